Background: an optimization exercise with open tools, aiming at small area. Do not read the settings as production practice.
Where RTL was checked, it was by simulation tests only, not by an equivalence proof against the original.
Runs are listed by start time; runs that overlapped did not see each other's results, and the first one shown may already differ from the original design.
The series may have gaps, and a smaller design here may also do less where the tests do not look.
The RTL of run 2 was laid out without a check of its function.

`design.v`:
```
`timescale 1ns / 1ps
module counter_100M(clk, rst, scale, cnt);
	input clk;
	input rst;
	input [26:0] scale;
	output reg [31:0] cnt;
	always @(posedge clk) begin
		if (rst) cnt <= 0;
		else if( cnt == scale - 1 )	cnt <= 0;
		else cnt <= cnt + 1;
	end
endmodule
module gen_rand_seq(clk, rst, clkCnt, scale, seq);
	input clk;
	input rst;
	input [31:0] clkCnt;
	input [26:0] scale;
	output reg [0:15] seq;
	reg [31:0] cnt;
	reg [31:0] pi;
	reg [5:0] mod;
	reg [31:0] var_r;
	reg [3:0] rand1;
	reg [3:0] rand2;
	reg [3:0] rand3;
	reg [3:0] rand4;
	reg [3:0] rand5;
	reg [3:0] rand6;
	reg [31:0] temp;
	reg [31:0] cnt_n;
	reg [31:0] pi_n;
	reg [5:0] mod_n;
	reg [31:0] var_r_n;
	reg [0:15] seq_n;
	always @ (*) begin
		seq_n = seq;
		pi_n = pi;
		mod_n = mod;
		var_r_n = var_r;
		temp = 0;
		rand1 = 0; rand2 = 0; rand3 = 0; rand4 = 0; rand5 = 0; rand6 = 0;
		if (cnt > 100000000) cnt_n = 0;
		else cnt_n = cnt + var_r;
		if (clkCnt == (scale/2)) begin
			seq_n = 16'b1000000110000001;
			temp = cnt_n;
			rand1 = temp % 8;
			temp = temp + (pi_n % mod_n);
			pi_n = pi_n/10;
			mod_n = mod_n + 1;
			rand2 = temp % 8;
			temp = temp + (pi_n % mod_n);
			pi_n = pi_n/10;
			mod_n = mod_n + 1;
			rand3 = temp % 8;
			temp = temp + (pi_n % mod_n);
			pi_n = pi_n/10;
			mod_n = mod_n + 1;
			rand4 = (temp % 8) + 8;
			temp = temp + (pi_n % mod_n);
			pi_n = pi_n/10;
			mod_n = mod_n + 1;
			rand5 = (temp % 8) + 8;
			temp = temp + (pi_n % mod_n);
			pi_n = pi_n/10;
			mod_n = mod_n + 1;
			rand6 = (temp % 8) + 8;
			temp = temp + (pi_n % mod_n);
			pi_n = pi_n/10;
			mod_n = mod_n + 1;
			seq_n[rand1] = 1;
			seq_n[rand2] = 1;
			seq_n[rand3] = 1;
			seq_n[rand4] = 1;
			seq_n[rand5] = 1;
			seq_n[rand6] = 1;
			pi_n = 314159265;
			mod_n = 3;
			if (var_r > 100000000) var_r_n = 0;
            else var_r_n = var_r + 1;
		end
	end
	always @ (posedge clk) begin
		if (rst) begin
			seq <= 16'b1000000110000001;
			pi <= 314159265;
			mod <= 3;
			cnt <= 0;
			var_r <= 1;
		end
		else begin
			seq <= seq_n;
			pi <= pi_n;
			mod <= mod_n;
			cnt <= cnt_n;
			var_r <= var_r_n;
		end
	end
endmodule
`timescale 1ns / 1ps
module moveCarImmunity (clk, rst, reset, nextRow, headRow, position, attemptMove, moveResult);
	input clk, rst, reset;
	input [5:0] nextRow, headRow;
	input [2:0] position;
	input [1:0] attemptMove;
	output reg [2:0] moveResult;  
	reg [1:0] moveInput;
	reg [2:0] state;
	reg immunity;
	reg [31:0] immuneCount;
	parameter immuneCycles = 4;	
    always @ (posedge clk) begin
		if (rst) begin
			moveResult <= 0;
			moveInput <= 0;
			state <= 0;
			immunity <= 0;
			immuneCount <= 0;
		end
		else
		case (state) 
			0: begin
				if (reset) state <= 1;
				else if (attemptMove && !moveInput) moveInput <= attemptMove;
            end
			1: begin
				state <= 2;
				if (immunity) begin
					if ((immuneCount + 1) == immuneCycles) begin	
						immunity <= 0;
						immuneCount <= 0;
					end
					else immuneCount <= immuneCount + 1;
					case (moveInput)
						2'b00: begin  
							moveResult <= {1'b0, moveInput};
						end
						2'b10: begin  
							if (position != 5) moveResult <= {1'b0, moveInput}; 
							else moveResult <= 3'b000; 
						end
						2'b01: begin  
							if (position != 0) moveResult <= {1'b0, moveInput}; 
							else moveResult <= 3'b000; 
						end		
					endcase
				end  
				else begin  
					case (moveInput)
						2'b00: begin  
							if (nextRow[position]) begin
								moveResult <= {1'b1, moveInput}; 
								immunity <= 1;
							end
							else moveResult <= {1'b0, moveInput};
						end
						2'b10: begin  
							if ((position != 5) && (nextRow[position + 1] || headRow[position + 1])) begin
								moveResult <= {1'b1, moveInput};
								immunity <= 1;
							end
							else if (position != 5) moveResult <= {1'b0, moveInput};
							else if(position == 5 && nextRow[position]) begin
								moveResult <= {1'b1, moveInput};
								immunity <= 1;
							end
							else moveResult <= 3'b000; 
						end
						2'b01: begin  
							if ((position != 0) && (nextRow[position - 1] || headRow[position - 1])) begin
								moveResult <= {1'b1, moveInput};
								immunity <= 1;
							end
							else if (position != 0) moveResult <= {1'b0, moveInput}; 
							else if(position == 0  && nextRow[position]) begin 
								moveResult <= {1'b1, moveInput};
								immunity <= 1;
							end
							else moveResult <= 3'b000; 
						end		
					endcase
				end
			end  
			2: begin
                if (!reset) begin
                    state <= 0;
				    moveInput <= 0;
                end
			end
		endcase
	end
endmodule
`timescale 1ns / 1ps
module format(
    output reg [1:0] OUT,
    input clk,
    input rst,
    input [9:0] xpos
    );
    always @ (posedge clk) begin
        if (rst) OUT <= 0;
        else if (xpos < 9'd400) begin
            OUT <= 2;
        end
        else if (xpos > 10'd600) begin
            OUT <= 1;
        end
        else OUT <= 0;
    end
endmodule
`timescale 1ns / 1ps
module LED_matrix(clk, rst, cnt_100M, wr_seq, wr_seq_nbits, cs, write, data, debug);
	parameter REFRESH = 25000000;
    input clk;
    input rst;
    input [31:0] cnt_100M;
	input [393:0] wr_seq;
	input [31:0] wr_seq_nbits;
	output reg cs;
	output reg write;
	output reg data;
	output reg debug;
	reg [4:0] curr_seq_idx;
	reg setup_complete;
	reg [393:0] seq_to_board;
	reg [31:0] nbits_to_board;
	parameter HT1632_SYS_DIS = 8'H00;
	parameter HT1632_SYS_EN = 8'H01;
	parameter HT1632_LED_OFF = 8'H02;
	parameter HT1632_LED_ON = 8'H03;
	parameter HT1632_BLINK_OFF = 8'H08;
	parameter HT1632_BLINK_ON = 8'H09;
	parameter HT1632_SLAVE_MODE = 8'H10;
	parameter HT1632_MASTER_MODE = 8'H14;
	parameter HT1632_INT_RC = 8'H18;
	parameter HT1632_EXT_CLK = 8'H1C;
	parameter HT1632_PWM_CONTROL = 8'HA0;
	parameter HT1632_COMMON_16NMOS = 8'H24;
	reg [19:0] sequence_val;
	reg [19:0] sequence_nbits;
	always @(*) begin
		sequence_val = 0;
		sequence_nbits = 0;
		case (curr_seq_idx)
			0: begin sequence_val = (( 4 << 8 ) | HT1632_SYS_EN) << 1; sequence_nbits = 12; end
			1: begin sequence_val = (( 4 << 8 ) | HT1632_LED_ON) << 1; sequence_nbits = 12; end
			2: begin sequence_val = (( 4 << 8 ) | HT1632_BLINK_OFF) << 1; sequence_nbits = 12; end
			3: begin sequence_val = (( 4 << 8 ) | HT1632_MASTER_MODE) << 1; sequence_nbits = 12; end
			4: begin sequence_val = (( 4 << 8 ) | HT1632_INT_RC) << 1; sequence_nbits = 12; end
			5: begin sequence_val = (( 4 << 8 ) | HT1632_COMMON_16NMOS) << 1; sequence_nbits = 12; end
			6: begin sequence_val = (( 4 << 8 ) | (HT1632_PWM_CONTROL | 15)) << 1; sequence_nbits = 12; end
			7: begin sequence_val = (( 5 << 15 ) | 8'b11110000); sequence_nbits = 18; end
			default: begin sequence_val = 0; sequence_nbits = 0; end
		endcase
	end
	integer state;
	always @(posedge clk) begin
		if (rst) begin
			debug <= 1;
			cs <= 1;
			write <= 1;
			data <= 0;
			curr_seq_idx <= 0;
			state <= 0;  
			setup_complete <= 0;
		end
		else
		case(state)
			0:  
				begin
				   if(!setup_complete)  begin
                       seq_to_board <= sequence_val;
                       nbits_to_board <= sequence_nbits;
					   state <= 1;  
                   end
                   else begin
					   if(!(cnt_100M % REFRESH)) begin
						   seq_to_board <= wr_seq;
						   nbits_to_board <= wr_seq_nbits;
						   state <= 1;  
					   end
                   end
                end
			1:  
				begin
					cs <= 0;
					state <= 2;  
				end
			2:  
				begin
					nbits_to_board <= nbits_to_board - 1;
					if( (seq_to_board >> (nbits_to_board - 1)) & 1 )
						data <= 1;
					else
						data <= 0;
					write <= 0;
					state <= 3;  
				end
			3:  
				begin
					write <= 1;
					if(nbits_to_board == 0)	state <= 4;  
					else	state <= 2;  
				end
			4:  
				begin
					cs <= 1;
					state <= 5;  
					curr_seq_idx <= curr_seq_idx + 1;
				end
		    5:  
		        begin
                    if( curr_seq_idx >= 7 ) setup_complete <= 1;
                    state <= 0;	 
	            end
	   endcase
	end
endmodule
`timescale 1ns / 1ps
module seven_seg(clk, rst, en, digit, pos, anode, segment);
    input clk;
    input rst;
    input en;
    input [3:0] digit;
	input [3:0] pos;
	output reg [7:0] anode;
	output reg [6:0] segment;
	always @(posedge clk) begin
		if (rst) begin
			anode <= 8'b11111111;
			segment <= 7'b1111111;
		end
		else if (en) begin
		case (digit)
			0: segment <= 7'b1000000;
			1: segment <= 7'b1111001;
			2: segment <= 7'b0100100;
			3: segment <= 7'b0110000;
			4: segment <= 7'b0011001;
			5: segment <= 7'b0010010;
			6: segment <= 7'b0000010;
			7: segment <= 7'b1111000;
			8: segment <= 7'b0000000;
			9: segment <= 7'b0010000;
		endcase
		case (pos)
		     1: anode <= 8'b11111110;
		     2: anode <= 8'b11111101;
		     3: anode <= 8'b11111011;
		     4: anode <= 8'b11110111;
		     5: anode <= 8'b11101111;
		     6: anode <= 8'b11011111;
		     7: anode <= 8'b10111111;
		     8: anode <= 8'b01111111;
		endcase
		end
	end
endmodule
`timescale 1ns / 1ps
module segmain(anode, segment, clk_100MHz, rst, wins1, wins2);
	parameter SEG_DIV = 100000;
	output [7:0] anode;
	output [6:0] segment;
	input clk_100MHz;
	input rst;
	input [5:0] wins1;
	input [5:0] wins2;
    reg clk_for_7seg;
	reg [3:0] pos;
	reg [3:0] digit;
	reg [31:0] cnt;
	reg [31:0] num;
	integer state;
	wire tick = (cnt == SEG_DIV) && !clk_for_7seg;
	seven_seg seven_seg(
		.clk(clk_100MHz),
		.rst(rst),
		.en(tick),
		.digit(digit),
		.pos(pos),
		.anode(anode),
		.segment(segment)
	);
	always @(posedge clk_100MHz) begin
	   if (rst) begin
			cnt <= 0;
			clk_for_7seg <= 0;
	   end
	   else if( cnt == SEG_DIV)	begin
			cnt <= 0;
			clk_for_7seg <= !clk_for_7seg;
		end
		else begin
		  cnt <= cnt + 1;
	    end
	end
	reg [3:0] pos_n;
	reg [3:0] digit_n;
	reg [31:0] num_n;
	integer state_n;
	always @(*) begin
	       pos_n = pos;
	       digit_n = digit;
	       num_n = num;
	       state_n = state;
	       case(state)
	       0: begin
	           pos_n = 1;
	           num_n = wins2;
	           digit_n = num_n%10;
	           num_n = num_n/10;
	           state_n = state + 1;
	        end
	        1: begin
	           pos_n = 2;
	           digit_n = num_n%10;
	           num_n = num_n/10;
	           state_n = state + 1;
	        end
	        2: begin
	           pos_n = 5;
	           if(num_n == 0) begin
	               num_n = wins1;
	           end
	           digit_n = num_n%10;
	           num_n = num_n/10;
	           state_n = state + 1;
	        end
	        3: begin
	           pos_n = 6;
	           digit_n = num_n%10;
	           num_n = num_n/10;
	           state_n = 0;
	        end
	      endcase
	end
	always @(posedge clk_100MHz) begin
		if (rst) begin
			digit <= 0;
			pos <= 1;
			num <= 0;
			state <= 0;
		end
		else if (tick) begin
			digit <= digit_n;
			pos <= pos_n;
			num <= num_n;
			state <= state_n;
		end
	end
endmodule
`timescale 1ns / 1ps
module car_dash(clk, RST, Buttons, SW, JSTK_X, cs, write, data, debug, anode, segment);
    input clk;
    input RST;                   
    input [1:0] Buttons;         
    input [15:0] SW;             
    input [9:0] JSTK_X;          
    output cs, write, data, debug;
    output [7:0] anode;
    output [6:0] segment;
	parameter SCALE = 2000;
	parameter SEG_DIV = 49;
	reg [3:0] state;
	reg [5:0] wins1;
	reg [5:0] wins2;
    wire [31:0] cnt_100M;
    wire [0:15] rand_seq;
    reg [1:0] get_rand;
	reg moveReset;
	wire [5:0] headRow1;
	wire [5:0] nextRow1;
	wire [5:0] headRow2;
	wire [5:0] nextRow2;
    reg [3:0] headpos1;
	reg [3:0] headpos2;
	wire [2:0] headIn1, headIn2;
	wire [2:0] nextMove1;
	wire [2:0] nextMove2;
    parameter headStart1 = 12;
    parameter headStart2 = 4;
    parameter nextPlace = 15;
    parameter headPlace = 16;
    parameter tailPlace = 17;
    wire [1:0] Joystick;				 
	reg [393:0] seq;
	reg [31:0] seq_nbits;
	parameter ROWS = 16;
	parameter COLS = 24;
	parameter MATRIX_TOTAL = ROWS * COLS;  
	(* mem2reg *) reg [31:0] game_matrix [0:ROWS*COLS-1];
	integer i, j;
    assign headIn1 = ((headpos1-3)%6);
    assign headIn2 = ((headpos2 - 1)% 6);
    wire po5, po4, po3, po2, po1, po0, pt5, pt4, pt3, pt2, pt1, pt0;
    wire pon5, pon4, pon3, pon2, pon1, pon0, ptn5, ptn4, ptn3, ptn2, ptn1, ptn0;
    assign pt5 = ((game_matrix[6*COLS+headPlace] == 100) ? 0 : game_matrix[6*COLS+headPlace]);
    assign pt4 = ((game_matrix[5*COLS+headPlace] == 100) ? 0 : game_matrix[5*COLS+headPlace]);
    assign pt3 = ((game_matrix[4*COLS+headPlace] == 100) ? 0 : game_matrix[4*COLS+headPlace]);
    assign pt2 = ((game_matrix[3*COLS+headPlace] == 100) ? 0 : game_matrix[3*COLS+headPlace]);
    assign pt1 = ((game_matrix[2*COLS+headPlace] == 100) ? 0 : game_matrix[2*COLS+headPlace]);
    assign pt0 = ((game_matrix[1*COLS+headPlace] == 100) ? 0 : game_matrix[1*COLS+headPlace]);
    assign headRow2 = {pt5, pt4, pt3, pt2, pt1, pt0};
    assign ptn5 = game_matrix[6*COLS+nextPlace];
    assign ptn4 = game_matrix[5*COLS+nextPlace];
    assign ptn3 = game_matrix[4*COLS+nextPlace];
    assign ptn2 = game_matrix[3*COLS+nextPlace];
    assign ptn1 = game_matrix[2*COLS+nextPlace];
    assign ptn0 = game_matrix[1*COLS+nextPlace];
    assign nextRow2 = {ptn5, ptn4, ptn3, ptn2, ptn1, ptn0};
    assign po5 = ((game_matrix[14*COLS+headPlace] == 100) ? 0 : game_matrix[14*COLS+headPlace]);
    assign po4 = ((game_matrix[13*COLS+headPlace] == 100) ? 0 : game_matrix[13*COLS+headPlace]);
    assign po3 = ((game_matrix[12*COLS+headPlace] == 100) ? 0 : game_matrix[12*COLS+headPlace]);
    assign po2 = ((game_matrix[11*COLS+headPlace] == 100) ? 0 : game_matrix[11*COLS+headPlace]);
    assign po1 = ((game_matrix[10*COLS+headPlace] == 100) ? 0 : game_matrix[10*COLS+headPlace]);
    assign po0 = ((game_matrix[9*COLS+headPlace] == 100) ? 0 : game_matrix[9*COLS+headPlace]);
    assign headRow1 = {po5, po4, po3, po2, po1, po0};
    assign pon5 = game_matrix[14*COLS+nextPlace];
    assign pon4 = game_matrix[13*COLS+nextPlace];
    assign pon3 = game_matrix[12*COLS+nextPlace];
    assign pon2 = game_matrix[11*COLS+nextPlace];
    assign pon1 = game_matrix[10*COLS+nextPlace];
    assign pon0 = game_matrix[9*COLS+nextPlace];
    assign nextRow1 = {pon5, pon4, pon3, pon2, pon1, pon0};
	counter_100M counter(
		clk,
		RST,
		SCALE,
		cnt_100M
    );
    gen_rand_seq rand_gen(
        clk,
        RST,
        cnt_100M,
        SCALE,
        rand_seq
    );
    moveCarImmunity player1(
        clk,
        RST,
        moveReset,
        nextRow1,
        headRow1,
        headIn1,
        Buttons,
        nextMove1
    );
    moveCarImmunity player2(
        clk,
        RST,
        moveReset,
        nextRow2,
        headRow2,
        headIn2,
        Joystick,
        nextMove2
    );
    format my_format(
       .xpos(JSTK_X),
       .clk(clk),
       .rst(RST),
       .OUT(Joystick)
       );
	LED_matrix #(.REFRESH(SCALE/4)) mat(
		.clk(clk),
		.rst(RST),
		.cnt_100M(cnt_100M),
		.wr_seq(seq),
		.wr_seq_nbits(seq_nbits),
		.cs(cs),
		.write(write),
		.data(data),
		.debug(debug)
    );
    segmain #(.SEG_DIV(SEG_DIV)) main_for_7_seg(
        .anode(anode),
        .segment(segment),
        .clk_100MHz(clk),
        .rst(RST),
        .wins1(wins1),
        .wins2(wins2)
    );
    reg [393:0] seq_comb;
    integer a, b, L, fr, fc;
    always @(*) begin
        seq_comb = 5 << (7 + MATRIX_TOTAL);
        for( a=0; a<ROWS; a = a + 1 ) begin
            for( b=0; b<COLS; b = b + 1 ) begin
                L = a*3 + b/8;
                fr = (L%16)/2 + 8*(L%2);
                fc = 8*(L/16) + b%8;
                if(game_matrix[fr*COLS+fc] == 0)	seq_comb[MATRIX_TOTAL-1 - (a*COLS+b)] = 1'b0;
                else    seq_comb[MATRIX_TOTAL-1 - (a*COLS+b)] = 1'b1;
            end
        end
    end
	always @ (posedge clk) begin
		if (RST) begin
			seq_nbits <= 394;
			get_rand <= 0;
			for( i=0; i<ROWS; i = i + 1 ) begin
				for( j=0; j<COLS; j = j + 1 ) begin
					if (i == 0 || i == 7 || i == 8 || i == 15)
						game_matrix[i*COLS+j] <= 2;
					else if ((i == headStart1 || i == headStart2) && (j == headPlace || j == tailPlace))
						game_matrix[i*COLS+j] <= 100;
					else
						game_matrix[i*COLS+j] <= 0;
				end
			end
			seq <= {10'b1010000000, 24'hffff00, 24'h000000, 24'h000000, 24'h000000,
			        24'h0000ff, 24'hffffff, 24'h000000, 24'h000000, 24'h000000, 24'h000000,
			        24'hffffff, 24'hff0000, 24'h000000, 24'h000000, 24'h000000, 24'h00ffff};
			headpos1 <= headStart1;
			headpos2 <= headStart2;
			state <= 0;
			moveReset <= 0;
			wins1 <= 0;
			wins2 <= 0;
		end
		else
		case (state)
			0: begin
				if (cnt_100M == ((SCALE/2)-6)) begin  
					state <= 1;
					moveReset <= 1;
				end
				else if ((cnt_100M == ((SCALE/2)+(SCALE/10)))) moveReset <= 0;
			end
			1: begin
				state <= 2;
				for( i=0; i<ROWS; i = i + 1 ) begin
					if (i == headpos1 || i == headpos2) begin
						game_matrix[i*COLS+headPlace] <= 0;
						game_matrix[i*COLS+tailPlace] <= 0;
					end
				end
			end
			2: begin
				state <= 3;
				for( j=COLS-1; j > 0; j = j - 1 ) begin
				   for( i=0; i < ROWS; i = i + 1 ) begin
						 game_matrix[i*COLS+j] <= game_matrix[i*COLS+j-1];
				   end
				end
			end
			3: begin
				state <= 4;
				for( i=0; i < ROWS; i = i + 1 ) begin
					if (i == 0 || i == 7 || i == 8 || i == 15) game_matrix[i*COLS] <= 2;
					else begin
						if (get_rand == 3) begin
							if (SW[i]) game_matrix[i*COLS] <= 1;
							else game_matrix[i*COLS] <= rand_seq[i];
						end
						else game_matrix[i*COLS] <= 0;
					end
				end
			end
			4: begin
				state <= 5;
				if (nextMove1[2])  wins2 <= wins2 + 1;
				case (nextMove1[1:0])
					2'b00: headpos1 <= headpos1;
					2'b01: headpos1 <= headpos1 - 1;
					2'b10: headpos1 <= headpos1 + 1;
				endcase
				if (nextMove2[2]) wins1 <= wins1 + 1;
				case (nextMove2[1:0])
					2'b00: headpos2 <= headpos2;
					2'b01: headpos2 <= headpos2 - 1;
					2'b10: headpos2 <= headpos2 + 1;
				endcase
			end
			5: begin
				state <= 6;
				for( i=0; i<ROWS; i = i + 1 ) begin
					if (i == headpos1 || i == headpos2) begin
						game_matrix[i*COLS+headPlace] <= 100;
						game_matrix[i*COLS+tailPlace] <= 100;
					end
				end
			end
			6: begin
				if (cnt_100M == (SCALE/2)) begin
					state <= 0;
					seq <= seq_comb;
					if (get_rand == 3) get_rand <= 0;
					else get_rand <= get_rand + 1;
				end
			end
        endcase
	end
endmodule
```
`run.sh`:
```
#!/bin/bash
# synth_recipe.tcl (not shown) runs the flow's synth.tcl, then flattens the netlist and writes it again
# the make line also repeats each setting of config.mk as NAME=value (left out here)
make -C /OpenROAD-flow-scripts/flow DESIGN_CONFIG=/design/flow/config.mk WORK_HOME=/design/flow/orfs CLKGATE_MAP_FILE= SYNTH_SCRIPT=/design/flow/synth_recipe.tcl finish
```
`config.mk`:
```
export PLATFORM = sky130hd
export DESIGN_NAME = car_dash
export DESIGN_NICKNAME = car_dash
export VERILOG_FILES = /design/flow/design.v
export SDC_FILE = /design/flow/constraint.sdc
export NUM_CORES = 8
export LEC_CHECK = 0
export CAP_MARGIN = 20
export CORE_MARGIN = 2
export CORE_UTILIZATION = 40
export SLEW_MARGIN = 20
```
`constraint.sdc`:
```
create_clock -name core_clock -period 40.0 [get_ports {clk}]
set_input_delay 8.0000 -clock core_clock [delete_from_list [all_inputs] [get_ports {clk}]]
set_output_delay 8.0000 -clock core_clock [all_outputs]
set_load 0.01 [all_outputs]
```
==> impl_metrics.toml, run 1 <==
[die]
ios = 49
row_count = 150
start_util_pct = 40.3
die_w_microns = 415
core_sq_um = 167000
die_h_microns = 415
dieArea_sq_um = 172000

[worst_setup_path]
max_stage_delay_ps = 830
cp_max_fo = 162
cp_top_family = "compound AO/OA/AOI/OAI gates"
crit_required_ps = 40390
cp_slowest_cell = "a21oi_1"
crit_buf_inv = 2
startpoint_type = "flip-flop"
criticalPathCategory = "flip-flop to flip-flop"
cp-end-kind = "flip-flop"
cp.arrival_ps = 23240

[final_layout]
fillers = 16254
num_antenna_cells = 0
num-nets-final = 7446
synthToLayoutAreaGrowth_pct = 10.3
drive_gt1_share_pct = 7.23
post-route-util_pct = 44.5
design_area_sq_um = 74500

[sta]
fin_ws_ps = 17150
period_share_pct = 57.1
report.final.slew_viol_count = 0
period_minus_slack_ps = 22850
worst_pin_slew_ps = 1120
slew_headroom_pct = 24.8
rsz0062_at_grt = "false"
clock.fmax_mhz = 43.8
hold_viol = 0
finalSetupTns_ps = 0
setup_viol = 0
finClkSkew_ps = 23.6

[global_routing]
grt_pass1_wl_microns = 249000
grt_max_degree = 205
antenna_found_initial = 0
track_usage_pct = 17.0
grt_pass1_vias = 48657
gr-total-overflow = 0

[logic_synthesis]
synth-seq-cells = 1447
synth_area_leaders = "dfxtp_1 32%, edfxtp_1 16%, nand2_1 8.0%"
syn_area_per_cell_sq_um = 8.94
muxShareOfSynthArea_pct = 4.80
synth_area_leader_cell = "dfxtp_1"
synth-compound-area-share_pct = 15.0
seq_area_frac_synth_pct = 48.1
synth_xor_area_share_pct = 3.57
synthAdderAreaFrac_pct = 2.17
ys_async_sr_fraction_pct = 0
syn_inst = 7553
synth_top_family_by_area = "simple AND/OR/NAND/NOR gates"
synth_edf_count = 353
yosys.area.top_type_share_pct = 32.4
syn_area_sq_um = 67500
synth_common_cells = "1447 x nand2_1, 1094 x dfxtp_1, 818 x a21oi_1, 619 x nor2_1, 434 x clkbuf_1"
synth_most_common_cell = "nand2_1"
synth_ff_type = "dfxtp_1"
ys_warn_count = 10
synth-simple-area-share_pct = 22.9
ys_types = 130

[place]
placed_cell_area_sq_um = 69400
post-place-ws_ps = 17460
port-buffer-count = 42
place_congestion = 0.820
hpwlAfterDp_microns = 89700

[run]
drv_cap = 0

[cts]
post_cts_resized = 0
htreeDepth = 4
clk_latency_ps = 790
cts_buffer_depth = 3
cts_tree = "done"
cts_sinks = 1447
root_buffer = "clkbuf_16"
cts_setup_buffers = 0
postCtsHoldBufs = 0
clk_pin_slew_ps = 60
cts-buffers-inserted = 153

[drt]
dr.pass1.iters = 6
first_iter_violations = 3418
vias = 51651
detail-route-antenna-nets = 0
routed_wl_microns = 150000
routed_via_density = 5.36
wl_per_cell_microns = 15.5
drc_errors = 0

[run_status]
status = "complete, no violations"

[hold_path]
hp-class = "flip-flop to flip-flop"
## path summary, 6_finish.rpt
check	startpoint	end	slack (ps)	depth (start not counted)
setup / recovery	counter.cnt[27]	mat.seq_to_board[191]	17150	59
hold / removal	mat.wr_seq[360]	mat.wr_seq[360]	450	2
setup reg to reg	counter.cnt[27]	mat.seq_to_board[191]	17150	59
hold reg to reg	mat.wr_seq[360]	mat.wr_seq[360]	450	2
## area by class of cell
cell class | count | area (sq um) | area share (%)
multi-input combinational | 5518 | 32900 | 44.1
sequential | 1447 | 32500 | 43.6
clock buffer | 236 | 4580 | 6.15
tap | 2204 | 2760 | 3.70
timing repair buffer | 92 | 921 | 1.24
clock inverter | 48 | 493 | 0.662
inverter | 98 | 368 | 0.494
## metal layers
metal	wire length (microns)	track usage, %	up-vias
li1	-	-	25946
met1	72200	23.1	24784
met2	69800	28.4	730
met3	5100	2.33	191
met4	2770	4.54	0
met5	0	0	-
## flip-flops by register name (all words and copies together) (netlist names), 4 cells and up, named ones only
| name | count |
|---|---|
| game_matrix | 448 |
| mat.seq_to_board | 321 |
| mat.wr_seq | 320 |
| counter.cnt | 32 |
| main_for_7_seg.cnt | 32 |
| main_for_7_seg.state | 32 |
| mat.nbits_to_board | 32 |
| player1.immuneCount | 32 |
| player2.immuneCount | 32 |
| rand_gen.cnt | 32 |
| rand_gen.var_r | 32 |
| rand_gen.seq | 12 |
| main_for_7_seg.seven_seg.anode | 7 |
| main_for_7_seg.seven_seg.segment | 7 |
| wins1 | 6 |
| wins2 | 6 |
| mat.curr_seq_idx | 5 |
| headpos1 | 4 |
| headpos2 | 4 |
| main_for_7_seg.digit | 4 |
## layout by cell type (no fill, tap or decap), types with 27 or more instances in the layout
cell and count:
mux4_2 107, nand2_1 1447, o211ai_1 45, nand3b_1 51, a22oi_1 65, a21o_1 32, a211oi_1 38, or3_1 43
nor3_1 304, and3_1 94, edfxtp_1 353, clkdlybuf4s50_1 41, nand2b_1 44, xor2_1 114, nor2_1 617, clkbuf_16 158
inv_1 95, nand3_1 130, clkbuf_8 33, ha_1 104, nor4_1 55, buf_4 41, clkinv_2 27, dfxtp_1 1093
mux2i_1 47, xnor2_1 153, o21ai_0 165, and2_1 369, a21oi_1 818, clkbuf_1 45, a31oi_1 39, nand4_1 45
nor3b_1 32, o21bai_1 61
## logic make-up (layout without fill, tap and decap cells)
| group | count (synthesis) | in the layout |
|---|---|---|
| xor+xnor | 273 | 273 |
| flops | 1447 | 1447 |
| compound gates | 1594 | 1594 |
| mux | 183 | 183 |
| simple gates | 3347 | 3347 |
| fa+ha+maj | 119 | 119 |
| other cells | 1 | 2 |
| buf+inv | 589 | 474 |
## tightest hold or removal path, cell delays in order (launching register included)
cell	delay, ps
dfxtp_1	300
nand2_1	50
a21oi_1	50
## stage by stage
stage,hold WS (ps),std cells
detailed placement,437,9358
global placement,437,9358
finish,447,9643
floorplan,430,7554
global route,464,9643
CTS,442,9642
Power of run 1 is not shown: the default activity estimate is doubtful for this run.
==> inputs of run 2 (changes only) <==
==> design.v (replaced) <==
`timescale 1ns / 1ps
module car_dash(clk, RST, Buttons, SW, JSTK_X, cs, write, data, debug, anode, segment);
    input clk;
    input RST;
    input [1:0] Buttons;
    input [15:0] SW;
    input [9:0] JSTK_X;
    output cs, write, data, debug;
    output [7:0] anode;
    output [6:0] segment;
    parameter [27:0] M = 28'd100000000;
    reg [9:0] y;
    reg h;
    reg [6:0] z;
    reg [1:0] z2;
    reg S;       
    reg F;       
    wire yw = (y == 10'd999);
    always @(posedge clk) begin
        if (RST) begin
            y <= 10'd478;
            h <= 1'b1;
        end else begin
            y <= yw ? 10'd0 : y + 10'd1;
            if (yw) h <= ~h;
        end
    end
    wire zw = (z == 7'd99);
    always @(posedge clk) begin
        if (RST) begin
            z <= 7'd50;
            z2 <= 2'd0;
            S <= 1'b0;
        end else begin
            z <= zw ? 7'd0 : z + 7'd1;
            if (zw) z2 <= z2 + 2'd1;
            if (z2[1]) S <= 1'b1;
        end
    end
    wire g0 = ~h;
    wire t_eval  = g0 && (y == 10'd474);    
    wire t_sw    = g0 && (y == 10'd475);    
    wire t_tick  = g0 && (y == 10'd478);    
    wire t_rand  = g0 && (y == 10'd479);    
    wire t_clr   = g0 && (y == 10'd678);    
    wire t_upd   = g0 && (y == 10'd768);    
    wire dis1    = g0 && (y >= 10'd473) && (y <= 10'd679);   
    wire dis2    = g0 && (y >= 10'd472) && (y <= 10'd678);   
    reg [27:0] d;
    reg [26:0] V;
    always @(posedge clk) begin
        if (RST) begin
            d <= M;
            V <= 27'd1;
        end else begin
            d <= d[27] ? M : d - {1'b0, V};
            if (t_tick) V <= (V > M[26:0]) ? 27'd0 : V + 27'd1;
        end
    end
    wire [2:0] u = 3'd0 - d[2:0];     
    reg [1:0] g;                     
    reg [3:0] hp1, hp2;
    reg [11:0] O [0:5];              
    reg [6:0] B [0:3];               
    reg [11:0] P;                    
    wire [7:0] lo_hot = (8'd1 << u) | (8'd1 << (u + 3'd2));
    wire [7:0] hi_hot = (8'd1 << (u + 3'd4)) | (8'd1 << (u + 3'd1)) | (8'd1 << (u + 3'd7));
    wire [11:0] rnd_col = {hi_hot[6:1], lo_hot[6:1]};
    wire [11:0] sw_col = {SW[14:9], SW[6:1]};
    always @(posedge clk) begin
        if (t_rand && g == 2'd2) P <= rnd_col;
        else if (t_sw && g == 2'd3) P <= P | sw_col;
    end
    reg [2:0] mR1, mR2;      
    reg [1:0] mi1, mi2;      
    reg I1, I2;              
    reg [1:0] C1, C2;        
    function [2:0] pos1;     
        input [3:0] hp;
        case (hp)
            4'd0: pos1 = 3'd1; 4'd1: pos1 = 3'd2; 4'd2: pos1 = 3'd3; 4'd3: pos1 = 3'd0;
            4'd4: pos1 = 3'd1; 4'd5: pos1 = 3'd2; 4'd6: pos1 = 3'd3; 4'd7: pos1 = 3'd4;
            4'd8: pos1 = 3'd5; 4'd9: pos1 = 3'd0; 4'd10: pos1 = 3'd1; 4'd11: pos1 = 3'd2;
            4'd12: pos1 = 3'd3; 4'd13: pos1 = 3'd4; 4'd14: pos1 = 3'd5; default: pos1 = 3'd0;
        endcase
    endfunction
    function [2:0] pos2;     
        input [3:0] hp;
        case (hp)
            4'd0: pos2 = 3'd3; 4'd1: pos2 = 3'd0; 4'd2: pos2 = 3'd1; 4'd3: pos2 = 3'd2;
            4'd4: pos2 = 3'd3; 4'd5: pos2 = 3'd4; 4'd6: pos2 = 3'd5; 4'd7: pos2 = 3'd0;
            4'd8: pos2 = 3'd1; 4'd9: pos2 = 3'd2; 4'd10: pos2 = 3'd3; 4'd11: pos2 = 3'd4;
            4'd12: pos2 = 3'd5; 4'd13: pos2 = 3'd0; 4'd14: pos2 = 3'd1; default: pos2 = 3'd2;
        endcase
    endfunction
    function [5:0] evalmove;
        input [2:0] mR;
        input I;
        input [1:0] C;
        input [1:0] mi;
        input [2:0] p;
        input [5:0] nr, hr;
        reg [2:0] r;
        reg In;
        reg [1:0] Cn;
        reg [6:0] nx, hx;
        begin
            r = mR; In = I; Cn = C;
            nx = {1'b0, nr}; hx = {1'b0, hr};
            if (I) begin
                if (C == 2'd3) begin In = 1'b0; Cn = 2'd0; end
                else Cn = C + 2'd1;
                case (mi)
                    2'b00: r = 3'b000;
                    2'b10: r = (p != 3'd5) ? 3'b010 : 3'b000;
                    2'b01: r = (p != 3'd0) ? 3'b001 : 3'b000;
                    default: r = mR;
                endcase
            end else begin
                case (mi)
                    2'b00: begin
                        if (nx[p]) begin r = 3'b100; In = 1'b1; end
                        else r = 3'b000;
                    end
                    2'b10: begin
                        if (p != 3'd5) begin
                            if (nx[p + 3'd1] || hx[p + 3'd1]) begin r = 3'b110; In = 1'b1; end
                            else r = 3'b010;
                        end else begin
                            if (nx[5]) begin r = 3'b110; In = 1'b1; end
                            else r = 3'b000;
                        end
                    end
                    2'b01: begin
                        if (p != 3'd0) begin
                            if (nx[p - 3'd1] || hx[p - 3'd1]) begin r = 3'b101; In = 1'b1; end
                            else r = 3'b001;
                        end else begin
                            if (nx[0]) begin r = 3'b101; In = 1'b1; end
                            else r = 3'b000;
                        end
                    end
                    default: r = mR;
                endcase
            end
            evalmove = {r, In, Cn};
        end
    endfunction
    wire [5:0] nr1 = (g == 2'd3) ? O[3][11:6] : 6'd0;
    wire [5:0] hr1 = (g == 2'd0) ? O[4][11:6] : 6'd0;
    wire [5:0] nr2 = (g == 2'd3) ? O[3][5:0] : 6'd0;
    wire [5:0] hr2 = (g == 2'd0) ? O[4][5:0] : 6'd0;
    wire [5:0] ev1 = evalmove(mR1, I1, C1, mi1, pos1(hp1), nr1, hr1);
    wire [5:0] ev2 = evalmove(mR2, I2, C2, mi2, pos2(hp2), nr2, hr2);
    wire [1:0] joy = (JSTK_X < 10'd400) ? 2'd2 : (JSTK_X > 10'd600) ? 2'd1 : 2'd0;
    always @(posedge clk) begin
        if (RST) begin
            mR1 <= 0; mR2 <= 0; mi1 <= 0; mi2 <= 0;
            I1 <= 0; I2 <= 0; C1 <= 0; C2 <= 0;
        end else begin
            if (t_eval) begin
                {mR1, I1, C1} <= ev1;
                {mR2, I2, C2} <= ev2;
            end
            if (t_clr) begin
                mi1 <= 2'd0;
                mi2 <= 2'd0;
            end else begin
                if (!dis1 && mi1 == 2'd0) mi1 <= Buttons;
                if (!dis2 && mi2 == 2'd0) mi2 <= joy;
            end
        end
    end
    reg [5:0] wins1, wins2;
    always @(posedge clk) begin
        if (RST) begin
            wins1 <= 0;
            wins2 <= 0;
        end else begin
            if (t_tick && mR2[2]) wins1 <= wins1 + 6'd1;
            if (t_clr && mR1[2]) wins2 <= wins2 + 6'd1;
        end
    end
    function [3:0] step;
        input [3:0] hp;
        input [1:0] mv;
        case (mv)
            2'b01: step = hp - 4'd1;
            2'b10: step = hp + 4'd1;
            default: step = hp;
        endcase
    endfunction
    wire [3:0] hp1n = step(hp1, mR1[1:0]);
    wire [3:0] hp2n = step(hp2, mR2[1:0]);
    wire [1:0] gn = g + 2'd1;
    function [3:0] orow;
        input integer q;
        orow = (q < 6) ? q + 1 : q + 3;
    endfunction
    function [3:0] brow;
        input integer q;
        brow = (q == 0) ? 4'd0 : (q == 1) ? 4'd7 : (q == 2) ? 4'd8 : 4'd15;
    endfunction
    integer k, q;
    always @(posedge clk) begin
        if (RST) begin
            hp1 <= 4'd12;
            hp2 <= 4'd4;
            g <= 2'd0;
            F <= 1'b0;
            for (k = 0; k < 6; k = k + 1) O[k] <= 12'd0;
            for (q = 0; q < 4; q = q + 1) B[q] <= 7'h7f;
        end else if (t_upd) begin
            hp1 <= hp1n;
            hp2 <= hp2n;
            g <= gn;
            F <= 1'b1;
            if (g == 2'd3) begin
                for (k = 1; k < 6; k = k + 1) O[k] <= O[k-1];
                O[0] <= P;
            end
            for (q = 0; q < 12; q = q + 1) begin
                if (gn[1] == 1'b0 && (orow(q) == hp1n || orow(q) == hp2n))
                    O[4][q] <= 1'b0;
            end
            for (q = 0; q < 4; q = q + 1) begin
                if (brow(q) == hp1 || brow(q) == hp2)
                    B[q] <= {B[q][5:1], 2'b00};
                else
                    B[q] <= {B[q][5:0], 1'b1};
            end
        end
    end
    wire [3:0] fr = {y[4], y[7:5]};    
    wire [1:0] cg = y[9:8];            
    wire [2:0] cj = y[3:1];            
    wire border = (fr[2:0] == 3'd0) || (fr[2:0] == 3'd7);
    wire car = F && cg == 2'd2 && cj[2:1] == 2'd0 && (fr == hp1 || fr == hp2);
    wire [1:0] bq = {fr[3], fr[0]};    
    wire bcell = (cg != 2'd2 || cj == 3'd0) ? 1'b1 : B[bq][cj - 3'd1];
    wire [3:0] oq = fr[3] ? {1'b0, fr[2:0]} + 4'd5 : {1'b0, fr[2:0]} - 4'd1;
    wire [11:0] ocol = O[{cg, cj[2]}];
    wire ocell = (cj[1:0] == g) && ocol[oq];
    wire cellv = car || (border ? bcell : ocell);
    wire su = !F && h && (y >= 10'd478) && (y < 10'd980);
    wire [9:0] t = y - 10'd478;
    reg su_cs, su_wr, su_send, su_bit;
    reg [4:0] so;
    reg [2:0] si;
    reg [3:0] sb;
    reg [11:0] cmd;
    integer tt;
    always @(*) begin
        su_cs = 1'b1; su_wr = 1'b1; su_send = 1'b0; su_bit = 1'b0;
        si = 0; so = 0; sb = 0; cmd = 0;
        if (t < 10'd196) begin
            tt = t;
            si = tt / 28;
            so = tt % 28;
            case (si)
                3'd0: cmd = {3'b100, 8'h01, 1'b0};
                3'd1: cmd = {3'b100, 8'h03, 1'b0};
                3'd2: cmd = {3'b100, 8'h08, 1'b0};
                3'd3: cmd = {3'b100, 8'h14, 1'b0};
                3'd4: cmd = {3'b100, 8'h18, 1'b0};
                3'd5: cmd = {3'b100, 8'h24, 1'b0};
                default: cmd = {3'b100, 8'haf, 1'b0};
            endcase
            su_cs = !(so >= 5'd2 && so <= 5'd26);
            su_wr = !(so[0] && so >= 5'd3 && so <= 5'd25);
            su_send = !so[0] && so >= 5'd2 && so <= 5'd24;
            sb = 4'd11 - (so[4:1] - 4'd1);
            su_bit = cmd[sb];
        end
    end
    wire fr_cs = !((y >= 10'd980) || (y <= 10'd768));
    wire fr_wr = !(y[0] && ((y >= 10'd981) || (y <= 10'd767)));
    wire fr_hdr = (y >= 10'd980);
    wire fr_send = !y[0] && ((y >= 10'd980) || (y <= 10'd766));
    wire fr_bit = fr_hdr ? (y == 10'd980 || y == 10'd984) : cellv;
    reg data_r;
    always @(posedge clk) begin
        if (RST) data_r <= 1'b0;
        else if (su) begin
            if (su_send) data_r <= su_bit;
        end else if (fr_send) data_r <= fr_bit;
    end
    assign cs = su ? su_cs : fr_cs;
    assign write = su ? su_wr : fr_wr;
    assign data = data_r;
    assign debug = 1'b1;
    wire [1:0] st = z2 ^ 2'b10;                   
    wire [5:0] wsel = st[1] ? wins1 : wins2;
    wire [3:0] dig = st[0] ? wsel / 6'd10 : wsel % 6'd10;
    reg [6:0] seg7;
    always @(*) begin
        case (dig)
            4'd0: seg7 = 7'b1000000;
            4'd1: seg7 = 7'b1111001;
            4'd2: seg7 = 7'b0100100;
            4'd3: seg7 = 7'b0110000;
            4'd4: seg7 = 7'b0011001;
            4'd5: seg7 = 7'b0010010;
            4'd6: seg7 = 7'b0000010;
            4'd7: seg7 = 7'b1111000;
            4'd8: seg7 = 7'b0000000;
            default: seg7 = 7'b0010000;
        endcase
    end
    reg [7:0] an;
    always @(*) begin
        case (st)
            2'd0: an = 8'b11111110;
            2'd1: an = 8'b11111101;
            2'd2: an = 8'b11101111;
            default: an = 8'b11011111;
        endcase
    end
    wire j0 = !S && z2 == 2'd0;
    wire j1 = !S && z2 == 2'd1;
    assign anode = j0 ? 8'hff : j1 ? 8'hfe : an;
    assign segment = j0 ? 7'h7f : j1 ? 7'b1000000 : seg7;
endmodule
==> run 2 against run 1 <==
Compared with the run above:
- area after synthesis is 77% lower
- non-clock buffer count is 40 lower
- flip-flop and latch count is 1213 lower
- utilization is 0.083 points lower
- wire length is 74% lower
- sequential share of layout area is 16 points lower
- synthesized cell count is 74% lower
- first-iteration DRC count is 66% lower
- worst setup slack better by 6100 ps
- critical endpoint is now cs
- largest cell class unchanged
==> impl_metrics.toml, run 2 <==
[final_layout]
synthToLayoutAreaGrowth_pct = 9.93
post-route-util_pct = 44.4
final_cell_mix = "293 x nand2_1, 222 x dfxtp_1, 159 x a21oi_1"
drive_gt1_share_pct = 6.54
largest_reg_flops = 72
num-nets-final = 2073
largest_register = "O"
fillers = 3849
design_area_sq_um = 17100
layout.cells.non_filler = 2476
num_antenna_cells = 0
final_common_cell = "nand2_1"

[sta]
period_minus_slack_ps = 16730
setup_viol = 0
report.final.slew_viol_count = 0
finClkSkew_ps = 11.5
finalSetupTns_ps = 0
clock.fmax_mhz = 59.8
rsz0062_at_grt = "false"
hold_viol = 0
worst_pin_slew_ps = 1010
period_share_pct = 41.8
slew_headroom_pct = 32.4

[die]
ios = 49
dieArea_sq_um = 40400
die_h_microns = 201
core_sq_um = 38500
die_w_microns = 201
start_util_pct = 40.4
row_count = 72

[worst_setup_path]
crit_buf_inv = 4
cp_top_family = "simple AND/OR/NAND/NOR gates"
crit_required_ps = 32000
cp-end-kind = "output pin"
cp.arrival_ps = 8730
criticalPathCategory = "flip-flop to output pin"
cpMostUsedCell = "ha_1"
cp_max_fo = 16
startpoint_type = "flip-flop"
cp_slowest_cell = "dfxtp_1"
max_stage_delay_ps = 740

[place]
placed_cells = 2427
place_congestion = 0.866
placed_cell_area_sq_um = 16200
port-buffer-count = 39
hpwlAfterDp_microns = 27700

[logic_synthesis]
yosys.area.top_type_share_pct = 28.6
synth_area_leader_cell = "dfxtp_1"
synthAdderAreaFrac_pct = 8.72
synth-simple-area-share_pct = 21.9
synth_common_cells = "294 x nand2_1, 222 x dfxtp_1, 159 x a21oi_1, 146 x nor2_1"
syn_area_per_cell_sq_um = 7.89
muxShareOfSynthArea_pct = 5.24
ys_types = 91
synth-seq-cells = 234
synth_ff_type = "dfxtp_1"
synth_most_common_cell = "nand2_1"
syn_inst = 1970
synth_xor_area_share_pct = 6.13
ys_async_sr_fraction_pct = 0
ys_warn_count = 3
synth_edf_count = 12
synth-compound-area-share_pct = 21.4
synth_top_family_by_area = "simple AND/OR/NAND/NOR gates"
syn_area_sq_um = 15500
seq_area_frac_synth_pct = 30.9
synth_area_leaders = "dfxtp_1 29%, ha_1 8.1%, nand2_1 7.1%"

[cts]
root_buffer = "clkbuf_16"
cts_sinks = 234
cts_buffer_depth = 3
htreeDepth = 1
clk_latency_ps = 550
cts_setup_buffers = 0
postCtsHoldBufs = 0
clk_pin_slew_ps = 60
cts-buffers-inserted = 27
cts_tree = "done"
post_cts_resized = 0

[drt]
first_iter_violations = 1149
routed_wl_microns = 39200
detail-route-antenna-nets = 0
dr.pass1.iters = 5
vias = 13909
drc_errors = 0
routed_via_density = 5.62
wl_per_cell_microns = 15.8

[global_routing]
grt_pass1_vias = 13331
gr-total-overflow = 0
antenna_found_initial = 2
grt_pass1_wl_microns = 66000
track_usage_pct = 19.1
grt_max_degree = 85

[run]
drv_cap = 0

[run_status]
status = "complete, no violations"

[hold_path]
hp-class = "flip-flop to flip-flop"
-- run 2: area by class of cell --
| cell class | count | area, sq um | share of cell area, % |
|---|---|---|---|
| clock buffers | 38 | 777 | 4.55 |
| clock inverters | 11 | 101 | 0.593 |
| inverters | 104 | 390 | 2.29 |
| multi-input cells | 1519 | 9870 | 57.8 |
| flip-flops and latches | 234 | 4800 | 28.1 |
| well taps | 518 | 648 | 3.79 |
| repair buffers | 52 | 485 | 2.84 |
-- run 2: logic make-up (layout without fill, tap and decap cells) --
kind of cell,count (synthesis),in the layout
other,1,5
xor gates and xnor gates,107,107
muxes,70,70
and+or+nand+nor,731,731
buffers and inverters,221,205
DFF,234,234
adders and majority gates,106,106
AOI/OAI and AO/OA,500,500
-- run 2: per-stage QoR --
stage	hold slack (ps)	setup WS, ps
6_report	452	23270
5_1_grt	480	22800
4_1_cts	457	23340
3_5_place_dp	448	23970
3_3_place_gp	440	23980
2_1_floorplan	426	25980
-- run 2: per-layer routing --
layer  share of wire (%)  track usage (%)
met2                  47             32.7
met1                  46             25.4
met5               0.059                0
met3                 4.4             2.62
met4                 2.3             5.00
-- run 2: path summary, 6_finish.rpt --
kind / from / to / slack [ps] / cells past startpoint
max: y[2] / cs / 23270 / 27
min: z[0] / z[0] / 450 / 1
max reg2reg: y[2] / data_r / 31960 / 27
min reg2reg: z[0] / z[0] / 450 / 1
-- run 2: worst reg2reg max path, cell delays in order, from the launching register on --
cell       delay, ps
dfxtp_1          740
ha_1             670
a31oi_1          280
or3_1            490
nand2_2          170
inv_1            130
ha_1             310
nand2b_1         200
o21bai_1         220
a2111oi_4        230
a221oi_2          90
or3_1            500
o211a_1          290
o21a_1           200
nor2_1           350
inv_2            150
o21ai_1          250
mux2_2           380
or4b_4           560
nand2_1          110
mux2_2           390
ha_1             210
inv_1             50
o21ai_0           60
o31ai_1          360
o22a_1           230
nor3_1            60
a311oi_1         260
Power of run 2 is not shown: the default activity estimate is doubtful for this run.
==> inputs of run 3 (changes only) <==
==> design.v (replaced) <==
`timescale 1ns / 1ps
module car_dash(clk, RST, Buttons, SW, JSTK_X, cs, write, data, debug, anode, segment);
    input clk;
    input RST;
    input [1:0] Buttons;
    input [15:0] SW;
    input [9:0] JSTK_X;
    output cs, write, data, debug;
    output [7:0] anode;
    output [6:0] segment;
    parameter [27:0] M = 28'd100000000;
    wire [9:0] y;
    wire h, S, F;
    wire [1:0] z2;
    cd_time u_time(.clk(clk), .RST(RST), .y(y), .h(h), .z2(z2), .S(S));
    wire q59     = !h && (y[9:3] == 7'd59);           
    wire blk1    = q59 && (y[2:0] == 3'd1);           
    wire blk2    = q59 && (y[2:0] <= 3'd2);           
    wire t_eval1 = q59 && (y[2:0] == 3'd2);           
    wire t_eval2 = q59 && (y[2:0] == 3'd3);           
    wire t_sw    = q59 && (y[2:0] == 3'd3);           
    wire t_tick  = q59 && (y[2:0] == 3'd6);           
    wire t_rand  = q59 && (y[2:0] == 3'd7);           
    wire q339    = !h && (y[9:1] == 9'd339);          
    wire t_clr2  = q339 && !y[0];                     
    wire t_clr1  = q339 && y[0];                      
    wire y768    = (y == 10'd768);
    wire t_upd   = !h && (y == 10'd776);              
    wire bstep   = !h && (y[9:3] == 7'd96) && (y[2] || (y[1] && y[0]));    
    wire live    = F || !h;                           
    wire clrph   = !F && h && (y[9:3] == 7'd60);      
    wire rot     = live && ((y[9:2] == 8'd60) || (y[9:2] == 8'd124) || (y[9:2] == 8'd188));
    wire brot    = live && (y[9:8] == 2'd2) && ((y[7:5] == 3'd0) || (y[7:5] == 3'd7)) && (y[3:1] != 3'd0) && !y[0];
    wire [2:0] w;
    cd_rand #(.M(M)) u_rand(.clk(clk), .RST(RST), .tick(t_tick), .w(w));
    wire [1:0] g;
    wire [11:0] P;
    cd_newcol u_newcol(.clk(clk), .w(w), .SW(SW), .ldr(t_rand && g == 2'd2), .lds(t_sw && g == 2'd3), .P(P));
    wire [11:0] W0, W1, W2;
    wire [3:0] Bt;
    wire [3:0] hp1, hp2;
    wire [2:0] mR1, mR2;
    cd_matrix u_mat(.clk(clk), .RST(RST), .t_upd(t_upd), .clrph(clrph), .rot(rot), .bstep(bstep), .brot(brot), .P(P),
                    .mv1(mR1[1:0]), .mv2(mR2[1:0]), .hp1(hp1), .hp2(hp2), .g(g), .F(F),
                    .W0(W0), .W1(W1), .W2(W2), .Bt(Bt));
    wire [11:0] nr = (g == 2'd3) ? W1 : 12'd0;
    wire [11:0] orow = (g == 2'd3) ? W1 : (g == 2'd0) ? W2 : 12'd0;
    cd_cars u_cars(.clk(clk), .RST(RST), .t_eval1(t_eval1), .t_eval2(t_eval2), .blk1(blk1), .blk2(blk2), .clr1(t_clr1), .clr2(t_clr2),
                   .Buttons(Buttons), .JSTK_X(JSTK_X), .hp1(hp1), .hp2(hp2), .nr(nr), .orow(orow), .mR1(mR1), .mR2(mR2));
    wire [3:0] w1o, w2o;
    wire [2:0] w1t, w2t;
    cd_score u_score(.clk(clk), .RST(RST), .inc1(t_tick && mR2[2]), .inc2(t_clr2 && mR1[2]),
                     .w1o(w1o), .w1t(w1t), .w2o(w2o), .w2t(w2t));
    wire cellv;
    cd_cell u_cell(.y(y), .g(g), .F(F), .hp1(hp1), .hp2(hp2), .W0(W0), .W1(W1), .Bt(Bt), .cellv(cellv));
    cd_led u_led(.clk(clk), .RST(RST), .y(y), .live(live), .y768(y768), .cellv(cellv),
                 .cs(cs), .write(write), .data(data));
    assign debug = 1'b1;
    cd_disp u_disp(.z2(z2), .S(S), .w1o(w1o), .w1t(w1t), .w2o(w2o), .w2t(w2t), .anode(anode), .segment(segment));
endmodule
module cd_time(input clk, input RST, output reg [9:0] y, output reg h, output reg [1:0] z2, output reg S);
    genvar gi;
    reg [6:0] z;
    wire [9:0] yc;
    assign yc[0] = 1'b1;
    for (gi = 1; gi < 10; gi = gi + 1) begin : g_yc
        assign yc[gi] = yc[gi-1] & y[gi-1];
    end
    wire yw = (&y[9:5]) & (&y[2:0]);                  
    wire zw = (z == 7'd93);
    always @(posedge clk) begin
        if (RST) begin
            y <= 10'd478;
            h <= 1'b1;
            z <= 7'd122;
            z2 <= 2'd0;
            S <= 1'b0;
        end else begin
            y <= yw ? 10'd0 : (y ^ yc);
            h <= h ^ yw;
            z <= zw ? 7'd1 : {z[5:0], z[6] ^ z[5]};
            z2 <= {z2[1] ^ (z2[0] & zw), z2[0] ^ zw};
            S <= S | z2[1];
        end
    end
endmodule
module cd_rand #(parameter [27:0] M = 28'd100000000) (input clk, input RST, input tick, output [2:0] w);
    localparam [26:0] M1 = M + 1;
    localparam [27:0] E0 = -(M + 1);
    genvar gi;
    reg [27:0] e;
    reg [26:0] V;
    wire [27:0] vx = {1'b0, V};
    wire [28:0] ec;
    wire [27:0] es;
    assign ec[0] = 1'b0;
    for (gi = 0; gi < 28; gi = gi + 1) begin : g_e
        assign es[gi] = e[gi] ^ vx[gi] ^ ec[gi];
        assign ec[gi+1] = (e[gi] & vx[gi]) | (ec[gi] & (e[gi] ^ vx[gi]));
    end
    wire [27:0] vc;
    assign vc[0] = tick;
    for (gi = 1; gi < 27; gi = gi + 1) begin : g_v
        assign vc[gi] = vc[gi-1] & V[gi-1];
    end
    wire vwrap = tick && ((V & M1) == M1);            
    always @(posedge clk) begin
        if (RST || !e[27]) e <= E0;
        else e <= es;
        if (RST) V <= 27'd1;
        else if (vwrap) V <= 27'd0;
        else V <= V ^ vc[26:0];
    end
    assign w = e[2:0];
endmodule
module cd_newcol(input clk, input [2:0] w, input [15:0] SW, input ldr, input lds, output reg [11:0] P);
    reg [11:0] rnd_col;
    integer q;
    always @(*) begin
        for (q = 1; q <= 6; q = q + 1) begin
            rnd_col[q-1] = (w == q - 1) || (w == ((q - 3) & 7));
            rnd_col[q+5] = (w == ((q - 5) & 7)) || (w == ((q - 2) & 7)) || (w == q);
        end
    end
    wire [11:0] sw_col = {SW[14:9], SW[6:1]};
    always @(posedge clk) begin
        if (ldr) P <= rnd_col;
        else if (lds) P <= P | sw_col;
    end
endmodule
module cd_matrix(input clk, input RST, input t_upd, input clrph, input rot, input bstep, input brot,
                 input [11:0] P, input [1:0] mv1, input [1:0] mv2,
                 output reg [3:0] hp1, output reg [3:0] hp2, output reg [1:0] g, output reg F,
                 output [11:0] W0, output [11:0] W1, output [11:0] W2, output [3:0] Bt);
    reg [11:0] OP [0:5];             
    reg [6:0] b [0:3];
    assign W0 = OP[0];
    assign W1 = OP[1];
    assign W2 = OP[2];
    assign Bt = {b[3][0], b[2][0], b[1][0], b[0][0]};
    function [3:0] step;
        input [3:0] hp;
        input [1:0] mv;
        case (mv)
            2'b01: step = hp - 4'd1;
            2'b10: step = hp + 4'd1;
            default: step = hp;
        endcase
    endfunction
    wire [3:0] hp1n = step(hp1, mv1);
    wire [3:0] hp2n = step(hp2, mv2);
    wire [1:0] gn = {g[1] ^ g[0], !g[0]};
    function [3:0] orow;
        input integer q;
        orow = (q < 6) ? q + 1 : q + 3;
    endfunction
    function [3:0] brow;
        input integer q;
        brow = (q == 0) ? 4'd0 : (q == 1) ? 4'd7 : (q == 2) ? 4'd8 : 4'd15;
    endfunction
    wire ins = t_upd && (g == 2'd3);
    wire shO = ins || clrph || rot;
    wire clr4 = t_upd && !gn[1];
    wire bfix = t_upd || clrph;
    wire ben = bfix || bstep || brot;
    integer k, q;
    always @(posedge clk) begin
        if (RST) begin
            hp1 <= 4'd12;
            hp2 <= 4'd4;
            g <= 2'd0;
            F <= 1'b0;
        end else if (t_upd) begin
            hp1 <= hp1n;
            hp2 <= hp2n;
            g <= gn;
            F <= 1'b1;
        end
    end
    always @(posedge clk) begin
        if (shO) begin
            for (k = 1; k < 6; k = k + 1) OP[k] <= OP[k-1];
            OP[0] <= rot ? OP[5] : (P & {12{F}});
        end
        if (clr4) begin
            for (q = 0; q < 12; q = q + 1) begin
                if (orow(q) == hp1n || orow(q) == hp2n)
                    OP[4][q] <= 1'b0;
                else if (shO)
                    OP[4][q] <= OP[3][q];
            end
        end
        if (ben) begin
            for (q = 0; q < 4; q = q + 1) begin
                b[q][0] <= bfix ? !(brow(q) == hp1 || brow(q) == hp2) : b[q][1];
                b[q][1] <= b[q][2] & !(bfix && (brow(q) == hp1 || brow(q) == hp2));
                for (k = 2; k < 6; k = k + 1) b[q][k] <= b[q][k+1];
                b[q][6] <= b[q][0];
            end
        end
    end
endmodule
module cd_cars(input clk, input RST, input t_eval1, input t_eval2, input blk1, input blk2, input clr1, input clr2,
               input [1:0] Buttons, input [9:0] JSTK_X, input [3:0] hp1, input [3:0] hp2,
               input [11:0] nr, input [11:0] orow, output reg [2:0] mR1, output reg [2:0] mR2);
    reg [1:0] mi1, mi2;      
    reg I1, I2;              
    reg [1:0] C1, C2;        
    function [2:0] pos;
        input pl2;
        input [3:0] hp;
        case ({pl2, hp})
            5'd0: pos = 3'd1; 5'd1: pos = 3'd2; 5'd2: pos = 3'd3; 5'd3: pos = 3'd0;
            5'd4: pos = 3'd1; 5'd5: pos = 3'd2; 5'd6: pos = 3'd3; 5'd7: pos = 3'd4;
            5'd8: pos = 3'd5; 5'd9: pos = 3'd0; 5'd10: pos = 3'd1; 5'd11: pos = 3'd2;
            5'd12: pos = 3'd3; 5'd13: pos = 3'd4; 5'd14: pos = 3'd5; 5'd15: pos = 3'd0;
            5'd16: pos = 3'd3; 5'd17: pos = 3'd0; 5'd18: pos = 3'd1; 5'd19: pos = 3'd2;
            5'd20: pos = 3'd3; 5'd21: pos = 3'd4; 5'd22: pos = 3'd5; 5'd23: pos = 3'd0;
            5'd24: pos = 3'd1; 5'd25: pos = 3'd2; 5'd26: pos = 3'd3; 5'd27: pos = 3'd4;
            5'd28: pos = 3'd5; 5'd29: pos = 3'd0; 5'd30: pos = 3'd1; default: pos = 3'd2;
        endcase
    endfunction
    function sel6;
        input [5:0] v;
        input [2:0] i;
        case (i)
            3'd0: sel6 = v[0]; 3'd1: sel6 = v[1]; 3'd2: sel6 = v[2];
            3'd3: sel6 = v[3]; 3'd4: sel6 = v[4]; 3'd5: sel6 = v[5];
            default: sel6 = 1'bx;
        endcase
    endfunction
    wire pl2 = t_eval2;
    wire [2:0] mR = pl2 ? mR2 : mR1;
    wire I = pl2 ? I2 : I1;
    wire [1:0] C = pl2 ? C2 : C1;
    wire [1:0] mi = pl2 ? mi2 : mi1;
    wire [2:0] p = pos(pl2, pl2 ? hp2 : hp1);
    wire [5:0] nx = pl2 ? nr[5:0] : nr[11:6];
    wire [5:0] ox = pl2 ? orow[5:0] : orow[11:6];
    wire p5 = (p == 3'd5);
    wire p0 = (p == 3'd0);
    wire a = sel6(nx, p);
    wire up = p5 ? a : sel6(ox, p + 3'd1);
    wire dn = p0 ? a : sel6(ox, p - 3'd1);
    wire crash = !I && ((mi == 2'b00 && a) || (mi == 2'b10 && up) || (mi == 2'b01 && dn));
    wire [2:0] mRn = (mi == 2'b11) ? mR : {crash, mi[1] & (!p5 | crash), mi[0] & (!p0 | crash)};
    wire In = I ? (C != 2'd3) : crash;
    wire [1:0] Cn = C + {1'b0, I};
    wire [9:0] x = JSTK_X;
    wire jlo = !x[9] && (!x[8] || !x[7] || (!x[6] && !x[5] && !x[4]));                   
    wire jhi = x[9] && (x[8] || x[7] || (x[6] && (x[5] || (x[4] && x[3] && (x[2] || x[1] || x[0])))));  
    wire [1:0] joy = {jlo, jhi};
    wire cap1 = !blk1 && !(mi1[1] || mi1[0]);
    wire cap2 = !blk2 && !(mi2[1] || mi2[0]);
    always @(posedge clk) begin
        if (RST) begin
            mR1 <= 0; mR2 <= 0; mi1 <= 0; mi2 <= 0;
            I1 <= 0; I2 <= 0; C1 <= 0; C2 <= 0;
        end else begin
            if (t_eval1) {mR1, I1, C1} <= {mRn, In, Cn};
            if (t_eval2) {mR2, I2, C2} <= {mRn, In, Cn};
            mi1 <= {2{!clr1}} & (mi1 | ({2{cap1}} & Buttons));
            mi2 <= {2{!clr2}} & (mi2 | ({2{cap2}} & joy));
        end
    end
endmodule
module cd_score(input clk, input RST, input inc1, input inc2,
                output reg [3:0] w1o, output reg [2:0] w1t, output reg [3:0] w2o, output reg [2:0] w2t);
    function [6:0] bcdinc;
        input inc;
        input [2:0] t;
        input [3:0] o;
        reg w63, o9;
        begin
            w63 = t[2] & t[1] & !o[2] & o[1] & o[0];
            o9 = o[3] & o[0];
            bcdinc[0] = o[0] ^ inc;
            bcdinc[1] = o[1] ^ (inc & o[0] & !o[3]);
            bcdinc[2] = o[2] ^ (inc & o[1] & o[0] & !w63);
            bcdinc[3] = o[3] ^ (inc & ((o[2] & o[1] & o[0]) | o9));
            bcdinc[4] = t[0] ^ (inc & o9);
            bcdinc[5] = t[1] ^ (inc & ((o9 & t[0]) | w63));
            bcdinc[6] = t[2] ^ (inc & ((o9 & t[0] & t[1]) | w63));
        end
    endfunction
    always @(posedge clk) begin
        if (RST) begin
            w1o <= 0; w1t <= 0; w2o <= 0; w2t <= 0;
        end else begin
            {w1t, w1o} <= bcdinc(inc1, w1t, w1o);
            {w2t, w2o} <= bcdinc(inc2, w2t, w2o);
        end
    end
endmodule
module cd_cell(input [9:0] y, input [1:0] g, input F, input [3:0] hp1, input [3:0] hp2,
               input [11:0] W0, input [11:0] W1, input [3:0] Bt, output cellv);
    wire [3:0] fr = {y[4], y[7:5]};    
    wire [1:0] cg = y[9:8];            
    wire [2:0] cj = y[3:1];            
    wire border = (fr[2:0] == 3'd0) || (fr[2:0] == 3'd7);
    wire c2 = cg[1] && !cg[0];
    wire car = F && c2 && cj[2:1] == 2'd0 && (fr == hp1 || fr == hp2);
    wire [1:0] bq = {fr[3], fr[0]};    
    wire bcell = !c2 || (cj == 3'd0) || Bt[bq];
    reg [11:0] ocol;
    reg ob;
    always @(*) begin
        ocol = cj[2] ? W1 : W0;
        case (fr)
            4'd1: ob = ocol[0]; 4'd2: ob = ocol[1]; 4'd3: ob = ocol[2];
            4'd4: ob = ocol[3]; 4'd5: ob = ocol[4]; 4'd6: ob = ocol[5];
            4'd9: ob = ocol[6]; 4'd10: ob = ocol[7]; 4'd11: ob = ocol[8];
            4'd12: ob = ocol[9]; 4'd13: ob = ocol[10]; 4'd14: ob = ocol[11];
            default: ob = 1'bx;
        endcase
    end
    wire ocell = (cj[1:0] == g) && ob;
    assign cellv = car || (border ? bcell : ocell);
endmodule
module cd_led(input clk, input RST, input [9:0] y, input live, input y768, input cellv,
              output cs, output write, output data);
    wire fA = (&y[9:6]) & (y[5] | (y[4] & (y[3] | y[2])));      
    wire fB = live && !(y[9] && y[8] && (y[7:0] != 8'd0));      
    wire fr_on = fA || fB;
    wire fr_send = fr_on && !y[0] && !y768;
    wire fr_hdr = fA && !y[5] && !y[1] && (y[3] ^ y[2]);       
    wire fr_bit = fA ? fr_hdr : cellv;
    reg [2:0] sq, si;
    wire sdone = &si;
    wire [1:0] t4 = y[1:0] ^ 2'd2;
    wire st3 = (t4 == 2'd3);
    always @(posedge clk) begin
        if (RST) begin
            sq <= 3'd0;
            si <= 3'd0;
        end else if (!sdone && st3) begin
            if (sq == 3'd6) begin
                sq <= 3'd0;
                si <= si + 3'd1;
            end else sq <= sq + 3'd1;
        end
    end
    wire smid = (sq != 3'd0) && (sq != 3'd6);
    wire s_cs = !sdone && ((sq == 3'd0 && t4[1]) || smid || (sq == 3'd6 && t4 != 2'd3));
    wire s_on = !sdone && ((sq == 3'd0 && t4[1]) || smid || (sq == 3'd6 && !t4[1]));
    wire s_wr = s_on && t4[0];
    wire s_send = s_on && !t4[0];
    reg [7:0] cmd;
    always @(*) begin
        case (si)
            3'd0: cmd = 8'h01;
            3'd1: cmd = 8'h03;
            3'd2: cmd = 8'h08;
            3'd3: cmd = 8'h14;
            3'd4: cmd = 8'h18;
            3'd5: cmd = 8'h24;
            default: cmd = 8'haf;
        endcase
    end
    wire [3:0] sb = {sq, t4[1]};
    reg s_bit;
    always @(*) begin
        case (sb)
            4'd1: s_bit = 1'b1;
            4'd4: s_bit = cmd[7];
            4'd5: s_bit = cmd[6];
            4'd6: s_bit = cmd[5];
            4'd7: s_bit = cmd[4];
            4'd8: s_bit = cmd[3];
            4'd9: s_bit = cmd[2];
            4'd10: s_bit = cmd[1];
            4'd11: s_bit = cmd[0];
            default: s_bit = 1'b0;
        endcase
    end
    reg data_r;
    always @(posedge clk) begin
        if (RST) data_r <= 1'b0;
        else if (fr_send) data_r <= fr_bit;
        else if (s_send) data_r <= s_bit;
    end
    assign cs = !(fr_on || s_cs);
    assign write = !((fr_on && y[0]) || s_wr);
    assign data = data_r;
endmodule
module cd_disp(input [1:0] z2, input S, input [3:0] w1o, input [2:0] w1t, input [3:0] w2o, input [2:0] w2t,
               output [7:0] anode, output [6:0] segment);
    wire [1:0] st = z2 ^ 2'b10;                   
    reg [3:0] dig;
    always @(*) begin
        case (st)
            2'd0: dig = w2o;
            2'd1: dig = {1'b0, w2t};
            2'd2: dig = w1o;
            default: dig = {1'b0, w1t};
        endcase
    end
    reg [6:0] seg7;
    always @(*) begin
        case (dig)
            4'd0: seg7 = 7'b1000000;
            4'd1: seg7 = 7'b1111001;
            4'd2: seg7 = 7'b0100100;
            4'd3: seg7 = 7'b0110000;
            4'd4: seg7 = 7'b0011001;
            4'd5: seg7 = 7'b0010010;
            4'd6: seg7 = 7'b0000010;
            4'd7: seg7 = 7'b1111000;
            4'd8: seg7 = 7'b0000000;
            4'd9: seg7 = 7'b0010000;
            default: seg7 = 7'bxxxxxxx;
        endcase
    end
    reg [7:0] an;
    always @(*) begin
        case (st)
            2'd0: an = 8'b11111110;
            2'd1: an = 8'b11111101;
            2'd2: an = 8'b11101111;
            default: an = 8'b11011111;
        endcase
    end
    wire j0 = !S && z2 == 2'd0;
    wire j1 = !S && z2 == 2'd1;
    assign anode = j0 ? 8'hff : j1 ? 8'hfe : an;
    assign segment = j0 ? 7'h7f : j1 ? 7'b1000000 : seg7;
endmodule
==> flow/run.sh (new file) <==
#!/bin/bash
# Own layout flow: the standard synthesis, then the combinational logic between the
# standard synthesis's registers is mapped again by ABC with an area-oriented script (the
# registers, their names and cell types are kept), then the standard layout steps run on
# that netlist with small port buffers and a clock tree of small buffers.
# Each tool's full output goes to a log file of its own in the work folder (log_*.txt).
set -euo pipefail
WORK=$(pwd)
PLAT=${FLOW_PLATFORM:-sky130hd}
RES=$WORK/orfs/results/$PLAT/car_dash/base
LIB=$FLOW_HOME/platforms/$PLAT/lib/sky130_fd_sc_hd__tt_025C_1v80.lib

# 1. the standard synthesis
bash standard.sh synth > log_1_std_synth.txt 2>&1

# 2. map the combinational logic again
cp $RES/1_2_yosys.v $WORK/std_synth.v
SEQ=$(awk '/^  sky130_fd_sc_hd__/{t=$1} /\.CLK\(/{print t}' $WORK/std_synth.v | sort -u | tr '\n' ' ')
DONTUSE=$(grep -o -- "-dont_use [A-Za-z0-9_]*" $WORK/orfs/logs/$PLAT/car_dash/base/1_2_yosys.log | sort -u | tr '\n' ' ')
sed -e "s#@LIB@#$LIB#g" -e "s#@IN@#$WORK/std_synth.v#g" -e "s#@OUT@#$WORK/resyn.v#g" \
    -e "s#@TOP@#${FLOW_TOP:-car_dash}#g" -e "s#@ABC@#$WORK/flow/area.abc#g" -e "s#@DONTUSE@#$DONTUSE#g" -e "s#@SEQ@#$SEQ sky130_fd_sc_hd__conb_1#g" \
    flow/resyn.ys > $WORK/resyn_run.ys
yosys -s $WORK/resyn_run.ys > log_2_resyn.txt 2>&1
cp $WORK/resyn.v $RES/1_2_yosys.v
rm -f $RES/1_synth.odb $RES/1_synth.sdc

# 3. the standard layout steps on the new netlist
bash standard.sh "BUFFER_PORTS_ARGS=-buffer_cell sky130_fd_sc_hd__buf_1" finish > log_3_std_layout.txt 2>&1
test -f out/final.def
==> flow/area.abc (new file) <==
strash
&get -n
&fraig -x
&put
scorr
dc2
strash
balance -l
resub -K 6 -l
rewrite -l
resub -K 6 -N 2 -l
refactor -l
resub -K 8 -l
balance -l
resub -K 8 -N 2 -l
rewrite -l
resub -K 10 -l
rewrite -z -l
resub -K 10 -N 2 -l
balance -l
resub -K 12 -l
refactor -z -l
resub -K 12 -N 2 -l
rewrite -z -l
balance -l
&get -n
&dch -f
&nf -p
&put
==> flow/resyn.ys (new file) <==
# map the standard synthesis's combinational logic again; registers stay as they are
read_liberty -ignore_miss_func @LIB@
read_verilog -defer @IN@
hierarchy -top @TOP@
setattr -mod -set keep_hierarchy 1 @SEQ@
flatten
blackbox @SEQ@
opt_clean -purge
abc -liberty @LIB@ @DONTUSE@ -script @ABC@
opt_clean -purge
setundef -zero
hilomap -singleton -hicell sky130_fd_sc_hd__conb_1 HI -locell sky130_fd_sc_hd__conb_1 LO
insbuf -buf sky130_fd_sc_hd__buf_1 A X
opt_clean -purge
rename -enumerate -pattern rs_%_
read_liberty -lib -nooverwrite @LIB@
check -assert
tee -o resyn_stat.txt stat -liberty @LIB@ -top @TOP@
write_verilog -noattr -nohex -nodec -selected @OUT@
==> standard.sh (new file) <==
#!/bin/bash
# synth_recipe.tcl (not shown) runs the flow's synth.tcl, then flattens the netlist and writes it again
# the make line also repeats each setting of config.mk as NAME=value (left out here)
make -C /OpenROAD-flow-scripts/flow DESIGN_CONFIG=/design/flow/config.mk WORK_HOME=/design/flow/orfs CLKGATE_MAP_FILE= SYNTH_SCRIPT=/design/flow/synth_recipe.tcl "${@:-finish}"
--- a/config.mk
+++ b/config.mk
@@ -5,7 +5,11 @@
 export SDC_FILE = /design/flow/constraint.sdc
 export NUM_CORES = 8
 export LEC_CHECK = 0
+export ABC_AREA = 1
 export CAP_MARGIN = 20
 export CORE_MARGIN = 2
 export CORE_UTILIZATION = 40
+export CTS_BUF_LIST = sky130_fd_sc_hd__clkbuf_8
+export CTS_CLUSTER_DIAMETER = 45
+export CTS_CLUSTER_SIZE = 20
 export SLEW_MARGIN = 20
removed: run.sh
==> run 3 against run 2 <==
Compared with the run above:
- still clean on timing, DRC and antenna
- synthesized cell count is 44% lower
- design area is 28% lower
- critical path depth is 17 lower
- hold slack worse by 27 ps
- global-route usage is 1.3 points lower
- worst setup slack improved by 5900 ps
- non-clock buffer count down 4
- clock skew increased by 14 ps
- area after synthesis decreased by 31%
- critical path type unchanged
==> impl_metrics.toml, run 3 <==
[run_status]
status = "complete, no violations"

[die]
dieArea_sq_um = 28300
row_count = 60
die_h_microns = 168
start_util_pct = 40.3
ios = 49
die_w_microns = 168
core_sq_um = 26700

[final_layout]
final_common_cell = "dfxtp_1"
fillers = 2537
register_area_sq_um = 5730
num-nets-final = 1217
multi_input_area_sq_um = 5020
final_cell_mix = "136 x dfxtp_1, 133 x nor2_1, 103 x nand2_1"
drive_gt1_share_pct = 6.41
largest_register = "u_mat.OP"
largest_reg_flops = 72
synthToLayoutAreaGrowth_pct = 14.2

[hold_path]
hp-class = "flip-flop to flip-flop"

[cts]
cts-buffers-inserted = 37
clk_latency_ps = 540
postCtsHoldBufs = 0
root_buffer = "clkbuf_8"
cts_tree = "done"
cts_setup_buffers = 0
post_cts_resized = 0
cts_buffer_depth = 3
htreeDepth = 2
clk_pin_slew_ps = 70
cts_sinks = 236

[drt]
detail-route-antenna-nets = 0
routed_via_density = 5.49
dr.pass1.iters = 5
wl_per_cell_microns = 16.1
drc_errors = 0
first_iter_violations = 539
routed_wl_microns = 25100
vias = 8561

[logic_synthesis]
syn_area_per_cell_sq_um = 9.80
syn_inst = 1100
syn_area_sq_um = 10800
ys_warn_count = 11

[worst_setup_path]
reg2reg_depth = 20
reg2reg_from = "u_time.y[6]"
criticalPathCategory = "flip-flop to output pin"
reg2reg_slack_ps = 33520
endpoint = "segment[4]"
reg2reg_to = "u_cars.mR1[0]"
cp_max_fo = 11
startpoint_type = "flip-flop"
cp.arrival_ps = 2820
critPathLaunch = "u_time.z2[1]"
cp-end-kind = "output pin"
crit_required_ps = 32000

[sta]
worst_pin_slew_ps = 974
clock.fmax_mhz = 92.4
rsz0062_at_grt = "false"
slew_headroom_pct = 35.0
finalSetupTns_ps = 0
setup_viol = 0
finClkSkew_ps = 25.3
hold_viol = 0
period_minus_slack_ps = 10820
period_share_pct = 27.0
report.final.slew_viol_count = 0

[global_routing]
grt_pass1_vias = 8394
antenna_found_initial = 2
track_usage_pct = 17.8
grt_pass1_wl_microns = 41500
gr-total-overflow = 0
grt_max_degree = 73

[place]
port-buffer-count = 39
place_congestion = 0.870
hpwlAfterDp_microns = 17300

[run]
drv_cap = 0
==> run 3: layer usage <==
metal	up-vias	global-route usage, %	routed length [microns]
met2	145	31.1	12100
met1	4068	22.6	11300
met4	2	5.62	544
li1	4294	-	-
met5	-	0	13
met3	52	3.13	1060
==> run 3: per-stage QoR <==
step | instances | utilization [%] | area, sq um | hold WS, ps | setup WS (ps)
detailed placement | 1489 | 42.8 | 11400 | 405 | 29710
global placement | 1489 | 42.8 | 11400 | 404 | 29730
floorplan | 1104 | - | 10800 | 400 | 30140
CTS | 1557 | 46.0 | 12300 | 427 | 29150
finish | 1558 | 46.1 | 12300 | 425 | 29180
global route | 1557 | 46.0 | 12300 | 438 | 28740
==> run 3: how the worst min path moves through the flow <==
stage                       start             to  slack [ps]  cells past startpoint
finish              u_mat.b[3][5]  u_mat.b[3][4]         420                      0
global route        u_mat.b[3][6]  u_mat.b[3][5]         440                      0
CTS                 u_mat.b[1][4]  u_mat.b[1][3]         430                      0
detailed placement  u_mat.b[1][3]  u_mat.b[1][2]         400                      0
global placement    u_mat.b[0][4]  u_mat.b[0][3]         400                      0
floorplan           u_mat.b[0][3]  u_mat.b[0][2]         400                      0
==> run 3: cell type report <==
type / count / share of cell area, %
Sequential cell: 236 / 46.5
Multi-Input combinational cell: 851 / 40.8
Clock buffer: 40 / 4.47
Tap cell: 341 / 3.47
Clock inverter: 28 / 2.61
Timing Repair Buffer: 48 / 1.75
Inverter: 13 / 0.396
Antenna cell: 1 / 0.0203
==> run 3: critical path, cell delays in order (launching register included) <==
cell and delay (ps):
dfxtp_1 520, nor2b_1 350, a22oi_1 110, o21ai_0 140, o21a_1 210, nor2_1 80, nor3_1 190, clkinv_1 100
a21boi_0 300, o21ai_0 140, buf_1 150
Power of run 3 is not shown: the default activity estimate is doubtful for this run.
==> inputs of run 4 (changes only) <==
--- a/config.mk
+++ b/config.mk
@@ -10,6 +10,6 @@
 export CORE_MARGIN = 2
 export CORE_UTILIZATION = 40
 export CTS_BUF_LIST = sky130_fd_sc_hd__clkbuf_8
-export CTS_CLUSTER_DIAMETER = 45
-export CTS_CLUSTER_SIZE = 20
+export CTS_CLUSTER_DIAMETER = 60
+export CTS_CLUSTER_SIZE = 16
 export SLEW_MARGIN = 20
==> run 4 against run 3 <==
Compared with the run above:
- sequential share of layout area increased by 1.1 points
- still clean
- worst setup slack got worse by 15 ps
- utilization decreased by 1.1 points
- maximum frequency decreased by 0.13%
- hold slack improved by 2.5 ps
- global-route usage decreased by 0.29 points
- critical path depth unchanged
- cell count decreased by 1.3%
==> impl_metrics.toml, run 4 <==
[drt]
dr.pass1.iters = 5
drc_errors = 0
routed_via_density = 5.54
routed_wl_microns = 24900
detail-route-antenna-nets = 0
wl_per_cell_microns = 16.2
vias = 8526
first_iter_violations = 606

[die]
dieArea_sq_um = 28300
row_count = 60
die_h_microns = 168
core_sq_um = 26700
die_w_microns = 168
ios = 49
start_util_pct = 40.3

[sta]
report.final.slew_viol_count = 0
slew_headroom_pct = 34.9
hold_viol = 0
clock.fmax_mhz = 92.3
finalSetupTns_ps = 0
worst_pin_slew_ps = 977
finClkSkew_ps = 16.8
period_share_pct = 27.1
setup_viol = 0
rsz0062_at_grt = "false"
period_minus_slack_ps = 10830

[worst_setup_path]
path_cells = "nor2b_1 > a22oi_1 > o21ai_0 > o21a_1 > nor2_1 > nor3_1 > clkinv_1 > a21boi_0 > o21ai_0 > buf_1"
max_stage_delay_ps = 520
reg2reg_to = "u_cars.mR1[0]"
endpoint = "segment[4]"
cp_top_family = "compound AO/OA/AOI/OAI gates"
cp-end-kind = "output pin"
cp_slowest_cell = "dfxtp_1"
startpoint_type = "flip-flop"
reg2reg_slack_ps = 33610
cp.depth = 10
crit_buf_inv = 2
cp_max_fo = 11
crit_required_ps = 32000
reg2reg_from = "u_time.y[6]"
cp.arrival_ps = 2830
critPathLaunch = "u_time.z2[1]"
reg2reg_depth = 22
cpMostUsedCell = "o21ai_0"
criticalPathCategory = "flip-flop to output pin"

[cts]
clk_latency_ps = 570
post_cts_resized = 0
root_buffer = "clkbuf_8"
postCtsHoldBufs = 0
htreeDepth = 1
cts_setup_buffers = 0
cts_tree = "done"
clk_pin_slew_ps = 100
cts-buffers-inserted = 26
cts_buffer_depth = 3
cts_sinks = 236

[final_layout]
num-nets-final = 1206
synthToLayoutAreaGrowth_pct = 11.5
multi_input_area_sq_um = 5020
drive_gt1_share_pct = 5.02
largest_register = "u_mat.OP"
register_area_sq_um = 5730
final_common_cell = "dfxtp_1"
final_cell_mix = "136 x dfxtp_1, 133 x nor2_1, 103 x nand2_1"
fillers = 2567
largest_reg_flops = 72

[global_routing]
grt_pass1_vias = 8282
track_usage_pct = 17.6
antenna_found_initial = 2
gr-total-overflow = 0
grtUsageMet3_pct = 2.49
met1_usage_pct = 22.5
use_met2_pct = 30.8
grt_max_degree = 73
busiest_layer = "met2"
grt_pass1_wl_microns = 41000

[hold_path]
hp-class = "flip-flop to flip-flop"

[run]
drv_cap = 0

[logic_synthesis]
ys_warn_count = 11
syn_area_sq_um = 10800
syn_area_per_cell_sq_um = 9.80
syn_inst = 1100

[place]
place_congestion = 0.870
port-buffer-count = 39
hpwlAfterDp_microns = 17300

[run_status]
status = "complete, no violations"
## run 4: stage by stage
step / instance area (sq um) / instances / utilization, % / hold slack (ps) / setup WS (ps)
after CTS: 12000 / 1537 / 45.0 / 430 / 29110
after global routing: 12000 / 1537 / 45.0 / 444 / 28700
after detailed placement: 11400 / 1489 / 42.8 / 405 / 29710
final: 12000 / 1538 / 45.0 / 427 / 29170
after floorplan: 10800 / 1104 / - / 400 / 30140
after global placement: 11400 / 1489 / 42.8 / 404 / 29730
## run 4: final cells by class
cell class | instances | share of cell area (%)
Multi-Input combinational cell | 851 | 41.7
Antenna cell | 1 | 0.0208
Clock buffer | 28 | 3.21
Sequential cell | 236 | 47.6
Clock inverter | 20 | 1.67
Inverter | 13 | 0.406
Tap cell | 341 | 3.55
Timing Repair Buffer | 48 | 1.79
## run 4: how the worst min path moves through the flow
| stage | from | end | slack, ps | depth (start not counted) |
|---|---|---|---|---|
| after floorplan | u_mat.b[0][3] | u_mat.b[0][2] | 400 | 0 |
| after global placement | u_mat.b[0][4] | u_mat.b[0][3] | 400 | 0 |
| after detailed placement | u_mat.b[1][3] | u_mat.b[1][2] | 400 | 0 |
| after CTS | u_mat.b[3][5] | u_mat.b[3][4] | 430 | 0 |
| after global routing | u_mat.b[3][6] | u_mat.b[3][5] | 440 | 0 |
| final | u_mat.b[3][5] | u_mat.b[3][4] | 430 | 0 |
## run 4: per-layer routing
metal,routed length [microns],vias to the layer above,part of all wire [%]
met5,13,-,0.052
met4,659,2,2.7
met3,1040,50,4.2
met2,12000,186,48
met1,11200,4027,45
li1,-,4261,-
Power of run 4 is not shown: the default activity estimate is doubtful for this run.
==> inputs of run 5 (changes only) <==
==> flow/run.sh (replaced) <==
#!/bin/bash
# Own layout flow: the standard synthesis, then the combinational logic between the
# standard synthesis's registers is mapped again by ABC with area-oriented scripts (several are
# tried and the smallest netlist is kept; the registers, their names and cell types are kept),
# then the standard layout steps run on that netlist, with small port buffers.
# Each tool's full output goes to a log file of its own in the work folder (log_*.txt).
set -euo pipefail
WORK=$(pwd)
PLAT=${FLOW_PLATFORM:-sky130hd}
RES=$WORK/orfs/results/$PLAT/car_dash/base
LIB=$FLOW_HOME/platforms/$PLAT/lib/sky130_fd_sc_hd__tt_025C_1v80.lib

# 1. the standard synthesis
bash standard.sh synth > log_1_std_synth.txt 2>&1

# 2. map the combinational logic again, with each ABC script in flow/abc_*.abc
cp $RES/1_2_yosys.v $WORK/std_synth.v
SEQ=$(awk '/^  sky130_fd_sc_hd__/{t=$1} /\.CLK\(/{print t}' $WORK/std_synth.v | sort -u | tr '\n' ' ')
DONTUSE=$(grep -o -- "-dont_use [A-Za-z0-9_]*" $WORK/orfs/logs/$PLAT/car_dash/base/1_2_yosys.log | sort -u | tr '\n' ' ')
for A in flow/abc_*.abc; do
  N=$(basename $A .abc)
  sed -e "s#@LIB@#$LIB#g" -e "s#@IN@#$WORK/std_synth.v#g" -e "s#@OUT@#$WORK/resyn_$N.v#g" \
      -e "s#@TOP@#${FLOW_TOP:-car_dash}#g" -e "s#@ABC@#$WORK/$A#g" -e "s#@DONTUSE@#$DONTUSE#g" \
      -e "s#@SEQ@#$SEQ sky130_fd_sc_hd__conb_1#g" -e "s#@STAT@#$WORK/resyn_$N.stat#g" \
      flow/resyn.ys > $WORK/resyn_$N.ys
  (yosys -s $WORK/resyn_$N.ys > log_2_resyn_$N.txt 2>&1 || rm -f $WORK/resyn_$N.stat) &
done
wait
BEST=""; BESTA=""
for S in $WORK/resyn_*.stat; do
  [[ -f $S ]] || continue
  A=$(grep "Chip area for module" $S | tail -1 | awk '{print $NF}')
  if [[ -z "$BEST" ]] || awk -v a="$A" -v b="$BESTA" 'BEGIN{exit !(a < b)}'; then BEST=${S%.stat}.v; BESTA=$A; fi
done
echo "kept $BEST, area $BESTA" > log_2_resyn_choice.txt
cp $BEST $RES/1_2_yosys.v
rm -f $RES/1_synth.odb $RES/1_synth.sdc

# 3. the standard layout steps on the new netlist
bash standard.sh "BUFFER_PORTS_ARGS=-buffer_cell sky130_fd_sc_hd__buf_1" finish > log_3_std_layout.txt 2>&1
test -f out/final.def
==> flow/abc_a.abc (new file) <==
strash
&get -n
&deepsyn -T 120
&put
dch -f
amap
topo
==> flow/abc_b.abc (new file) <==
strash
&get -n
&deepsyn -T 120 -S 3
&put
&get -n
&dch -f
&nf -p
&put
==> flow/abc_c.abc (new file) <==
strash
&get -n
&fraig -x
&put
scorr
dc2
strash
balance -l
resub -K 6 -l
rewrite -l
resub -K 6 -N 2 -l
refactor -l
resub -K 8 -l
balance -l
resub -K 8 -N 2 -l
rewrite -l
resub -K 10 -l
rewrite -z -l
resub -K 10 -N 2 -l
balance -l
resub -K 12 -l
refactor -z -l
resub -K 12 -N 2 -l
rewrite -z -l
balance -l
&get -n
&dch -f
&nf -p
&put
==> flow/abc_d.abc (new file) <==
strash
balance -l
resub -K 6 -l
rewrite -l
resub -K 6 -N 2 -l
refactor -l
resub -K 8 -l
balance -l
resub -K 8 -N 2 -l
rewrite -l
resub -K 10 -l
rewrite -z -l
resub -K 10 -N 2 -l
balance -l
resub -K 12 -l
refactor -z -l
resub -K 12 -N 2 -l
rewrite -z -l
balance -l
dch -f
amap
topo
--- a/flow/resyn.ys
+++ b/flow/resyn.ys
@@ -15,5 +15,5 @@
 rename -enumerate -pattern rs_%_
 read_liberty -lib -nooverwrite @LIB@
 check -assert
-tee -o resyn_stat.txt stat -liberty @LIB@ -top @TOP@
+tee -o @STAT@ stat -liberty @LIB@ -top @TOP@
 write_verilog -noattr -nohex -nodec -selected @OUT@
--- a/config.mk
+++ b/config.mk
@@ -8,8 +8,8 @@
 export ABC_AREA = 1
 export CAP_MARGIN = 20
 export CORE_MARGIN = 2
-export CORE_UTILIZATION = 40
+export CORE_UTILIZATION = 70
 export CTS_BUF_LIST = sky130_fd_sc_hd__clkbuf_8
-export CTS_CLUSTER_DIAMETER = 60
-export CTS_CLUSTER_SIZE = 16
+export CTS_CLUSTER_DIAMETER = 50
+export CTS_CLUSTER_SIZE = 20
 export SLEW_MARGIN = 20
removed: flow/area.abc
==> run 5 against run 4 <==
Compared with the run above:
- still clean on timing, DRC and antenna
- global-route usage grew 14 points
- wire length is 3.5% higher
- flip-flop and latch count unchanged
==> impl_metrics.toml, run 5 <==
[place]
place_congestion = 0.976
hpwlAfterDp_microns = 18300
port-buffer-count = 39

[cts]
cts_sinks = 236
post_cts_resized = 0
clk_latency_ps = 560
cts_setup_buffers = 0
postCtsHoldBufs = 0
cts_buffer_depth = 3
root_buffer = "clkbuf_8"
clk_pin_slew_ps = 100
cts_tree = "done"
htreeDepth = 1
cts-buffers-inserted = 22

[final_layout]
final_cell_mix = "249 x nor2_1, 136 x dfxtp_1, 120 x clkinv_1"
largest_reg_flops = 72
drive_gt1_share_pct = 4.15
synthToLayoutAreaGrowth_pct = 9.69
num-nets-final = 1268
largest_register = "u_mat.OP"
final_common_cell = "nor2_1"
num_antenna_cells = 0
fillers = 998

[logic_synthesis]
syn_inst = 1166
ys_warn_count = 11
syn_area_per_cell_sq_um = 8.96
syn_area_sq_um = 10500

[drt]
vias = 9168
dr.pass1.iters = 8
routed_wl_microns = 25700
wl_per_cell_microns = 17.9
first_iter_violations = 995
routed_via_density = 6.38
detail-route-antenna-nets = 0
drc_errors = 0

[die]
die_h_microns = 126
row_count = 44
dieArea_sq_um = 15900
ios = 49
start_util_pct = 71.9
core_sq_um = 14500
die_w_microns = 126

[worst_setup_path]
max_stage_delay_ps = 460
cp.arrival_ps = 2580
crit_required_ps = 32000
cp-end-kind = "output pin"
cp_slowest_cell = "dfxtp_1"
reg2reg_depth = 47
startpoint_type = "flip-flop"
cp_max_fo = 7
critPathLaunch = "u_time.z2[0]"
reg2reg_slack_ps = 33210
reg2reg_to = "u_rand.e[27]"
criticalPathCategory = "flip-flop to output pin"
reg2reg_from = "u_rand.e[0]"
endpoint = "segment[4]"
path_cells = "clkinv_1 > nand2_1 > o22ai_1 > nor2_1 > clkinv_1 > or2_0 > nand3_1 > nand2_1 > or2_0 > buf_1"

[sta]
finClkSkew_ps = 27.6
period_minus_slack_ps = 10580
clock.fmax_mhz = 94.5
worst_pin_slew_ps = 893
slew_headroom_pct = 40.5
hold_viol = 0
finalSetupTns_ps = 0
report.final.slew_viol_count = 0
rsz0062_at_grt = "false"
period_share_pct = 26.5
setup_viol = 0

[run_status]
status = "complete, no violations"

[run]
drv_cap = 0

[global_routing]
gr-total-overflow = 0
grt_pass1_vias = 8697
grt_pass1_wl_microns = 41100
grt_max_degree = 44
track_usage_pct = 31.7
antenna_found_initial = 0

[hold_path]
hp-class = "flip-flop to flip-flop"
## run 5: through the flow
step                setup WS, ps  area (sq um)  hold WS (ps)  std cells  util (%)
floorplan                  30170         10500           400       1170         -
global placement           29750         10900           401       1398      75.0
detailed placement         29670         10900           405       1398      75.0
CTS                        29440         11500           431       1438      78.9
global route               29080         11500           431       1438      78.9
finish                     29420         11500           428       1438      78.9
## run 5: worst min-delay path by stage
stage,slack [ps],to,start,cells after the start
floorplan,400,u_mat.b[0][2],u_mat.b[0][3],0
global placement,400,u_mat.b[0][4],u_mat.b[0][5],0
detailed placement,400,u_mat.b[0][4],u_mat.b[0][5],0
CTS,430,u_mat.b[0][4],u_mat.b[0][5],0
global route,430,u_mat.b[0][4],u_mat.b[0][5],0
finish,430,u_mat.b[0][4],u_mat.b[0][5],0
## run 5: area by class of cell
cell class              instances  area [sq um]  area share [%]
clock inverters                17           240            2.10
repair buffers                 48           215            1.88
well taps                     184           230            2.01
inverters                     120           450            3.93
multi-input cells             810          4280            37.4
clock buffers                  23           317            2.76
flip-flops and latches        236          5730            50.0
## run 5: routing by layer
| layer | vias to the layer above | share of wire, % | GRT usage (%) |
|---|---|---|---|
| met4 | 0 | 3.3 | 12.7 |
| met1 | 4250 | 40 | 40.2 |
| met5 | - | 0 | 0 |
| li1 | 4416 | - | - |
| met2 | 418 | 50 | 55.0 |
| met3 | 84 | 7.2 | 4.33 |
## run 5: worst max-delay path: cells and delay by family, from the launching register on
| family | cells | cell delay, ps |
|---|---|---|
| simple gates | 6 | 1000 |
| buf+inv | 3 | 490 |
| flops | 1 | 460 |
| compound gates | 1 | 100 |
Power of run 5 is not shown: the default activity estimate is doubtful for this run.
==> inputs of run 6 (changes only) <==
--- a/design.v
+++ b/design.v
@@ -41,6 +41,7 @@
     wire [3:0] hp1, hp2;
     wire [2:0] mR1, mR2;
     cd_matrix u_mat(.clk(clk), .RST(RST), .t_upd(t_upd), .clrph(clrph), .rot(rot), .bstep(bstep), .brot(brot), .P(P),
+                    .oclr(oclr), .fr({y[4], y[7:5]}),
                     .mv1(mR1[1:0]), .mv2(mR2[1:0]), .hp1(hp1), .hp2(hp2), .g(g), .F(F),
                     .W0(W0), .W1(W1), .W2(W2), .Bt(Bt));
     wire [11:0] nr = (g == 2'd3) ? W1 : 12'd0;
@@ -51,8 +52,8 @@
     wire [2:0] w1t, w2t;
     cd_score u_score(.clk(clk), .RST(RST), .inc1(t_tick && mR2[2]), .inc2(t_clr2 && mR1[2]),
                      .w1o(w1o), .w1t(w1t), .w2o(w2o), .w2t(w2t));
-    wire cellv;
-    cd_cell u_cell(.y(y), .g(g), .F(F), .hp1(hp1), .hp2(hp2), .W0(W0), .W1(W1), .Bt(Bt), .cellv(cellv));
+    wire cellv, oclr;
+    cd_cell u_cell(.y(y), .g(g), .F(F), .hp1(hp1), .hp2(hp2), .W0(W0), .W1(W1), .Bt(Bt), .cellv(cellv), .oclr(oclr));
     cd_led u_led(.clk(clk), .RST(RST), .y(y), .live(live), .y768(y768), .cellv(cellv),
                  .cs(cs), .write(write), .data(data));
     assign debug = 1'b1;
@@ -129,6 +130,7 @@
     end
 endmodule
 module cd_matrix(input clk, input RST, input t_upd, input clrph, input rot, input bstep, input brot,
+                 input oclr, input [3:0] fr,
                  input [11:0] P, input [1:0] mv1, input [1:0] mv2,
                  output reg [3:0] hp1, output reg [3:0] hp2, output reg [1:0] g, output reg F,
                  output [11:0] W0, output [11:0] W1, output [11:0] W2, output [3:0] Bt);
@@ -160,7 +162,6 @@
     endfunction
     wire ins = t_upd && (g == 2'd3);
     wire shO = ins || clrph || rot;
-    wire clr4 = t_upd && !gn[1];
     wire bfix = t_upd || clrph;
     wire ben = bfix || bstep || brot;
     integer k, q;
@@ -182,12 +183,10 @@
             for (k = 1; k < 6; k = k + 1) OP[k] <= OP[k-1];
             OP[0] <= rot ? OP[5] : (P & {12{F}});
         end
-        if (clr4) begin
+        if (oclr) begin
             for (q = 0; q < 12; q = q + 1) begin
-                if (orow(q) == hp1n || orow(q) == hp2n)
-                    OP[4][q] <= 1'b0;
-                else if (shO)
-                    OP[4][q] <= OP[3][q];
+                if (orow(q) == fr)
+                    OP[0][q] <= 1'b0;
             end
         end
         if (ben) begin
@@ -293,7 +292,7 @@
     end
 endmodule
 module cd_cell(input [9:0] y, input [1:0] g, input F, input [3:0] hp1, input [3:0] hp2,
-               input [11:0] W0, input [11:0] W1, input [3:0] Bt, output cellv);
+               input [11:0] W0, input [11:0] W1, input [3:0] Bt, output cellv, output oclr);
     wire [3:0] fr = {y[4], y[7:5]};    
     wire [1:0] cg = y[9:8];            
     wire [2:0] cj = y[3:1];            
@@ -316,6 +315,7 @@
     end
     wire ocell = (cj[1:0] == g) && ob;
     assign cellv = car || (border ? bcell : ocell);
+    assign oclr = car && (cj[1:0] == g);
 endmodule
 module cd_led(input clk, input RST, input [9:0] y, input live, input y768, input cellv,
               output cs, output write, output data);
==> run 6 against run 5 <==
Compared with the run above:
- global-route usage down 1.4 points
- register-to-register slack worse by 40 ps
- via count down 7.3%
- area after synthesis down 3.8%
- clock skew down 12 ps
- still clean
- critical path depth down 3
- sequential share of layout area up 2.3 points
- hold slack worse by 17 ps
- highest routed layer unchanged
- wire length down 11%
- utilization down 0.20 points
- count of clock-buffer cells in the layout down 4
- flip-flop and latch count unchanged
==> impl_metrics.toml, run 6 <==
[final_layout]
design_area_sq_um = 11000
num-nets-final = 1192
post-route-util_pct = 78.7
synthToLayoutAreaGrowth_pct = 9.02
largest_register = "u_mat.OP"
num_antenna_cells = 0
largest_reg_flops = 72
fillers = 945
final_common_cell = "nor2_1"
drive_gt1_share_pct = 3.92
final_cell_mix = "237 x nor2_1, 136 x dfxtp_1, 119 x clkinv_1"

[run_status]
status = "complete, no violations"

[worst_setup_path]
cp_max_fo = 10
criticalPathCategory = "flip-flop to output pin"
crit_required_ps = 32000
startpoint_type = "flip-flop"
cp-end-kind = "output pin"
cp.arrival_ps = 2940

[drt]
vias = 8496
detail-route-antenna-nets = 0
wl_per_cell_microns = 16.9
first_iter_violations = 918
routed_wl_microns = 22800
routed_via_density = 6.27
drc_errors = 0
dr.pass1.iters = 6

[place]
place_congestion = 0.999
port-buffer-count = 39
placed_cell_area_sq_um = 10500
hpwlAfterDp_microns = 16200

[die]
die_h_microns = 124
die_w_microns = 124
core_sq_um = 13900
row_count = 43
dieArea_sq_um = 15300
ios = 49
start_util_pct = 72.2

[cts]
cts_setup_buffers = 0
cts_buffer_depth = 3
cts-buffers-inserted = 19
postCtsHoldBufs = 0
clk_latency_ps = 520
cts_sinks = 236
root_buffer = "clkbuf_8"
cts_tree = "done"
htreeDepth = 1
post_cts_resized = 0
clk_pin_slew_ps = 110

[global_routing]
track_usage_pct = 30.3
grt_pass1_vias = 7826
antenna_found_initial = 0
grt_pass1_wl_microns = 37000
grt_max_degree = 61
gr-total-overflow = 0

[sta]
rsz0062_at_grt = "false"
setup_viol = 0
worst_pin_slew_ps = 1010
finClkSkew_ps = 15.9
clock.fmax_mhz = 91.4
whs_ps = 412
period_share_pct = 27.3
hold_viol = 0
period_minus_slack_ps = 10940
finalSetupTns_ps = 0
slew_headroom_pct = 31.9
report.final.slew_viol_count = 0

[hold_path]
hp-class = "flip-flop to flip-flop"

[logic_synthesis]
syn_area_sq_um = 10100
syn_inst = 1094
ys_warn_count = 11
syn_area_per_cell_sq_um = 9.19

[run]
drv_cap = 0
run 6: critical path: stages (launching register included):
cell and delay, ps:
dfxtp_1 590, clkinv_1 390, nor2_1 350, clkinv_1 300, o21a_1 290, o21ai_0 190
a31oi_1 140, buf_1 160
run 6: path summary, 6_finish.rpt:
check                      start        endpoint  slack (ps)  cells after the start
setup / recovery     u_time.y[7]              cs       29060                      7
hold / removal    u_mat.OP[4][8]  u_mat.OP[5][8]         410                      0
setup reg to reg     u_rand.e[0]    u_rand.e[27]       33170                     50
hold reg to reg   u_mat.OP[4][8]  u_mat.OP[5][8]         410                      0
run 6: stage by stage:
stage	std cells	setup slack [ps]
final	1354	29060
after detailed placement	1321	29690
after floorplan	1098	30120
after CTS	1354	29160
after global placement	1321	29740
after global routing	1354	28930
run 6: area by class of cell:
type	instances	area [sq um]	area share, %
Clock buffer	19	262	2.39
Multi-Input combinational cell	739	3910	35.7
Clock inverter	14	185	1.69
Tap cell	180	225	2.05
Inverter	119	447	4.07
Timing Repair Buffer	47	208	1.89
Sequential cell	236	5730	52.2
run 6: layer usage:
metal	wire length [microns]	part of all wire, %	GRT usage (%)
met2	10900	48	52.2
met1	9630	42	39.6
met4	621	2.7	8.52
met3	1700	7.4	4.99
met5	0	0	0
Power of run 6 is not shown: the default activity estimate is doubtful for this run.
==> inputs of run 7 (changes only) <==
--- a/config.mk
+++ b/config.mk
@@ -6,10 +6,10 @@
 export NUM_CORES = 8
 export LEC_CHECK = 0
 export ABC_AREA = 1
-export CAP_MARGIN = 20
+export CAP_MARGIN = 0
 export CORE_MARGIN = 2
 export CORE_UTILIZATION = 70
 export CTS_BUF_LIST = sky130_fd_sc_hd__clkbuf_8
 export CTS_CLUSTER_DIAMETER = 50
 export CTS_CLUSTER_SIZE = 20
-export SLEW_MARGIN = 20
+export SLEW_MARGIN = 0
==> run 7 against run 6 <==
Compared with the run above:
- register-to-register slack got worse by 70 ps
- critical path depth is 2 higher
- sequential share of layout area down 0.52 points
- non-clock buffer count decreased by 5
- via count decreased by 0.48%
- highest routed layer unchanged
- area after synthesis is 1.5% higher
- cell count up 2.5%
- flip-flop and latch count did not move
- count of clock-buffer cells in the layout up 2
==> impl_metrics.toml, run 7 <==
[sta]
rsz0062_at_grt = "false"
period_share_pct = 28.3
finClkSkew_ps = 25.0
finalSetupTns_ps = 0
setup_viol = 0
period_minus_slack_ps = 11310
worst_pin_slew_ps = 895
report.final.slew_viol_count = 0
hold_viol = 0
slew_headroom_pct = 40.1
clock.fmax_mhz = 88.4

[run_status]
status = "complete, no violations"

[drt]
routed_via_density = 6.09
dr.pass1.iters = 5
vias = 8455
first_iter_violations = 749
wl_per_cell_microns = 16.2
detail-route-antenna-nets = 0
routed_wl_microns = 22400
drc_errors = 0

[logic_synthesis]
syn_inst = 1129
syn_area_per_cell_sq_um = 9.04
syn_area_sq_um = 10200
ys_warn_count = 11

[cts]
root_buffer = "clkbuf_8"
cts_sinks = 236
cts_tree = "done"
htreeDepth = 1
cts_buffer_depth = 3
post_cts_resized = 0
postCtsHoldBufs = 0
clk_pin_slew_ps = 110
clk_latency_ps = 530
cts_setup_buffers = 0
cts-buffers-inserted = 19

[worst_setup_path]
cp.arrival_ps = 3310
cp_slowest_cell = "dfxtp_1"
criticalPathCategory = "flip-flop to output pin"
startpoint_type = "flip-flop"
cp-end-kind = "output pin"
cpMostUsedCell = "clkinv_1"
max_stage_delay_ps = 580
crit_required_ps = 32000
path_cells = "clkinv_1 > nor2_1 > clkinv_1 > nor2_1 > clkinv_1 > a32oi_1 > o21bai_1 > nand2_1 > buf_1"
cp_max_fo = 9

[final_layout]
synthToLayoutAreaGrowth_pct = 8.48
largest_reg_flops = 72
num_antenna_cells = 0
final_cell_mix = "208 x nor2_1, 136 x dfxtp_1, 133 x clkinv_1"
largest_register = "u_mat.OP"
num-nets-final = 1222
final_common_cell = "nor2_1"
drive_gt1_share_pct = 3.16

[die]
core_sq_um = 14400
die_h_microns = 125
dieArea_sq_um = 15600
die_w_microns = 125
start_util_pct = 71.0
ios = 49
row_count = 44

[global_routing]
grt_max_degree = 73
grt_pass1_wl_microns = 37300
track_usage_pct = 28.8
gr-total-overflow = 0
antenna_found_initial = 0
grt_pass1_vias = 7826

[place]
place_congestion = 0.934
port-buffer-count = 39
hpwlAfterDp_microns = 16100

[hold_path]
hp-class = "flip-flop to flip-flop"

[run]
drv_cap = 0
[run 7: path summary, 6_finish.rpt]
kind	start	to	slack [ps]	depth (start not counted)
hold reg to reg	u_mat.b[0][3]	u_mat.b[0][2]	430	0
hold / removal	u_mat.b[0][3]	u_mat.b[0][2]	430	0
setup / recovery	u_time.y[7]	write	28690	9
setup reg to reg	u_time.y[7]	u_rand.V[26]	33100	33
[run 7: through the flow]
stage	instances	worst slack [ps]	hold slack (ps)	util (%)	instance area [sq um]
global placement	1355	28720	401	74.0	10600
floorplan	1133	29880	400	-	10200
detailed placement	1355	28730	405	74.0	10600
finish	1388	28690	426	77.1	11100
CTS	1388	28810	427	77.1	11100
global route	1388	28560	431	77.1	11100
[run 7: cell type report]
cell class,instances,area (sq um)
clock buffers,21,289
clock inverters,12,155
fillers,1041,3300
inverters,132,495
multi-input cells,761,4010
flip-flops and latches,236,5730
well taps,184,230
repair buffers,42,170
[run 7: worst max-delay path, delay by kind of cell, from the launching register on]
| kind | cells | cell delay [ps] |
|---|---|---|
| AND/OR/NAND/NOR | 3 | 870 |
| AO/OA/AOI/OAI | 2 | 510 |
| buffers and inverters | 4 | 800 |
| flip-flops | 1 | 580 |
[run 7: metal layers]
| layer | up-vias | global-route usage [%] | routed length [microns] |
|---|---|---|---|
| li1 | 4178 | - | - |
| met1 | 3932 | 40.0 | 9910 |
| met2 | 297 | 48.5 | 10600 |
| met3 | 48 | 3.14 | 1330 |
| met4 | 0 | 8.26 | 561 |
| met5 | - | 0 | 0 |
Power of run 7 is not shown: the default activity estimate is doubtful for this run.
==> inputs of run 8 (changes only) <==
--- a/config.mk
+++ b/config.mk
@@ -9,7 +9,7 @@
 export CAP_MARGIN = 0
 export CORE_MARGIN = 2
 export CORE_UTILIZATION = 70
-export CTS_BUF_LIST = sky130_fd_sc_hd__clkbuf_8
-export CTS_CLUSTER_DIAMETER = 50
-export CTS_CLUSTER_SIZE = 20
+export CTS_BUF_LIST = sky130_fd_sc_hd__clkbuf_16
+export CTS_CLUSTER_DIAMETER = 70
+export CTS_CLUSTER_SIZE = 36
 export SLEW_MARGIN = 0
==> run 8 against run 7 <==
Compared with the run above:
- cell count decreased by 3.5%
- critical endpoint is now cs
- count of clock-buffer cells in the layout decreased by 8
- utilization increased by 1.3 points
==> impl_metrics.toml, run 8 <==
[worst_setup_path]
startpoint_type = "flip-flop"
reg2reg_from = "u_rand.e[0]"
criticalPathCategory = "flip-flop to output pin"
cp_slowest_cell = "dfxtp_1"
reg2reg_to = "u_rand.e[27]"
cp-end-kind = "output pin"
cpMostUsedCell = "clkinv_1"
crit_buf_inv = 3
crit_required_ps = 32000
cp.arrival_ps = 2880
reg2reg_depth = 50
path_cells = "clkinv_1 > nor2_1 > clkinv_1 > o21a_1 > o21ai_0 > a31oi_1 > buf_1"
cp_max_fo = 10
max_stage_delay_ps = 590
cp_top_family = "buffers and inverters"
reg2reg_slack_ps = 33210

[drt]
wl_per_cell_microns = 17.1
dr.pass1.iters = 7
first_iter_violations = 1006
drc_errors = 0
detail-route-antenna-nets = 0
vias = 8463
routed_wl_microns = 22900
routed_via_density = 6.32

[logic_synthesis]
syn_area_sq_um = 10100
ys_warn_count = 11
syn_inst = 1094
syn_area_per_cell_sq_um = 9.19

[cts]
root_buffer = "clkbuf_16"
cts_tree = "done"
postCtsHoldBufs = 0
cts_buffer_depth = 3
post_cts_resized = 0
clk_latency_ps = 490
cts_setup_buffers = 0
cts-buffers-inserted = 12
cts_sinks = 236
clk_pin_slew_ps = 120
htreeDepth = 1

[global_routing]
grt_pass1_wl_microns = 36800
antenna_found_initial = 0
gr-total-overflow = 0
grt_pass1_vias = 7818
track_usage_pct = 30.1
grt_max_degree = 61

[final_layout]
final_cell_mix = "237 x nor2_1, 136 x dfxtp_1, 118 x clkinv_1"
num_antenna_cells = 0
synthToLayoutAreaGrowth_pct = 8.56
drive_gt1_share_pct = 2.76
final_common_cell = "nor2_1"
largest_register = "u_mat.OP"
num-nets-final = 1185
layout.cells.non_filler = 1340
largest_reg_flops = 72

[sta]
rsz0062_at_grt = "false"
hold_viol = 0
slew_headroom_pct = 32.4
clock.fmax_mhz = 92.0
worst_pin_slew_ps = 1000
finClkSkew_ps = 34.7
finalSetupTns_ps = 0
period_share_pct = 27.2
period_minus_slack_ps = 10880
whs_ps = 419
setup_viol = 0
report.final.slew_viol_count = 0

[die]
die_h_microns = 124
row_count = 43
ios = 49
start_util_pct = 72.2
die_w_microns = 124
dieArea_sq_um = 15300
core_sq_um = 13900

[place]
placed_cells = 1321
place_congestion = 0.999
port-buffer-count = 39
hpwlAfterDp_microns = 16200

[hold_path]
min_from = "u_mat.OP[3][10]"
min_path_cells = 0
hp-class = "flip-flop to flip-flop"
hold_end = "u_mat.OP[4][10]"

[run_status]
status = "complete, no violations"

[run]
drv_cap = 0
[run 8: layer usage]
metal  GRT usage [%]  wire length (microns)
met5               0                      0
met2            52.2                  11000
met3            4.62                   1600
met4            8.88                    588
met1            39.1                   9680
[run 8: layout make-up]
class,count,area (sq um)
clock inverter,6,75.1
clock buffer,13,325
fill,949,3020
sequential,236,5730
tap,180,225
multi-input combinational,739,3910
inverter,119,447
timing repair buffer,47,208
[run 8: how the worst max path moves through the flow]
stage	startpoint	to	slack, ps	cells past startpoint
after detailed placement	RST	u_rand.e[18]	29690	6
after global placement	RST	u_rand.e[18]	29740	6
after floorplan	u_time.z2[0]	segment[4]	30120	11
after global routing	u_time.z2[0]	segment[4]	28990	12
after CTS	u_time.y[7]	cs	29230	7
final	u_time.y[7]	cs	29120	7
[run 8: stage by stage]
step | utilization (%) | worst slack [ps] | instance area [sq um]
3_3_place_gp | 75.5 | 29740 | 10500
3_5_place_dp | 75.5 | 29690 | 10500
5_1_grt | 78.3 | 28990 | 10900
2_1_floorplan | - | 30120 | 10100
4_1_cts | 78.3 | 29230 | 10900
6_report | 78.3 | 29120 | 10900
[run 8: worst reg2reg max path: cells and delay by family, from the launching register on]
family,cells,cell delay [ps]
compound gates,26,3420
simple gates,23,2580
buf+inv,1,220
flops,1,470
Power of run 8 is not shown: the default activity estimate is doubtful for this run.
==> inputs of run 9 (changes only) <==
--- a/design.v
+++ b/design.v
@@ -14,10 +14,12 @@
     wire [1:0] z2;
     cd_time u_time(.clk(clk), .RST(RST), .y(y), .h(h), .z2(z2), .S(S));
     wire q59     = !h && (y[9:3] == 7'd59);           
-    wire blk1    = q59 && (y[2:0] == 3'd1);           
-    wire blk2    = q59 && (y[2:0] <= 3'd2);           
-    wire t_eval1 = q59 && (y[2:0] == 3'd2);           
-    wire t_eval2 = q59 && (y[2:0] == 3'd3);           
+    wire q60     = !h && (y[9:4] == 6'd30);           
+    wire blk1    = (q59 && (y[2:0] != 3'd0)) || (q60 && (y[3:0] <= 4'd8));    
+    wire blk2    = q59 || (q60 && (y[3:0] <= 4'd9));                          
+    wire t_eval1 = q60 && (y[3:0] == 4'd8);           
+    wire t_eval2 = q60 && (y[3:0] == 4'd9);           
+    wire t_win1  = q60 && (y[3:0] == 4'd15);          
     wire t_sw    = q59 && (y[2:0] == 3'd3);           
     wire t_tick  = q59 && (y[2:0] == 3'd6);           
     wire t_rand  = q59 && (y[2:0] == 3'd7);           
@@ -29,31 +31,36 @@
     wire bstep   = !h && (y[9:3] == 7'd96) && (y[2] || (y[1] && y[0]));    
     wire live    = F || !h;                           
     wire clrph   = !F && h && (y[9:3] == 7'd60);      
-    wire rot     = live && ((y[9:2] == 8'd60) || (y[9:2] == 8'd124) || (y[9:2] == 8'd188));
+    wire [3:0] m = {y[3:1] - {1'b0, g}, y[0]};
+    wire bw = (y[3:1] < {1'b0, g});
+    wire [3:0] vl = y[7:4] - {3'd0, bw};
+    wire rot     = live && (y[9:8] != 2'd3) && m[3] && (m[2:0] != 3'd0) && (m[2:0] != 3'd7)
+                   && (vl >= 4'd2) && (vl <= 4'd13);
     wire brot    = live && (y[9:8] == 2'd2) && ((y[7:5] == 3'd0) || (y[7:5] == 3'd7)) && (y[3:1] != 3'd0) && !y[0];
     wire [2:0] w;
     cd_rand #(.M(M)) u_rand(.clk(clk), .RST(RST), .tick(t_tick), .w(w));
     wire [1:0] g;
     wire [11:0] P;
     cd_newcol u_newcol(.clk(clk), .w(w), .SW(SW), .ldr(t_rand && g == 2'd2), .lds(t_sw && g == 2'd3), .P(P));
-    wire [11:0] W0, W1, W2;
+    wire [5:0] tap;
+    wire [11:0] W3, W4;
     wire [3:0] Bt;
+    wire cellv, oclr;
     wire [3:0] hp1, hp2;
     wire [2:0] mR1, mR2;
     cd_matrix u_mat(.clk(clk), .RST(RST), .t_upd(t_upd), .clrph(clrph), .rot(rot), .bstep(bstep), .brot(brot), .P(P),
-                    .oclr(oclr), .fr({y[4], y[7:5]}),
+                    .oclr(oclr),
                     .mv1(mR1[1:0]), .mv2(mR2[1:0]), .hp1(hp1), .hp2(hp2), .g(g), .F(F),
-                    .W0(W0), .W1(W1), .W2(W2), .Bt(Bt));
-    wire [11:0] nr = (g == 2'd3) ? W1 : 12'd0;
-    wire [11:0] orow = (g == 2'd3) ? W1 : (g == 2'd0) ? W2 : 12'd0;
+                    .tap(tap), .W3(W3), .W4(W4), .Bt(Bt));
+    wire [11:0] nr = (g == 2'd3) ? W3 : 12'd0;
+    wire [11:0] orow = (g == 2'd3) ? W3 : (g == 2'd0) ? W4 : 12'd0;
     cd_cars u_cars(.clk(clk), .RST(RST), .t_eval1(t_eval1), .t_eval2(t_eval2), .blk1(blk1), .blk2(blk2), .clr1(t_clr1), .clr2(t_clr2),
                    .Buttons(Buttons), .JSTK_X(JSTK_X), .hp1(hp1), .hp2(hp2), .nr(nr), .orow(orow), .mR1(mR1), .mR2(mR2));
     wire [3:0] w1o, w2o;
     wire [2:0] w1t, w2t;
-    cd_score u_score(.clk(clk), .RST(RST), .inc1(t_tick && mR2[2]), .inc2(t_clr2 && mR1[2]),
+    cd_score u_score(.clk(clk), .RST(RST), .inc1(t_win1 && mR2[2]), .inc2(t_clr2 && mR1[2]),
                      .w1o(w1o), .w1t(w1t), .w2o(w2o), .w2t(w2t));
-    wire cellv, oclr;
-    cd_cell u_cell(.y(y), .g(g), .F(F), .hp1(hp1), .hp2(hp2), .W0(W0), .W1(W1), .Bt(Bt), .cellv(cellv), .oclr(oclr));
+    cd_cell u_cell(.y(y), .g(g), .F(F), .hp1(hp1), .hp2(hp2), .tap(tap), .Bt(Bt), .cellv(cellv), .oclr(oclr));
     cd_led u_led(.clk(clk), .RST(RST), .y(y), .live(live), .y768(y768), .cellv(cellv),
                  .cs(cs), .write(write), .data(data));
     assign debug = 1'b1;
@@ -130,15 +137,22 @@
     end
 endmodule
 module cd_matrix(input clk, input RST, input t_upd, input clrph, input rot, input bstep, input brot,
-                 input oclr, input [3:0] fr,
+                 input oclr,
                  input [11:0] P, input [1:0] mv1, input [1:0] mv2,
                  output reg [3:0] hp1, output reg [3:0] hp2, output reg [1:0] g, output reg F,
-                 output [11:0] W0, output [11:0] W1, output [11:0] W2, output [3:0] Bt);
-    reg [11:0] OP [0:5];             
+                 output [5:0] tap, output [11:0] W3, output [11:0] W4, output [3:0] Bt);
+    reg [71:0] Q;
     reg [6:0] b [0:3];
-    assign W0 = OP[0];
-    assign W1 = OP[1];
-    assign W2 = OP[2];
+    function integer rk;
+        input integer q;
+        rk = (q < 6) ? 2 * q : 2 * (q - 6) + 1;
+    endfunction
+    genvar gq;
+    for (gq = 0; gq < 12; gq = gq + 1) begin : g_w
+        assign W3[gq] = Q[6 * (11 - rk(gq)) + 3];
+        assign W4[gq] = Q[6 * (11 - rk(gq)) + 4];
+    end
+    assign tap = Q[71:66];
     assign Bt = {b[3][0], b[2][0], b[1][0], b[0][0]};
     function [3:0] step;
         input [3:0] hp;
@@ -180,15 +194,11 @@
     end
     always @(posedge clk) begin
         if (shO) begin
-            for (k = 1; k < 6; k = k + 1) OP[k] <= OP[k-1];
-            OP[0] <= rot ? OP[5] : (P & {12{F}});
-        end
-        if (oclr) begin
-            for (q = 0; q < 12; q = q + 1) begin
-                if (orow(q) == fr)
-                    OP[0][q] <= 1'b0;
-            end
+            Q <= {Q[70:0], Q[71]};
+            if (!rot)
+                for (q = 0; q < 12; q = q + 1) Q[6 * (11 - rk(q))] <= P[q] & F;
         end
+        if (oclr) Q[70] <= 1'b0;
         if (ben) begin
             for (q = 0; q < 4; q = q + 1) begin
                 b[q][0] <= bfix ? !(brow(q) == hp1 || brow(q) == hp2) : b[q][1];
@@ -292,7 +302,7 @@
     end
 endmodule
 module cd_cell(input [9:0] y, input [1:0] g, input F, input [3:0] hp1, input [3:0] hp2,
-               input [11:0] W0, input [11:0] W1, input [3:0] Bt, output cellv, output oclr);
+               input [5:0] tap, input [3:0] Bt, output cellv, output oclr);
     wire [3:0] fr = {y[4], y[7:5]};    
     wire [1:0] cg = y[9:8];            
     wire [2:0] cj = y[3:1];            
@@ -301,21 +311,10 @@
     wire car = F && c2 && cj[2:1] == 2'd0 && (fr == hp1 || fr == hp2);
     wire [1:0] bq = {fr[3], fr[0]};    
     wire bcell = !c2 || (cj == 3'd0) || Bt[bq];
-    reg [11:0] ocol;
-    reg ob;
-    always @(*) begin
-        ocol = cj[2] ? W1 : W0;
-        case (fr)
-            4'd1: ob = ocol[0]; 4'd2: ob = ocol[1]; 4'd3: ob = ocol[2];
-            4'd4: ob = ocol[3]; 4'd5: ob = ocol[4]; 4'd6: ob = ocol[5];
-            4'd9: ob = ocol[6]; 4'd10: ob = ocol[7]; 4'd11: ob = ocol[8];
-            4'd12: ob = ocol[9]; 4'd13: ob = ocol[10]; 4'd14: ob = ocol[11];
-            default: ob = 1'bx;
-        endcase
-    end
+    wire ob = tap[{cg, cj[2]}];
     wire ocell = (cj[1:0] == g) && ob;
     assign cellv = car || (border ? bcell : ocell);
-    assign oclr = car && (cj[1:0] == g);
+    assign oclr = car && !border && (cj[1:0] == g);
 endmodule
 module cd_led(input clk, input RST, input [9:0] y, input live, input y768, input cellv,
               output cs, output write, output data);
--- a/flow/run.sh
+++ b/flow/run.sh
@@ -37,5 +37,8 @@
 rm -f $RES/1_synth.odb $RES/1_synth.sdc
 
 # 3. the standard layout steps on the new netlist
-bash standard.sh "BUFFER_PORTS_ARGS=-buffer_cell sky130_fd_sc_hd__buf_1" finish > log_3_std_layout.txt 2>&1
+# flow/cts_args, if there, holds the clock tree synthesis arguments (CTS_ARGS)
+EXTRA=()
+if [[ -f flow/cts_args ]]; then EXTRA+=("CTS_ARGS=$(cat flow/cts_args)"); fi
+bash standard.sh "BUFFER_PORTS_ARGS=-buffer_cell sky130_fd_sc_hd__buf_1" "${EXTRA[@]}" finish > log_3_std_layout.txt 2>&1
 test -f out/final.def
==> flow/cts_args (new file) <==
-sink_clustering_enable -repair_clock_nets -sink_clustering_size 20 -sink_clustering_max_diameter 50 -buf_list sky130_fd_sc_hd__clkbuf_8 -dont_use_dummy_load
--- a/config.mk
+++ b/config.mk
@@ -9,7 +9,7 @@
 export CAP_MARGIN = 0
 export CORE_MARGIN = 2
 export CORE_UTILIZATION = 70
-export CTS_BUF_LIST = sky130_fd_sc_hd__clkbuf_16
-export CTS_CLUSTER_DIAMETER = 70
-export CTS_CLUSTER_SIZE = 36
+export CTS_BUF_LIST = sky130_fd_sc_hd__clkbuf_8
+export CTS_CLUSTER_DIAMETER = 50
+export CTS_CLUSTER_SIZE = 20
 export SLEW_MARGIN = 0
==> run 9 against run 8 <==
Compared with the run above:
- register-to-register slack worse by 410 ps
- synthesized cell count down 2.2%
- global-route usage down 2.6 points
- maximum frequency down 0.26%
- count of clock-buffer cells in the layout up 8
- sequential share of layout area up 1.6 points
- wire length down 7.3%
- first-iteration DRC count down 30%
- die area up 0.24%
- critical path depth unchanged
- design area down 1.1%
- via count down 5.0%
==> impl_metrics.toml, run 9 <==
[worst_setup_path]
path_cells = "clkinv_1 > nor3_1 > nor2_1 > or3_1 > nor3_1 > nor3_1 > buf_1"
reg2reg_to = "u_rand.e[27]"
cpMostUsedCell = "nor3_1"
cp-end-kind = "output pin"
cp_slowest_cell = "nor3_1"
cp.arrival_ps = 2900
startpoint_type = "flip-flop"
reg2reg_depth = 49
reg2reg_from = "u_rand.e[0]"
criticalPathCategory = "flip-flop to output pin"
reg2reg_slack_ps = 32800
crit_required_ps = 32000
max_stage_delay_ps = 730
cp_max_fo = 7

[cts]
post_cts_resized = 0
cts_sinks = 236
cts_setup_buffers = 0
root_buffer = "clkbuf_8"
cts_tree = "done"
clk_latency_ps = 530
cts-buffers-inserted = 21
clk_pin_slew_ps = 110
postCtsHoldBufs = 0
cts_buffer_depth = 3
htreeDepth = 1

[final_layout]
num-nets-final = 1167
synthToLayoutAreaGrowth_pct = 7.14
final_common_cell = "nor2_1"
largest_register = "u_mat.Q"
largest_reg_flops = 72
final_cell_mix = "190 x nor2_1, 125 x dfxtp_1, 120 x clkinv_1"
register_area_sq_um = 5840
num_antenna_cells = 0
multi_input_area_sq_um = 3810
fillers = 955
drive_gt1_share_pct = 2.64

[run]
drv_cap = 0

[run_status]
status = "complete, no violations"

[global_routing]
busiest_layer = "met2"
antenna_found_initial = 0
met1_usage_pct = 37.1
gr-total-overflow = 0
use_met2_pct = 46.4
grt_max_degree = 46
grtUsageMet3_pct = 4.67
track_usage_pct = 27.5
grt_pass1_wl_microns = 33700
grt_pass1_vias = 7268

[hold_path]
hold_end = "u_mat.Q[49]"
min_path_cells = 0
hp-class = "flip-flop to flip-flop"
min_from = "u_mat.Q[48]"

[sta]
period_share_pct = 27.3
finClkSkew_ps = 38.7
setup_viol = 0
clock.fmax_mhz = 91.7
worst_pin_slew_ps = 1080
hold_viol = 0
report.final.slew_viol_count = 0
period_minus_slack_ps = 10900
rsz0062_at_grt = "false"
slew_headroom_pct = 27.4
finalSetupTns_ps = 0

[logic_synthesis]
syn_area_per_cell_sq_um = 9.42
ys_warn_count = 9
syn_inst = 1070
syn_area_sq_um = 10100

[die]
row_count = 43
start_util_pct = 72.1
die_h_microns = 124
ios = 49
die_w_microns = 124
dieArea_sq_um = 15400
core_sq_um = 14000

[drt]
dr.pass1.iters = 5
wl_per_cell_microns = 16.1
routed_via_density = 6.11
vias = 8040
first_iter_violations = 707
drc_errors = 0
detail-route-antenna-nets = 0
routed_wl_microns = 21200

[place]
port-buffer-count = 39
place_congestion = 0.911
hpwlAfterDp_microns = 15000
==> run 9: area by class of cell <==
class | instances | share of cell area, %
Clock buffer | 21 | 2.68
Inverter | 120 | 4.17
Sequential cell | 236 | 54.0
Tap cell | 180 | 2.09
Multi-Input combinational cell | 714 | 35.3
Timing Repair Buffer | 44 | 1.71
==> run 9: how the worst max path moves through the flow <==
stage	start	to	slack, ps
floorplan	u_time.y[5]	cs	30270
global placement	RST	u_rand.V[19]	29630
detailed placement	RST	u_rand.V[16]	29540
CTS	u_time.y[5]	cs	29160
global route	u_time.y[5]	cs	28970
finish	u_time.y[5]	cs	29100
==> run 9: metal layers <==
metal  up-vias  share of wire [%]
met4         0                1.7
met2       259                 47
met3        38                6.1
li1       4038                  -
met1      3705                 45
met5         -                  0
==> run 9: stage by stage <==
| stage | util [%] | cells | hold WS (ps) | instance area, sq um | worst slack (ps) |
|---|---|---|---|---|---|
| 2_1_floorplan | - | 1074 | 398 | 10100 | 30270 |
| 3_3_place_gp | 75.1 | 1294 | 401 | 10500 | 29630 |
| 3_5_place_dp | 75.1 | 1294 | 405 | 10500 | 29540 |
| 4_1_cts | 77.2 | 1315 | 411 | 10800 | 29160 |
| 5_1_grt | 77.2 | 1315 | 409 | 10800 | 28970 |
| 6_report | 77.2 | 1315 | 406 | 10800 | 29100 |
==> run 9: worst max-delay path, delay by kind of cell (launching register included) <==
| family | cells | cell delay, ps |
|---|---|---|
| simple gates | 5 | 1540 |
| flops | 1 | 480 |
| buf+inv | 2 | 380 |
Power of run 9 is not shown: the default activity estimate is doubtful for this run.
==> inputs of run 10 (changes only) <==
==> flow/cts_args (replaced) <==
-sink_clustering_enable -repair_clock_nets -sink_clustering_size 10 -sink_clustering_max_diameter 40 -buf_list sky130_fd_sc_hd__clkbuf_4 -dont_use_dummy_load
==> run 10 against run 9 <==
Compared with the run above:
- count of clock-buffer cells in the layout grew 8
- synthesized cell count is the same
- clock skew grew 12 ps
- global-route usage grew 0.11 points
- die area is the same
- still clean
- via count grew 1.0%
- flip-flop and latch count is the same
- worst setup slack lost 97 ps
- sequential share of layout area grew 0.35 points
- critical path type unchanged
- design area shrank 0.64%
- critical path depth is the same
==> impl_metrics.toml, run 10 <==
[run_status]
status = "complete, no violations"

[final_layout]
post-route-util_pct = 76.7
final_cell_mix = "190 x nor2_1, 125 x dfxtp_1, 120 x clkinv_1"
final_common_cell = "nor2_1"
largest_reg_flops = 72
num-nets-final = 1175
largest_register = "u_mat.Q"
drive_gt1_share_pct = 3.32
layout.cells.non_filler = 1324
synthToLayoutAreaGrowth_pct = 6.45

[worst_setup_path]
path_cells = "clkinv_1 > nor3_1 > nor2_1 > or3_1 > nor3_1 > nor3_1 > buf_1"
startpoint_type = "flip-flop"
crit_buf_inv = 2
crit_required_ps = 32000
cp_slowest_cell = "nor3_1"
reg2reg_depth = 49
cp_top_family = "simple AND/OR/NAND/NOR gates"
critPathLaunch = "u_time.y[5]"
reg2reg_to = "u_rand.e[27]"
reg2reg_from = "u_rand.e[0]"
max_stage_delay_ps = 720
criticalPathCategory = "flip-flop to output pin"
cp.arrival_ps = 3000
cp-end-kind = "output pin"
cpMostUsedCell = "nor3_1"
cp_max_fo = 7
reg2reg_slack_ps = 32810

[cts]
htreeDepth = 1
cts_buffer_depth = 3
cts_sinks = 236
postCtsHoldBufs = 0
cts_tree = "done"
clk_latency_ps = 660
post_cts_resized = 0
cts_setup_buffers = 0
clk_pin_slew_ps = 100
cts-buffers-inserted = 29
root_buffer = "clkbuf_4"

[die]
dieArea_sq_um = 15400
ios = 49
row_count = 43
die_h_microns = 124
die_w_microns = 124
start_util_pct = 72.1
core_sq_um = 14000

[global_routing]
gr-total-overflow = 0
grt_max_degree = 46
track_usage_pct = 27.6
grt_pass1_wl_microns = 33900
antenna_found_initial = 1
grt_pass1_vias = 7342

[place]
port-buffer-count = 39
hpwlAfterDp_microns = 15000
placed_cells = 1294
place_congestion = 0.911

[hold_path]
min_from = "u_mat.Q[43]"
hp-class = "flip-flop to flip-flop"
hold_end = "u_mat.Q[44]"
min_path_cells = 0

[sta]
report.final.slew_viol_count = 0
finClkSkew_ps = 50.6
clock.fmax_mhz = 90.9
setup_viol = 0
period_share_pct = 27.5
finalSetupTns_ps = 0
whs_ps = 424
worst_pin_slew_ps = 1110
rsz0062_at_grt = "false"
hold_viol = 0
period_minus_slack_ps = 11000
slew_headroom_pct = 25.6

[logic_synthesis]
syn_inst = 1070
syn_area_sq_um = 10100
ys_warn_count = 9
syn_area_per_cell_sq_um = 9.42

[run]
drv_cap = 0

[drt]
first_iter_violations = 633
vias = 8123
routed_wl_microns = 21300
drc_errors = 0
dr.pass1.iters = 5
wl_per_cell_microns = 16.1
routed_via_density = 6.14
detail-route-antenna-nets = 0
[run 10: worst max-delay path by stage]
stage          cells past startpoint  slack [ps]      endpoint
2_1_floorplan                      6       30270            cs
3_3_place_gp                       4       29630  u_rand.V[19]
3_5_place_dp                       4       29540  u_rand.V[16]
4_1_cts                            7       29040            cs
5_1_grt                            7       28860            cs
6_report                           7       29000            cs
[run 10: routing by layer]
metal / routed length, microns / vias up / share of wire, % / GRT usage, %
li1: - / 4059 / - / -
met1: 9490 / 3728 / 45 / 37.1
met2: 10100 / 294 / 47 / 46.4
met3: 1320 / 42 / 6.2 / 4.81
met4: 430 / 0 / 2.0 / 8.15
met5: 0 / - / 0 / 0
[run 10: final cells by class]
class / count / area, sq um
Antenna cell: 1 / 2.50
Clock buffer: 29 / 218
Fill cell: 964 / 3260
Inverter: 120 / 450
Multi-Input combinational cell: 714 / 3810
Sequential cell: 236 / 5840
Tap cell: 180 / 225
Timing Repair Buffer: 44 / 185
[run 10: metrics by stage]
stage                     setup slack (ps)  area (sq um)
after floorplan                      30270         10100
after global placement               29630         10500
after detailed placement             29540         10500
after CTS                            29040         10700
after global routing                 28860         10700
final                                29000         10700
Power of run 10 is not shown: the default activity estimate is doubtful for this run.
==> inputs of run 11 (changes only) <==
--- a/flow/run.sh
+++ b/flow/run.sh
@@ -18,12 +18,17 @@
 SEQ=$(awk '/^  sky130_fd_sc_hd__/{t=$1} /\.CLK\(/{print t}' $WORK/std_synth.v | sort -u | tr '\n' ' ')
 DONTUSE=$(grep -o -- "-dont_use [A-Za-z0-9_]*" $WORK/orfs/logs/$PLAT/car_dash/base/1_2_yosys.log | sort -u | tr '\n' ' ')
 for A in flow/abc_*.abc; do
-  N=$(basename $A .abc)
-  sed -e "s#@LIB@#$LIB#g" -e "s#@IN@#$WORK/std_synth.v#g" -e "s#@OUT@#$WORK/resyn_$N.v#g" \
-      -e "s#@TOP@#${FLOW_TOP:-car_dash}#g" -e "s#@ABC@#$WORK/$A#g" -e "s#@DONTUSE@#$DONTUSE#g" \
-      -e "s#@SEQ@#$SEQ sky130_fd_sc_hd__conb_1#g" -e "s#@STAT@#$WORK/resyn_$N.stat#g" \
-      flow/resyn.ys > $WORK/resyn_$N.ys
-  (yosys -s $WORK/resyn_$N.ys > log_2_resyn_$N.txt 2>&1 || rm -f $WORK/resyn_$N.stat) &
+  for K in 0 1; do
+    # variant K=1 also keeps the standard synthesis's full adders
+    N=$(basename $A .abc)_k$K
+    KEEP="$SEQ sky130_fd_sc_hd__conb_1"
+    if [[ $K == 1 ]]; then KEEP="$KEEP sky130_fd_sc_hd__fa_1"; fi
+    sed -e "s#@LIB@#$LIB#g" -e "s#@IN@#$WORK/std_synth.v#g" -e "s#@OUT@#$WORK/resyn_$N.v#g" \
+        -e "s#@TOP@#${FLOW_TOP:-car_dash}#g" -e "s#@ABC@#$WORK/$A#g" -e "s#@DONTUSE@#$DONTUSE#g" \
+        -e "s#@SEQ@#$KEEP#g" -e "s#@STAT@#$WORK/resyn_$N.stat#g" \
+        flow/resyn.ys > $WORK/resyn_$N.ys
+    (yosys -s $WORK/resyn_$N.ys > log_2_resyn_$N.txt 2>&1 || rm -f $WORK/resyn_$N.stat) &
+  done
 done
 wait
 BEST=""; BESTA=""
--- a/config.mk
+++ b/config.mk
@@ -9,7 +9,4 @@
 export CAP_MARGIN = 0
 export CORE_MARGIN = 2
 export CORE_UTILIZATION = 70
-export CTS_BUF_LIST = sky130_fd_sc_hd__clkbuf_8
-export CTS_CLUSTER_DIAMETER = 50
-export CTS_CLUSTER_SIZE = 20
 export SLEW_MARGIN = 0
==> run 11 against run 10 <==
Compared with the run above:
- still clean
- clock skew up 40 ps
- non-clock buffer count up 1
- die area down 0.74%
- global-route usage up 2.0 points
- cell count down 7.4%
- critical path type is now flip-flop to flip-flop
==> impl_metrics.toml, run 11 <==
[die]
row_count = 43
start_util_pct = 71.8
die_h_microns = 124
core_sq_um = 13900
ios = 49
die_w_microns = 124
dieArea_sq_um = 15300

[cts]
cts-buffers-inserted = 34
htreeDepth = 2
cts_sinks = 236
root_buffer = "clkbuf_4"
postCtsHoldBufs = 0
cts_buffer_depth = 3
cts_setup_buffers = 0
clk_pin_slew_ps = 110
cts_tree = "done"
clk_latency_ps = 610
post_cts_resized = 0

[drt]
first_iter_violations = 851
routed_wl_microns = 21900
vias = 7671
detail-route-antenna-nets = 0
drc_errors = 0
routed_via_density = 6.26
wl_per_cell_microns = 17.8
dr.pass1.iters = 7

[run]
drv_cap = 0

[worst_setup_path]
criticalPathCategory = "flip-flop to flip-flop"
max_stage_delay_ps = 420
startpoint_type = "flip-flop"
cp_max_fo = 5
crit_required_ps = 40550
cp_slowest_cell = "fa_1"
cp.arrival_ps = 11600
cpMostUsedCell = "fa_1"
cp-end-kind = "flip-flop"

[place]
hpwlAfterDp_microns = 15200
port-buffer-count = 39
place_congestion = 0.965
post-place-ws_ps = 28970

[logic_synthesis]
syn_area_per_cell_sq_um = 10.4
syn_inst = 966
syn_area_sq_um = 10000
ys_warn_count = 9

[sta]
period_minus_slack_ps = 11050
period_share_pct = 27.6
hold_viol = 0
finalSetupTns_ps = 0
report.final.slew_viol_count = 0
rsz0062_at_grt = "false"
fin_ws_ps = 28950
clock.fmax_mhz = 90.5
finClkSkew_ps = 90.9
setup_viol = 0
worst_pin_slew_ps = 1080
slew_headroom_pct = 27.9

[run_status]
status = "complete, no violations"

[global_routing]
grt_pass1_wl_microns = 35300
track_usage_pct = 29.7
gr-total-overflow = 0
grt_max_degree = 74
grt_pass1_vias = 7261
antenna_found_initial = 1

[final_layout]
num-nets-final = 1106
final_common_cell = "nor2_1"
largest_register = "u_mat.Q"
drive_gt1_share_pct = 4.21
largest_reg_flops = 72
final_cell_mix = "162 x nor2_1, 125 x dfxtp_1, 111 x edfxtp_1"
synthToLayoutAreaGrowth_pct = 6.88

[hold_path]
hp-class = "flip-flop to flip-flop"
[run 11: cell count changes in the layout (fill, tap and decap cells not counted), sizes merged, moves of 6 or more]
cell / change
a22oi: -6
clkinv: -24
a21oi: -22
o21ai: -24
fa: +29
nor2: -28
o22ai: -10
nor3: +6
nand2: -27
and3: +24
a211oi: -8
nand3: +13
o21a: -9
a31oi: -6
[run 11: final cells by class]
| cell class | count | area [sq um] |
|---|---|---|
| Antenna cell | 1 | 2.50 |
| Clock buffer | 34 | 255 |
| Fill cell | 948 | 3240 |
| Inverter | 96 | 360 |
| Multi-Input combinational cell | 634 | 3820 |
| Sequential cell | 236 | 5840 |
| Tap cell | 180 | 225 |
| Timing Repair Buffer | 45 | 193 |
[run 11: critical path: cells and delay by family, from the launching register on]
kind                     cells  cell delay (ps)
adder cells (fa/ha/maj)     26            10280
buffers and inverters        2              160
flip-flops                   1              330
AND/OR/NAND/NOR              2              180
[run 11: metal layers]
metal | share of wire, % | wire length, microns | GRT usage (%) | vias to the layer above
met2 | 48 | 10500 | 48.3 | 320
met5 | 0 | 0 | 0 | -
met3 | 7.2 | 1570 | 5.21 | 39
li1 | - | - | - | 3657
met4 | 1.8 | 388 | 9.23 | 0
met1 | 43 | 9460 | 40.9 | 3655
[run 11: worst paths after layout]
kind,start,end,slack [ps],depth (start not counted)
setup / recovery,u_rand.e[0],u_rand.e[26],28950,30
hold / removal,u_mat.Q[25],u_mat.Q[26],390,0
setup reg to reg,u_rand.e[0],u_rand.e[26],28950,30
hold reg to reg,u_mat.Q[25],u_mat.Q[26],390,0
[run 11: metrics by stage]
step / utilization, % / cells / hold slack (ps) / instance area, sq um
after floorplan: - / 970 / 400 / 10000
after global placement: 74.9 / 1191 / 402 / 10400
after detailed placement: 74.9 / 1191 / 405 / 10400
after CTS: 76.7 / 1225 / 395 / 10700
after global routing: 76.7 / 1226 / 407 / 10700
final: 76.7 / 1226 / 395 / 10700
Power of run 11 is not shown: the default activity estimate is doubtful for this run.
==> inputs of run 12 (changes only) <==
==> flow/abc_a0.abc (new file) <==
strash
&get -n
&deepsyn -T 120 -S 0
&put
dch -f
amap
topo
==> flow/abc_a1.abc (new file) <==
strash
&get -n
&deepsyn -T 120 -S 1
&put
dch -f
amap
topo
==> flow/abc_a2.abc (new file) <==
strash
&get -n
&deepsyn -T 120 -S 2
&put
dch -f
amap
topo
==> flow/abc_a3.abc (new file) <==
strash
&get -n
&deepsyn -T 120 -S 3
&put
dch -f
amap
topo
==> flow/abc_a4.abc (new file) <==
strash
&get -n
&deepsyn -T 120 -S 4
&put
dch -f
amap
topo
==> flow/abc_a5.abc (new file) <==
strash
&get -n
&deepsyn -T 120 -S 5
&put
dch -f
amap
topo
removed: flow/abc_a.abc
removed: flow/abc_b.abc
removed: flow/abc_c.abc
==> run 12 against run 11 <==
Compared with the run above:
- largest cell class unchanged
- maximum frequency is 0.29% higher
- worst setup slack improved by 32 ps
- highest routed layer unchanged
- utilization down 0.33 points
- critical endpoint unchanged
- hold slack improved by 17 ps
==> impl_metrics.toml, run 12 <==
[worst_setup_path]
reg2reg_from = "u_rand.V[0]"
reg2reg_to = "u_rand.e[26]"
reg2reg_slack_ps = 28980
crit_required_ps = 40590
startpoint_type = "flip-flop"
cpMostUsedCell = "fa_1"
max_stage_delay_ps = 420
criticalPathCategory = "flip-flop to flip-flop"
cp_slowest_cell = "fa_1"
cp_max_fo = 3
cp.arrival_ps = 11610
reg2reg_depth = 30
cp-end-kind = "flip-flop"

[drt]
wl_per_cell_microns = 18.0
routed_via_density = 6.34
first_iter_violations = 737
routed_wl_microns = 21700
detail-route-antenna-nets = 0
drc_errors = 0
vias = 7650
dr.pass1.iters = 8

[hold_path]
min_path_cells = 0
hold_end = "u_mat.Q[2]"
hp-class = "flip-flop to flip-flop"
min_from = "u_mat.Q[1]"

[sta]
setup_viol = 0
hold_viol = 0
rsz0062_at_grt = "false"
period_share_pct = 27.5
finalSetupTns_ps = 0
slew_headroom_pct = 23.3
clock.fmax_mhz = 90.8
worst_pin_slew_ps = 1140
report.final.slew_viol_count = 0
period_minus_slack_ps = 11020
whs_ps = 411
finClkSkew_ps = 52.4

[cts]
cts-buffers-inserted = 30
postCtsHoldBufs = 0
cts_tree = "done"
cts_setup_buffers = 0
cts_sinks = 236
clk_latency_ps = 660
clk_pin_slew_ps = 100
post_cts_resized = 0
root_buffer = "clkbuf_4"
htreeDepth = 1
cts_buffer_depth = 3

[global_routing]
grt_pass1_vias = 7381
grt_max_degree = 51
grt_pass1_wl_microns = 35000
track_usage_pct = 29.2
gr-total-overflow = 0
antenna_found_initial = 1

[die]
core_sq_um = 13900
ios = 49
row_count = 43
start_util_pct = 71.7
dieArea_sq_um = 15200
die_h_microns = 123
die_w_microns = 123

[final_layout]
final_common_cell = "nor2_1"
drive_gt1_share_pct = 3.90
largest_reg_flops = 72
num-nets-final = 1086
layout.cells.non_filler = 1206
synthToLayoutAreaGrowth_pct = 6.60
largest_register = "u_mat.Q"
final_cell_mix = "137 x nor2_1, 125 x dfxtp_1, 111 x edfxtp_1"

[place]
port-buffer-count = 39
placed_cells = 1175
place_congestion = 0.931
hpwlAfterDp_microns = 15400

[logic_synthesis]
syn_area_sq_um = 9990
syn_area_per_cell_sq_um = 10.5
syn_inst = 950
ys_warn_count = 9

[run]
drv_cap = 0

[run_status]
status = "complete, no violations"
## run 12: area by class of cell
cell class,count,area (sq um)
Multi-Input combinational cell,613,3780
Inverter,101,379
Sequential cell,236,5840
Fill cell,947,3290
Antenna cell,1,2.50
Tap cell,180,225
Clock buffer,30,225
Timing Repair Buffer,45,193
## run 12: worst max-delay path by stage
stage	to	slack [ps]	depth (start not counted)	startpoint
floorplan	u_rand.e[26]	29530	30	u_rand.e[0]
global placement	u_rand.e[26]	29160	30	u_rand.e[0]
detailed placement	u_rand.e[26]	29000	30	u_rand.V[0]
CTS	u_rand.e[26]	28950	30	u_rand.V[0]
global route	u_rand.e[26]	28630	30	u_rand.e[0]
finish	u_rand.e[26]	28980	30	u_rand.V[0]
## run 12: stage by stage
| step | setup slack [ps] | utilization [%] | instance area [sq um] |
|---|---|---|---|
| floorplan | 29530 | - | 10000 |
| global placement | 29160 | 74.8 | 10400 |
| detailed placement | 29000 | 74.8 | 10400 |
| CTS | 28950 | 76.4 | 10600 |
| global route | 28630 | 76.4 | 10600 |
| finish | 28980 | 76.4 | 10600 |
## run 12: routing by layer
| layer | track usage (%) | routed length (microns) |
|---|---|---|
| met5 | 0 | 0 |
| met4 | 8.95 | 473 |
| met3 | 4.38 | 1480 |
| met2 | 48.7 | 10500 |
| met1 | 40.0 | 9250 |
## run 12: critical path, delay by kind of cell, from the launching register on
| kind | cells | cell delay, ps |
|---|---|---|
| flops | 1 | 330 |
| buf+inv | 2 | 140 |
| simple gates | 2 | 160 |
| fa+ha+maj | 26 | 10310 |
Power of run 12 is not shown: the default activity estimate is doubtful for this run.
==> inputs of run 13 (changes only) <==
--- a/design.v
+++ b/design.v
@@ -48,6 +48,7 @@
     wire cellv, oclr;
     wire [3:0] hp1, hp2;
     wire [2:0] mR1, mR2;
+    wire sstep;
     cd_matrix u_mat(.clk(clk), .RST(RST), .t_upd(t_upd), .clrph(clrph), .rot(rot), .bstep(bstep), .brot(brot), .P(P),
                     .oclr(oclr),
                     .mv1(mR1[1:0]), .mv2(mR2[1:0]), .hp1(hp1), .hp2(hp2), .g(g), .F(F),
@@ -55,14 +56,14 @@
     wire [11:0] nr = (g == 2'd3) ? W3 : 12'd0;
     wire [11:0] orow = (g == 2'd3) ? W3 : (g == 2'd0) ? W4 : 12'd0;
     cd_cars u_cars(.clk(clk), .RST(RST), .t_eval1(t_eval1), .t_eval2(t_eval2), .blk1(blk1), .blk2(blk2), .clr1(t_clr1), .clr2(t_clr2),
-                   .Buttons(Buttons), .JSTK_X(JSTK_X), .hp1(hp1), .hp2(hp2), .nr(nr), .orow(orow), .mR1(mR1), .mR2(mR2));
+                   .Buttons(Buttons), .JSTK_X(JSTK_X), .hp1(hp1), .hp2(hp2), .nr(nr), .orow(orow), .sstep(sstep), .mR1(mR1), .mR2(mR2));
     wire [3:0] w1o, w2o;
     wire [2:0] w1t, w2t;
     cd_score u_score(.clk(clk), .RST(RST), .inc1(t_win1 && mR2[2]), .inc2(t_clr2 && mR1[2]),
                      .w1o(w1o), .w1t(w1t), .w2o(w2o), .w2t(w2t));
     cd_cell u_cell(.y(y), .g(g), .F(F), .hp1(hp1), .hp2(hp2), .tap(tap), .Bt(Bt), .cellv(cellv), .oclr(oclr));
     cd_led u_led(.clk(clk), .RST(RST), .y(y), .live(live), .y768(y768), .cellv(cellv),
-                 .cs(cs), .write(write), .data(data));
+                 .sq(mR2), .si(mR1), .sstep(sstep), .cs(cs), .write(write), .data(data));
     assign debug = 1'b1;
     cd_disp u_disp(.z2(z2), .S(S), .w1o(w1o), .w1t(w1t), .w2o(w2o), .w2t(w2t), .anode(anode), .segment(segment));
 endmodule
@@ -211,7 +212,7 @@
 endmodule
 module cd_cars(input clk, input RST, input t_eval1, input t_eval2, input blk1, input blk2, input clr1, input clr2,
                input [1:0] Buttons, input [9:0] JSTK_X, input [3:0] hp1, input [3:0] hp2,
-               input [11:0] nr, input [11:0] orow, output reg [2:0] mR1, output reg [2:0] mR2);
+               input [11:0] nr, input [11:0] orow, input sstep, output reg [2:0] mR1, output reg [2:0] mR2);
     reg [1:0] mi1, mi2;      
     reg I1, I2;              
     reg [1:0] C1, C2;        
@@ -244,14 +245,14 @@
     wire [1:0] C = pl2 ? C2 : C1;
     wire [1:0] mi = pl2 ? mi2 : mi1;
     wire [2:0] p = pos(pl2, pl2 ? hp2 : hp1);
-    wire [5:0] nx = pl2 ? nr[5:0] : nr[11:6];
-    wire [5:0] ox = pl2 ? orow[5:0] : orow[11:6];
     wire p5 = (p == 3'd5);
     wire p0 = (p == 3'd0);
-    wire a = sel6(nx, p);
-    wire up = p5 ? a : sel6(ox, p + 3'd1);
-    wire dn = p0 ? a : sel6(ox, p - 3'd1);
-    wire crash = !I && ((mi == 2'b00 && a) || (mi == 2'b10 && up) || (mi == 2'b01 && dn));
+    wire side = (mi == 2'b10 && !p5) || (mi == 2'b01 && !p0);
+    wire [2:0] pi = (mi == 2'b10 && !p5) ? p + 3'd1 : (mi == 2'b01 && !p0) ? p - 3'd1 : p;
+    wire [3:0] qi = {1'b0, pi} + (pl2 ? 4'd0 : 4'd6);
+    wire [11:0] vec = side ? orow : nr;
+    wire hit = vec[qi];
+    wire crash = !I && (mi != 2'b11) && hit;
     wire [2:0] mRn = (mi == 2'b11) ? mR : {crash, mi[1] & (!p5 | crash), mi[0] & (!p0 | crash)};
     wire In = I ? (C != 2'd3) : crash;
     wire [1:0] Cn = C + {1'b0, I};
@@ -263,11 +264,17 @@
     wire cap2 = !blk2 && !(mi2[1] || mi2[0]);
     always @(posedge clk) begin
         if (RST) begin
-            mR1 <= 0; mR2 <= 0; mi1 <= 0; mi2 <= 0;
+            mR1 <= 3'd7; mR2 <= 0; mi1 <= 0; mi2 <= 0;
             I1 <= 0; I2 <= 0; C1 <= 0; C2 <= 0;
         end else begin
             if (t_eval1) {mR1, I1, C1} <= {mRn, In, Cn};
             if (t_eval2) {mR2, I2, C2} <= {mRn, In, Cn};
+            if (sstep) begin
+                if (mR2 == 3'd6) begin
+                    mR2 <= 3'd0;
+                    mR1 <= mR1 - 3'd1;
+                end else mR2 <= mR2 + 3'd1;
+            end
             mi1 <= {2{!clr1}} & (mi1 | ({2{cap1}} & Buttons));
             mi2 <= {2{!clr2}} & (mi2 | ({2{cap2}} & joy));
         end
@@ -317,28 +324,17 @@
     assign oclr = car && !border && (cj[1:0] == g);
 endmodule
 module cd_led(input clk, input RST, input [9:0] y, input live, input y768, input cellv,
-              output cs, output write, output data);
+              input [2:0] sq, input [2:0] si, output sstep, output cs, output write, output data);
     wire fA = (&y[9:6]) & (y[5] | (y[4] & (y[3] | y[2])));      
     wire fB = live && !(y[9] && y[8] && (y[7:0] != 8'd0));      
     wire fr_on = fA || fB;
     wire fr_send = fr_on && !y[0] && !y768;
     wire fr_hdr = fA && !y[5] && !y[1] && (y[3] ^ y[2]);       
     wire fr_bit = fA ? fr_hdr : cellv;
-    reg [2:0] sq, si;
-    wire sdone = &si;
+    wire sdone = live || (si == 3'd0);
     wire [1:0] t4 = y[1:0] ^ 2'd2;
     wire st3 = (t4 == 2'd3);
-    always @(posedge clk) begin
-        if (RST) begin
-            sq <= 3'd0;
-            si <= 3'd0;
-        end else if (!sdone && st3) begin
-            if (sq == 3'd6) begin
-                sq <= 3'd0;
-                si <= si + 3'd1;
-            end else sq <= sq + 3'd1;
-        end
-    end
+    assign sstep = !sdone && st3;
     wire smid = (sq != 3'd0) && (sq != 3'd6);
     wire s_cs = !sdone && ((sq == 3'd0 && t4[1]) || smid || (sq == 3'd6 && t4 != 2'd3));
     wire s_on = !sdone && ((sq == 3'd0 && t4[1]) || smid || (sq == 3'd6 && !t4[1]));
@@ -347,12 +343,12 @@
     reg [7:0] cmd;
     always @(*) begin
         case (si)
-            3'd0: cmd = 8'h01;
-            3'd1: cmd = 8'h03;
-            3'd2: cmd = 8'h08;
-            3'd3: cmd = 8'h14;
-            3'd4: cmd = 8'h18;
-            3'd5: cmd = 8'h24;
+            3'd7: cmd = 8'h01;
+            3'd6: cmd = 8'h03;
+            3'd5: cmd = 8'h08;
+            3'd4: cmd = 8'h14;
+            3'd3: cmd = 8'h18;
+            3'd2: cmd = 8'h24;
             default: cmd = 8'haf;
         endcase
     end
==> flow/abc_a6.abc (new file) <==
strash
&get -n
&deepsyn -T 120 -S 6
&put
dch -f
amap
topo
==> flow/abc_a7.abc (new file) <==
strash
&get -n
&deepsyn -T 120 -S 7
&put
dch -f
amap
topo
==> run 13 against run 12 <==
Compared with the run above:
- still clean
- flip-flop and latch count down 6
- cell count grew 6.7%
- critical path depth decreased by 19
- critical path type is now flip-flop to output pin
- largest cell class unchanged
==> impl_metrics.toml, run 13 <==
[cts]
postCtsHoldBufs = 0
root_buffer = "clkbuf_4"
clk_pin_slew_ps = 100
cts_buffer_depth = 3
cts_sinks = 230
cts_setup_buffers = 0
clk_latency_ps = 670
htreeDepth = 1
post_cts_resized = 0
cts_tree = "done"
cts-buffers-inserted = 30

[final_layout]
drive_gt1_share_pct = 3.89
register_area_sq_um = 5720
fillers = 1006
largest_register = "u_mat.Q"
post-route-util_pct = 76.3
final_cell_mix = "174 x nor2_1, 119 x dfxtp_1, 111 x edfxtp_1"
largest_reg_flops = 72
design_area_sq_um = 10500
multi_input_area_sq_um = 3730
final_common_cell = "nor2_1"
num-nets-final = 1138
synthToLayoutAreaGrowth_pct = 7.08

[place]
place_congestion = 0.963
port-buffer-count = 39
hpwlAfterDp_microns = 15200
placed_cell_area_sq_um = 10300

[sta]
setup_viol = 0
slew_headroom_pct = 19.1
hold_viol = 0
worst_pin_slew_ps = 1200
period_minus_slack_ps = 11070
whs_ps = 398
finalSetupTns_ps = 0
period_share_pct = 27.7
clock.fmax_mhz = 90.4
finClkSkew_ps = 59.7
report.final.slew_viol_count = 0
rsz0062_at_grt = "false"

[drt]
first_iter_violations = 846
drc_errors = 0
routed_wl_microns = 21500
detail-route-antenna-nets = 0
wl_per_cell_microns = 16.7
dr.pass1.iters = 6
routed_via_density = 6.36
vias = 8188

[die]
dieArea_sq_um = 15000
core_sq_um = 13800
row_count = 43
die_w_microns = 122
ios = 49
die_h_microns = 122
start_util_pct = 71.2

[worst_setup_path]
crit_buf_inv = 3
cp_max_fo = 10
crit_required_ps = 32000
startpoint_type = "flip-flop"
cp-end-kind = "output pin"
cp_slowest_cell = "dfxtp_1"
reg2reg_depth = 22
cp_top_family = "compound AO/OA/AOI/OAI gates"
criticalPathCategory = "flip-flop to output pin"
reg2reg_slack_ps = 33170
path_cells = "clkinv_1 > nand2_1 > o22ai_1 > a311oi_1 > clkinv_1 > nand2_1 > o21ai_0 > nor2_1 > nor2_1 > o22ai_1 > buf_1"
cp.arrival_ps = 3070
reg2reg_from = "u_time.y[6]"
reg2reg_to = "u_cars.mR2[1]"
max_stage_delay_ps = 520

[global_routing]
gr-total-overflow = 0
grt_pass1_vias = 7457
antenna_found_initial = 1
grt_pass1_wl_microns = 34900
grt_max_degree = 55
track_usage_pct = 29.0

[run_status]
status = "complete, no violations"

[hold_path]
min_from = "u_mat.b[3][6]"
hp-class = "flip-flop to flip-flop"
hold_end = "u_mat.b[3][5]"
min_path_cells = 0

[logic_synthesis]
syn_inst = 1029
ys_warn_count = 9
syn_area_per_cell_sq_um = 9.54
syn_area_sq_um = 9810

[run]
drv_cap = 0
run 13: worst reg2reg max path, delay by kind of cell, from the launching register on:
kind	cells	cell delay, ps
AO/OA/AOI/OAI	11	3180
flip-flops	1	510
buffers and inverters	3	780
AND/OR/NAND/NOR	8	2230
run 13: how the worst max path moves through the flow:
stage | start | end | slack, ps | depth (start not counted)
final | u_time.z2[0] | segment[4] | 28930 | 11
after global routing | u_time.z2[0] | segment[6] | 28640 | 11
after global placement | RST | u_rand.e[24] | 29030 | 7
after floorplan | u_time.z2[0] | segment[6] | 30110 | 10
after CTS | u_time.z2[0] | segment[4] | 28940 | 11
after detailed placement | RST | u_rand.e[24] | 28950 | 7
run 13: layout make-up:
| type | count | share of cell area [%] |
|---|---|---|
| flip-flops and latches | 230 | 54.4 |
| multi-input cells | 693 | 35.5 |
| inverters | 106 | 3.79 |
| clock buffers | 30 | 2.14 |
| well taps | 180 | 2.14 |
| repair buffers | 47 | 1.96 |
| diodes | 1 | 0.0238 |
run 13: per-stage QoR:
| step | std cells | worst slack [ps] |
|---|---|---|
| floorplan | 1033 | 30110 |
| global placement | 1256 | 29030 |
| detailed placement | 1256 | 28950 |
| CTS | 1286 | 28940 |
| global route | 1287 | 28640 |
| finish | 1287 | 28930 |
run 13: routing by layer:
metal / wire [microns] / share of wire [%] / up-vias / global-route usage [%]
met5: 0 / 0 / - / 0
met4: 876 / 4.1 / 0 / 11.6
met3: 1770 / 8.2 / 89 / 5.16
met2: 9580 / 45 / 423 / 45.1
met1: 9260 / 43 / 3708 / 40.6
li1: - / - / 3968 / -
Power of run 13 is not shown: the default activity estimate is doubtful for this run.
==> inputs of run 14 (changes only) <==
--- a/design.v
+++ b/design.v
@@ -12,7 +12,7 @@
     wire [9:0] y;
     wire h, S, F;
     wire [1:0] z2;
-    cd_time u_time(.clk(clk), .RST(RST), .y(y), .h(h), .z2(z2), .S(S));
+    cd_time u_time(.clk(clk), .RST(RST), .F(F), .y(y), .h(h), .z2(z2), .S(S));
     wire q59     = !h && (y[9:3] == 7'd59);           
     wire q60     = !h && (y[9:4] == 6'd30);           
     wire blk1    = (q59 && (y[2:0] != 3'd0)) || (q60 && (y[3:0] <= 4'd8));    
@@ -67,29 +67,38 @@
     assign debug = 1'b1;
     cd_disp u_disp(.z2(z2), .S(S), .w1o(w1o), .w1t(w1t), .w2o(w2o), .w2t(w2t), .anode(anode), .segment(segment));
 endmodule
-module cd_time(input clk, input RST, output reg [9:0] y, output reg h, output reg [1:0] z2, output reg S);
+module cd_time(input clk, input RST, input F, output reg [9:0] y, output reg h, output [1:0] z2, output S);
     genvar gi;
-    reg [6:0] z;
     wire [9:0] yc;
     assign yc[0] = 1'b1;
     for (gi = 1; gi < 10; gi = gi + 1) begin : g_yc
         assign yc[gi] = yc[gi-1] & y[gi-1];
     end
     wire yw = (&y[9:5]) & (&y[2:0]);                  
-    wire zw = (z == 7'd93);
+    reg [1:0] k;
+    always @(*) begin
+        if (y < 10'd28) k = 2'd0;
+        else if (y < 10'd128) k = 2'd1;
+        else if (y < 10'd228) k = 2'd2;
+        else if (y < 10'd328) k = 2'd3;
+        else if (y < 10'd428) k = 2'd0;
+        else if (y < 10'd528) k = 2'd1;
+        else if (y < 10'd628) k = 2'd2;
+        else if (y < 10'd728) k = 2'd3;
+        else if (y < 10'd828) k = 2'd0;
+        else if (y < 10'd928) k = 2'd1;
+        else if (y < 10'd1000) k = 2'd2;
+        else k = 2'bxx;
+    end
+    assign z2 = k + {h, 1'b1};
+    assign S = F || !h || (y >= 10'd628);
     always @(posedge clk) begin
         if (RST) begin
             y <= 10'd478;
             h <= 1'b1;
-            z <= 7'd122;
-            z2 <= 2'd0;
-            S <= 1'b0;
         end else begin
             y <= yw ? 10'd0 : (y ^ yc);
             h <= h ^ yw;
-            z <= zw ? 7'd1 : {z[5:0], z[6] ^ z[5]};
-            z2 <= {z2[1] ^ (z2[0] & zw), z2[0] ^ zw};
-            S <= S | z2[1];
         end
     end
 endmodule
==> run 14 against run 13 <==
Compared with the run above:
- wire length up 0.25%
- count of clock-buffer cells in the layout shrank 1
- flip-flop and latch count down 10
- utilization up 0.67 points
- hold slack improved by 25 ps
- via count shrank 0.53%
- synthesized cell count increased by 0.39%
- worst setup slack worse by 1600 ps
- design area is 2.2% lower
- cell count shrank 0.31%
- critical path depth grew 9
- global-route usage increased by 0.59 points
==> impl_metrics.toml, run 14 <==
[sta]
finClkSkew_ps = 98.3
hold_viol = 0
clock.fmax_mhz = 79.1
report.final.slew_viol_count = 0
finalSetupTns_ps = 0
slew_headroom_pct = 30.3
period_share_pct = 31.6
period_minus_slack_ps = 12650
setup_viol = 0
rsz0062_at_grt = "false"
worst_pin_slew_ps = 1040

[worst_setup_path]
crit_required_ps = 32000
reg2reg_from = "u_rand.e[1]"
endpoint = "segment[1]"
cp.arrival_ps = 4650
cp_max_fo = 10
reg2reg_to = "u_rand.e[26]"
critPathLaunch = "u_time.y[7]"
reg2reg_slack_ps = 33330
startpoint_type = "flip-flop"
reg2reg_depth = 50
cp-end-kind = "output pin"
criticalPathCategory = "flip-flop to output pin"

[final_layout]
largest_register = "u_mat.Q"
layout.cells.non_filler = 1283
drive_gt1_share_pct = 3.25
num-nets-final = 1138
design_area_sq_um = 10300
final_cell_mix = "211 x nor2_1, 111 x edfxtp_1, 109 x dfxtp_1"
synthToLayoutAreaGrowth_pct = 6.55
largest_reg_flops = 72
final_common_cell = "nor2_1"

[run_status]
status = "complete, no violations"

[logic_synthesis]
ys_warn_count = 9
syn_area_per_cell_sq_um = 9.33
syn_inst = 1033
syn_area_sq_um = 9640

[cts]
cts_setup_buffers = 0
root_buffer = "clkbuf_4"
clk_pin_slew_ps = 100
cts-buffers-inserted = 29
post_cts_resized = 0
htreeDepth = 1
cts_sinks = 220
cts_buffer_depth = 3
postCtsHoldBufs = 0
cts_tree = "done"
clk_latency_ps = 680

[hold_path]
hp-class = "flip-flop to flip-flop"
min_path_cells = 0

[die]
ios = 49
start_util_pct = 72.2
core_sq_um = 13300
dieArea_sq_um = 14700
row_count = 42
die_w_microns = 121
die_h_microns = 121

[drt]
routed_wl_microns = 21500
routed_via_density = 6.35
wl_per_cell_microns = 16.8
first_iter_violations = 900
drc_errors = 0
vias = 8145
dr.pass1.iters = 5
detail-route-antenna-nets = 0

[place]
placed_cell_area_sq_um = 10100
placed_cells = 1253
hpwlAfterDp_microns = 15400
port-buffer-count = 39
place_congestion = 0.985

[run]
drv_cap = 0

[global_routing]
track_usage_pct = 29.6
grt_pass1_vias = 7212
grt_max_degree = 73
grt_pass1_wl_microns = 34700
gr-total-overflow = 0
antenna_found_initial = 1
-- run 14: area by class of cell --
type / count / area (sq um)
diodes: 1 / 2.50
inverters: 108 / 405
repair buffers: 44 / 184
clock buffers: 29 / 218
flip-flops and latches: 220 / 5520
fillers: 940 / 3080
multi-input cells: 705 / 3730
well taps: 176 / 220
-- run 14: critical path: stages (launching register included) --
cell,delay [ps]
dfxtp_1,450
clkinv_1,330
nand2_1,210
nor2_1,80
clkinv_1,100
nor2_1,60
nor4_1,380
clkinv_1,200
o21ai_0,150
nor2_1,60
a21oi_1,300
clkinv_1,180
nor2_1,240
clkinv_1,120
nor2_1,260
nor2_1,130
nand2_1,100
o22ai_1,80
a21o_1,170
o32ai_1,200
buf_1,180
-- run 14: worst min-delay path by stage --
stage / startpoint / to / slack, ps
6_report: u_mat.b[3][6] / u_mat.b[3][5] / 420
3_5_place_dp: u_mat.Q[43] / u_mat.Q[44] / 400
3_3_place_gp: u_mat.Q[12] / u_mat.Q[13] / 400
5_1_grt: u_mat.b[3][6] / u_mat.b[3][5] / 420
2_1_floorplan: u_mat.Q[12] / u_mat.Q[13] / 400
4_1_cts: u_mat.b[3][6] / u_mat.b[3][5] / 420
-- run 14: metrics by stage --
stage                     setup slack, ps  util [%]  hold WS, ps
final                               27350      77.0          423
after global routing                26790      77.0          424
after CTS                           27370      76.9          418
after detailed placement            28120      75.3          405
after global placement              28190      75.3          401
after floorplan                     28790         -          400
-- run 14: metal layers --
layer  part of all wire (%)  track usage (%)
met1                     42             40.9
met2                     47             48.2
met3                    8.0             4.56
met4                    3.2             9.70
met5                      0                0
Power of run 14 is not shown: the default activity estimate is doubtful for this run.
==> inputs of run 15 (changes only) <==
--- a/design.v
+++ b/design.v
@@ -30,7 +30,7 @@
     wire t_upd   = !h && (y == 10'd776);              
     wire bstep   = !h && (y[9:3] == 7'd96) && (y[2] || (y[1] && y[0]));    
     wire live    = F || !h;                           
-    wire clrph   = !F && h && (y[9:3] == 7'd60);      
+    wire clrph   = !F && h && (y[9:4] >= 6'd30) && (y[9:4] <= 6'd34);    
     wire [3:0] m = {y[3:1] - {1'b0, g}, y[0]};
     wire bw = (y[3:1] < {1'b0, g});
     wire [3:0] vl = y[7:4] - {3'd0, bw};
@@ -205,10 +205,10 @@
     always @(posedge clk) begin
         if (shO) begin
             Q <= {Q[70:0], Q[71]};
-            if (!rot)
-                for (q = 0; q < 12; q = q + 1) Q[6 * (11 - rk(q))] <= P[q] & F;
+            if (ins)
+                for (q = 0; q < 12; q = q + 1) Q[6 * (11 - rk(q))] <= P[q];
         end
-        if (oclr) Q[70] <= 1'b0;
+        if (oclr || clrph) Q[70] <= 1'b0;
         if (ben) begin
             for (q = 0; q < 4; q = q + 1) begin
                 b[q][0] <= bfix ? !(brow(q) == hp1 || brow(q) == hp2) : b[q][1];
--- a/flow/run.sh
+++ b/flow/run.sh
@@ -17,27 +17,39 @@
 cp $RES/1_2_yosys.v $WORK/std_synth.v
 SEQ=$(awk '/^  sky130_fd_sc_hd__/{t=$1} /\.CLK\(/{print t}' $WORK/std_synth.v | sort -u | tr '\n' ' ')
 DONTUSE=$(grep -o -- "-dont_use [A-Za-z0-9_]*" $WORK/orfs/logs/$PLAT/car_dash/base/1_2_yosys.log | sort -u | tr '\n' ' ')
-for A in flow/abc_*.abc; do
-  for K in 0 1; do
-    # variant K=1 also keeps the standard synthesis's full adders
-    N=$(basename $A .abc)_k$K
-    KEEP="$SEQ sky130_fd_sc_hd__conb_1"
-    if [[ $K == 1 ]]; then KEEP="$KEEP sky130_fd_sc_hd__fa_1"; fi
-    sed -e "s#@LIB@#$LIB#g" -e "s#@IN@#$WORK/std_synth.v#g" -e "s#@OUT@#$WORK/resyn_$N.v#g" \
-        -e "s#@TOP@#${FLOW_TOP:-car_dash}#g" -e "s#@ABC@#$WORK/$A#g" -e "s#@DONTUSE@#$DONTUSE#g" \
-        -e "s#@SEQ@#$KEEP#g" -e "s#@STAT@#$WORK/resyn_$N.stat#g" \
-        flow/resyn.ys > $WORK/resyn_$N.ys
-    (yosys -s $WORK/resyn_$N.ys > log_2_resyn_$N.txt 2>&1 || rm -f $WORK/resyn_$N.stat) &
+# one round: map netlist $1 with every script, keeping registers (and full adders when $3 = 1)
+resyn_round() {
+  local IN=$1 TAG=$2 K
+  for A in flow/abc_*.abc; do
+    for K in $3; do
+      local N=${TAG}_$(basename $A .abc)_k$K
+      local KEEP="$SEQ sky130_fd_sc_hd__conb_1"
+      if [[ $K == 1 ]]; then KEEP="$KEEP sky130_fd_sc_hd__fa_1"; fi
+      sed -e "s#@LIB@#$LIB#g" -e "s#@IN@#$IN#g" -e "s#@OUT@#$WORK/resyn_$N.v#g" \
+          -e "s#@TOP@#${FLOW_TOP:-car_dash}#g" -e "s#@ABC@#$WORK/$A#g" -e "s#@DONTUSE@#$DONTUSE#g" \
+          -e "s#@SEQ@#$KEEP#g" -e "s#@STAT@#$WORK/resyn_$N.stat#g" -e "s#@TAG@#$TAG#g" \
+          flow/resyn.ys > $WORK/resyn_$N.ys
+      (yosys -s $WORK/resyn_$N.ys > log_2_resyn_$N.txt 2>&1 || rm -f $WORK/resyn_$N.stat) &
+    done
   done
-done
-wait
-BEST=""; BESTA=""
-for S in $WORK/resyn_*.stat; do
-  [[ -f $S ]] || continue
-  A=$(grep "Chip area for module" $S | tail -1 | awk '{print $NF}')
-  if [[ -z "$BEST" ]] || awk -v a="$A" -v b="$BESTA" 'BEGIN{exit !(a < b)}'; then BEST=${S%.stat}.v; BESTA=$A; fi
-done
-echo "kept $BEST, area $BESTA" > log_2_resyn_choice.txt
+  wait
+}
+pick_best() {
+  BEST=""; BESTA=""
+  for S in $WORK/resyn_*.stat; do
+    [[ -f $S ]] || continue
+    A=$(grep "Chip area for module" $S | tail -1 | awk '{print $NF}')
+    if [[ -z "$BEST" ]] || awk -v a="$A" -v b="$BESTA" 'BEGIN{exit !(a < b)}'; then BEST=${S%.stat}.v; BESTA=$A; fi
+  done
+}
+# first round from the standard synthesis, both variants; second round from the best netlist
+resyn_round $WORK/std_synth.v r1 "0 1"
+pick_best
+echo "round 1: $BEST, area $BESTA" > log_2_resyn_choice.txt
+KB=0; if [[ $BEST == *_k1.v ]]; then KB=1; fi
+resyn_round $BEST r2 "$KB"
+pick_best
+echo "kept $BEST, area $BESTA" >> log_2_resyn_choice.txt
 cp $BEST $RES/1_2_yosys.v
 rm -f $RES/1_synth.odb $RES/1_synth.sdc
 
--- a/flow/resyn.ys
+++ b/flow/resyn.ys
@@ -12,7 +12,7 @@
 hilomap -singleton -hicell sky130_fd_sc_hd__conb_1 HI -locell sky130_fd_sc_hd__conb_1 LO
 insbuf -buf sky130_fd_sc_hd__buf_1 A X
 opt_clean -purge
-rename -enumerate -pattern rs_%_
+rename -enumerate -pattern rs@TAG@_%_
 read_liberty -lib -nooverwrite @LIB@
 check -assert
 tee -o @STAT@ stat -liberty @LIB@ -top @TOP@
==> run 15 against run 14 <==
Compared with the run above:
- still clean on timing, DRC and antenna
- synthesized cell count decreased by 1.2%
- wire length increased by 1.5%
- sequential share of layout area increased by 0.46 points
- global-route usage increased by 1.5 points
- area after synthesis decreased by 0.88%
- cell count decreased by 1.1%
- die area decreased by 0.85%
- non-clock buffer count decreased by 2
- critical endpoint is now segment[5]
- largest cell class unchanged
- highest routed layer unchanged
==> impl_metrics.toml, run 15 <==
[cts]
htreeDepth = 1
cts_setup_buffers = 0
cts_sinks = 220
root_buffer = "clkbuf_4"
post_cts_resized = 0
cts-buffers-inserted = 30
cts_buffer_depth = 3
clk_latency_ps = 680
clk_pin_slew_ps = 100
postCtsHoldBufs = 0
cts_tree = "done"

[final_layout]
drive_gt1_share_pct = 3.20
multi_input_area_sq_um = 3690
synthToLayoutAreaGrowth_pct = 6.59
fillers = 896
final_common_cell = "nor2_1"
num-nets-final = 1125
final_cell_mix = "194 x nor2_1, 111 x edfxtp_1, 109 x dfxtp_1"
largest_reg_flops = 72
register_area_sq_um = 5520
num_antenna_cells = 0
largest_register = "u_mat.Q"

[worst_setup_path]
cp_slowest_cell = "dfxtp_1"
startpoint_type = "flip-flop"
reg2reg_to = "u_rand.e[27]"
criticalPathCategory = "flip-flop to output pin"
reg2reg_from = "u_rand.e[1]"
reg2reg_slack_ps = 32950
cp.arrival_ps = 4770
max_stage_delay_ps = 490
reg2reg_depth = 48
path_cells = "clkinv_1 > nand2_1 > nand2_1 > a31oi_1 > clkinv_1 > nand2_1 > o21ai_0 > o21ai_0 > clkinv_1 > nor2_1 > clkinv_1 > nor3_1 > a221o_1 > nor2b_1 > a31oi_1 > o21ai_0 > nand2_1 > o21ai_0 > buf_1"
cp_max_fo = 11
crit_required_ps = 32000
cp-end-kind = "output pin"

[sta]
finClkSkew_ps = 81.1
period_share_pct = 31.9
finalSetupTns_ps = 0
rsz0062_at_grt = "false"
setup_viol = 0
slew_headroom_pct = 16.6
worst_pin_slew_ps = 1250
period_minus_slack_ps = 12770
report.final.slew_viol_count = 0
hold_viol = 0
clock.fmax_mhz = 78.3

[global_routing]
use_met2_pct = 49.3
met1_usage_pct = 44.0
gr-total-overflow = 0
grt_pass1_vias = 7563
track_usage_pct = 31.0
grt_max_degree = 73
grtUsageMet3_pct = 5.47
grt_pass1_wl_microns = 36700
busiest_layer = "met2"
antenna_found_initial = 0

[place]
port-buffer-count = 39
place_congestion = 0.970
hpwlAfterDp_microns = 15400

[drt]
routed_via_density = 6.40
first_iter_violations = 833
routed_wl_microns = 21900
detail-route-antenna-nets = 0
drc_errors = 0
wl_per_cell_microns = 17.2
dr.pass1.iters = 6
vias = 8127

[die]
die_h_microns = 121
die_w_microns = 121
core_sq_um = 13300
row_count = 42
ios = 49
dieArea_sq_um = 14600
start_util_pct = 71.9

[logic_synthesis]
syn_inst = 1021
ys_warn_count = 9
syn_area_per_cell_sq_um = 9.36
syn_area_sq_um = 9560

[hold_path]
hold_end = "u_mat.Q[62]"
min_path_cells = 0
min_from = "u_mat.Q[61]"
hp-class = "flip-flop to flip-flop"

[run_status]
status = "complete, no violations"

[run]
drv_cap = 0
==> run 15: cell count changes in the layout (fill, tap and decap cells not counted), sizes merged, moves of 9 or more <==
| cell | delta |
|---|---|
| a32o | -16 |
| clkinv | -9 |
| nor2 | -17 |
| nor3 | -14 |
| o21ai | +20 |
| o22a | +14 |
==> run 15: how the worst max path moves through the flow <==
stage	cells past startpoint	to	slack, ps	start
2_1_floorplan	18	segment[5]	28740	u_time.y[4]
6_report	19	segment[5]	27230	u_time.y[4]
4_1_cts	19	segment[5]	27350	u_time.y[4]
3_5_place_dp	19	segment[5]	28090	u_time.y[4]
3_3_place_gp	19	segment[5]	28100	u_time.y[4]
5_1_grt	19	segment[5]	26630	u_time.y[4]
==> run 15: metal layers <==
metal,up-vias,wire (microns)
met1,3725,9150
met4,0,519
met5,-,0
met3,60,1990
li1,3899,-
met2,443,10200
==> run 15: per-stage QoR <==
stage	util, %	hold slack, ps	setup WS (ps)	std cells	cell area (sq um)
after floorplan	-	400	28740	1025	9570
after global placement	74.9	400	28100	1239	9960
after detailed placement	74.9	406	28090	1239	9960
after CTS	76.6	393	27350	1269	10200
after global routing	76.6	402	26630	1269	10200
final	76.6	403	27230	1269	10200
==> run 15: layout make-up <==
| type | count | share of cell area [%] |
|---|---|---|
| timing repair buffer | 42 | 1.66 |
| tap | 176 | 2.16 |
| multi-input combinational | 703 | 36.2 |
| clock buffer | 30 | 2.21 |
| sequential | 220 | 54.2 |
| inverter | 98 | 3.61 |
==> run 15: worst max-delay path, delay by kind of cell (launching register included) <==
| kind | cells | cell delay (ps) |
|---|---|---|
| buffers and inverters | 5 | 1010 |
| DFF | 1 | 490 |
| and+or+nand+nor | 7 | 1100 |
| AOI/OAI and AO/OA | 7 | 1540 |
Power of run 15 is not shown: the default activity estimate is doubtful for this run.
==> inputs of run 16 (changes only) <==
--- a/design.v
+++ b/design.v
@@ -249,9 +249,9 @@
         endcase
     endfunction
     wire pl2 = t_eval2;
-    wire [2:0] mR = pl2 ? mR2 : mR1;
-    wire I = pl2 ? I2 : I1;
-    wire [1:0] C = pl2 ? C2 : C1;
+    wire [2:0] mR = mR1;
+    wire I = I1;
+    wire [1:0] C = C1;
     wire [1:0] mi = pl2 ? mi2 : mi1;
     wire [2:0] p = pos(pl2, pl2 ? hp2 : hp1);
     wire p5 = (p == 3'd5);
@@ -276,8 +276,10 @@
             mR1 <= 3'd7; mR2 <= 0; mi1 <= 0; mi2 <= 0;
             I1 <= 0; I2 <= 0; C1 <= 0; C2 <= 0;
         end else begin
-            if (t_eval1) {mR1, I1, C1} <= {mRn, In, Cn};
-            if (t_eval2) {mR2, I2, C2} <= {mRn, In, Cn};
+            if (t_eval1 || t_eval2) begin
+                {mR1, I1, C1} <= {mR2, I2, C2};
+                {mR2, I2, C2} <= {mRn, In, Cn};
+            end
             if (sstep) begin
                 if (mR2 == 3'd6) begin
                     mR2 <= 3'd0;
--- a/flow/run.sh
+++ b/flow/run.sh
@@ -42,14 +42,16 @@
     if [[ -z "$BEST" ]] || awk -v a="$A" -v b="$BESTA" 'BEGIN{exit !(a < b)}'; then BEST=${S%.stat}.v; BESTA=$A; fi
   done
 }
-# first round from the standard synthesis, both variants; second round from the best netlist
+# first round from the standard synthesis, both variants; two more rounds from the best netlist
 resyn_round $WORK/std_synth.v r1 "0 1"
 pick_best
 echo "round 1: $BEST, area $BESTA" > log_2_resyn_choice.txt
-KB=0; if [[ $BEST == *_k1.v ]]; then KB=1; fi
-resyn_round $BEST r2 "$KB"
-pick_best
-echo "kept $BEST, area $BESTA" >> log_2_resyn_choice.txt
+for R in r2 r3; do
+  KB=0; if [[ $BEST == *_k1.v ]]; then KB=1; fi
+  resyn_round $BEST $R "$KB"
+  pick_best
+  echo "after $R: $BEST, area $BESTA" >> log_2_resyn_choice.txt
+done
 cp $BEST $RES/1_2_yosys.v
 rm -f $RES/1_synth.odb $RES/1_synth.sdc
 
==> run 16 against run 15 <==
Compared with the run above:
- worst setup slack worse by 69 ps
- utilization up 0.41 points
- critical endpoint is now segment[1]
- first-iteration DRC count down 7.1%
- non-clock buffer count up 5
- maximum frequency down 0.54%
==> impl_metrics.toml, run 16 <==
[drt]
routed_wl_microns = 21900
detail-route-antenna-nets = 0
dr.pass1.iters = 6
routed_via_density = 6.34
first_iter_violations = 774
drc_errors = 0
wl_per_cell_microns = 17.2
vias = 8078

[sta]
period_minus_slack_ps = 12840
worst_pin_slew_ps = 877
finalSetupTns_ps = 0
rsz0062_at_grt = "false"
period_share_pct = 32.1
setup_viol = 0
clock.fmax_mhz = 77.9
slew_headroom_pct = 41.6
finClkSkew_ps = 35.1
hold_viol = 0
report.final.slew_viol_count = 0

[final_layout]
synthToLayoutAreaGrowth_pct = 7.05
layout.cells.non_filler = 1275
final_cell_mix = "195 x nor2_1, 114 x clkinv_1, 111 x edfxtp_1"
final_common_cell = "nor2_1"
largest_register = "u_mat.Q"
num-nets-final = 1130
post-route-util_pct = 77.0
design_area_sq_um = 10200
fillers = 942
largest_reg_flops = 72
drive_gt1_share_pct = 3.83

[worst_setup_path]
reg2reg_depth = 37
reg2reg_slack_ps = 32530
reg2reg_to = "u_rand.V[25]"
cp.arrival_ps = 4840
cp_max_fo = 10
startpoint_type = "flip-flop"
reg2reg_from = "u_time.y[8]"
criticalPathCategory = "flip-flop to output pin"
crit_required_ps = 32000
cp-end-kind = "output pin"

[die]
die_h_microns = 121
start_util_pct = 71.9
die_w_microns = 121
row_count = 42
core_sq_um = 13200
dieArea_sq_um = 14600
ios = 49

[cts]
cts_sinks = 220
clk_latency_ps = 640
cts_tree = "done"
root_buffer = "clkbuf_4"
clk_pin_slew_ps = 100
postCtsHoldBufs = 0
cts_setup_buffers = 0
post_cts_resized = 0
cts-buffers-inserted = 29
cts_buffer_depth = 3
htreeDepth = 1

[hold_path]
min_path_cells = 0
hold_end = "u_mat.b[3][3]"
hp-class = "flip-flop to flip-flop"
min_from = "u_mat.b[3][4]"

[run_status]
status = "complete, no violations"

[place]
hpwlAfterDp_microns = 15400
place_congestion = 0.971
port-buffer-count = 39
placed_cell_area_sq_um = 9980
placed_cells = 1245

[logic_synthesis]
syn_area_per_cell_sq_um = 9.32
ys_warn_count = 9
syn_area_sq_um = 9530
syn_inst = 1022

[run]
drv_cap = 0

[global_routing]
track_usage_pct = 30.5
grt_pass1_vias = 7510
grt_pass1_wl_microns = 35600
gr-total-overflow = 0
antenna_found_initial = 1
grt_max_degree = 73
run 16: worst max path at each step:
stage                startpoint         end  cells past startpoint
finish              u_time.y[8]  segment[1]                     17
global placement    u_time.y[8]  segment[1]                     17
global route        u_time.y[8]  segment[1]                     18
detailed placement  u_time.y[8]  segment[1]                     17
CTS                 u_time.y[8]  segment[1]                     17
floorplan           u_time.y[8]  segment[1]                     16
run 16: area by class of cell:
| class | count | area, sq um | area share, % |
|---|---|---|---|
| sequential | 220 | 5520 | 54.1 |
| multi-input combinational | 688 | 3610 | 35.4 |
| inverter | 114 | 428 | 4.20 |
| tap | 176 | 220 | 2.16 |
| clock buffer | 29 | 218 | 2.13 |
| timing repair buffer | 47 | 206 | 2.02 |
| antenna | 1 | 2.50 | 0.0245 |
run 16: metal layers:
| layer | vias to the layer above | wire (microns) | GRT usage, % |
|---|---|---|---|
| met5 | - | 0 | 0 |
| met4 | 0 | 677 | 10.8 |
| met3 | 77 | 1610 | 5.33 |
| met2 | 381 | 10500 | 51.0 |
| met1 | 3737 | 9050 | 40.3 |
| li1 | 3883 | - | - |
run 16: stage by stage:
stage | setup WS, ps | hold WS, ps
finish | 27160 | 406
global route | 26550 | 421
CTS | 27190 | 409
detailed placement | 27890 | 405
global placement | 27940 | 400
floorplan | 28470 | 400
run 16: worst max-delay path, stage by stage, from the launching register on:
cell	delay, ps
dfxtp_1	550
clkinv_1	330
nor2_1	280
clkinv_1	120
a21oi_1	130
nor2_1	70
nor3_1	390
o21ai_0	190
o21ai_0	420
nor2_1	170
a221oi_1	420
nor2_1	100
or2_0	250
nor3_1	230
clkinv_1	120
o21ai_0	230
o21bai_1	100
buf_1	130
Power of run 16 is not shown: the default activity estimate is doubtful for this run.

## re-timing with driven ports
Ports are ideal in the flow. The routed layouts listed here were re-timed in OpenROAD.
Step 1: set_driving_cell puts a clkbuf_16 on clk and a buf_2 on each other input, an assumption about the parent block.
Step 2 moves the port delays by t, midway between the first and last clock arrival at a register: inputs arrive t later, outputs are due t later. That takes back most of the time a late clock gives input paths.
Three values: no drivers, after step 1, after step 2; two values: the first two.
run | t (ns) | slack for setup (ns) | worst setup path after step 2
run 1 | 0.859 | 17.152 / 17.152 / 17.152 | register to register
run 2 | 0.603 | 23.274 / 23.217 / 23.820 | register to output
run 3 | 0.571 | 29.181 / 29.138 / 29.709 | register to output
run 4 | 0.601 | 29.166 / 29.121 / 29.723 | register to output
run 5 | 0.583 | 29.416 / 29.374 / 29.657 | input to register
run 6 | 0.552 | 29.064 / 29.026 / 29.578 | register to output
run 7 | 0.554 | 28.694 / 28.654 / 28.678 | input to register
run 8 | 0.522 | 29.125 / 29.079 / 29.601 | register to output
run 9 | 0.547 | 29.096 / 29.057 / 29.534 | input to register
run 10 | 0.671 | 29.000 / 28.961 / 29.544 | input to register
run 11 | 0.608 | 28.950 / 28.950 / 28.950 | register to register
run 12 | 0.684 | 28.982 / 28.982 / 28.982 | register to register
run 13 | 0.683 | 28.932 / 28.892 / 28.983 | input to register
run 14 | 0.666 | 27.352 / 27.314 / 27.980 | register to output
run 15 | 0.678 | 27.231 / 27.194 / 27.873 | register to output
run 16 | 0.656 | 27.162 / 27.127 / 27.783 | register to output
After both steps setup and hold are still met in every run listed. The setup slack of run 7, which loses most, moves by -0.040 ns with the drivers and by -0.016 ns with both steps.
